Background: an optimization exercise with open tools, aiming at small area and a short achievable clock period. Do not read the settings as production practice.
At most, simulation tests tie the RTL to the original design; equivalence was not proved.
Order is by start time. A run may have started before the one above it ended, and the first run may already hold edits.
Not every run is shown, and edits may drop behaviour that the tests do not exercise.
For run 16, only the layout was checked, not whether the RTL still works.
No driver is modelled on the clock port, so clocking that relies on it looks cheaper here than on a real chip.
Power is estimated from default activity; no workload was simulated.

==> flow/design.v <==
module cpu (
  input clk, rst,
  output [15:0] MeAaddr, Baddr,
  output [15:0] MeMemResult,
  output [1:0] MeMemControl,
  input [15:0] AmemRead, BmemRead,
  output [175:0] registerValue
);
wire [15:0] nextPC, IfIR;
wire [3:0] registerS, registerM, IdRegisterT, MeRegisterT;
wire [15:0] ExCalResult, MeCalResult;
wire [15:0] IfPC, IdIR, IdPC;
wire [15:0] rs, rm;
wire t;
wire tWriteEnable, tToWrite;
wire [2:0] jumpControl;
wire [1:0] ExMemControl;
wire [15:0] originValueS, originValueM;
wire [15:0] sourceValueS, sourceValueM;
wire [3:0] ExRegisterT;
wire [15:0] ExAaddr;
PCadder pcAdder (
  clk, rst,
  nextPC,
  IfIR,
  rs,
  t,
  jumpControl,
  nextPC
);
instructionReader reader (
  clk, rst,
  nextPC,
  BmemRead,
  Baddr,
  IfIR
);
instructionDecoder decoder (
  clk, rst,
  IfIR,
  registerS, registerM, IdRegisterT,
  jumpControl
);
Register registerFile (
  clk, rst,
  registerS, registerM,
  tWriteEnable, tToWrite,
  MeRegisterT,
  MeCalResult,
  registerValue,
  originValueS, originValueM,
  t
);
flipflop #(16) IfPCFF (clk, rst, nextPC, IfPC);
flipflop #(16) IdIRFF (clk, rst, IfIR, IdIR);
flipflop #(4) ExRegisterTFF ( clk, rst, IdRegisterT, ExRegisterT );
flipflop #(4) MeRegisterTFF(clk, rst, ExRegisterT, MeRegisterT );
flipflop #(2) MeMemControlFF( clk, rst, ExMemControl, MeMemControl );
flipflop #(16) MeMemResultFF(clk, rst, ExCalResult, MeMemResult);
flipflop #(16) MeAaddrResultFF(clk, rst, ExAaddr, MeAaddr);
alu calculator (
  clk, rst,
  rs, rm,
  IfPC, IdIR,
  ExCalResult,
  tWriteEnable, tToWrite
);
memAddressCalculator addrCalculator(
  clk, rst,
  IdIR,
  rm,
  ExMemControl,
  ExAaddr
);
mux_B_buffered MeCalResultMux (
  clk, rst,
  MeMemControl[1],
  AmemRead,
  ExCalResult,
  MeCalResult
);
byPass MeIdByPassS (
  registerS,
  originValueS,
  MeRegisterT,
  MeCalResult,
  sourceValueS
);
byPass MeIdByPassM (
  registerM,
  originValueM,
  MeRegisterT,
  MeCalResult,
  sourceValueM
);
byPass ExIdByPassS (
  registerS,
  sourceValueS,
  ExRegisterT,
  ExCalResult,
  rs
);
byPass ExIdByPassM (
  registerM,
  sourceValueM,
  ExRegisterT,
  ExCalResult,
  rm
);
endmodule
module flipflop (clk, rst, in, out);
parameter width = 1;
input clk, rst;
input [width-1:0] in;
output reg [width-1:0] out;
reg [width-1:0] buffer;
always @ (negedge clk or negedge rst)
  if (!rst)
    buffer <= 0;
  else
    buffer <= in;
always @ (posedge clk or negedge rst)
  if (!rst)
    out <= 0;
  else
    out <= buffer;
endmodule
module mux_B_buffered (clk, rst, chooseA, opA, opB, result);
parameter width = 16;
input clk, rst, chooseA;
input [width-1:0] opA, opB;
output [width-1:0] result;
reg [width:0] opBbuffer;
always @ (negedge clk or negedge rst)
  if (!rst)
    opBbuffer <= 0;
  else
    opBbuffer <= opB;
assign result = chooseA? opA : opBbuffer;
endmodule
module byPass (
  input [3:0] sourceIndex,
  input [15:0] sourceValue,
  input [3:0] updateIndex,
  input [15:0] updateValue,
  output [15:0] selectedValue
);
assign selectedValue = updateIndex == sourceIndex? updateValue : sourceValue;
endmodule
module PCadder (
  input clk, rst,
  input [15:0] currentPCIn,
  input [15:0] instructionIn,
  input [15:0] rs,
  input t,
  input [2:0] jumpControl,
  output [15:0] nextPC
);
reg [15:0] currentPC;
localparam  IDLE = 3'b000,
  EQZ = 3'b001,
  NEZ = 3'b010,
  TEQZ = 3'b011,
  TNEZ = 3'b100,
  JUMP = 3'b101,
  DB = 3'b110;
reg [15:0] instruction, jumpPC;
reg jump;
wire [15:0] imm16s = {instruction[7] ? 8'hff : 8'h00, instruction[7:0]};
wire [15:0] imm16sfrom10 = {instruction[10] ? 5'b11111 : 5'b00000, instruction[10:0]};
always @ (negedge clk or negedge rst)
  if (!rst)
  begin
    instruction <= 16'h0800;
    currentPC <= 16'hffff;
  end
  else
  begin
    instruction <= instructionIn;
    currentPC <= currentPCIn;
  end
always @ (*)
begin
  jumpPC = 0;
  jump = 0;
  if (!rst)
  begin
    jumpPC = 0;
    jump = 0;
  end
  else
  begin
    case (jumpControl)
      EQZ:
        if (rs == 0)
        begin
          jumpPC = currentPC + imm16s;
          jump = 1;
        end
      NEZ:
        if (rs != 0)
        begin
          jumpPC = currentPC + imm16s;
          jump = 1;
        end
      TEQZ:
        if (t == 0)
        begin
          jumpPC = currentPC + imm16s;
          jump = 1;
        end
      TNEZ:
        if (t != 0)
        begin
          jumpPC = currentPC + imm16s;
          jump = 1;
        end
      JUMP:
        begin
          jumpPC = rs;
          jump = 1;
        end
      DB:
        begin
          jumpPC = currentPC + imm16sfrom10;
          jump = 1;
        end
      default: ;
    endcase
  end
end
assign nextPC = jump? jumpPC : currentPC + 1;
endmodule
module instructionReader (
  input clk, rst,
  input [15:0] currentPC,
  input [15:0] memRead,
  output reg [15:0] IRaddr,
  output reg [15:0] currentIR
);
always @ (negedge clk)
  IRaddr <= currentPC;
always @ (negedge rst or posedge clk)
  if (!rst)
    currentIR <= 16'h0800; 
  else
    currentIR <= memRead;
endmodule
module instructionDecoder (
  input clk, rst,
  input [15:0] instruction,
  output reg [3:0] id_registerX, id_registerY, id_registerZ,
  output reg [2:0] jumpControl
);
localparam  IDLE = 3'b000,
  EQZ = 3'b001,
  NEZ = 3'b010,
  TEQZ = 3'b011,
  TNEZ = 3'b100,
  JUMP = 3'b101,
  DB = 3'b110;
reg [15:0] instructionBuffer;
always @ (negedge clk or negedge rst)
  if (!rst)
    instructionBuffer <= 16'b0000100000000000;  
  else
    instructionBuffer <= instruction;
reg [3:0] x_n, y_n, z_n;
reg [2:0] jc_n;
always @ (*)
begin
  x_n = 0;
  y_n = 0;
  z_n = 4'hf;
  jc_n = 0;
    case (instructionBuffer[15:11])
      5'b00000:                          
      begin
        x_n = 4'b1001;             
        z_n = instructionBuffer[10:8];
      end
      5'b00010:                          
        jc_n = DB;
      5'b00100:                          
      begin
        x_n = instructionBuffer[10:8];
        jc_n = EQZ;
      end
      5'b00101:                          
      begin
        x_n = instructionBuffer[10:8];
        jc_n = NEZ;
      end
      5'b00110:                          
      begin
        x_n = instructionBuffer[7:5];
        z_n = instructionBuffer[10:8];
      end
      5'b01000:                          
      begin
        x_n = instructionBuffer[10:8];
        z_n = instructionBuffer[7:5];
      end
      5'b01001:                          
      begin
        x_n = instructionBuffer[10:8];
        z_n = instructionBuffer[10:8];
      end
      5'b01010:                          
        x_n = instructionBuffer[10:8];
      5'b01100:                          
        case (instructionBuffer[10:8])
          3'b000:                        
            jc_n = TEQZ;
          3'b001:                        
            jc_n = TNEZ;
          3'b011:                        
          begin
            x_n = 4'b1001;         
            z_n = 4'b1001;         
          end
          3'b100:                        
          begin
            x_n = instructionBuffer[7:5];
            z_n = 4'b1001;         
          end
        endcase
      5'b01101:                          
        z_n = instructionBuffer[10:8];
      5'b01111:                          
      begin
        x_n = instructionBuffer[7:5];
        z_n = instructionBuffer[10:8];
      end
      5'b10010:                          
      begin
        y_n = 4'b1001;             
        z_n = instructionBuffer[10:8];
      end
      5'b10011:                          
      begin
        y_n = instructionBuffer[10:8];
        z_n = instructionBuffer[7:5];
      end
      5'b11010:                          
      begin
        x_n = instructionBuffer[10:8];
        y_n = 4'b1001;             
      end
      5'b11011:                          
      begin
        x_n = instructionBuffer[7:5];
        y_n = instructionBuffer[10:8];
      end
      5'b11100:                          
      begin
        x_n = instructionBuffer[10:8];
        y_n = instructionBuffer[7:5];
        z_n = instructionBuffer[4:2];
      end
      5'b11101:                          
        case (instructionBuffer[4:0])
          5'b00000:                      
            case (instructionBuffer[7:5])
              3'b000:                    
              begin
                x_n = instructionBuffer[10:8];
                jc_n = JUMP;
              end
              3'b010:                    
                z_n = instructionBuffer[10:8];
            endcase
          5'b00110:                      
          begin
            x_n = instructionBuffer[7:5];
            y_n = instructionBuffer[10:8];
            z_n = instructionBuffer[7:5];
          end
          5'b00111:                      
          begin
            x_n = instructionBuffer[7:5];
            y_n = instructionBuffer[10:8];
            z_n = instructionBuffer[7:5];
          end
          5'b01010:                      
          begin
            x_n = instructionBuffer[7:5];
            y_n = instructionBuffer[10:8];
          end
          5'b01100:                      
          begin
            x_n = instructionBuffer[7:5];
            y_n = instructionBuffer[10:8];
            z_n = instructionBuffer[10:8];
          end
          5'b01101:                      
          begin
            x_n = instructionBuffer[7:5];
            y_n = instructionBuffer[10:8];
            z_n = instructionBuffer[10:8];
          end
        endcase
      5'b11110:                          
        case (instructionBuffer[0])
          1'b0:                          
          begin
            x_n = 4'b1000;         
            z_n = instructionBuffer[10:8];
          end
          1'b1:                          
          begin
            x_n = instructionBuffer[10:8];
            z_n = 4'b1000;         
          end
        endcase
      default:
      begin
        x_n = 0;
        y_n = 0;
        z_n = 4'hF;
        jc_n = 0;
      end
    endcase
end
always @ (posedge clk or negedge rst)
  if (!rst)  
  begin
    id_registerX <= 0;
    id_registerY <= 0;
    id_registerZ <= 4'hf;
    jumpControl <= 0;
  end
  else
  begin
    id_registerX <= x_n;
    id_registerY <= y_n;
    id_registerZ <= z_n;
    jumpControl <= jc_n;
  end
endmodule
module Register (
  input clk, rst,
  input [3:0] readIndexS, readIndexM,
  input tWriteEnable, tToWrite,
  input [3:0] writeIndex,
  input [15:0] dataToWrite,
  output [175:0] registersVGA,
  output [15:0] readResultS, readResultM,
  output tResuit
);
wire [15:0] registers [0:4'b1010];
reg tHold;
assign registersVGA = {
  registers[0],
  registers[1],
  registers[2],
  registers[3],
  registers[4],
  registers[5],
  registers[6],
  registers[7],
  registers[8],
  registers[9],
  registers[10]
  };
assign readResultS = readIndexS <= 10 ? registers[readIndexS] : 16'h0000;
assign readResultM = readIndexM <= 10 ? registers[readIndexM] : 16'h0000;
assign tResuit = tWriteEnable ? tHold : tToWrite;
always @ (posedge clk or negedge rst)
  if (!rst)
    tHold <= 0;
  else
    tHold <= tResuit;
genvar i;
generate
  for (i = 0; i <= 10; i = i + 1)
  begin : regs
    reg [15:0] q;
    always @ (negedge clk or negedge rst)
      if (!rst)
        q <= 0;
      else if (writeIndex == i)
        q <= dataToWrite;
    assign registers[i] = q;
  end
endgenerate
endmodule
module alu(
  input clk, rst,
  input[15:0] opXin, opYin,
  input[15:0] currentPCIn, instructionIn,
  output reg[15:0] res,
  output reg t_written, t
);
reg [15:0] currentPC, instruction, opX, opY;
wire[15:0] imm16 = {8'd0, instruction[7:0]};
wire[15:0] imm16s = { {8{instruction[7]}}, instruction[7:0]};
wire[15:0] imm16from4s = { {12{instruction[3]}}, instruction[3:0]};
wire[3:0] shift_imm4 = instruction[4:2] ? instruction[4:2] : 8;
always @ (negedge clk or negedge rst)
begin
  if (!rst)
  begin
    currentPC <= 0;
   instruction <= 16'b0000100000000000;  
   opX <= 0;
   opY <= 0;
  end
  else
  begin
    currentPC <= currentPCIn;
   instruction <= instructionIn;
   opX <= opXin;
   opY <= opYin;
  end
end
reg [15:0] res_n;
reg tw_n, t_n;
always @ (*)
begin
  tw_n = 1;
  t_n = 0;
  res_n = 0;
    case (instruction[15:11])
      5'b00000:                          
        res_n = opX + imm16s;
      5'b00110:                          
        case (instruction[1:0])
          2'b00:   res_n = opX << shift_imm4;   
          2'b10:   res_n = opX >> shift_imm4;   
          2'b11:   res_n = opX >>> shift_imm4;  
        endcase
      5'b01000:                          
        res_n = opX + imm16from4s;
      5'b01001:                          
        res_n = opX + imm16s;
      5'b01010:                          
      begin
        tw_n = 0;
        t_n = $signed(opX) < imm16s;
      end
      5'b01100:                          
        case (instruction[10:8])
          3'b011:                        
            res_n = opX + imm16s;
          3'b100:                        
            res_n = opX;
        endcase
      5'b01101:                          
        res_n = imm16;
      5'b01111:                          
        res_n = opX;
      5'b11010:                          
        res_n = opX;
      5'b11011:                          
        res_n = opX;
      5'b11100:                          
        case (instruction[1:0])
          2'b01:   res_n = opX + opY;            
          2'b11:   res_n = opX - opY;            
        endcase
      5'b11101:                          
        case (instruction[4:0])
          5'b00000:                      
            case (instruction[7:5])
              3'b010:                    
                res_n = currentPC;
            endcase
          5'b00010:                      
          begin
            tw_n = 0;
            t_n = $signed(opX) < $signed(opY);
          end
          5'b00110:                      
            res_n = opX >> opY;
          5'b00111:                      
            res_n = opX >>> opY;
          5'b01010:                      
          begin
            tw_n = 0;
            t_n = opX != opY;
          end
          5'b01100:                      
            res_n = opX & opY;
          5'b01101:                      
            res_n = opX | opY;
        endcase
      5'b11110:                          
        case (instruction[0])
          1'b0:                          
            res_n = opX;
          1'b1:                          
            res_n = opX;
        endcase
    endcase
end
always @(posedge clk or negedge rst)
  if (!rst)  
  begin
    t_written <= 1;
    t <= 0;
    res <= 0;
  end
  else
  begin
    t_written <= tw_n;
    t <= t_n;
    res <= res_n;
  end
endmodule
module memAddressCalculator (
  input clk, rst,
  input [15:0] instructionIn,
  input [15:0] opMem,
  output reg [1:0] memControl,
  output reg [15:0] memAddr
);
wire [15:0] imm16sfrom5, imm16sfrom8;
reg [15:0] instruction, rm;
assign imm16sfrom5 = { {11{instruction[4]}}, instruction[4:0]};
assign imm16sfrom8 = { {8{instruction[7]}}, instruction[7:0]};
always @ (negedge clk or negedge rst)
  if (!rst)
  begin
    instruction <= 16'b0000100000000000;
    rm <= 0;
  end
  else
  begin
    instruction <= instructionIn;
    rm <= opMem;
  end
reg [15:0] addr_n;
reg [1:0] ctl_n;
always @ (*)
begin
  addr_n = 16'hFFFF;
  ctl_n = 2'b00;
    case (instruction[15:11])
      5'b10010:                          
      begin
        addr_n = rm + imm16sfrom8;
        ctl_n = 2'b10;  
      end
      5'b10011:                          
      begin
        addr_n = rm + imm16sfrom5;
        ctl_n = 2'b10;  
      end
      5'b11010:                          
      begin
        addr_n = rm + imm16sfrom8;
        ctl_n = 2'b01;  
      end
      5'b11011:                          
      begin
        addr_n = rm + imm16sfrom5;
        ctl_n = 2'b01;  
      end
    endcase
end
always @ (posedge clk or negedge rst)
  if (!rst)
  begin
    memAddr <= 16'hFFFF;
    memControl <= 2'b00;
  end
  else
  begin
    memAddr <= addr_n;
    memControl <= ctl_n;
  end
endmodule
==> flow/run.sh <==
#!/bin/bash
# synth_recipe.tcl (not shown) runs the flow's synth.tcl, then flattens the netlist and writes it again
# the make line also repeats each setting of config.mk as NAME=value (left out here)
make -C /OpenROAD-flow-scripts/flow DESIGN_CONFIG=/design/flow/config.mk WORK_HOME=/design/flow/orfs CLKGATE_MAP_FILE= SYNTH_SCRIPT=/design/flow/synth_recipe.tcl finish
==> flow/config.mk <==
export PLATFORM = sky130hd
export DESIGN_NAME = cpu
export DESIGN_NICKNAME = cpu
export VERILOG_FILES = /design/flow/design.v
export SDC_FILE = /design/flow/constraint.sdc
export NUM_CORES = 4
export LEC_CHECK = 0
export CAP_MARGIN = 20
export CORE_MARGIN = 2
export CORE_UTILIZATION = 40
export SLEW_MARGIN = 20
==> flow/constraint.sdc <==
create_clock -name core_clock -period 10.5 [get_ports {clk}]
set_input_delay 2.1000 -clock core_clock [delete_from_list [all_inputs] [get_ports {clk}]]
set_output_delay 2.1000 -clock core_clock [all_outputs]
set_load 0.01 [all_outputs]
==> metrics.yaml, run 1 <==
status: "finished clean"
critical_path_class: "in2reg"
irDropWorstVdd_uv: 221
rsz0062_at_grt: "no"
largest_register_ffs: 176
yosysTopAreaCell: "dfrtn_1"
clock_latency_ps: 630
p_clk_share_pct: 20.8
clock_sinks: 489
synth_edf_count: 0
relSlewSlack_pct: 28.3
tns_ps: 0
finalClockSkew_ps: 63.8
drt_wl_total_microns: 121000
power_density_nw_per_um2: 295
path_delay_family: "simple AND/OR/NAND/NOR gates"
layout-drive-gt1-share_pct: 9.47
num_vias: 25473
combPwrFrac_pct: 43.5
cp-end-kind: "flip-flop"
synth_commonest_cells: "a21oi_1 (383), nor2_1 (340), dfrtn_1 (313)"
internal-power_w: 0.00558
cts.repair.resized: 0
io_pins: 260
gp_congestion: 1.05
power_switching_share_pct: 43.2
finalPower_w: 0.00982
slew_viol_final: 0
row_count: 95
ant_nets: 0
cts_buffers: 53
final-setup-viol-count: 0
grt_max_degree: 144
synth.most_common_cell: "a21oi_1"
min_from: "registerFile.regs[7].q[2]"
worstHoldPathType: "reg2reg"
clockBufferDepth: 3
path_buf_inv: 4
area_growth_pct: 21.6
drc: 0
first_pass_iters: 8
grt_pass1_wl_microns: 175000
start_kind: "input port"
synth_area_leaders: "dfrtn_1 (29%), dfrtp_1 (11%), a21oi_1 (7.0%), ha_1 (5.9%), nor2_1 (4.7%)"
synth-async-reset-ratio_pct: 96.7
largest-register: "registerFile.regs.q"
cp_max_fo: 7
nets: 3439
cts_tree: "built"
hold_viol_final: 0
cp-startpoint: "AmemRead[11]"
critPathSlowestCell: "or4_4"
cts_setup_buffers: 0
path_clk_slew_ps: 40
design.die.area_sq_um: 70500
fp.dieH_microns: 266
portBuffers: 259
start_util_pct: 40.5
synth_top_area_share_pct: 28.6
grt_usage_pct: 33.8
fin_util_pct: 49.3
r2r-start: "decoder.id_registerX[3]"
dpl-instance-area_sq_um: 31300
core_area_sq_um: 67500
ys_ff_latch: 489
hold_buffers: 0
htreeDepth: 2
whs_ps: 538
gr-total-overflow: 0
cp.required_ps: 5760
tightest_slew_ps: 1070
ys_types: 92
max_stage_delay_ps: 590
cts_root_buf: "clkbuf_16"
synthFlopType: "dfrtn_1"
synth.avg_cell_area_sq_um: 9.13
fin_area_sq_um: 33300
seq_area_frac_synth_pct: 44.6
syn-instance-count: 2997
place.detailed.hpwl_microns: 92400
pwr-share-seq_pct: 35.8
first_global_vias: 24900
p_leak_nw: 14.2
num-fill-cells: 6255
critical_path_arrival_ps: 5100
wl_per_cell_microns: 28.8
maxCapViolCount: 0
syn_area_sq_um: 27400
yosys_warnings: 10
antenna_found_initial: 4
p_sw_w: 0.00424
die_x_microns: 266
drt_iter0_drc: 2947
via_per_inst: 6.08
crit_chain: "clkdlybuf4s50_1 -> mux2i_1 -> buf_4 -> inv_1 -> nand3_1 -> o221ai_1 -> or4_4 -> nor4_4 -> nand3_2 -> mux2i_2 -> buf_4 -> a21oi_1 -> mux2i_1"
==> per-stage QoR <==
step / std cells / setup WS (ps)
after CTS: 4187 / 673
after global routing: 4187 / 452
after detailed placement: 4057 / 40.5
after floorplan: 2997 / 913
after global placement: 4057 / 135
final: 4188 / 661
==> power groups by stage <==
stage	logic (W)	clock network (W)	registers [W]
2_1_floorplan	0.00216	0.0000204	0.00320
3_3_place_gp	0.00415	0.0000204	0.00352
5_1_grt	0.00459	0.00217	0.00355
6_report	0.00427	0.00204	0.00351
4_1_cts	0.00422	0.00208	0.00349
3_5_place_dp	0.00419	0.0000204	0.00350
==> cell families after synthesis <==
group | count (synthesis) | share of synthesized area, %
flip-flops | 489 | 44.6
XOR/XNOR | 102 | 3.26
adder cells (fa/ha/maj) | 133 | 6.22
buffers and inverters | 310 | 4.54
multiplexers | 94 | 3.88
AND/OR/NAND/NOR | 891 | 14.8
AO/OA/AOI/OAI | 978 | 22.7
==> final timing paths <==
kind                                                   to  slack [ps]  cells after the start
worst max register to register          reader.IRaddr[14]         900                     14
worst min-delay path            registerFile.regs[7].q[2]         540                      2
worst max-delay path                    reader.IRaddr[14]         660                     13
max in group asynchronous       registerFile.regs[1].q[1]        2820                      2
worst min register to register  registerFile.regs[7].q[2]         540                      2
min in group asynchronous               calculator.res[5]        1380                      1
==> layer usage <==
metal / wire length (microns) / vias to the layer above / global-route usage [%]
met3: 8280 / 222 / 4.98
met2: 56300 / 1148 / 54.9
met1: 50300 / 12758 / 45.0
met5: 15 / - / 0
li1: - / 11343 / -
met4: 5920 / 2 / 14.9
==> cells in the final DEF (no fill, tap or decap), drive strengths merged, types with 15 or more instances in the layout <==
cell	count
a21oi	383
nor2	341
dfrtn	313
nand2	260
clkdlybuf4s50	258
o21ai	166
inv	153
ha	128
buf	125
dfrtp	120
mux2i	72
clkbuf	72
xnor2	62
nor3	62
nand3	46
a221oi	42
a31oi	41
a22oi	41
nand2b	40
xor2	40
dfstp	40
a22o	37
a21o	31
nor2b	30
o221ai	30
o22ai	22
and3	21
a211oi	20
o21a	19
a222oi	19
or3	18
o211ai	18
dfxtp	16
o21bai	15
mux2	15
nor4	15
==> final cells by class <==
class / instances / area [sq um] / share of cell area (%)
Inverter: 113 / 424 / 1.27
Antenna cell: 1 / 2.50 / 0.00752
Timing Repair Buffer: 383 / 3580 / 10.7
Clock buffer: 72 / 1570 / 4.70
Sequential cell: 489 / 12200 / 36.7
Clock inverter: 59 / 423 / 1.27
Tap cell: 873 / 1090 / 3.28
Multi-Input combinational cell: 2198 / 14000 / 42.1
==> tightest hold or removal path: stages (launching register included) <==
cell and delay (ps):
dfrtn_1 480, nand2_1 60, o21ai_0 70
==> run 2: changes to the inputs <==
==> flow/design.v (replaced) <==
module cpu (
  input clk, rst,
  output [15:0] MeAaddr, Baddr,
  output [15:0] MeMemResult,
  output [1:0] MeMemControl,
  input [15:0] AmemRead, BmemRead,
  output [175:0] registerValue
);
localparam NOP = 5'b00001;
localparam IDLE = 3'd0, EQZ = 3'd1, NEZ = 3'd2, TEQZ = 3'd3, TNEZ = 3'd4,
           JUMP = 3'd5, DB = 3'd6;
reg [4:0]  ifop, op;       
reg [10:0] iflo, lo;       
reg [15:0] pc;             
reg        s1, s2;         
always @(posedge clk or negedge rst)
  if (!rst) begin
    ifop <= NOP;
    op <= NOP;
    pc <= 16'h0000;
    s1 <= 1'b0;
    s2 <= 1'b0;
  end else begin
    ifop <= BmemRead[15:11];
    op <= ifop;
    pc <= Baddr;
    s1 <= 1'b1;
    s2 <= s1;
  end
always @(posedge clk) begin
  iflo <= BmemRead[10:0];
  lo <= iflo;
end
reg [3:0] xi, yi, zi;
reg [2:0] jc;
always @(*) begin
  xi = 0;
  yi = 0;
  zi = 4'hf;
  jc = IDLE;
  case (op)
    5'b00000: begin xi = 4'd9; zi = lo[10:8]; end                  
    5'b00010: jc = DB;                                             
    5'b00100: begin xi = lo[10:8]; jc = EQZ; end                   
    5'b00101: begin xi = lo[10:8]; jc = NEZ; end                   
    5'b00110: begin xi = lo[7:5]; zi = lo[10:8]; end               
    5'b01000: begin xi = lo[10:8]; zi = lo[7:5]; end               
    5'b01001: begin xi = lo[10:8]; zi = lo[10:8]; end              
    5'b01010: xi = lo[10:8];                                       
    5'b01100:
      case (lo[10:8])
        3'b000: jc = TEQZ;                                         
        3'b001: jc = TNEZ;                                         
        3'b011: begin xi = 4'd9; zi = 4'd9; end                    
        3'b100: begin xi = lo[7:5]; zi = 4'd9; end                 
        default: ;
      endcase
    5'b01101: zi = lo[10:8];                                       
    5'b01111: begin xi = lo[7:5]; zi = lo[10:8]; end               
    5'b10010: begin yi = 4'd9; zi = lo[10:8]; end                  
    5'b10011: begin yi = lo[10:8]; zi = lo[7:5]; end               
    5'b11010: begin xi = lo[10:8]; yi = 4'd9; end                  
    5'b11011: begin xi = lo[7:5]; yi = lo[10:8]; end               
    5'b11100: begin xi = lo[10:8]; yi = lo[7:5]; zi = lo[4:2]; end  
    5'b11101:
      case (lo[4:0])
        5'b00000:
          case (lo[7:5])
            3'b000: begin xi = lo[10:8]; jc = JUMP; end            
            3'b010: zi = lo[10:8];                                 
            default: ;
          endcase
        5'b00110, 5'b00111:                                        
          begin xi = lo[7:5]; yi = lo[10:8]; zi = lo[7:5]; end
        5'b01010: begin xi = lo[7:5]; yi = lo[10:8]; end           
        5'b01100, 5'b01101:                                        
          begin xi = lo[7:5]; yi = lo[10:8]; zi = lo[10:8]; end
        default: ;
      endcase
    5'b11110:
      if (lo[0]) begin xi = lo[10:8]; zi = 4'd8; end               
      else begin xi = 4'd8; zi = lo[10:8]; end                     
    default: ;
  endcase
end
reg  [15:0] exRes, meRes, exAddr, meAddr;
reg  [3:0]  exZ, meZ;
reg  [1:0]  exCtl, meCtl;
reg         tf;
wire [15:0] meVal = meCtl[1] ? AmemRead : meRes;
reg  [15:0] q [0:9];       
wire [15:0] rv [0:9];      
genvar i;
generate
  for (i = 0; i < 10; i = i + 1) begin : regs
    assign rv[i] = (meZ == i) ? meVal : q[i];
    always @(posedge clk or negedge rst)
      if (!rst)
        q[i] <= 16'h0000;
      else
        q[i] <= rv[i];
  end
endgenerate
assign registerValue = {rv[0], rv[1], rv[2], rv[3], rv[4], rv[5], rv[6], rv[7],
                        rv[8], rv[9], 16'h0000};
reg [15:0] qx, qy;
always @(*) begin
  qx = 16'h0000;
  qy = 16'h0000;
  case (xi)
    4'd0: qx = q[0]; 4'd1: qx = q[1]; 4'd2: qx = q[2]; 4'd3: qx = q[3];
    4'd4: qx = q[4]; 4'd5: qx = q[5]; 4'd6: qx = q[6]; 4'd7: qx = q[7];
    4'd8: qx = q[8]; 4'd9: qx = q[9];
    default: ;
  endcase
  case (yi)
    4'd0: qy = q[0]; 4'd1: qy = q[1]; 4'd2: qy = q[2]; 4'd3: qy = q[3];
    4'd4: qy = q[4]; 4'd5: qy = q[5]; 4'd6: qy = q[6]; 4'd7: qy = q[7];
    4'd9: qy = q[9];
    default: ;
  endcase
end
wire [15:0] opX = (exZ == xi) ? exRes : (meZ == xi) ? meVal : qx;
wire [15:0] opY = (exZ == yi) ? exRes : (meZ == yi) ? meVal : qy;
wire [15:0] sext8 = {{8{lo[7]}}, lo[7:0]};
wire [15:0] sext11 = {{5{lo[10]}}, lo[10:0]};
wire xZero = ~|opX;
reg take;
always @(*)
  case (jc)
    EQZ:  take = xZero;
    NEZ:  take = ~xZero;
    TEQZ: take = ~tf;
    TNEZ: take = tf;
    JUMP: take = 1'b1;
    DB:   take = 1'b1;
    default: take = 1'b0;
  endcase
wire [15:0] relPC = pc + ((jc == DB) ? sext11 : sext8);
wire [15:0] seqPC = pc + {15'd0, s2};
assign Baddr = take ? ((jc == JUMP) ? opX : relPC) : seqPC;
wire is11101 = (op == 5'b11101);
wire isSub = (op == 5'b11100 && lo[1]) || op == 5'b01010 || is11101;
wire [15:0] addB = (op == 5'b11100 || is11101) ? opY :
                   (op == 5'b01000) ? {{12{lo[3]}}, lo[3:0]} : sext8;
wire [16:0] sum = {1'b0, opX} + {1'b0, isSub ? ~addB : addB} + {16'd0, isSub};
wire [3:0] shImm = (lo[4:2] == 3'd0) ? 4'd8 : {1'b0, lo[4:2]};
wire [3:0] shrAmt = (op == 5'b00110) ? shImm : opY[3:0];
wire [15:0] shr = (is11101 && |opY[15:4]) ? 16'h0000 : (opX >> shrAmt);
wire [15:0] shl = opX << shImm;
wire selAdd = op == 5'b00000 || op == 5'b01000 || op == 5'b01001 ||
              (op == 5'b01100 && lo[10:8] == 3'b011) || (op == 5'b11100 && lo[0]);
wire selX = (op == 5'b01100 && lo[10:8] == 3'b100) || op == 5'b01111 ||
            op == 5'b11010 || op == 5'b11011 || op == 5'b11110;
wire selLi = op == 5'b01101;
wire selShl = op == 5'b00110 && lo[1:0] == 2'b00;
wire selShr = (op == 5'b00110 && lo[1]) || (is11101 && lo[4:1] == 4'b0011);
wire selPC = is11101 && lo[7:0] == 8'b01000000;
wire selAnd = is11101 && lo[4:0] == 5'b01100;
wire selOr = is11101 && lo[4:0] == 5'b01101;
wire [15:0] res = ({16{selAdd}} & sum[15:0]) | ({16{selX}} & opX) |
                  ({16{selLi}} & {8'd0, lo[7:0]}) | ({16{selShl}} & shl) |
                  ({16{selShr}} & shr) | ({16{selPC}} & pc) |
                  ({16{selAnd}} & (opX & opY)) | ({16{selOr}} & (opX | opY));
wire tSlti = op == 5'b01010;
wire tSlt = is11101 && lo[4:0] == 5'b00010;
wire tCmp = is11101 && lo[4:0] == 5'b01010;
wire tNext = tSlti ? ~sum[16] : tCmp ? |sum[15:0] : tSlt ? 1'b0 : tf;
wire isMem = op[4] && !op[2] && op[1];           
wire [1:0] ctl = isMem ? (op[3] ? 2'b01 : 2'b10) : 2'b00;
wire [15:0] addr = opY + (op[0] ? {{11{lo[4]}}, lo[4:0]} : sext8);
always @(posedge clk or negedge rst)
  if (!rst) begin
    exZ <= 4'hf;
    meZ <= 4'hf;
    exCtl <= 2'b00;
    meCtl <= 2'b00;
    tf <= 1'b0;
  end else begin
    exZ <= zi;
    meZ <= exZ;
    exCtl <= ctl;
    meCtl <= exCtl;
    tf <= tNext;
  end
always @(posedge clk) begin
  exRes <= res;
  meRes <= exRes;
  exAddr <= addr;
  meAddr <= exAddr;
end
assign MeAaddr = meAddr;
assign MeMemResult = meRes;
assign MeMemControl = meCtl;
endmodule
==> metrics.yaml, run 2 <==
worstReg2RegEnd: "tf"
p_sw_w: 0.00301  # -29%
synthMuxAreaShare_pct: 9.29  # +5.4 points
path_buf_inv: 1  # -3
antenna_found_initial: 1  # -3
path_delay_family: "simple AND/OR/NAND/NOR gates"
synth_top_family_by_area: "compound AO/OA/AOI/OAI gates"
synthXorXnorAreaFrac_pct: 4.07  # +0.81 points
synth.avg_cell_area_sq_um: 8.59  # -5.9%
fin_crit_sh_pct: 95.3
nets: 2400  # -30%
yosys_warnings: 2  # -8
yosysTopAreaCell: "dfrtp_1"
crit_top_cell: "mux2i_1"
seq_area_frac_synth_pct: 37.2  # -7.4 points
start_kind: "flip-flop"
portBuffers: 243  # -6.2%
status: "finished clean"
clock_latency_ps: 560  # -70 ps
area_growth_pct: 23.3
largest-register: "q"
synth-async-reset-ratio_pct: 70.0  # -27 points
via_per_inst: 6.23  # +2.5%
num-fill-cells: 4367  # -30%
cp_max_fo: 35  # +28
synth_commonest_cells: "a21oi_1 (271), nor2_1 (245), dfrtp_1 (191)"
fin_util_pct: 49.8  # +0.43 points
tns_ps: 0  # unchanged
place.detailed.hpwl_microns: 61600  # -33%
p_leak_nw: 9.47  # -33%
synth_area_leaders: "dfrtp_1 (26%), dfxtp_1 (9.5%), a21oi_1 (7.5%), mux2i_1 (6.1%), nor2_1 (5.1%)"
clock_sinks: 287  # -41%
critical_path_class: "reg2out"
ff2ff_setup_slack_ps: 1670  # +770 ps
drc: 0  # unchanged
critical_path_arrival_ps: 7910  # +2810 ps
start_util_pct: 40.3  # -0.21 points
relSlewSlack_pct: 23.6  # -4.8 points
fp.dieH_microns: 217  # -18%
critPathSlowestCell: "dfstp_2"
synth_top_area_share_pct: 26.3  # -2.3 points
cts.repair.resized: 0  # unchanged
setup.worst_path.end: "Baddr[6]"
cts_tree: "built"
synth_edf_count: 0  # unchanged
r2r-start: "op[0]"
combPwrFrac_pct: 51.5  # +8.0 points
gr-total-overflow: 0  # unchanged
rsz0062_at_grt: "no"
max_freq_mhz: 99.9
min_from: "exAddr[10]"
maxCapViolCount: 0  # unchanged
ant_nets: 0  # unchanged
drt_wl_total_microns: 82300  # -32%
pwr-share-seq_pct: 30.5  # -5.3 points
gp_congestion: 1.00  # -4.8%
layout-drive-gt1-share_pct: 10.0  # +0.52 points
row_count: 78  # -18%
p_clk_share_pct: 18.0  # -2.8 points
power_switching_share_pct: 43.9  # +0.79 points
irDropWorstVdd_uv: 201  # -9.3%
synth_fa_ha_area_share_pct: 3.56  # -2.7 points
drt_iter0_drc: 2436  # -17%
slew_viol_final: 0  # unchanged
synth.most_common_cell: "a21oi_1"
largest_register_ffs: 160  # -9.1%
core_area_sq_um: 45100  # -33%
final_common_cell: "a21oi_1"
synth-simple-area-share_pct: 16.0  # +1.3 points
antennaDiodeCount: 0  # -1
synthFlopType: "dfrtp_1"
syn-instance-count: 2117  # -29%
crit_chain: "or3b_2 -> nor4_4 -> a211o_1 -> a22o_2 -> xnor2_1 -> o2111a_1 -> and2_1 -> a31oi_1 -> nor4_1 -> a21oi_1 -> or4_4 -> mux2i_1 -> nor2_2 -> mux2i_1 -> clkdlybuf4s50_1"
io_pins: 260  # unchanged
path_clk_slew_ps: 60  # +20 ps
cp-end-kind: "output pin"
r2r.worst_path.cells: 25  # +11
worst-path-stages: 15  # +2
first_pass_iters: 6  # -2
power_density_nw_per_um2: 305  # +3.5%
cts_setup_buffers: 0  # unchanged
tightest_slew_ps: 1120  # +52.2 ps
period_minus_slack_ps: 10010
grt_max_degree: 120  # -17%
ys_ff_latch: 287  # -41%
final-setup-viol-count: 0  # unchanged
clockBufferDepth: 3  # unchanged
cp.required_ps: 8400  # +2640 ps
whs_path_depth: 0  # -2
htreeDepth: 2  # unchanged
finalWorstSetupSlack_ps: 491  # -169 ps
grt_usage_pct: 34.2  # +0.42 points
layout_common_cells: "a21oi_1 (271), clkdlybuf4s50_1 (242), nor2_1 (241)"
whs_ps: 325  # -213 ps
worstHoldPathType: "reg2reg"
hold_viol_final: 0  # unchanged
pre_cts_ws_ps: 1200  # +1160 ps
num_vias: 18327  # -28%
cp-startpoint: "op[0]"
hold_buffers: 0  # unchanged
grt_pass1_wl_microns: 120000  # -31%
synth_compound_area_share_pct: 24.3  # +1.5 points
first_global_vias: 17511  # -30%
internal-power_w: 0.00384  # -31%
design.die.area_sq_um: 47200  # -33%
cts_root_buf: "clkbuf_16"
wl_per_cell_microns: 28.0  # -3.0%
max_stage_delay_ps: 930  # +340 ps
finalClockSkew_ps: 21.2  # -42.7 ps
die_x_microns: 217  # -18%
ys_types: 103  # +12%
syn_area_sq_um: 18200  # -34%
cts_buffers: 34  # -36%
==> run 2: worst reg2reg max path, stage by stage, from the launching register on <==
cell	delay, ps
dfstp_2	930
or3b_2	570
nor4_4	550
a211o_1	440
a22o_2	570
xnor2_1	260
o2111a_1	760
and2_0	220
a31oi_1	50
mux2_2	430
inv_1	310
fa_1	280
nor2b_1	50
o21ai_0	230
a21boi_0	210
o2111ai_1	290
a21oi_1	150
o311a_1	330
o41ai_1	470
nor2b_1	100
o21a_1	190
o31ai_1	670
nor4b_1	140
nand3_1	130
nor4_1	60
a31oi_1	330
==> run 2: layout make-up <==
cell class | count | area, sq um | area share, %
multi-input combinational | 1618 | 10600 | 47.1
sequential | 287 | 6760 | 30.2
timing repair buffer | 314 | 2970 | 13.3
clock buffer | 48 | 1010 | 4.52
tap | 600 | 751 | 3.35
inverter | 61 | 229 | 1.02
clock inverter | 13 | 140 | 0.625
==> run 2: power groups by stage <==
stage	combinational (W)	clock (W)	sequential [W]
after global routing	0.00376	0.00129	0.00211
after global placement	0.00343	0	0.00207
final	0.00353	0.00123	0.00209
after floorplan	0.00193	0	0.00181
after CTS	0.00348	0.00126	0.00205
after detailed placement	0.00346	0	0.00206
==> run 2: worst min-delay path by stage <==
stage	end
3_5_place_dp	lo[2]
5_1_grt	meAddr[8]
4_1_cts	meAddr[2]
2_1_floorplan	lo[0]
6_report	meAddr[10]
3_3_place_gp	meAddr[7]
==> run 2: stage by stage <==
step	total power, W	instances	cell area, sq um
2_1_floorplan	0.00374	2132	18200
3_3_place_gp	0.00550	2880	21300
3_5_place_dp	0.00553	2880	21300
4_1_cts	0.00679	2941	22400
5_1_grt	0.00716	2941	22400
6_report	0.00685	2941	22400
==> run 2: metal layers <==
metal | routed length, microns | GRT usage [%] | up-vias
met3 | 7920 | 7.07 | 203
met4 | 3160 | 12.1 | 0
met5 | 0 | 0 | -
li1 | - | - | 8089
met1 | 35400 | 48.4 | 8967
met2 | 35800 | 51.7 | 1068
==> run 2: kinds of logic after synthesis <==
group	Yosys count
AO/OA/AOI/OAI	669
AND/OR/NAND/NOR	645
flip-flops	287
buffers and inverters	227
multiplexers	154
XOR/XNOR	83
adder cells (fa/ha/maj)	50
other	2
==> run 3: changes to the inputs <==
--- a/flow/config.mk
+++ b/flow/config.mk
@@ -7,2 +7,3 @@
 export LEC_CHECK = 0
+export ABC_CLOCK_PERIOD_IN_PS = 5000
 export CAP_MARGIN = 20
@@ -10,2 +11,3 @@
 export CORE_UTILIZATION = 40
+export SETUP_SLACK_MARGIN = 4.5
 export SLEW_MARGIN = 20
==> metrics.yaml, run 3 <==
cp_max_fo: 6  # -83%
p_clk_share_pct: 15.0  # -3.0 points
start_kind: "flip-flop"
start_util_pct: 40.3  # unchanged
synth_top_area_share_pct: 26.3  # unchanged
ys_types: 103  # unchanged
seq_area_frac_synth_pct: 37.2  # unchanged
drt_iter0_drc: 2395  # -1.7%
num_vias: 19533  # +6.6%
via_per_inst: 6.28  # +0.72%
portBuffers: 243  # unchanged
finalClockSkew_ps: 21.5  # +0.295 ps
area_growth_pct: 39.0
worstHoldPathType: "reg2reg"
ys_ff_latch: 287  # unchanged
antenna_found_initial: 1  # unchanged
grt_max_degree: 82  # -32%
die_x_microns: 217  # unchanged
htreeDepth: 1  # -1
cp.required_ps: 8400  # about the same
irDropWorstVdd_uv: 177  # -12%
max_freq_mhz: 132  # +32%
synth_commonest_cells: "a21oi_1 (271), nor2_1 (245), dfrtp_1 (191)"
combPwrFrac_pct: 55.8  # +4.3 points
nets: 2569  # +7.0%
synth_edf_count: 0  # unchanged
core_area_sq_um: 45100  # unchanged
final-setup-viol-count: 0  # unchanged
gr-total-overflow: 0  # unchanged
power_switching_share_pct: 44.9  # +0.96 points
hold_viol_final: 0  # unchanged
layout_common_cells: "a21oi_1 (254), nor2_1 (230), clkdlybuf4s50_1 (225)"
drc: 0  # unchanged
critical_path_arrival_ps: 5490  # -2420 ps
io_pins: 260  # unchanged
status: "finished clean"
path_clk_slew_ps: 60  # about the same
power_density_nw_per_um2: 284  # -7.0%
clockBufferDepth: 3  # unchanged
first_global_vias: 18560  # +6.0%
rsz0062_at_grt: "yes"
cts_buffers: 31  # -8.8%
clock_sinks: 287  # unchanged
yosys_warnings: 2  # unchanged
grt_usage_pct: 37.7  # +3.4 points
pwr-share-seq_pct: 29.2  # -1.3 points
final_common_cell: "a21oi_1"
period_minus_slack_ps: 7590  # -2420 ps
drt_wl_total_microns: 92700  # +13%
design.die.area_sq_um: 47200  # unchanged
hold_buffers: 0  # unchanged
cts_root_buf: "clkbuf_16"
syn_area_sq_um: 18200  # unchanged
critical_path_class: "reg2out"
cp-end-kind: "output pin"
gp_congestion: 1.02  # +2.5%
relSlewSlack_pct: 33.1  # +9.5 points
synthFlopType: "dfrtp_1"
num-fill-cells: 4136  # -5.3%
slew_viol_final: 0  # unchanged
grt_pass1_wl_microns: 131000  # +8.7%
place.detailed.hpwl_microns: 65500  # +6.3%
internal-power_w: 0.00396  # +3.1%
yosysTopAreaCell: "dfrtp_1"
synth.most_common_cell: "a21oi_1"
p_sw_w: 0.00322  # +7.1%
multi_input_area_sq_um: 11800  # +12%
syn-instance-count: 2117  # unchanged
wl_per_cell_microns: 29.8  # +6.4%
synth.avg_cell_area_sq_um: 8.59  # unchanged
first_pass_iters: 9  # +3
ant_nets: 0  # unchanged
synth_area_leaders: "dfrtp_1 (26%), dfxtp_1 (9.5%), a21oi_1 (7.5%), mux2i_1 (6.1%), nor2_1 (5.1%)"
synth-async-reset-ratio_pct: 70.0  # unchanged
dp.cells: 2880  # unchanged
tns_ps: 0  # unchanged
largest_register_ffs: 160  # unchanged
largest-register: "q"
p_leak_nw: 10.7  # +13%
instances_no_fill: 3112  # +5.8%
cts_tree: "built"
fin_crit_sh_pct: 72.3  # -23 points
tightest_slew_ps: 994  # -131 ps
layout-drive-gt1-share_pct: 22.4  # +12 points
seqCellArea_sq_um: 6810  # +0.65%
fp.dieH_microns: 217  # unchanged
row_count: 78  # unchanged
maxCapViolCount: 0  # unchanged
clock_latency_ps: 600  # +40 ps
[run 3: area by class of cell]
cell class | count | share of cell area [%]
diodes | 2 | 0.0198
clock buffers | 48 | 3.65
clock inverters | 10 | 0.267
inverters | 61 | 0.935
multi-input cells | 1624 | 46.6
flip-flops and latches | 287 | 26.9
well taps | 600 | 2.97
repair buffers | 480 | 18.6
[run 3: per-stage QoR]
step           utilization [%]  power, W  hold WS, ps  cell area (sq um)  worst slack [ps]
6_report                  56.1   0.00718          325              25300              2910
3_3_place_gp              47.6   0.00564          310              21500              1870
3_5_place_dp              47.6   0.00563          312              21500              1670
4_1_cts                   53.7   0.00697          326              24200              2890
5_1_grt                   56.1   0.00748          329              25300              2780
2_1_floorplan                -   0.00381          310              18500              4210
[run 3: kinds of logic (layout without fill, tap and decap cells)]
group	count (synthesis)	count (layout)	synth area share (%)
compound gates	669	675	24.3
simple gates	645	645	16.0
flops	287	287	37.2
buf+inv	227	599	5.54
mux	154	154	9.29
xor+xnor	83	83	4.07
fa+ha+maj	50	50	3.56
other cells	2	19	0.0413
[run 3: layer usage]
| layer | up-vias | GRT usage, % | part of all wire [%] |
|---|---|---|---|
| li1 | 8482 | - | - |
| met4 | 0 | 15.0 | 5.1 |
| met1 | 9462 | 52.3 | 41 |
| met2 | 1301 | 57.8 | 44 |
| met3 | 288 | 7.11 | 10 |
| met5 | - | 0 | 0 |
[run 3: final timing paths]
kind | cells after the start | to | slack (ps) | startpoint
min in group asynchronous | 1 | q[1][3] | 1440 | rst
max | 21 | Baddr[2] | 2910 | op[0]
max reg2reg | 29 | tf | 4250 | op[0]
min reg2reg | 0 | meAddr[13] | 320 | exAddr[13]
min | 0 | meAddr[13] | 320 | exAddr[13]
max in group asynchronous | 2 | op[1] | 7610 | rst
[run 3: power by group through the flow]
stage / Combinational (W) / Sequential [W] / Clock (W)
finish: 0.00401 / 0.00209 / 0.00108
detailed placement: 0.00355 / 0.00207 / 0
floorplan: 0.00200 / 0.00181 / 0
CTS: 0.00381 / 0.00206 / 0.00110
global placement: 0.00355 / 0.00209 / 0
global route: 0.00424 / 0.00211 / 0.00113
[run 3: what timing repair did]
item | 4_1_cts | 5_1_grt
gates resized for setup | 254 | 102
pin swaps | 41 | 49
endpoints found under the setup margin | 78 | 39
cloned | 10 | 7
setup buffers | 106 | 48
[run 3: critical path: stages (launching register included)]
cell and delay (ps):
dfstp_4 500, buf_6 140, or3_4 400, or3_4 360
o221ai_4 110, buf_6 150, buf_4 110, a22oi_4 100
buf_6 160, xnor2_2 130, or3_4 350, or3_4 350
o211ai_1 190, nand3_1 100, or4_4 600, mux2i_4 230
nor2_4 160, buf_12 130, buf_16 110, buf_8 120
mux2i_1 220, buf_2 160
==> run 4: changes to the inputs <==
--- a/flow/design.v
+++ b/flow/design.v
@@ -33,39 +33,39 @@
 end
-reg [3:0] xi, yi, zi;
+reg [3:0] xd, yd, zd;
 reg [2:0] jc;
 always @(*) begin
-  xi = 0;
-  yi = 0;
-  zi = 4'hf;
+  xd = 0;
+  yd = 0;
+  zd = 4'hf;
   jc = IDLE;
-  case (op)
-    5'b00000: begin xi = 4'd9; zi = lo[10:8]; end                  
+  case (ifop)
+    5'b00000: begin xd = 4'd9; zd = iflo[10:8]; end                  
     5'b00010: jc = DB;                                             
-    5'b00100: begin xi = lo[10:8]; jc = EQZ; end                   
-    5'b00101: begin xi = lo[10:8]; jc = NEZ; end                   
-    5'b00110: begin xi = lo[7:5]; zi = lo[10:8]; end               
-    5'b01000: begin xi = lo[10:8]; zi = lo[7:5]; end               
-    5'b01001: begin xi = lo[10:8]; zi = lo[10:8]; end              
-    5'b01010: xi = lo[10:8];                                       
+    5'b00100: begin xd = iflo[10:8]; jc = EQZ; end                   
+    5'b00101: begin xd = iflo[10:8]; jc = NEZ; end                   
+    5'b00110: begin xd = iflo[7:5]; zd = iflo[10:8]; end               
+    5'b01000: begin xd = iflo[10:8]; zd = iflo[7:5]; end               
+    5'b01001: begin xd = iflo[10:8]; zd = iflo[10:8]; end              
+    5'b01010: xd = iflo[10:8];                                       
     5'b01100:
-      case (lo[10:8])
+      case (iflo[10:8])
         3'b000: jc = TEQZ;                                         
         3'b001: jc = TNEZ;                                         
-        3'b011: begin xi = 4'd9; zi = 4'd9; end                    
-        3'b100: begin xi = lo[7:5]; zi = 4'd9; end                 
+        3'b011: begin xd = 4'd9; zd = 4'd9; end                    
+        3'b100: begin xd = iflo[7:5]; zd = 4'd9; end                 
         default: ;
       endcase
-    5'b01101: zi = lo[10:8];                                       
-    5'b01111: begin xi = lo[7:5]; zi = lo[10:8]; end               
-    5'b10010: begin yi = 4'd9; zi = lo[10:8]; end                  
-    5'b10011: begin yi = lo[10:8]; zi = lo[7:5]; end               
-    5'b11010: begin xi = lo[10:8]; yi = 4'd9; end                  
-    5'b11011: begin xi = lo[7:5]; yi = lo[10:8]; end               
-    5'b11100: begin xi = lo[10:8]; yi = lo[7:5]; zi = lo[4:2]; end  
+    5'b01101: zd = iflo[10:8];                                       
+    5'b01111: begin xd = iflo[7:5]; zd = iflo[10:8]; end               
+    5'b10010: begin yd = 4'd9; zd = iflo[10:8]; end                  
+    5'b10011: begin yd = iflo[10:8]; zd = iflo[7:5]; end               
+    5'b11010: begin xd = iflo[10:8]; yd = 4'd9; end                  
+    5'b11011: begin xd = iflo[7:5]; yd = iflo[10:8]; end               
+    5'b11100: begin xd = iflo[10:8]; yd = iflo[7:5]; zd = iflo[4:2]; end  
     5'b11101:
-      case (lo[4:0])
+      case (iflo[4:0])
         5'b00000:
-          case (lo[7:5])
-            3'b000: begin xi = lo[10:8]; jc = JUMP; end            
-            3'b010: zi = lo[10:8];                                 
+          case (iflo[7:5])
+            3'b000: begin xd = iflo[10:8]; jc = JUMP; end            
+            3'b010: zd = iflo[10:8];                                 
             default: ;
@@ -73,6 +73,6 @@
         5'b00110, 5'b00111:                                        
-          begin xi = lo[7:5]; yi = lo[10:8]; zi = lo[7:5]; end
-        5'b01010: begin xi = lo[7:5]; yi = lo[10:8]; end           
+          begin xd = iflo[7:5]; yd = iflo[10:8]; zd = iflo[7:5]; end
+        5'b01010: begin xd = iflo[7:5]; yd = iflo[10:8]; end           
         5'b01100, 5'b01101:                                        
-          begin xi = lo[7:5]; yi = lo[10:8]; zi = lo[10:8]; end
+          begin xd = iflo[7:5]; yd = iflo[10:8]; zd = iflo[10:8]; end
         default: ;
@@ -80,4 +80,4 @@
     5'b11110:
-      if (lo[0]) begin xi = lo[10:8]; zi = 4'd8; end               
-      else begin xi = 4'd8; zi = lo[10:8]; end                     
+      if (iflo[0]) begin xd = iflo[10:8]; zd = 4'd8; end               
+      else begin xd = 4'd8; zd = iflo[10:8]; end                     
     default: ;
@@ -85,6 +85,33 @@
 end
+reg [3:0]  xi, yi, zi;      
+reg        jEqz, jNez, jTeqz, jTnez, jJr, jB;
+reg        fxE, fxM, fyE, fyM;  
 reg  [15:0] exRes, meRes, exAddr, meAddr;
-reg  [3:0]  exZ, meZ;
+reg         exZero, meZero;
+reg  [3:0]  exZ;
+reg  [9:0]  meSel;          
 reg  [1:0]  exCtl, meCtl;
 reg         tf;
+always @(posedge clk or negedge rst)
+  if (!rst) begin
+    xi <= 4'd0;
+    yi <= 4'd0;
+    zi <= 4'hf;
+    {jEqz, jNez, jTeqz, jTnez, jJr, jB} <= 6'b000000;
+    {fxE, fxM, fyE, fyM} <= 4'b0000;
+  end else begin
+    xi <= xd;
+    yi <= yd;
+    zi <= zd;
+    jEqz <= jc == EQZ;
+    jNez <= jc == NEZ;
+    jTeqz <= jc == TEQZ;
+    jTnez <= jc == TNEZ;
+    jJr <= jc == JUMP;
+    jB <= jc == DB;
+    fxE <= xd == zi;
+    fxM <= xd == exZ;
+    fyE <= yd == zi;
+    fyM <= yd == exZ;
+  end
 wire [15:0] meVal = meCtl[1] ? AmemRead : meRes;
@@ -95,8 +122,5 @@
   for (i = 0; i < 10; i = i + 1) begin : regs
-    assign rv[i] = (meZ == i) ? meVal : q[i];
-    always @(posedge clk or negedge rst)
-      if (!rst)
-        q[i] <= 16'h0000;
-      else
-        q[i] <= rv[i];
+    assign rv[i] = meSel[i] ? meVal : q[i];
+    always @(posedge clk)
+      q[i] <= rv[i];
   end
@@ -122,21 +146,16 @@
 end
-wire [15:0] opX = (exZ == xi) ? exRes : (meZ == xi) ? meVal : qx;
-wire [15:0] opY = (exZ == yi) ? exRes : (meZ == yi) ? meVal : qy;
+wire [15:0] opX = fxE ? exRes : fxM ? meVal : qx;
+wire [15:0] opY = fyE ? exRes : fyM ? meVal : qy;
 wire [15:0] sext8 = {{8{lo[7]}}, lo[7:0]};
 wire [15:0] sext11 = {{5{lo[10]}}, lo[10:0]};
-wire xZero = ~|opX;
-reg take;
-always @(*)
-  case (jc)
-    EQZ:  take = xZero;
-    NEZ:  take = ~xZero;
-    TEQZ: take = ~tf;
-    TNEZ: take = tf;
-    JUMP: take = 1'b1;
-    DB:   take = 1'b1;
-    default: take = 1'b0;
-  endcase
-wire [15:0] relPC = pc + ((jc == DB) ? sext11 : sext8);
+wire xZero = fxE ? exZero : fxM ? (meCtl[1] ? ~|AmemRead : meZero) : ~|qx;
+wire tTake = (jTeqz & ~tf) | (jTnez & tf) | jJr | jB;
+wire takeZ = tTake | jEqz;      
+wire takeNz = tTake | jNez;     
+wire [15:0] relPC = pc + (jB ? sext11 : sext8);
 wire [15:0] seqPC = pc + {15'd0, s2};
-assign Baddr = take ? ((jc == JUMP) ? opX : relPC) : seqPC;
+wire [15:0] target = jJr ? opX : relPC;
+wire [15:0] pcZ = takeZ ? target : seqPC;
+wire [15:0] pcNz = takeNz ? target : seqPC;
+assign Baddr = xZero ? pcZ : pcNz;
 wire is11101 = (op == 5'b11101);
@@ -174,3 +193,3 @@
     exZ <= 4'hf;
-    meZ <= 4'hf;
+    meSel <= 10'h3ff;
     exCtl <= 2'b00;
@@ -178,5 +197,6 @@
     tf <= 1'b0;
+    meRes <= 16'h0000;
   end else begin
     exZ <= zi;
-    meZ <= exZ;
+    meSel <= 10'd1 << exZ;
     exCtl <= ctl;
@@ -184,2 +204,3 @@
     tf <= tNext;
+    meRes <= exRes;
   end
@@ -187,3 +208,4 @@
   exRes <= res;
-  meRes <= exRes;
+  exZero <= ~|res;
+  meZero <= exZero;
   exAddr <= addr;
==> metrics.yaml, run 4 <==
status: "finished clean"
grt_pass1_wl_microns: 123000  # -5.8%
fin_crit_sh_pct: 65.4  # -6.9 points
yosys_warnings: 2  # unchanged
ant_nets: 0  # unchanged
die_x_microns: 222  # +2.3%
drt_iter0_drc: 2302  # -3.9%
pwr-share-seq_pct: 29.9  # +0.7 points
yosysTopAreaCell: "dfxtp_1"
portBuffers: 243  # unchanged
power_density_nw_per_um2: 318  # +12%
via_per_inst: 6.26  # -0.30%
combPwrFrac_pct: 52.8  # -3.0 points
hold_viol_final: 0  # unchanged
place.detailed.hpwl_microns: 63800  # -2.6%
syn_area_sq_um: 19000  # +4.7%
layout_common_cells: "nor2_1 (273), a21oi_1 (253), dfxtp_1 (229)"
clockBufferDepth: 3  # unchanged
synth.most_common_cell: "nor2_1"
rsz0062_at_grt: "yes"
cp-end-kind: "output pin"
final_common_cell: "nor2_1"
cts_tree: "built"
htreeDepth: 2  # +1
row_count: 79  # +1.3%
power_switching_share_pct: 44.3  # -0.56 points
synthFlopType: "dfxtp_1"
p_clk_share_pct: 17.4  # +2.4 points
largest-register: "q"
clock_sinks: 317  # +10%
clock_latency_ps: 580  # -20 ps
p_leak_nw: 9.51  # -11%
fin_util_pct: 51.5  # -4.6 points
io_pins: 260  # unchanged
critical_path_class: "in2out"
start_kind: "input port"
synth.avg_cell_area_sq_um: 8.53  # -0.75%
final-setup-viol-count: 0  # unchanged
wl_per_cell_microns: 27.8  # -6.6%
maxCapViolCount: 0  # unchanged
synth-async-reset-ratio_pct: 26.8  # -43 points
layout-drive-gt1-share_pct: 14.5  # -7.9 points
worstHoldPathType: "reg2reg"
critical_path_arrival_ps: 4770  # -720 ps
internal-power_w: 0.00427  # +7.8%
cts_buffers: 36  # +16%
irDropWorstVdd_uv: 187  # +5.6%
cp.required_ps: 8400  # about the same
tns_ps: 0  # unchanged
synth_commonest_cells: "nor2_1 (274), a21oi_1 (263), dfxtp_1 (232)"
cts_root_buf: "clkbuf_16"
finalClockSkew_ps: 47.0  # +25.5 ps
seq_area_frac_synth_pct: 35.7  # -1.5 points
antenna_found_initial: 1  # unchanged
area_growth_pct: 26.5
ys_ff_latch: 317  # +10%
tightest_slew_ps: 1070  # +76.4 ps
fp.dieH_microns: 222  # +2.3%
largest_register_ffs: 160  # unchanged
path_clk_slew_ps: 60  # about the same
syn-instance-count: 2233  # +5.5%
num_vias: 19318  # -1.1%
period_minus_slack_ps: 6870  # -720 ps
gp_congestion: 0.964  # -5.9%
first_pass_iters: 6  # -3
relSlewSlack_pct: 28.7  # -4.4 points
grt_usage_pct: 33.2  # -4.4 points
hold_buffers: 0  # unchanged
grt_max_degree: 70  # -15%
slew_viol_final: 0  # unchanged
ys_types: 108  # +4.9%
drc: 0  # unchanged
design.die.area_sq_um: 49400  # +4.6%
gr-total-overflow: 0  # unchanged
p_sw_w: 0.00340  # +5.4%
num-fill-cells: 4439  # +7.3%
core_area_sq_um: 46800  # +3.7%
first_global_vias: 18112  # -2.4%
synth_top_area_share_pct: 24.4  # -1.9 points
max_freq_mhz: 146  # +10%
start_util_pct: 40.7  # +0.39 points
nets: 2536  # -1.3%
cp_max_fo: 8  # +2
synth_edf_count: 0  # unchanged
drt_wl_total_microns: 85800  # -7.4%
whs_ps: 323  # -1.88 ps
synth_area_leaders: "dfxtp_1 (24%), dfrtp_1 (8.5%), a21oi_1 (6.9%), mux2i_1 (5.8%), nor2_1 (5.4%)"
==> run 4: path summary, 6_finish.rpt <==
check	slack (ps)	from	end	cells past startpoint
max	3630	AmemRead[14]	Baddr[10]	14
min in group asynchronous	1430	rst	tf	1
max reg2reg	4710	fyM	exZero	18
min	320	exAddr[3]	meAddr[3]	0
min reg2reg	320	exAddr[3]	meAddr[3]	0
max in group asynchronous	7770	rst	xi[0]	2
==> run 4: repair_timing <==
item                       CTS  global route
resized for setup          183            57
buffers inserted            27            20
setup endpoints to repair   32            28
gates cloned                 1             3
pin swaps                   26            34
==> run 4: power groups by stage <==
stage          logic (W)  registers (W)  clock network (W)
2_1_floorplan    0.00213        0.00198                  0
3_3_place_gp     0.00374        0.00227                  0
3_5_place_dp     0.00376        0.00227                  0
4_1_cts          0.00388        0.00225            0.00135
5_1_grt          0.00427        0.00231            0.00139
6_report         0.00404        0.00229            0.00133
==> run 4: worst max-delay path: stages <==
cell and delay, ps:
buf_2 120, nor4b_2 240, nand4_1 170, nor4_4 300, o21ai_1 100, o31a_1 130, o21ai_2 230, mux2_4 340
nor4_4 120, buf_4 180, buf_6 120, buf_16 160, mux2i_2 250, buf_2 170
==> run 4: kinds of logic (layout without fill, tap and decap cells) <==
family          after synthesis  count (layout)  synth area share (%)
simple gates                740             740                  20.1
compound gates              650             650                  22.0
flops                       317             317                  35.7
buf+inv                     237             468                  5.75
mux                         156             156                  9.30
xor+xnor                     81              81                  3.73
fa+ha+maj                    50              50                  3.40
other cells                   2              18                0.0394
==> run 4: layer usage <==
layer  global-route usage (%)  wire [microns]  vias to the layer above  share of wire (%)
li1                         -               -                     8595                  -
met1                     47.5           37400                     9501                 44
met2                     50.4           37600                     1045                 44
met3                     6.14            8080                      177                9.4
met4                     10.8            2710                        0                3.2
met5                        0               0                        -                  0
==> run 4: cell type report <==
| type | instances | area [sq um] | area share, % |
|---|---|---|---|
| multi-input combinational | 1694 | 11700 | 48.5 |
| sequential | 317 | 6810 | 28.3 |
| timing repair buffer | 340 | 3370 | 14.0 |
| clock buffer | 46 | 998 | 4.15 |
| tap | 607 | 759 | 3.15 |
| inverter | 63 | 236 | 0.982 |
| clock inverter | 19 | 231 | 0.961 |
| antenna | 1 | 2.50 | 0.0104 |
==> run 4: through the flow <==
step                instances  worst slack [ps]  total power (W)  area (sq um)
floorplan                2248              4230          0.00411         19200
global placement         2969              2530          0.00601         21900
detailed placement       2970              2550          0.00602         21900
CTS                      3063              3570          0.00747         23600
global route             3086              3550          0.00797         24100
finish                   3087              3630          0.00766         24100
==> run 5: changes to the inputs <==
--- a/flow/design.v
+++ b/flow/design.v
@@ -85,3 +85,3 @@
 end
-reg [3:0]  xi, yi, zi;      
+reg [3:0]  zi;              
 reg        jEqz, jNez, jTeqz, jTnez, jJr, jB;
@@ -96,4 +96,2 @@
   if (!rst) begin
-    xi <= 4'd0;
-    yi <= 4'd0;
     zi <= 4'hf;
@@ -102,4 +100,2 @@
   end else begin
-    xi <= xd;
-    yi <= yd;
     zi <= zd;
@@ -129,18 +125,25 @@
                         rv[8], rv[9], 16'h0000};
-reg [15:0] qx, qy;
+reg [15:0] rx, ry;
 always @(*) begin
-  qx = 16'h0000;
-  qy = 16'h0000;
-  case (xi)
-    4'd0: qx = q[0]; 4'd1: qx = q[1]; 4'd2: qx = q[2]; 4'd3: qx = q[3];
-    4'd4: qx = q[4]; 4'd5: qx = q[5]; 4'd6: qx = q[6]; 4'd7: qx = q[7];
-    4'd8: qx = q[8]; 4'd9: qx = q[9];
+  rx = 16'h0000;
+  ry = 16'h0000;
+  case (xd)
+    4'd0: rx = rv[0]; 4'd1: rx = rv[1]; 4'd2: rx = rv[2]; 4'd3: rx = rv[3];
+    4'd4: rx = rv[4]; 4'd5: rx = rv[5]; 4'd6: rx = rv[6]; 4'd7: rx = rv[7];
+    4'd8: rx = rv[8]; 4'd9: rx = rv[9];
     default: ;
   endcase
-  case (yi)
-    4'd0: qy = q[0]; 4'd1: qy = q[1]; 4'd2: qy = q[2]; 4'd3: qy = q[3];
-    4'd4: qy = q[4]; 4'd5: qy = q[5]; 4'd6: qy = q[6]; 4'd7: qy = q[7];
-    4'd9: qy = q[9];
+  case (yd)
+    4'd0: ry = rv[0]; 4'd1: ry = rv[1]; 4'd2: ry = rv[2]; 4'd3: ry = rv[3];
+    4'd4: ry = rv[4]; 4'd5: ry = rv[5]; 4'd6: ry = rv[6]; 4'd7: ry = rv[7];
+    4'd9: ry = rv[9];
     default: ;
   endcase
+end
+reg [15:0] qx, qy;
+reg        qxZero;
+always @(posedge clk) begin
+  qx <= rx;
+  qy <= ry;
+  qxZero <= ~|rx;
 end
@@ -150,3 +153,3 @@
 wire [15:0] sext11 = {{5{lo[10]}}, lo[10:0]};
-wire xZero = fxE ? exZero : fxM ? (meCtl[1] ? ~|AmemRead : meZero) : ~|qx;
+wire xZero = fxE ? exZero : fxM ? (meCtl[1] ? ~|AmemRead : meZero) : qxZero;
 wire tTake = (jTeqz & ~tf) | (jTnez & tf) | jJr | jB;
==> flow/flow/run.sh (new file) <==
#!/bin/bash
# The standard layout, with the smallest buffer (buf_1) on the ports instead of
# the one buffer_ports picks by itself; repair_timing upsizes those on slow paths.
set -euo pipefail
bash standard.sh "BUFFER_PORTS_ARGS=-buffer_cell sky130_fd_sc_hd__buf_1" finish > make.log 2>&1
==> flow/standard.sh (new file) <==
#!/bin/bash
# synth_recipe.tcl (not shown) runs the flow's synth.tcl, then flattens the netlist and writes it again
# the make line also repeats each setting of config.mk as NAME=value (left out here)
make -C /OpenROAD-flow-scripts/flow DESIGN_CONFIG=/design/flow/config.mk WORK_HOME=/design/flow/orfs CLKGATE_MAP_FILE= SYNTH_SCRIPT=/design/flow/synth_recipe.tcl "${@:-finish}"
removed: flow/run.sh
==> metrics.yaml, run 5 <==
synth_top_area_share_pct: 27.5  # +3.1 points
tns_ps: 0  # unchanged
nets: 2629  # +3.7%
num-fill-cells: 4695  # +5.8%
largest-register: "q"
drt_iter0_drc: 2318  # +0.70%
area_growth_pct: 17.9
critical_path_class: "in2out"
layout-drive-gt1-share_pct: 10.8  # -3.7 points
start_util_pct: 40.4  # -0.29 points
instances_no_fill: 3192  # +3.4%
syn-instance-count: 2343  # +4.9%
start_kind: "input port"
io_pins: 260  # unchanged
synth-async-reset-ratio_pct: 22.5  # -4.3 points
pre_cts_ws_ps: 3220  # +674 ps
tightest_slew_ps: 1100  # +29.9 ps
largest_register_ffs: 160  # unchanged
fin_area_sq_um: 22700  # -5.7%
slew_viol_final: 0  # unchanged
synth.most_common_cell: "dfxtp_1"
synth_commonest_cells: "dfxtp_1 (265), nor2_1 (244), a21oi_1 (210)"
cp.required_ps: 8400  # about the same
dp.cells: 3102  # +4.4%
final_common_cell: "dfxtp_1"
fp.dieH_microns: 223  # +0.58%
dr.max_layer_used: "met5"
status: "finished clean"
maxCapViolCount: 0  # unchanged
finalWorstSetupSlack_ps: 3780  # +150 ps
antenna_found_initial: 1  # unchanged
first_pass_iters: 6  # unchanged
max_freq_mhz: 149  # +2.2%
synth_area_leaders: "dfxtp_1 (28%), dfrtp_1 (7.4%), a21oi_1 (5.5%), nor2_1 (4.8%), o21ai_0 (4.4%)"
gp_congestion: 1.01  # +5.0%
finalClockSkew_ps: 52.0  # +5.00 ps
drt_wl_total_microns: 88200  # +2.7%
place.detailed.hpwl_microns: 65600  # +2.8%
critical_path_arrival_ps: 4620  # -150 ps
clockBufferDepth: 3  # unchanged
portBuffers: 243  # unchanged
met1_length_microns: 35700  # -4.5%
ys_ff_latch: 342  # +7.9%
final-setup-viol-count: 0  # unchanged
first_global_vias: 18560  # +2.5%
via_per_inst: 6.22  # -0.67%
synth_edf_count: 0  # unchanged
cts_root_buf: "clkbuf_16"
power_density_nw_per_um2: 331  # +4.0%
clock_sinks: 342  # +7.9%
ff2ff_setup_slack_ps: 4770  # +60 ps
layout_common_cells: "dfxtp_1 (265), nor2_1 (243), buf_1 (220)"
gr-total-overflow: 0  # unchanged
yosys_warnings: 2  # unchanged
htreeDepth: 2  # unchanged
die_x_microns: 223  # +0.58%
dpl-instance-area_sq_um: 20900  # -4.7%
seq_area_frac_synth_pct: 37.7  # +2.0 points
hold_buffers: 0  # unchanged
wl_met2_microns: 40600  # +7.9%
rsz0062_at_grt: "yes"
hold_viol_final: 0  # unchanged
fin_crit_sh_pct: 64.0  # -1.4 points
row_count: 80  # +1.3%
ant_nets: 0  # unchanged
relSlewSlack_pct: 25.2  # -3.4 points
p_leak_nw: 9.26  # -2.6%
synthFlopType: "dfxtp_1"
whs_ps: 325  # +2.01 ps
cp_max_fo: 3  # -5
core_area_sq_um: 47600  # +1.9%
cp-end-kind: "output pin"
path_clk_slew_ps: 50  # about the same
cts_tree: "built"
grt_pass1_wl_microns: 127000  # +3.2%
period_minus_slack_ps: 6720  # -150 ps
grt_max_degree: 78  # +11%
clock_latency_ps: 610  # +30 ps
design.die.area_sq_um: 49900  # +1.2%
syn_area_sq_um: 19300  # +1.2%
worstHoldPathType: "reg2reg"
yosysTopAreaCell: "dfxtp_1"
drc: 0  # unchanged
ys_types: 93  # -14%
irDropWorstVdd_uv: 203  # +8.6%
grt_usage_pct: 34.5  # +1.3 points
cts_buffers: 40  # +11%
wl_per_cell_microns: 27.6  # -0.64%
num_vias: 19842  # +2.7%
wl_met3_microns: 7350  # -9.1%
synth.avg_cell_area_sq_um: 8.22  # -3.6%
-- run 5: cell count changes after synthesis, moves of 22 or more --
| cell | previous run | this run |
|---|---|---|
| inv_1 | 58 | 111 |
| xnor2_1 | 32 | 57 |
| nand3b_1 | 29 | 7 |
| o211ai_1 | 12 | 60 |
| o21ai_0 | 108 | 168 |
| a21oi_1 | 263 | 210 |
| dfxtp_1 | 232 | 265 |
| nand2_1 | 123 | 204 |
| a221oi_1 | 7 | 35 |
| xor2_1 | 49 | 23 |
| nor2_1 | 274 | 244 |
| mux2i_1 | 110 | 68 |
-- run 5: worst max-delay path: stages --
cell and delay (ps):
buf_8 100, nor4_4 270, buf_4 200, nand3_2 80, o221ai_2 140, o21ai_1 100, o21ai_2 140, mux2_4 330
nor4_4 280, buf_12 170, nor3b_4 40, mux2_4 290, a221oi_4 190, buf_2 170
-- run 5: path summary, 6_finish.rpt --
check | startpoint | endpoint | depth (start not counted)
max | AmemRead[10] | Baddr[14] | 14
min | exAddr[12] | meAddr[12] | 0
max reg2reg | op[4] | exZero | 15
min reg2reg | exAddr[12] | meAddr[12] | 0
max in group asynchronous | rst | pc[15] | 2
min in group asynchronous | rst | meRes[9] | 2
-- run 5: stage by stage --
step           power, W  utilization (%)
4_1_cts         0.00741             47.4
3_5_place_dp    0.00582             43.8
5_1_grt         0.00789             47.7
2_1_floorplan   0.00433                -
6_report        0.00752             47.7
3_3_place_gp    0.00581             43.7
-- run 5: cell families after synthesis --
family | synth area share, %
adders and majority gates | 3.43
other | 0.0390
AOI/OAI and AO/OA | 26.0
muxes | 5.27
xor gates and xnor gates | 3.64
and+or+nand+nor | 17.8
buffers and inverters | 6.13
DFF | 37.7
-- run 5: layout make-up --
cell class	count	area (sq um)	area share, %
clock inverter	14	248	1.09
sequential	342	7260	31.9
clock buffer	60	1220	5.36
inverter	116	442	1.94
antenna	1	2.50	0.0110
timing repair buffer	314	1610	7.07
tap	615	769	3.39
multi-input combinational	1730	11200	49.2
-- run 5: layer usage --
metal / vias up / global-route usage [%]
li1: 8889 / -
met1: 9645 / 44.9
met2: 1070 / 55.8
met3: 236 / 5.52
met4: 2 / 16.8
met5: - / 0
-- run 5: power breakdown --
group | total [W] | switching, W | internal (W)
combinational | 0.00380 | 0.00257 | 0.00123
sequential | 0.00218 | 0.000324 | 0.00186
clock | 0.00154 | 0.000606 | 0.000933
-- run 5: what timing repair did --
action,CTS,global route
pin swaps,10,4
gates resized for setup,48,19
setup buffers,8,4
endpoints found under the setup margin,18,18
gates cloned,2,0
==> run 6: changes to the inputs <==
--- a/flow/design.v
+++ b/flow/design.v
@@ -170,4 +170,12 @@
 wire [3:0] shrAmt = (op == 5'b00110) ? shImm : opY[3:0];
-wire [15:0] shr = (is11101 && |opY[15:4]) ? 16'h0000 : (opX >> shrAmt);
-wire [15:0] shl = opX << shImm;
+function [15:0] rev16(input [15:0] v);
+  integer k;
+  for (k = 0; k < 16; k = k + 1)
+    rev16[k] = v[15 - k];
+endfunction
+wire shLeft = lo[1:0] == 2'b00;       
+wire [15:0] shIn = shLeft ? rev16(opX) : opX;
+wire [15:0] shOut = shIn >> shrAmt;
+wire [15:0] shr = (is11101 && |opY[15:4]) ? 16'h0000 : shOut;
+wire [15:0] shl = rev16(shOut);
 wire selAdd = op == 5'b00000 || op == 5'b01000 || op == 5'b01001 ||
==> metrics.yaml, run 6 <==
die_x_microns: 221  # -0.99%
synth-async-reset-ratio_pct: 22.5  # unchanged
maxCapViolCount: 0  # unchanged
synth_edf_count: 0  # unchanged
final-setup-viol-count: 0  # unchanged
ant_nets: 0  # unchanged
yosysTopAreaCell: "dfxtp_1"
ys_ff_latch: 342  # unchanged
seqCellArea_sq_um: 7260  # about the same
path_buf_inv: 25  # +21
start_kind: "input port"
p_leak_nw: 9.38  # +1.3%
synth_top_family_by_area: "compound AO/OA/AOI/OAI gates"
syn_area_sq_um: 18900  # -2.0%
slew_viol_final: 0  # unchanged
synth_commonest_cells: "nand2_1 (270), dfxtp_1 (265), nor2_1 (237)"
clock_latency_ps: 580  # -30 ps
core_area_sq_um: 46600  # -2.3%
area_growth_pct: 19.8
first_global_vias: 18056  # -2.7%
clock_sinks: 342  # unchanged
yosys_warnings: 2  # unchanged
synth_top_area_share_pct: 28.1  # +0.57 points
via_per_inst: 6.00  # -3.4%
synthMuxAreaShare_pct: 5.62  # +0.35 points
ys_types: 82  # -12%
row_count: 79  # -1.3%
max_freq_mhz: 154  # +3.2%
layout_common_cells: "nand2_1 (269), dfxtp_1 (264), nor2_1 (234)"
grt_usage_pct: 32.3  # -2.2 points
io_pins: 260  # unchanged
cp_max_fo: 4  # +1
irDropWorstVdd_uv: 214  # +5.3%
critical_path_class: "in2reg"
largest_register_ffs: 160  # unchanged
num-fill-cells: 4560  # -2.9%
synthXorXnorAreaFrac_pct: 3.90  # +0.26 points
tns_ps: 0  # unchanged
drt_iter0_drc: 2282  # -1.6%
num_vias: 19316  # -2.7%
relSlewSlack_pct: 23.1  # -2.1 points
final_common_cell: "nand2_1"
cts_root_buf: "clkbuf_16"
tightest_slew_ps: 1150  # +46.3 ps
instances_no_fill: 3218  # +0.81%
htreeDepth: 2  # unchanged
synthFlopType: "dfxtp_1"
status: "finished clean"
grt_pass1_wl_microns: 120000  # -5.5%
critical_path_arrival_ps: 6980  # +2360 ps
syn-instance-count: 2335  # -0.34%
layout-drive-gt1-share_pct: 12.0  # +1.3 points
p_sw_w: 0.00304  # -13%
start_util_pct: 40.6  # +0.11 points
seq_area_frac_synth_pct: 38.4  # +0.77 points
grt_max_degree: 54  # -31%
drc: 0  # unchanged
synth_compound_area_share_pct: 23.5  # -2.5 points
crit_top_cell: "buf_4"
synth.most_common_cell: "nand2_1"
critPathSlowestCell: "nor4_4"
fin_util_pct: 48.6  # +0.89 points
internal-power_w: 0.00389  # -3.3%
finalClockSkew_ps: 13.6  # -38.4 ps
period_minus_slack_ps: 6510  # -209 ps
combPwrFrac_pct: 48.8  # -1.7 points
first_pass_iters: 6  # unchanged
synth-simple-area-share_pct: 18.8  # +1.0 points
multi_input_area_sq_um: 10900  # -2.1%
hold_viol_final: 0  # unchanged
cp-end-kind: "flip-flop"
portBuffers: 243  # unchanged
design.die.area_sq_um: 49000  # -2.0%
max_stage_delay_ps: 360  # +30 ps
pwr-share-seq_pct: 30.3  # +1.3 points
path_delay_family: "buffers and inverters"
cts_tree: "built"
fp.dieH_microns: 221  # -0.99%
path_clk_slew_ps: 60  # about the same
place.detailed.hpwl_microns: 58800  # -10%
dp.cells: 3081  # -0.68%
power_density_nw_per_um2: 306  # -7.4%
synth_fa_ha_area_share_pct: 3.82  # +0.39 points
worstHoldPathType: "reg2reg"
gp_congestion: 0.992  # -1.9%
drt_wl_total_microns: 82600  # -6.3%
rsz0062_at_grt: "yes"
synth_area_leaders: "dfxtp_1 (28%), dfrtp_1 (7.6%), a21oi_1 (5.9%), nand2_1 (5.4%), o21ai_0 (5.0%)"
power_switching_share_pct: 43.9  # -2.6 points
p_clk_share_pct: 20.9  # +0.4 points
gr-total-overflow: 0  # unchanged
wl_per_cell_microns: 25.7  # -7.0%
nets: 2667  # +1.4%
cts_buffers: 40  # unchanged
fin_crit_sh_pct: 62.0  # -2.0 points
clockBufferDepth: 3  # unchanged
finalPower_w: 0.00693  # -7.8%
largest-register: "q"
synth.avg_cell_area_sq_um: 8.09  # -1.7%
antenna_found_initial: 4  # +3
cp.required_ps: 10980  # +2580 ps
-- run 6: cell types whose count changed after synthesis, sizes merged, moves of 9 or more --
cell / previous run / this run
nor3: 32 / 42
o21ai: 172 / 193
buf: 49 / 40
nand2: 204 / 270
a22oi: 39 / 20
o211ai: 60 / 14
a21oi: 210 / 221
a221oi: 40 / 22
nand3: 63 / 42
-- run 6: worst paths after layout --
| kind | start | end | slack, ps | depth (start not counted) |
|---|---|---|---|---|
| worst min register to register | exAddr[1] | meAddr[1] | 320 | 0 |
| max in group asynchronous | rst | ifop[0] | 7900 | 2 |
| min in group asynchronous | rst | meRes[13] | 1580 | 1 |
| worst min-delay path | exAddr[1] | meAddr[1] | 320 | 0 |
| worst max register to register | lo[2] | pc[15] | 4590 | 34 |
| worst max-delay path | AmemRead[15] | pc[15] | 3990 | 36 |
-- run 6: area by class of cell --
| class | count | share of cell area, % |
|---|---|---|
| Antenna cell | 1 | 0.0111 |
| Clock buffer | 56 | 5.38 |
| Clock inverter | 14 | 0.603 |
| Inverter | 104 | 1.73 |
| Multi-Input combinational cell | 1740 | 48.4 |
| Sequential cell | 342 | 32.1 |
| Tap cell | 607 | 3.36 |
| Timing Repair Buffer | 354 | 8.44 |
-- run 6: cell families after synthesis --
group | after synthesis
xor gates and xnor gates | 84
and+or+nand+nor | 775
other | 2
AOI/OAI and AO/OA | 710
buffers and inverters | 271
adders and majority gates | 57
DFF | 342
muxes | 94
-- run 6: per-layer routing --
layer	track usage, %	wire length [microns]
met4	15.5	4130
met3	5.42	7350
met5	0	11
met1	43.5	34200
met2	50.4	36900
-- run 6: power by group through the flow --
stage	logic, W	clock network (W)	registers [W]
after global routing	0.00363	0.00152	0.00214
final	0.00338	0.00145	0.00210
after floorplan	0.00195	0	0.00201
after global placement	0.00300	0	0.00211
after detailed placement	0.00300	0	0.00211
after CTS	0.00318	0.00147	0.00209
-- run 6: stage by stage --
stage	setup WS (ps)	hold slack (ps)	area, sq um
floorplan	4550	310	18900
global placement	3110	311	20400
detailed placement	3020	312	20400
CTS	4060	326	22300
global route	3890	332	22600
finish	3990	324	22600
-- run 6: worst register-to-register path, delay by kind of cell, from the launching register on --
kind	cells	cell delay (ps)
xor+xnor	1	170
simple gates	1	90
buf+inv	23	2930
flops	1	680
compound gates	8	1580
fa+ha+maj	1	360
-- run 6: what timing repair did --
item	4_1_cts	5_1_grt
resized for setup	52	66
hold buffers	0	0
pin swaps	10	9
gates cloned	3	0
hold endpoints to repair	0	0
setup endpoints to repair	19	21
buffers inserted	54	9
==> run 7: changes to the inputs <==
--- a/flow/design.v
+++ b/flow/design.v
@@ -89,3 +89,2 @@
 reg  [15:0] exRes, meRes, exAddr, meAddr;
-reg         exZero, meZero;
 reg  [3:0]  exZ;
@@ -143,3 +142,2 @@
 reg [15:0] qx, qy;
-reg        qxZero;
 always @(posedge clk) begin
@@ -147,3 +145,2 @@
   qy <= ry;
-  qxZero <= ~|rx;
 end
@@ -153,3 +150,5 @@
 wire [15:0] sext11 = {{5{lo[10]}}, lo[10:0]};
-wire xZero = fxE ? exZero : fxM ? (meCtl[1] ? ~|AmemRead : meZero) : qxZero;
+wire useAm = fxM & ~fxE & meCtl[1];
+wire earlyZero = fxE ? ~|exRes : fxM ? ~|meRes : ~|qx;
+wire amZero = ~|AmemRead;
 wire tTake = (jTeqz & ~tf) | (jTnez & tf) | jJr | jB;
@@ -162,3 +161,4 @@
 wire [15:0] pcNz = takeNz ? target : seqPC;
-assign Baddr = xZero ? pcZ : pcNz;
+wire [15:0] pcE = earlyZero ? pcZ : pcNz;
+assign Baddr = useAm ? (amZero ? pcZ : pcNz) : pcE;
 wire is11101 = (op == 5'b11101);
@@ -219,4 +219,2 @@
   exRes <= res;
-  exZero <= ~|res;
-  meZero <= exZero;
   exAddr <= addr;
==> metrics.yaml, run 7 <==
clock_sinks: 339  # -0.88%
finalClockSkew_ps: 26.7  # +13.0 ps
largest-register: "q"
whs_ps: 325  # +0.487 ps
slew_viol_final: 0  # unchanged
tns_ps: 0  # unchanged
num-fill-cells: 4348  # -4.6%
wl_per_cell_microns: 24.1  # -6.1%
grt_pass1_wl_microns: 106000  # -11%
gp_congestion: 1.00  # +0.91%
yosysTopAreaCell: "dfxtp_1"
via_per_inst: 5.94  # -1.0%
multi_input_area_sq_um: 10100  # -7.3%
fin_crit_sh_pct: 59.7  # -2.3 points
cp-end-kind: "output pin"
period_minus_slack_ps: 6270  # -243 ps
synth_top_area_share_pct: 29.0  # +0.91 points
synth_edf_count: 0  # unchanged
design.die.area_sq_um: 46900  # -4.2%
first_global_vias: 16215  # -10%
portBuffers: 243  # unchanged
grt_max_degree: 78  # +44%
critical_path_arrival_ps: 4170  # -2810 ps
die_x_microns: 217  # -2.1%
drc: 0  # unchanged
dpl-instance-area_sq_um: 19500  # -4.3%
finalWorstSetupSlack_ps: 4230  # +243 ps
area_growth_pct: 17.7
synth.most_common_cell: "nor2_1"
fp.dieH_microns: 217  # -2.1%
final-setup-viol-count: 0  # unchanged
irDropWorstVdd_uv: 189  # -12%
fin_util_pct: 47.9  # -0.65 points
drt_iter0_drc: 2131  # -6.6%
core_area_sq_um: 44400  # -4.6%
start_kind: "input port"
synth_commonest_cells: "nor2_1 (268), dfxtp_1 (262), a21oi_1 (246)"
path_clk_slew_ps: 50  # about the same
syn-instance-count: 2192  # -6.1%
power_density_nw_per_um2: 338  # +10%
nets: 2474  # -7.2%
start_util_pct: 40.7  # +0.15 points
gr-total-overflow: 0  # unchanged
worstHoldPathType: "reg2reg"
seq_area_frac_synth_pct: 39.8  # +1.4 points
ant_nets: 0  # unchanged
critical_path_class: "in2out"
drt_wl_total_microns: 72600  # -12%
relSlewSlack_pct: 26.3  # +3.2 points
hold_buffers: 0  # unchanged
synthFlopType: "dfxtp_1"
rsz0062_at_grt: "yes"
cp.required_ps: 8400  # -2580 ps
layout_common_cells: "nor2_1 (263), dfxtp_1 (260), buf_1 (232)"
yosys_warnings: 2  # unchanged
largest_register_ffs: 160  # unchanged
seqCellArea_sq_um: 7200  # -0.81%
htreeDepth: 2  # unchanged
pre_cts_ws_ps: 2550  # -464 ps
fin_area_sq_um: 21300  # -5.9%
grt_usage_pct: 29.9  # -2.5 points
status: "finished clean"
synth_area_leaders: "dfxtp_1 (29%), dfrtp_1 (7.9%), a21oi_1 (6.8%), nor2_1 (5.6%), nand2_1 (4.5%)"
num_vias: 17882  # -7.4%
cts_buffers: 39  # -2.5%
tightest_slew_ps: 1110  # -40.1 ps
synth-async-reset-ratio_pct: 22.7  # +0.20 points
io_pins: 260  # unchanged
layout-drive-gt1-share_pct: 9.59  # -2.4 points
place.detailed.hpwl_microns: 54100  # -8.0%
synth.avg_cell_area_sq_um: 8.25  # +2.0%
first_pass_iters: 6  # unchanged
max_freq_mhz: 160  # +3.9%
clockBufferDepth: 3  # unchanged
cts_root_buf: "clkbuf_16"
cp_max_fo: 5  # +1
ys_types: 81  # -1.2%
final_common_cell: "nor2_1"
cts_tree: "built"
antennaDiodeCount: 0  # -1
syn_area_sq_um: 18100  # -4.2%
maxCapViolCount: 0  # unchanged
p_leak_nw: 8.80  # -6.2%
row_count: 77  # -2.5%
antenna_found_initial: 0  # -4
ys_ff_latch: 339  # -0.88%
hold_viol_final: 0  # unchanged
clock_latency_ps: 580  # about the same
run 7: cell types whose count changed after synthesis, sizes merged, moves of 16 or more:
cell,previous run,this run
o21ai,193,146
mux2i,72,51
inv,104,120
nor2,237,268
nand2,270,219
a21oi,221,247
nand2b,34,17
run 7: path summary, 6_finish.rpt:
check	start	slack, ps	endpoint	depth (start not counted)
setup reg to reg	op[4]	4800	tf	14
max in group asynchronous	rst	8270	fxM	2
min in group asynchronous	rst	1690	pc[14]	2
hold / removal	exAddr[1]	320	meAddr[1]	0
setup / recovery	AmemRead[9]	4230	Baddr[15]	12
hold reg to reg	exAddr[1]	320	meAddr[1]	0
run 7: metrics by stage:
step                      std cells  total power (W)
after detailed placement       2925          0.00559
after CTS                      3001          0.00709
after global routing           3010          0.00759
after floorplan                2207          0.00427
final                          3010          0.00720
after global placement         2925          0.00556
run 7: layout make-up:
type | instances | area share [%]
sequential | 339 | 33.8
clock inverter | 16 | 1.01
multi-input combinational | 1590 | 47.7
inverter | 120 | 2.12
clock buffer | 55 | 5.44
timing repair buffer | 298 | 6.46
tap | 592 | 3.48
run 7: cell families after synthesis:
| family | Yosys count | synth area share [%] |
|---|---|---|
| fa+ha+maj | 52 | 3.72 |
| compound gates | 676 | 23.7 |
| other cells | 2 | 0.0415 |
| mux | 76 | 5.74 |
| xor+xnor | 81 | 3.92 |
| simple gates | 686 | 16.7 |
| buf+inv | 280 | 6.36 |
| flops | 339 | 39.8 |
run 7: report_power, final:
| group | internal, W | switching (W) | leakage [nW] |
|---|---|---|---|
| combinational | 0.00120 | 0.00241 | 5.00 |
| sequential | 0.00184 | 0.000296 | 3.13 |
| clock | 0.000872 | 0.000574 | 0.668 |
run 7: timing repair:
action	4_1_cts	5_1_grt
pin swaps	9	11
endpoints found under the hold margin	0	0
gates resized for setup	48	27
buffers inserted	4	8
endpoints found under the setup margin	19	17
cloned	1	1
run 7: critical path, cell delays in order:
cell,delay (ps)
buf_6,100
nor4_4,330
nand4_1,210
nand3_2,140
o21ai_4,100
mux2i_4,220
nand3_4,120
nand2b_4,160
nor3_2,50
mux2_4,280
nor3_4,190
buf_2,160
run 7: layer usage:
layer,up-vias,routed length (microns),GRT usage (%)
li1,8189,-,-
met1,8570,31500,42.8
met2,996,31800,45.5
met3,127,6650,4.55
met4,0,2570,10.7
met5,-,0,0
==> run 8: changes to the inputs <==
--- a/flow/design.v
+++ b/flow/design.v
@@ -152,3 +152,9 @@
 wire earlyZero = fxE ? ~|exRes : fxM ? ~|meRes : ~|qx;
-wire amZero = ~|AmemRead;
+wire xZero;
+zeroSelect xZeroSelect (
+  .am(AmemRead),
+  .useAm(useAm),
+  .early(earlyZero),
+  .zero(xZero)
+);
 wire tTake = (jTeqz & ~tf) | (jTnez & tf) | jJr | jB;
@@ -161,4 +167,8 @@
 wire [15:0] pcNz = takeNz ? target : seqPC;
-wire [15:0] pcE = earlyZero ? pcZ : pcNz;
-assign Baddr = useAm ? (amZero ? pcZ : pcNz) : pcE;
+mux16 baddrMux (
+  .sel(xZero),
+  .a(pcZ),
+  .b(pcNz),
+  .y(Baddr)
+);
 wire is11101 = (op == 5'b11101);
@@ -226 +236,15 @@
 endmodule
+module zeroSelect (
+  input [15:0] am,
+  input useAm, early,
+  output zero
+);
+assign zero = useAm ? ~|am : early;
+endmodule
+module mux16 (
+  input sel,
+  input [15:0] a, b,
+  output [15:0] y
+);
+assign y = sel ? a : b;
+endmodule
--- a/flow/config.mk
+++ b/flow/config.mk
@@ -7,7 +7,7 @@
 export LEC_CHECK = 0
-export ABC_CLOCK_PERIOD_IN_PS = 5000
 export CAP_MARGIN = 20
 export CORE_MARGIN = 2
-export CORE_UTILIZATION = 40
-export SETUP_SLACK_MARGIN = 4.5
+export CORE_UTILIZATION = 55
+export SETUP_SLACK_MARGIN = 5
 export SLEW_MARGIN = 20
+export SYNTH_HIERARCHICAL = 1
==> metrics.yaml, run 8 <==
status: "finished clean"
p_leak_nw: 9.08  # +3.2%
clockBufferDepth: 3  # unchanged
power_density_nw_per_um2: 342  # +1.2%
seqCellArea_sq_um: 7210  # +0.16%
start_kind: "input port"
clock_latency_ps: 580  # about the same
syn_area_sq_um: 18700  # +3.6%
final_common_cell: "dfxtp_1"
first_global_vias: 17265  # +6.5%
num_vias: 18936  # +5.9%
maxCapViolCount: 0  # unchanged
area_growth_pct: 17.1
clock_sinks: 339  # unchanged
row_count: 67  # -13%
dr.max_layer_used: "met4"
r2r.worst_path.cells: 16  # +2
antenna_found_initial: 0  # unchanged
gr-total-overflow: 0  # unchanged
via_per_inst: 6.47  # +8.9%
drc: 0  # unchanged
synth_top_area_share_pct: 28.0  # -1.0 points
ys_ff_latch: 339  # unchanged
syn-instance-count: 2224  # +1.5%
finalClockSkew_ps: 18.1  # -8.60 ps
fp.dieH_microns: 189  # -13%
min_from: "exAddr[5]"
cp-end-kind: "output pin"
ff2ff_setup_slack_ps: 5280  # +480 ps
worstHoldPathType: "reg2reg"
synth_commonest_cells: "dfxtp_1 (262), nor2_1 (252), a21oi_1 (229)"
period_minus_slack_ps: 5860  # -407 ps
seq_area_frac_synth_pct: 38.4  # -1.4 points
start_util_pct: 55.9  # +15 points
largest-register: "q"
whs_path_depth: 0  # unchanged
layout-drive-gt1-share_pct: 13.2  # +3.6 points
yosys_warnings: 8  # +6
cp.required_ps: 8400  # about the same
pre_cts_ws_ps: 4030  # +1470 ps
portBuffers: 243  # unchanged
io_pins: 260  # unchanged
rsz0062_at_grt: "yes"
cts_root_buf: "clkbuf_16"
synth-async-reset-ratio_pct: 22.7  # unchanged
tns_ps: 0  # unchanged
antennaDiodeCount: 0  # unchanged
design.die.area_sq_um: 35500  # -24%
relSlewSlack_pct: 21.1  # -5.2 points
yosysTopAreaCell: "dfxtp_1"
cts_tree: "built"
tightest_slew_ps: 1180  # +70.1 ps
grt_max_degree: 59  # -24%
layout_common_cells: "dfxtp_1 (258), nor2_1 (252), buf_1 (232)"
slew_viol_final: 0  # unchanged
cts_buffers: 38  # -2.6%
max_freq_mhz: 171  # +6.9%
fin_util_pct: 65.4  # +18 points
synth_area_leaders: "dfxtp_1 (28%), dfrtp_1 (7.6%), a21oi_1 (6.1%), nor2_1 (5.1%), nand2_1 (4.0%)"
ys_types: 96  # +19%
largest_register_ffs: 160  # unchanged
wl_met3_microns: 8540  # +28%
drt_wl_total_microns: 73800  # +1.7%
num-fill-cells: 2858  # -34%
synth.most_common_cell: "dfxtp_1"
ant_nets: 0  # unchanged
irDropWorstVdd_uv: 222  # +18%
r2r-start: "op[4]"
wl_per_cell_microns: 25.2  # +4.6%
synth_edf_count: 0  # unchanged
core_area_sq_um: 33500  # -25%
place.detailed.hpwl_microns: 54200  # +0.31%
htreeDepth: 2  # unchanged
nets: 2534  # +2.4%
first_pass_iters: 8  # +2
drt_iter0_drc: 2297  # +7.8%
synth.avg_cell_area_sq_um: 8.42  # +2.1%
hold_viol_final: 0  # unchanged
grt_pass1_wl_microns: 109000  # +2.8%
worstReg2RegEnd: "tf"
gp_congestion: 1.05  # +4.9%
cp_max_fo: 16  # +11
grt_usage_pct: 40.4  # +11 points
met1_length_microns: 29200  # -7.3%
wl_met2_microns: 31400  # -1.1%
critical_path_arrival_ps: 3760  # -410 ps
final-setup-viol-count: 0  # unchanged
critical_path_class: "in2out"
die_x_microns: 189  # -13%
synthFlopType: "dfxtp_1"
fin_crit_sh_pct: 55.8  # -3.9 points
multi_input_area_sq_um: 10800  # +6.3%
worstHoldEndpoint: "meAddr[5]"
finalWorstSetupSlack_ps: 4640  # +407 ps
path_clk_slew_ps: 60  # about the same
[run 8: final cells by class]
cell class / count / area share (%)
clock buffers: 53 / 5.20
clock inverters: 17 / 0.907
inverters: 113 / 1.93
multi-input cells: 1633 / 49.2
flip-flops and latches: 339 / 32.9
well taps: 448 / 2.55
repair buffers: 323 / 7.37
[run 8: logic make-up (layout without fill, tap and decap cells)]
group / after synthesis / in the layout / synth area share [%]
compound gates: 685 / 685 / 23.5
mux: 111 / 111 / 7.53
fa+ha+maj: 52 / 52 / 3.59
xor+xnor: 89 / 89 / 4.16
buf+inv: 267 / 506 / 6.15
simple gates: 679 / 679 / 16.6
other cells: 2 / 17 / 0.0401
flops: 339 / 339 / 38.4
[run 8: worst max-delay path, cell delays in order]
cell and delay, ps:
buf_2 130, nor4_1 380, nand4_1 170, o22ai_2 140, buf_6 270, mux2_2 400
buf_2 150
[run 8: per-stage QoR]
step | instances | hold slack, ps | cell area, sq um | power, W
global route | 2926 | 336 | 21900 | 0.00785
detailed placement | 2810 | 312 | 19900 | 0.00566
finish | 2926 | 325 | 21900 | 0.00751
global placement | 2810 | 310 | 19900 | 0.00562
CTS | 2918 | 325 | 21800 | 0.00730
floorplan | 2239 | 310 | 18800 | 0.00441
[run 8: modules after synthesis, one instance, submodules excluded]
module      cells  flops+latches  area (sq um)  times used
zeroSelect      8              0          53.8           1
mux16          18              0           249           1
cpu          2198            339         18400           1
[run 8: report_power, final]
part           internal [W]  switching, W  leakage, nW
clock network      0.000845      0.000581        0.662
logic               0.00140       0.00252         5.29
registers           0.00184      0.000323         3.13
total               0.00408       0.00343         9.08
[run 8: metal layers]
metal	vias up	track usage [%]
met5	-	0
met4	0	21.4
met3	263	8.38
met2	1369	59.9
met1	8890	55.6
li1	8414	-
[run 8: repair_timing]
item,CTS,global route
resized for setup,84,38
gates cloned,0,0
pin swaps,11,7
hold endpoints to repair,0,0
hold buffers,0,0
setup buffers,38,8
endpoints found under the setup margin,29,33
[run 8: how the worst max path moves through the flow]
stage	from	to	slack (ps)
6_report	AmemRead[13]	Baddr[13]	4640
5_1_grt	AmemRead[3]	Baddr[3]	4600
4_1_cts	AmemRead[10]	Baddr[10]	4670
3_5_place_dp	AmemRead[8]	Baddr[8]	4030
3_3_place_gp	AmemRead[6]	Baddr[6]	4110
2_1_floorplan	AmemRead[7]	tf	4990
==> run 9: changes to the inputs <==
==> flow/flow/run.sh (replaced) <==
#!/bin/bash
# The standard layout, with the smallest buffer (buf_1) on the ports, and
# clock tree synthesis without dummy loads.
set -euo pipefail
bash standard.sh "BUFFER_PORTS_ARGS=-buffer_cell sky130_fd_sc_hd__buf_1" "CTS_ARGS=-sink_clustering_enable -repair_clock_nets -dont_use_dummy_load" finish > make.log 2>&1
==> metrics.yaml, run 9 <==
status: "finished clean"
critPathSlowestCell: "mux2_2"
synthFlopType: "dfxtp_1"
cp-startpoint: "AmemRead[13]"
drc: 0  # unchanged
max_stage_delay_ps: 400  # about the same
die_x_microns: 189  # unchanged
ys_types: 96  # unchanged
yosys_warnings: 8  # unchanged
finalClockSkew_ps: 49.1  # +31.0 ps
grt_pass1_wl_microns: 109000  # -0.45%
synth_edf_count: 0  # unchanged
fin_crit_sh_pct: 55.8  # about the same
crit_top_cell: "buf_2"
synth-async-reset-ratio_pct: 22.7  # unchanged
clock_latency_ps: 570  # about the same
via_per_inst: 6.51  # +0.55%
path_buf_inv: 3  # unchanged
start_util_pct: 55.9  # unchanged
hold_buffers: 0  # unchanged
wl_per_cell_microns: 25.4  # +0.81%
relSlewSlack_pct: 26.8  # +5.8 points
gr-total-overflow: 0  # unchanged
design.die.area_sq_um: 35500  # unchanged
ys_ff_latch: 339  # unchanged
first_global_vias: 17201  # -0.37%
cp_max_fo: 16  # unchanged
nets: 2546  # +0.47%
ant_nets: 0  # unchanged
tightest_slew_ps: 1090  # -82.7 ps
worstHoldPathType: "reg2reg"
drt_iter0_drc: 2428  # +5.7%
syn-instance-count: 2224  # unchanged
grt_usage_pct: 40.3  # -0.11 points
r2r-start: "op[4]"
io_pins: 260  # unchanged
ff2ff_setup_slack_ps: 5290  # about the same
finalPower_w: 0.00727  # -3.3%
layout-drive-gt1-share_pct: 13.2  # -0.014 points
synth.avg_cell_area_sq_um: 8.42  # unchanged
layout_common_cells: "dfxtp_1 (258), nor2_1 (252), buf_1 (230)"
path_clk_slew_ps: 50  # about the same
rsz0062_at_grt: "yes"
slew_viol_final: 0  # unchanged
first_pass_iters: 7  # -1
setup.worst_path.end: "Baddr[13]"
final-setup-viol-count: 0  # unchanged
synth.most_common_cell: "dfxtp_1"
cp.required_ps: 8400  # about the same
tns_ps: 0  # unchanged
worst-path-stages: 7  # unchanged
fp.dieH_microns: 189  # unchanged
p_leak_nw: 8.96  # -1.4%
seq_area_frac_synth_pct: 38.4  # unchanged
grt_max_degree: 59  # unchanged
critical_path_arrival_ps: 3750  # about the same
core_area_sq_um: 33500  # unchanged
r2r.worst_path.cells: 16  # unchanged
cp-end-kind: "output pin"
hold_viol_final: 0  # unchanged
clock_sinks: 339  # unchanged
num_vias: 18916  # -0.11%
synth_commonest_cells: "dfxtp_1 (262), nor2_1 (252), a21oi_1 (229)"
syn_area_sq_um: 18700  # unchanged
period_minus_slack_ps: 5850  # -5.00 ps
start_kind: "input port"
worstReg2RegEnd: "tf"
yosysTopAreaCell: "dfxtp_1"
area_growth_pct: 15.9
portBuffers: 243  # unchanged
maxCapViolCount: 0  # unchanged
cts_buffers: 38  # unchanged
cts_root_buf: "clkbuf_16"
final_common_cell: "dfxtp_1"
gp_congestion: 1.05  # unchanged
max_freq_mhz: 171  # about the same
synth_top_area_share_pct: 28.0  # unchanged
drt_wl_total_microns: 73900  # +0.15%
path_delay_family: "buffers and inverters"
htreeDepth: 2  # unchanged
antenna_found_initial: 0  # unchanged
largest-register: "q"
clockBufferDepth: 3  # unchanged
crit_chain: "buf_2 -> nor4_1 -> nand4_1 -> o22ai_2 -> buf_6 -> mux2_2 -> buf_2"
largest_register_ffs: 160  # unchanged
irDropWorstVdd_uv: 223  # +0.53%
critical_path_class: "in2out"
synth_area_leaders: "dfxtp_1 (28%), dfrtp_1 (7.6%), a21oi_1 (6.1%), nor2_1 (5.1%), nand2_1 (4.0%)"
row_count: 67  # unchanged
place.detailed.hpwl_microns: 54200  # unchanged
power_density_nw_per_um2: 335  # -2.3%
cts_tree: "built"
## run 9: cell counts after synthesis
Identical to the previous run, type by type.
## run 9: final cells by class
cell class | count | area (sq um)
inverter | 113 | 424
tap | 448 | 561
sequential | 339 | 7210
clock buffer | 38 | 951
timing repair buffer | 335 | 1720
antenna | 1 | 2.50
fill | 2914 | 11800
multi-input combinational | 1633 | 10800
## run 9: per-layer routing
layer  up-vias  global-route usage, %  wire (microns)
li1       8397                      -               -
met4         0                   20.3            4370
met3       247                   8.44            8220
met1      8916                   55.4           29500
met5         -                      0               0
met2      1356                   60.2           31800
## run 9: worst min path at each step
stage          startpoint    endpoint  slack, ps  depth (start not counted)
6_report        exAddr[7]   meAddr[7]        320                          0
5_1_grt        exAddr[13]  meAddr[13]        330                          0
4_1_cts         exAddr[5]   meAddr[5]        320                          0
3_5_place_dp   exAddr[11]  meAddr[11]        310                          0
3_3_place_gp   exAddr[14]  meAddr[14]        310                          0
2_1_floorplan   exAddr[0]   meAddr[0]        310                          0
## run 9: stage by stage
step                      utilization (%)  std cells  instance area [sq um]  hold slack (ps)  setup WS [ps]
after global routing                 64.7       2906                  21700              335           4590
final                                64.7       2907                  21700              324           4650
after detailed placement             59.3       2810                  19900              312           4030
after floorplan                         -       2239                  18800              310           4990
after CTS                            63.7       2884                  21300              325           4670
after global placement               59.3       2810                  19900              310           4110
## run 9: repair_timing
item,4_1_cts,5_1_grt
endpoints found under the hold margin,0,0
pin swaps,7,13
endpoints found under the setup margin,29,34
setup buffers,36,21
resized for setup,83,55
## run 9: cell families after synthesis
family | after synthesis | share of synthesized area, %
XOR/XNOR | 89 | 4.16
buffers and inverters | 267 | 6.15
adder cells (fa/ha/maj) | 52 | 3.59
AND/OR/NAND/NOR | 679 | 16.6
other | 2 | 0.0401
multiplexers | 111 | 7.53
flip-flops | 339 | 38.4
AO/OA/AOI/OAI | 685 | 23.5
## run 9: power breakdown
group	total, W	switching (W)	internal (W)
logic	0.00396	0.00253	0.00143
registers	0.00217	0.000321	0.00184
clock network	0.00114	0.000505	0.000634
## run 9: per-module statistics from Yosys (local to each module, per instance)
module      cells inside  times used  area [sq um]  flops+latches
zeroSelect             8           1          53.8              0
mux16                 18           1           249              0
cpu                 2198           1         18400            339
==> run 10: changes to the inputs <==
--- a/flow/design.v
+++ b/flow/design.v
@@ -88,2 +88,4 @@
 reg        fxE, fxM, fyE, fyM;  
+reg        aSub, aBy, aB4;      
+reg        tSlti, tSlt, tCmp;   
 reg  [15:0] exRes, meRes, exAddr, meAddr;
@@ -98,2 +100,4 @@
     {fxE, fxM, fyE, fyM} <= 4'b0000;
+    {aSub, aBy, aB4} <= 3'b000;
+    {tSlti, tSlt, tCmp} <= 3'b000;
   end else begin
@@ -110,2 +114,8 @@
     fyM <= yd == exZ;
+    aSub <= (ifop == 5'b11100 && iflo[1]) || ifop == 5'b01010 || ifop == 5'b11101;
+    aBy <= ifop == 5'b11100 || ifop == 5'b11101;
+    aB4 <= ifop == 5'b01000;
+    tSlti <= ifop == 5'b01010;
+    tSlt <= ifop == 5'b11101 && iflo[4:0] == 5'b00010;
+    tCmp <= ifop == 5'b11101 && iflo[4:0] == 5'b01010;
   end
@@ -146,3 +156,5 @@
 end
-wire [15:0] opX = fxE ? exRes : fxM ? meVal : qx;
+wire useAm = fxM & ~fxE & meCtl[1];
+wire [15:0] opXEarly = fxE ? exRes : fxM ? meRes : qx;
+wire [15:0] opX = useAm ? AmemRead : opXEarly;
 wire [15:0] opY = fyE ? exRes : fyM ? meVal : qy;
@@ -150,4 +162,3 @@
 wire [15:0] sext11 = {{5{lo[10]}}, lo[10:0]};
-wire useAm = fxM & ~fxE & meCtl[1];
-wire earlyZero = fxE ? ~|exRes : fxM ? ~|meRes : ~|qx;
+wire earlyZero = ~|opXEarly;
 wire xZero;
@@ -164,6 +175,8 @@
 wire [15:0] seqPC = pc + {15'd0, s2};
-wire [15:0] target = jJr ? opX : relPC;
+wire [15:0] target = jJr ? opXEarly : relPC;
 wire [15:0] pcZ = takeZ ? target : seqPC;
 wire [15:0] pcNz = takeNz ? target : seqPC;
-mux16 baddrMux (
+baddrMux baddrSelect (
+  .am(AmemRead),
+  .useAm(jJr & useAm),
   .sel(xZero),
@@ -174,6 +187,4 @@
 wire is11101 = (op == 5'b11101);
-wire isSub = (op == 5'b11100 && lo[1]) || op == 5'b01010 || is11101;
-wire [15:0] addB = (op == 5'b11100 || is11101) ? opY :
-                   (op == 5'b01000) ? {{12{lo[3]}}, lo[3:0]} : sext8;
-wire [16:0] sum = {1'b0, opX} + {1'b0, isSub ? ~addB : addB} + {16'd0, isSub};
+wire [15:0] addB = aBy ? opY : aB4 ? {{12{lo[3]}}, lo[3:0]} : sext8;
+wire [16:0] sum = {1'b0, opX} + {1'b0, aSub ? ~addB : addB} + {16'd0, aSub};
 wire [3:0] shImm = (lo[4:2] == 3'd0) ? 4'd8 : {1'b0, lo[4:2]};
@@ -204,5 +215,2 @@
                   ({16{selAnd}} & (opX & opY)) | ({16{selOr}} & (opX | opY));
-wire tSlti = op == 5'b01010;
-wire tSlt = is11101 && lo[4:0] == 5'b00010;
-wire tCmp = is11101 && lo[4:0] == 5'b01010;
 wire tNext = tSlti ? ~sum[16] : tCmp ? |sum[15:0] : tSlt ? 1'b0 : tf;
@@ -243,4 +251,5 @@
 endmodule
-module mux16 (
-  input sel,
+module baddrMux (
+  input [15:0] am,
+  input useAm, sel,
   input [15:0] a, b,
@@ -248,3 +257,3 @@
 );
-assign y = sel ? a : b;
+assign y = useAm ? am : sel ? a : b;
 endmodule
==> flow/flow/run.sh (replaced) <==
#!/bin/bash
# The standard layout, with the smallest buffer (buf_1) on the ports instead of
# the one buffer_ports picks by itself; repair_timing upsizes those on slow paths.
set -euo pipefail
bash standard.sh "BUFFER_PORTS_ARGS=-buffer_cell sky130_fd_sc_hd__buf_1" finish > make.log 2>&1
==> metrics.yaml, run 10 <==
status: "finished clean"
dpl-instance-area_sq_um: 20000  # +0.82%
gr-total-overflow: 0  # unchanged
power_density_nw_per_um2: 318  # -4.9%
clock_sinks: 345  # +1.8%
largest-register: "q"
clock_latency_ps: 590  # +20 ps
grt_max_degree: 50  # -15%
finalPower_w: 0.00710  # -2.2%
clockBufferDepth: 3  # unchanged
first_pass_iters: 7  # unchanged
fin_crit_sh_pct: 56.6  # +0.84 points
synthFlopType: "dfxtp_1"
ff2ff_setup_slack_ps: 4560  # -730 ps
relSlewSlack_pct: 17.4  # -9.5 points
critPathSlowestCell: "o21ai_0"
design.die.area_sq_um: 35600  # +0.20%
layout-drive-gt1-share_pct: 13.7  # +0.50 points
start_util_pct: 56.0  # +0.11 points
start_kind: "flip-flop"
row_count: 67  # unchanged
portBuffers: 243  # unchanged
path_clk_slew_ps: 70  # +20 ps
tns_ps: 0  # unchanged
antenna_found_initial: 0  # unchanged
max_freq_mhz: 168  # -1.5%
seq_area_frac_synth_pct: 39.1  # +0.72 points
grt_usage_pct: 43.6  # +3.3 points
min_from: "exAddr[13]"
dp.cells: 2858  # +1.7%
r2r.worst_path.cells: 34  # +18
drt_wl_total_microns: 79900  # +8.1%
cp.required_ps: 10980  # +2580 ps
largest_register_ffs: 160  # unchanged
ys_types: 92  # -4.2%
whs_ps: 305  # -19.0 ps
cp-end-kind: "flip-flop"
synth.most_common_cell: "dfxtp_1"
worstHoldEndpoint: "meAddr[13]"
whs_path_depth: 0  # unchanged
synth_commonest_cells: "dfxtp_1 (262), nand2_1 (259), nor2_1 (234)"
tightest_slew_ps: 1200  # +112 ps
synth_top_area_share_pct: 27.9  # -0.056 points
cts_buffers: 38  # unchanged
slew_viol_final: 0  # unchanged
period_minus_slack_ps: 5940  # +88.0 ps
critical_path_class: "reg2reg"
worstHoldPathType: "reg2reg"
fp.dieH_microns: 189  # about the same
crit_top_cell: "buf_4"
synth-async-reset-ratio_pct: 24.1  # +1.3 points
layout_common_cells: "nand2_1 (259), dfxtp_1 (257), nor2_1 (231)"
max_stage_delay_ps: 950  # +550 ps
area_growth_pct: 18.9
place.detailed.hpwl_microns: 56400  # +4.0%
drc: 0  # unchanged
ant_nets: 0  # unchanged
syn_area_sq_um: 18800  # +0.20%
finalClockSkew_ps: 44.0  # -5.07 ps
die_x_microns: 189  # about the same
via_per_inst: 6.57  # +0.92%
cts_root_buf: "clkbuf_16"
grt_pass1_wl_microns: 116000  # +6.8%
ys_ff_latch: 345  # +1.8%
critical_path_arrival_ps: 6420  # +2670 ps
instances_no_fill: 2984  # +2.6%
gp_congestion: 1.05  # -0.50%
io_pins: 260  # unchanged
yosys_warnings: 8  # unchanged
worstReg2RegEnd: "pc[13]"
synth_area_leaders: "dfxtp_1 (28%), dfrtp_1 (8.4%), mux2i_1 (5.5%), nand2_1 (5.2%), o21ai_0 (5.1%)"
irDropWorstVdd_uv: 228  # +2.3%
hold_viol_final: 0  # unchanged
num_vias: 19595  # +3.6%
maxCapViolCount: 0  # unchanged
htreeDepth: 2  # unchanged
first_global_vias: 18103  # +5.2%
core_area_sq_um: 33500  # unchanged
cts_tree: "built"
final_common_cell: "nand2_1"
cp_max_fo: 17  # +1
p_leak_nw: 9.28  # +3.6%
synth.avg_cell_area_sq_um: 8.34  # -1.0%
final-setup-viol-count: 0  # unchanged
wl_per_cell_microns: 26.8  # +5.3%
syn-instance-count: 2251  # +1.2%
fin_area_sq_um: 22300  # +2.8%
drt_iter0_drc: 2679  # +10%
nets: 2591  # +1.8%
synth_edf_count: 0  # unchanged
r2r-start: "fxM"
antennaDiodeCount: 0  # -1
rsz0062_at_grt: "yes"
yosysTopAreaCell: "dfxtp_1"
run 10: cell types whose count changed in the layout (fill, tap and decap cells not counted), sizes merged, moves of 18 or more:
cell    change
a211oi     -23
a21oi      -46
a221oi     -24
clkbuf     +19
inv        +18
mux2i      +41
nand2      +62
nand3      -21
nor2       -21
o21ai      +66
run 10: critical path, delay by kind of cell, from the launching register on:
family | cells | cell delay, ps
compound gates | 3 | 1180
buf+inv | 27 | 3620
flops | 1 | 340
mux | 2 | 320
simple gates | 2 | 360
run 10: per-layer routing:
layer	vias to the layer above	GRT usage [%]	part of all wire, %
li1	8499	-	-
met2	1553	65.2	43
met5	-	0	0
met1	9182	56.5	38
met3	361	10.7	12
met4	0	27.6	7.2
run 10: cell families (layout without fill, tap and decap cells):
group           count (synthesis)  count (layout)  synth area share, %
simple gates                  678             678                 16.0
compound gates                671             671                 22.3
flops                         345             345                 39.1
buf+inv                       280             549                 6.30
mux                           141             142                 8.75
xor+xnor                       84              84                 3.92
fa+ha+maj                      50              50                 3.45
other cells                     2              17               0.0400
run 10: what timing repair did:
action | CTS | global route
resized for setup | 80 | 69
gates cloned | 2 | 0
hold buffers | 0 | 0
pin swaps | 25 | 22
buffers inserted | 46 | 9
setup endpoints to repair | 69 | 27
run 10: power by group:
part | switching [W] | internal, W
sequential | 0.000322 | 0.00184
clock | 0.000583 | 0.000756
combinational | 0.00233 | 0.00127
total | 0.00324 | 0.00386
run 10: per-module statistics from Yosys, one instance, submodules excluded:
module      times used  flops+latches  cells inside
cpu                  1            345          2190
zeroSelect           1              0             8
baddrMux             1              0            53
run 10: layout make-up:
cell class	instances	area, sq um
fillers	2817	11200
flip-flops and latches	345	7360
inverters	130	488
multi-input cells	1642	10800
well taps	448	561
repair buffers	350	1900
clock inverters	18	164
clock buffers	51	1080
run 10: worst max path at each step:
stage,depth (start not counted),startpoint,endpoint
2_1_floorplan,6,AmemRead[14],Baddr[12]
3_3_place_gp,7,AmemRead[1],Baddr[14]
3_5_place_dp,18,AmemRead[2],tf
4_1_cts,14,pc[1],Baddr[13]
5_1_grt,34,fxM,pc[13]
6_report,34,fxM,pc[13]
run 10: through the flow:
step | utilization, % | worst slack [ps]
finish | 66.6 | 4560
global route | 66.6 | 4470
CTS | 65.6 | 4710
detailed placement | 59.8 | 4090
global placement | 59.8 | 4150
floorplan | - | 5190
==> run 11: changes to the inputs <==
--- a/flow/design.v
+++ b/flow/design.v
@@ -162,3 +162,3 @@
 wire [15:0] sext11 = {{5{lo[10]}}, lo[10:0]};
-wire earlyZero = ~|opXEarly;
+wire earlyZero = fxE ? ~|exRes : fxM ? ~|meRes : ~|qx;
 wire xZero;
==> flow/flow/run.sh (replaced) <==
#!/bin/bash
# The standard layout, with the smallest buffer (buf_1) on the ports, and
# clock tree synthesis without dummy loads.
set -euo pipefail
bash standard.sh "BUFFER_PORTS_ARGS=-buffer_cell sky130_fd_sc_hd__buf_1" "CTS_ARGS=-sink_clustering_enable -repair_clock_nets -dont_use_dummy_load" finish > make.log 2>&1
==> metrics.yaml, run 11 <==
grt_pass1_wl_microns: 112000  # -3.5%
worst-path-stages: 15  # -56%
fp.dieH_microns: 191  # +1.2%
worstReg2RegEnd: "exRes[14]"
gp_congestion: 1.05  # +0.42%
path_delay_family: "compound AO/OA/AOI/OAI gates"
cts_root_buf: "clkbuf_16"
synth_top_area_share_pct: 27.3  # -0.67 points
r2r.worst_path.cells: 17  # -50%
num_vias: 19322  # -1.4%
cts_buffers: 38  # unchanged
ys_ff_latch: 345  # unchanged
yosysTopAreaCell: "dfxtp_1"
relSlewSlack_pct: 27.0  # +9.6 points
fin_crit_sh_pct: 54.8  # -1.8 points
area_growth_pct: 14.1
cp.required_ps: 8400  # -2580 ps
synth_commonest_cells: "nor2_1 (274), dfxtp_1 (262), nand2_1 (238)"
clock_sinks: 345  # unchanged
first_pass_iters: 6  # -1
crit_chain: "ha_2 -> inv_2 -> fa_2 -> nor2b_2 -> o21ai_2 -> a21boi_2 -> o211ai_1 -> a21oi_2 -> nor3_4 -> o31ai_2 -> xor2_1 -> o221a_2 -> mux2i_1 -> o21ai_1 -> buf_2"
via_per_inst: 6.54  # -0.39%
hold_viol_final: 0  # unchanged
syn_area_sq_um: 19200  # +2.5%
start_util_pct: 55.8  # -0.16 points
finalClockSkew_ps: 64.8  # +20.8 ps
slew_viol_final: 0  # unchanged
antenna_found_initial: 3  # +3
tightest_slew_ps: 1080  # -121 ps
largest_register_ffs: 160  # unchanged
place.detailed.hpwl_microns: 55700  # -1.3%
whs_ps: 324  # +19.2 ps
drt_wl_total_microns: 76400  # -4.4%
nets: 2584  # -0.27%
design.die.area_sq_um: 36500  # +2.4%
instances_no_fill: 2954  # -1.0%
largest-register: "q"
cp-startpoint: "pc[0]"
whs_path_depth: 0  # unchanged
syn-instance-count: 2305  # +2.4%
worstHoldPathType: "reg2reg"
critical_path_arrival_ps: 3650  # -2770 ps
tns_ps: 0  # unchanged
drt_iter0_drc: 2298  # -14%
max_freq_mhz: 174  # +3.4%
cp-end-kind: "output pin"
synthFlopType: "dfxtp_1"
path_buf_inv: 2  # -93%
yosys_warnings: 8  # unchanged
gr-total-overflow: 0  # unchanged
clock_latency_ps: 580  # about the same
critPathSlowestCell: "dfrtp_1"
layout_common_cells: "nor2_1 (272), dfxtp_1 (257), nand2_1 (238)"
hold_buffers: 0  # unchanged
portBuffers: 243  # unchanged
period_minus_slack_ps: 5750  # -193 ps
layout-drive-gt1-share_pct: 10.8  # -2.9 points
max_stage_delay_ps: 390  # -560 ps
dp.cells: 2892  # +1.2%
rsz0062_at_grt: "yes"
final-setup-viol-count: 0  # unchanged
final_common_cell: "nor2_1"
seq_area_frac_synth_pct: 38.2  # -0.94 points
power_density_nw_per_um2: 297  # -6.7%
critical_path_class: "reg2out"
first_global_vias: 17708  # -2.2%
status: "finished clean"
cts_tree: "built"
drc: 0  # unchanged
synth-async-reset-ratio_pct: 24.1  # unchanged
start_kind: "flip-flop"
die_x_microns: 191  # +1.2%
grt_usage_pct: 41.2  # -2.4 points
synth.most_common_cell: "nor2_1"
path_clk_slew_ps: 60  # about the same
grt_max_degree: 68  # +36%
htreeDepth: 2  # unchanged
ff2ff_setup_slack_ps: 5580  # +1020 ps
ys_types: 91  # -1.1%
io_pins: 260  # unchanged
core_area_sq_um: 34500  # +2.8%
setup.worst_path.end: "Baddr[14]"
synth_area_leaders: "dfxtp_1 (27%), dfrtp_1 (8.2%), mux2i_1 (5.7%), a21oi_1 (5.4%), nor2_1 (5.3%)"
synth.avg_cell_area_sq_um: 8.34  # about the same
finalPower_w: 0.00651  # -8.3%
r2r-start: "meCtl[1]"
synth_edf_count: 0  # unchanged
irDropWorstVdd_uv: 207  # -9.3%
row_count: 68  # +1.5%
p_leak_nw: 8.99  # -3.1%
maxCapViolCount: 0  # unchanged
clockBufferDepth: 3  # unchanged
wl_per_cell_microns: 25.9  # -3.4%
cp_max_fo: 3  # -14
num-fill-cells: 3036  # +7.8%
ant_nets: 0  # unchanged
## run 11: cell count changes after synthesis, moves of 10 or more
| cell | previous run | this run |
|---|---|---|
| o21ai_1 | 23 | 12 |
| nand2_1 | 259 | 238 |
| nor4_1 | 15 | 26 |
| a22oi_1 | 43 | 33 |
| mux4_2 | 15 | 25 |
| nor2_1 | 234 | 274 |
| inv_1 | 129 | 110 |
| a21oi_1 | 185 | 207 |
| nand3_1 | 30 | 43 |
| a211oi_1 | 15 | 30 |
| mux2_2 | 21 | 8 |
| a221oi_1 | 15 | 25 |
## run 11: worst register-to-register path: cells and delay by family, from the launching register on
family	cells	cell delay, ps
AO/OA/AOI/OAI	8	2040
XOR/XNOR	1	170
adder cells (fa/ha/maj)	1	250
buffers and inverters	2	530
flip-flops	1	1010
AND/OR/NAND/NOR	5	810
## run 11: cell type report
cell class	count	area (sq um)	share of cell area, %
inverter	112	424	1.93
clock buffer	38	951	4.34
antenna	1	2.50	0.0114
timing repair buffer	302	1490	6.79
tap	455	569	2.60
multi-input combinational	1701	11100	50.8
sequential	345	7360	33.6
## run 11: worst min path at each step
| stage | slack (ps) | to | start |
|---|---|---|---|
| 5_1_grt | 330 | meAddr[2] | exAddr[2] |
| 3_5_place_dp | 310 | meAddr[0] | exAddr[0] |
| 6_report | 320 | meAddr[8] | exAddr[8] |
| 3_3_place_gp | 310 | meAddr[3] | exAddr[3] |
| 2_1_floorplan | 310 | meAddr[0] | exAddr[0] |
| 4_1_cts | 320 | meAddr[3] | exAddr[3] |
## run 11: stage by stage
step                      util (%)  cell area, sq um  worst slack, ps
after floorplan                  -             19300             5190
after global placement        59.1             20400             3830
after detailed placement      59.1             20400             3850
after CTS                     62.6             21600             4810
after global routing          63.6             21900             4540
final                         63.7             21900             4750
## run 11: cell families after synthesis
| logic type | after synthesis | share of synthesized area, % |
|---|---|---|
| AO/OA/AOI/OAI | 684 | 22.4 |
| XOR/XNOR | 79 | 3.60 |
| adder cells (fa/ha/maj) | 50 | 3.37 |
| buffers and inverters | 275 | 6.10 |
| flip-flops | 345 | 38.2 |
| multiplexers | 143 | 9.19 |
| other | 2 | 0.0391 |
| AND/OR/NAND/NOR | 727 | 17.1 |
## run 11: metal layers
| metal | GRT usage [%] | vias to the layer above | wire length [microns] |
|---|---|---|---|
| met4 | 25.0 | 2 | 5340 |
| met3 | 9.49 | 313 | 8540 |
| met2 | 62.8 | 1299 | 33000 |
| met1 | 53.0 | 9118 | 29500 |
| li1 | - | 8590 | - |
| met5 | 0 | - | 5 |
## run 11: modules after synthesis (local to each module, per instance)
module | cell area [sq um] | copies in the design | cells inside
cpu | 18800 | 1 | 2244
baddrMux | 345 | 1 | 53
zeroSelect | 53.8 | 1 | 8
## run 11: repair_timing
action / in CTS / in global routing
gates resized for setup: 55 / 73
cloned: 1 / 1
pin swaps: 10 / 20
hold endpoints to repair: 0 / 0
buffers inserted: 5 / 16
endpoints found under the setup margin: 99 / 48
## run 11: power by group
group | total, W | internal [W] | switching, W
Combinational | 0.00321 | 0.00111 | 0.00210
Clock | 0.00115 | 0.000634 | 0.000512
Sequential | 0.00216 | 0.00182 | 0.000340
==> run 12: changes to the inputs <==
==> flow/design.v: back to that of run 8 <==
--- a/flow/config.mk
+++ b/flow/config.mk
@@ -9,3 +9,3 @@
 export CORE_MARGIN = 2
-export CORE_UTILIZATION = 55
+export CORE_UTILIZATION = 45
 export SETUP_SLACK_MARGIN = 5
==> metrics.yaml, run 12 <==
layout_common_cells: "dfxtp_1 (257), nor2_1 (252), buf_1 (227)"
fin_area_sq_um: 21900  # -0.34%
maxCapViolCount: 0  # unchanged
io_pins: 260  # unchanged
status: "finished clean"
rsz0062_at_grt: "yes"
clock_sinks: 339  # -1.7%
syn-instance-count: 2224  # -3.5%
gr-total-overflow: 0  # unchanged
relSlewSlack_pct: 25.6  # -1.3 points
grt_max_degree: 65  # -4.4%
tightest_slew_ps: 1120  # +31.6 ps
irDropWorstVdd_uv: 195  # -5.8%
num-fill-cells: 3879  # +28%
wl_per_cell_microns: 25.4  # -1.7%
min_from: "exAddr[2]"
clock_latency_ps: 580  # about the same
period_minus_slack_ps: 5830  # +78.9 ps
drt_iter0_drc: 2108  # -8.3%
portBuffers: 243  # unchanged
finalClockSkew_ps: 53.8  # -11.0 ps
design.die.area_sq_um: 43300  # +19%
seq_area_frac_synth_pct: 38.4  # +0.22 points
grt_usage_pct: 33.5  # -7.7 points
ys_types: 96  # +5.5%
start_util_pct: 45.8  # -10 points
drt_wl_total_microns: 75900  # -0.63%
largest_register_ffs: 160  # unchanged
critPathSlowestCell: "mux2_4"
max_stage_delay_ps: 280  # -110 ps
max_freq_mhz: 172  # -1.4%
worstHoldEndpoint: "meAddr[2]"
critical_path_class: "in2out"
dpl-instance-area_sq_um: 20000  # -1.9%
grt_pass1_wl_microns: 111000  # -1.4%
start_kind: "input port"
via_per_inst: 6.14  # -6.1%
die_x_microns: 208  # +8.9%
synth_top_area_share_pct: 28.0  # +0.73 points
synth_commonest_cells: "dfxtp_1 (262), nor2_1 (252), a21oi_1 (229)"
ys_ff_latch: 339  # -1.7%
htreeDepth: 2  # unchanged
r2r.worst_path.cells: 14  # -3
yosysTopAreaCell: "dfxtp_1"
antennaDiodeCount: 0  # -1
synthFlopType: "dfxtp_1"
core_area_sq_um: 40900  # +19%
layout-drive-gt1-share_pct: 13.2  # +2.3 points
cts_root_buf: "clkbuf_16"
clockBufferDepth: 3  # unchanged
gp_congestion: 0.994  # -5.3%
final-setup-viol-count: 0  # unchanged
whs_path_depth: 0  # unchanged
tns_ps: 0  # unchanged
largest-register: "q"
num_vias: 18353  # -5.0%
drc: 0  # unchanged
hold_viol_final: 0  # unchanged
antenna_found_initial: 0  # -3
r2r-start: "op[1]"
ff2ff_setup_slack_ps: 5260  # -320 ps
crit_chain: "buf_6 -> mux2i_4 -> a211oi_2 -> a21oi_2 -> inv_2 -> nand2_2 -> o21ai_2 -> mux2_4 -> mux2_4 -> buf_6"
yosys_warnings: 8  # unchanged
path_clk_slew_ps: 70  # about the same
nets: 2543  # -1.6%
synth-async-reset-ratio_pct: 22.7  # -1.3 points
synth_area_leaders: "dfxtp_1 (28%), dfrtp_1 (7.6%), a21oi_1 (6.1%), nor2_1 (5.1%), nand2_1 (4.0%)"
fin_crit_sh_pct: 55.5  # +0.75 points
hold_buffers: 0  # unchanged
slew_viol_final: 0  # unchanged
first_pass_iters: 6  # unchanged
cts_buffers: 38  # unchanged
syn_area_sq_um: 18700  # -2.6%
synth.most_common_cell: "dfxtp_1"
place.detailed.hpwl_microns: 56200  # +0.93%
worstHoldPathType: "reg2reg"
area_growth_pct: 16.7
fp.dieH_microns: 208  # +8.9%
synth_edf_count: 0  # unchanged
critical_path_arrival_ps: 3730  # +80 ps
cts_tree: "built"
synth.avg_cell_area_sq_um: 8.42  # +0.95%
first_global_vias: 16867  # -4.7%
cp-end-kind: "output pin"
cp.required_ps: 8400  # about the same
p_leak_nw: 8.99  # about the same
power_density_nw_per_um2: 333  # +12%
row_count: 74  # +8.8%
cp_max_fo: 4  # +1
final_common_cell: "dfxtp_1"
ant_nets: 0  # unchanged
finalPower_w: 0.00728  # +12%
worstReg2RegEnd: "tf"
-- run 12: how the worst max path moves through the flow --
stage                     start        to  slack, ps  cells after the start
floorplan           AmemRead[7]        tf       4990                     16
global placement    AmemRead[6]  Baddr[6]       4070                     10
detailed placement  AmemRead[8]  Baddr[8]       4000                     10
global route        AmemRead[3]        tf       4620                     18
CTS                 AmemRead[6]  Baddr[6]       4650                     10
finish              AmemRead[6]  Baddr[6]       4670                     10
-- run 12: Yosys stat by module (local to each module, per instance) --
module,cell area (sq um),cells,flip-flops and latches,copies in the design
cpu,18400,2198,339,1
mux16,249,18,0,1
zeroSelect,53.8,8,0,1
-- run 12: area by class of cell --
cell class	instances	area (sq um)	share of cell area, %
clock buffers	38	951	4.35
inverters	113	424	1.94
multi-input cells	1633	10900	49.7
flip-flops and latches	339	7210	33.0
well taps	532	666	3.05
repair buffers	332	1750	8.00
-- run 12: worst max-delay path, delay by kind of cell --
kind / cells / cell delay (ps)
simple gates: 1 / 80
compound gates: 3 / 450
buf+inv: 3 / 320
mux: 3 / 750
-- run 12: power breakdown --
part	internal (W)	leakage [nW]	switching (W)	total (W)
clock network	0.000634	0.468	0.000502	0.00114
logic	0.00144	5.39	0.00253	0.00397
registers	0.00184	3.13	0.000334	0.00218
-- run 12: cell families (layout without fill, tap and decap cells) --
group	Yosys count	in the layout	share of synthesized area, %
mux	111	111	7.53
buf+inv	267	483	6.15
xor+xnor	89	89	4.16
other cells	2	17	0.0401
flops	339	339	38.4
fa+ha+maj	52	52	3.59
compound gates	685	685	23.5
simple gates	679	679	16.6
-- run 12: what timing repair did --
action                     4_1_cts  5_1_grt
gates resized for setup         79       73
pin swaps                        7       13
hold endpoints to repair         0        0
cloned                           0        0
setup buffers                   38       17
setup endpoints to repair       27       45
-- run 12: layer usage --
metal  GRT usage (%)  share of wire [%]
met1            45.6                 41
met2            52.2                 45
met3            5.66                8.7
met4            15.1                5.0
met5               0                  0
-- run 12: stage by stage --
stage / hold slack, ps / utilization [%] / worst slack (ps) / instances
2_1_floorplan: 310 / - / 4990 / 2239
6_report: 314 / 53.4 / 4670 / 2987
4_1_cts: 317 / 52.4 / 4650 / 2969
5_1_grt: 326 / 53.4 / 4620 / 2987
3_3_place_gp: 313 / 48.8 / 4070 / 2893
3_5_place_dp: 312 / 48.8 / 4000 / 2893
==> run 13: changes to the inputs <==
==> flow/flow/run.sh (replaced) <==
#!/bin/bash
# The standard layout with three changes to how it is made: the smallest
# buffer (buf_1) on the ports, clock tree synthesis without dummy loads, and
# timing repair free to resize a cell into one of another footprint.
set -euo pipefail
bash standard.sh "BUFFER_PORTS_ARGS=-buffer_cell sky130_fd_sc_hd__buf_1" \
  "CTS_ARGS=-sink_clustering_enable -repair_clock_nets -dont_use_dummy_load" \
  "MATCH_CELL_FOOTPRINT=0" finish > make.log 2>&1
--- a/flow/config.mk
+++ b/flow/config.mk
@@ -9,3 +9,3 @@
 export CORE_MARGIN = 2
-export CORE_UTILIZATION = 45
+export CORE_UTILIZATION = 55
 export SETUP_SLACK_MARGIN = 5
==> metrics.yaml, run 13 <==
antennaDiodeCount: 0  # unchanged
max_freq_mhz: 171  # -0.41%
synthFlopType: "dfxtp_1"
synth-simple-area-share_pct: 16.6  # unchanged
synth_commonest_cells: "dfxtp_1 (262), nor2_1 (252), a21oi_1 (229)"
synthMuxAreaShare_pct: 7.53  # unchanged
grt_max_degree: 59  # -9.2%
critical_path_arrival_ps: 3750  # +20 ps
gr-total-overflow: 0  # unchanged
fin_crit_sh_pct: 55.7  # +0.23 points
gp_congestion: 1.02  # +2.1%
finalPower_w: 0.00717  # -1.5%
cts_root_buf: "clkbuf_16"
drt_iter0_drc: 2305  # +9.3%
maxCapViolCount: 0  # unchanged
via_per_inst: 6.50  # +5.8%
critical_path_class: "in2out"
synth.avg_cell_area_sq_um: 8.42  # unchanged
yosysTopAreaCell: "dfxtp_1"
instances_no_fill: 2894  # -3.1%
cp-end-kind: "output pin"
ff2ff_setup_slack_ps: 5210  # -50 ps
clock_latency_ps: 570  # about the same
cts_buffers: 37  # -2.6%
worstReg2RegEnd: "tf"
area_growth_pct: 14.7
largest-register: "q"
io_pins: 260  # unchanged
synth_fa_ha_area_share_pct: 3.59  # unchanged
relSlewSlack_pct: 24.2  # -1.4 points
ant_nets: 0  # unchanged
start_util_pct: 55.9  # +10 points
syn_area_sq_um: 18700  # unchanged
irDropWorstVdd_uv: 243  # +25%
first_global_vias: 17270  # +2.4%
drc: 0  # unchanged
whs_ps: 319  # +5.48 ps
nets: 2534  # -0.35%
synth_edf_count: 0  # unchanged
setup.worst_path.end: "Baddr[6]"
place.detailed.hpwl_microns: 53800  # -4.2%
finalClockSkew_ps: 52.2  # -1.57 ps
period_minus_slack_ps: 5850  # +24.2 ps
layout_common_cells: "dfxtp_1 (258), nor2_1 (252), buf_1 (234)"
start_kind: "input port"
clockBufferDepth: 3  # unchanged
synth_area_leaders: "dfxtp_1 (28%), dfrtp_1 (7.6%), a21oi_1 (6.1%), nor2_1 (5.1%), nand2_1 (4.0%)"
cp-startpoint: "AmemRead[6]"
p_leak_nw: 8.88  # -1.3%
wl_per_cell_microns: 25.2  # -0.99%
row_count: 67  # -9.5%
dp.cells: 2809  # -2.9%
slew_viol_final: 0  # unchanged
synth-async-reset-ratio_pct: 22.7  # unchanged
synth_compound_area_share_pct: 23.5  # unchanged
design.die.area_sq_um: 35500  # -18%
grt_pass1_wl_microns: 108000  # -2.2%
path_clk_slew_ps: 50  # -20 ps
yosys_warnings: 8  # unchanged
ys_types: 96  # unchanged
grt_usage_pct: 40.0  # +6.5 points
die_x_microns: 189  # -9.4%
cp.required_ps: 8400  # about the same
cts_tree: "built"
ys_ff_latch: 339  # unchanged
crit_chain: "buf_6 -> mux2i_4 -> a211oi_2 -> a21oi_2 -> inv_2 -> nand2_2 -> o21ai_2 -> mux2_4 -> mux2_4 -> buf_6"
antenna_found_initial: 2  # +2
status: "finished clean"
power_density_nw_per_um2: 334  # +0.17%
max_stage_delay_ps: 300  # +20 ps
drt_wl_total_microns: 72800  # -4.1%
first_pass_iters: 6  # unchanged
portBuffers: 243  # unchanged
tightest_slew_ps: 1130  # +14.9 ps
tns_ps: 0  # unchanged
largest_register_ffs: 160  # unchanged
htreeDepth: 2  # unchanged
hold_viol_final: 0  # unchanged
synth_top_family_by_area: "compound AO/OA/AOI/OAI gates"
synthXorXnorAreaFrac_pct: 4.16  # unchanged
seq_area_frac_synth_pct: 38.4  # unchanged
critPathSlowestCell: "mux2_4"
final-setup-viol-count: 0  # unchanged
num_vias: 18810  # +2.5%
synth_top_area_share_pct: 28.0  # unchanged
core_area_sq_um: 33500  # -18%
final_common_cell: "dfxtp_1"
syn-instance-count: 2224  # unchanged
cp_max_fo: 5  # +1
rsz0062_at_grt: "yes"
fp.dieH_microns: 189  # -9.4%
r2r-start: "op[4]"
layout-drive-gt1-share_pct: 12.3  # -0.89 points
clock_sinks: 339  # unchanged
synth.most_common_cell: "dfxtp_1"
hold_buffers: 0  # unchanged
worstHoldPathType: "reg2reg"
r2r.worst_path.cells: 16  # +2
## run 13: changes by cell type in the layout (fill, tap and decap cells not counted), sizes merged
cell    before  now
buf        329  319
clkbuf      41   42
## run 13: layout make-up
cell class,count,area [sq um]
Inverter,113,424
Fill cell,2898,12000
Tap cell,448,561
Clock buffer,37,926
Sequential cell,339,7210
Multi-Input combinational cell,1633,10800
Timing Repair Buffer,324,1590
## run 13: Yosys stat by module, one instance, submodules excluded
module,cells,times used
zeroSelect,8,1
mux16,18,1
cpu,2198,1
## run 13: worst max-delay path: cells and delay by family
family	cells	cell delay [ps]
multiplexers	3	780
AND/OR/NAND/NOR	1	90
buffers and inverters	3	340
AO/OA/AOI/OAI	3	460
## run 13: cells by family (layout without fill, tap and decap cells)
kind of cell	after synthesis	count (layout)
buffers and inverters	267	474
multiplexers	111	111
XOR/XNOR	89	89
flip-flops	339	339
AND/OR/NAND/NOR	679	679
other	2	17
adder cells (fa/ha/maj)	52	52
AO/OA/AOI/OAI	685	685
## run 13: worst min-delay path by stage
stage,endpoint,depth (start not counted),startpoint
floorplan,meAddr[0],0,exAddr[0]
global placement,meAddr[1],0,exAddr[1]
detailed placement,meAddr[11],0,exAddr[11]
CTS,meAddr[11],0,exAddr[11]
global route,meAddr[10],0,exAddr[10]
finish,meAddr[11],0,exAddr[11]
## run 13: metrics by stage
step,setup slack (ps),util [%],cell area [sq um]
2_1_floorplan,4960,-,18800
3_3_place_gp,3820,59.2,19900
3_5_place_dp,4010,59.2,19900
4_1_cts,4660,63.4,21200
5_1_grt,4600,64.1,21500
6_report,4650,64.1,21500
## run 13: timing repair
item | 4_1_cts | 5_1_grt
endpoints found under the setup margin | 38 | 48
resized for setup | 70 | 53
buffers inserted | 38 | 10
pin swaps | 4 | 7
## run 13: where the power goes
| part | internal (W) | leakage, nW | switching, W |
|---|---|---|---|
| logic | 0.00139 | 5.29 | 0.00249 |
| registers | 0.00184 | 3.13 | 0.000331 |
| clock network | 0.000618 | 0.456 | 0.000494 |
## run 13: layer usage
layer  vias up  global-route usage, %  share of wire [%]
met1      8880                   54.8                 40
met2      1315                   60.8                 43
met5         -                      0              0.026
met4         4                   18.4                5.3
met3       238                   8.23                 11
li1       8373                      -                  -
==> run 14: changes to the inputs <==
==> flow/design.v: back to that of run 11 <==
==> flow/flow/run.sh (replaced) <==
#!/bin/bash
# The standard layout with these changes to how it is made:
# - synthesis maps with an area-leaning ABC script (flow/abc_speed.script, put in
#   place of ORFS's in a copy of its scripts folder); everything else in synthesis
#   is ORFS's own, so the registers are the standard synthesis's;
# - the smallest buffer (buf_1) on the ports;
# - clock tree synthesis without dummy loads;
# - timing repair free to resize a cell into one of another footprint.
set -euo pipefail
rm -rf myscripts
cp -r "$FLOW_HOME/scripts" myscripts
cp flow/abc_speed.script myscripts/abc_speed.script
bash standard.sh "SCRIPTS_DIR=$PWD/myscripts" \
  "BUFFER_PORTS_ARGS=-buffer_cell sky130_fd_sc_hd__buf_1" \
  "CTS_ARGS=-sink_clustering_enable -repair_clock_nets -dont_use_dummy_load" \
  "MATCH_CELL_FOOTPRINT=0" finish > make.log 2>&1
==> flow/flow/abc_speed.script (new file) <==
&get -n
&st
&dch
&nf -R 100
&put
==> metrics.yaml, run 14 <==
status: "finished clean"
critPathSlowestCell: "nor4_4"
clock_sinks: 345  # +1.8%
period_minus_slack_ps: 6020  # +167 ps
instances_no_fill: 2858  # -1.2%
finalClockSkew_ps: 69.9  # +17.7 ps
fp.dieH_microns: 182  # -3.6%
start_kind: "input port"
cts_root_buf: "clkbuf_16"
row_count: 65  # -3.0%
area_growth_pct: 21.7
io_pins: 260  # unchanged
layout_common_cells: "nand2_1 (323), dfxtp_1 (257), o21ai_0 (227)"
first_global_vias: 17182  # -0.51%
synth.avg_cell_area_sq_um: 8.28  # -1.7%
antenna_found_initial: 1  # -1
clock_latency_ps: 540  # -30 ps
drt_iter0_drc: 2284  # -0.91%
synth_area_leaders: "dfxtp_1 (30%), dfrtp_1 (9.1%), o21ai_0 (7.4%), nand2_1 (7.0%), mux2i_1 (5.5%)"
cts_tree: "built"
fin_util_pct: 67.6  # +3.5 points
dp.cells: 2775  # -1.2%
synth-async-reset-ratio_pct: 24.1  # +1.3 points
largest-register: "q"
power_density_nw_per_um2: 309  # -7.4%
ant_nets: 0  # unchanged
final_common_cell: "nand2_1"
tightest_slew_ps: 1080  # -46.8 ps
grt_pass1_wl_microns: 102000  # -6.2%
wl_per_cell_microns: 24.4  # -2.9%
gr-total-overflow: 0  # unchanged
ys_types: 53  # -45%
final-setup-viol-count: 0  # unchanged
core_area_sq_um: 31300  # -6.6%
drc: 0  # unchanged
grt_max_degree: 59  # unchanged
path_clk_slew_ps: 60  # about the same
cp_max_fo: 8  # +3
relSlewSlack_pct: 27.2  # +2.9 points
grt_usage_pct: 40.2  # +0.22 points
synth_edf_count: 0  # unchanged
syn_area_sq_um: 17400  # -7.2%
synth_commonest_cells: "nand2_1 (323), dfxtp_1 (262), o21ai_0 (257)"
largest_register_ffs: 160  # unchanged
nets: 2541  # +0.28%
num_vias: 18404  # -2.2%
place.detailed.hpwl_microns: 49200  # -8.6%
start_util_pct: 55.5  # -0.35 points
cp-end-kind: "output pin"
max_stage_delay_ps: 410  # +110 ps
p_leak_nw: 8.21  # -7.4%
crit_chain: "buf_12 -> nor4_4 -> nand4_1 -> mux2i_4 -> buf_12 -> mux2i_4 -> o21ai_2 -> buf_2"
tns_ps: 0  # unchanged
path_buf_inv: 3  # unchanged
yosys_warnings: 8  # unchanged
portBuffers: 243  # unchanged
cts_buffers: 36  # -2.7%
ff2ff_setup_slack_ps: 5480  # +270 ps
synthFlopType: "dfxtp_1"
slew_viol_final: 0  # unchanged
irDropWorstVdd_uv: 244  # +0.32%
num-fill-cells: 2598  # -10%
yosysTopAreaCell: "dfxtp_1"
clockBufferDepth: 3  # unchanged
maxCapViolCount: 0  # unchanged
cp.required_ps: 8400  # about the same
layout-drive-gt1-share_pct: 10.9  # -1.3 points
syn-instance-count: 2100  # -5.6%
synth.most_common_cell: "nand2_1"
whs_ps: 325  # +5.41 ps
ys_ff_latch: 345  # +1.8%
first_pass_iters: 8  # +2
fin_crit_sh_pct: 57.3  # +1.6 points
seq_area_frac_synth_pct: 42.3  # +3.8 points
critical_path_arrival_ps: 3920  # +170 ps
gp_congestion: 1.01  # -0.38%
hold_viol_final: 0  # unchanged
critical_path_class: "in2out"
via_per_inst: 6.44  # -0.93%
synth_top_area_share_pct: 30.2  # +2.2 points
path_delay_family: "simple AND/OR/NAND/NOR gates"
worstHoldPathType: "reg2reg"
max_freq_mhz: 166  # -2.8%
rsz0062_at_grt: "yes"
die_x_microns: 182  # -3.6%
drt_wl_total_microns: 69800  # -4.1%
design.die.area_sq_um: 33000  # -7.1%
htreeDepth: 2  # unchanged
run 14: cell count changes after synthesis, moves of 31 or more:
cell	delta
clkbuf_1	-98
mux2i_1	+31
nor2_1	-97
inv_1	-113
o22ai_1	+45
clkinv_1	+159
nand2_1	+125
o21ai_0	+112
a21oi_1	-63
run 14: final timing paths:
check,startpoint,cells after the start,end
max in group asynchronous,rst,2,pc[8]
worst min register to register,exAddr[0],0,meAddr[0]
worst min-delay path,exAddr[0],0,meAddr[0]
worst max register to register,meCtl[1],23,tf
min in group asynchronous,rst,1,jNez
worst max-delay path,AmemRead[2],8,Baddr[5]
run 14: layer usage:
| metal | part of all wire (%) | up-vias | routed length, microns | track usage [%] |
|---|---|---|---|---|
| met5 | 0 | - | 0 | 0 |
| met4 | 6.1 | 0 | 4260 | 22.0 |
| met3 | 12 | 319 | 8090 | 7.76 |
| met2 | 44 | 1375 | 30900 | 64.0 |
| met1 | 38 | 8474 | 26500 | 51.8 |
| li1 | - | 8236 | - | - |
run 14: modules after synthesis, one instance, submodules excluded:
module	copies in the design	cells	flip-flops and latches
zeroSelect	1	7	0
baddrMux	1	48	0
cpu	1	2045	345
run 14: per-stage QoR:
stage	worst slack, ps	area (sq um)	power [W]
floorplan	4980	17600	0.00392
global placement	4180	19200	0.00498
detailed placement	4010	19200	0.00502
CTS	4680	20500	0.00620
global route	4530	21200	0.00685
finish	4480	21200	0.00654
run 14: cell type report:
| type | instances | area, sq um | area share [%] |
|---|---|---|---|
| clock buffer | 36 | 901 | 4.26 |
| timing repair buffer | 318 | 1610 | 7.59 |
| multi-input combinational | 1597 | 10200 | 48.1 |
| sequential | 345 | 7370 | 34.8 |
| inverter | 159 | 597 | 2.82 |
| tap | 402 | 503 | 2.38 |
| antenna | 1 | 2.50 | 0.0118 |
run 14: timing repair:
action                     CTS  global route
hold buffers                 0             0
pin swaps                   16            29
resized for setup           80           108
setup endpoints to repair  136            81
buffers inserted            16            28
gates cloned                 0             2
run 14: kinds of logic after synthesis:
family | synth area share, %
buffers and inverters | 4.12
adders and majority gates | 3.73
DFF | 42.3
xor gates and xnor gates | 4.54
AOI/OAI and AO/OA | 22.4
muxes | 5.80
and+or+nand+nor | 17.1
other | 0.0432
run 14: power by group:
group | switching [W] | internal [W] | total, W
combinational | 0.00218 | 0.00113 | 0.00331
clock | 0.000487 | 0.000602 | 0.00109
sequential | 0.000302 | 0.00184 | 0.00214
==> run 15: changes to the inputs <==
--- a/flow/design.v
+++ b/flow/design.v
@@ -85,3 +85,3 @@
 end
-reg [3:0]  zi;              
+reg [3:0]  xi, yi, zi;      
 reg        jEqz, jNez, jTeqz, jTnez, jJr, jB;
@@ -97,2 +97,4 @@
   if (!rst) begin
+    xi <= 4'd0;
+    yi <= 4'd0;
     zi <= 4'hf;
@@ -103,2 +105,4 @@
   end else begin
+    xi <= xd;
+    yi <= yd;
     zi <= zd;
@@ -134,23 +138,18 @@
                         rv[8], rv[9], 16'h0000};
-reg [15:0] rx, ry;
+reg [15:0] qx, qy;
 always @(*) begin
-  rx = 16'h0000;
-  ry = 16'h0000;
-  case (xd)
-    4'd0: rx = rv[0]; 4'd1: rx = rv[1]; 4'd2: rx = rv[2]; 4'd3: rx = rv[3];
-    4'd4: rx = rv[4]; 4'd5: rx = rv[5]; 4'd6: rx = rv[6]; 4'd7: rx = rv[7];
-    4'd8: rx = rv[8]; 4'd9: rx = rv[9];
+  qx = 16'h0000;
+  qy = 16'h0000;
+  case (xi)
+    4'd0: qx = q[0]; 4'd1: qx = q[1]; 4'd2: qx = q[2]; 4'd3: qx = q[3];
+    4'd4: qx = q[4]; 4'd5: qx = q[5]; 4'd6: qx = q[6]; 4'd7: qx = q[7];
+    4'd8: qx = q[8]; 4'd9: qx = q[9];
     default: ;
   endcase
-  case (yd)
-    4'd0: ry = rv[0]; 4'd1: ry = rv[1]; 4'd2: ry = rv[2]; 4'd3: ry = rv[3];
-    4'd4: ry = rv[4]; 4'd5: ry = rv[5]; 4'd6: ry = rv[6]; 4'd7: ry = rv[7];
-    4'd9: ry = rv[9];
+  case (yi)
+    4'd0: qy = q[0]; 4'd1: qy = q[1]; 4'd2: qy = q[2]; 4'd3: qy = q[3];
+    4'd4: qy = q[4]; 4'd5: qy = q[5]; 4'd6: qy = q[6]; 4'd7: qy = q[7];
+    4'd9: qy = q[9];
     default: ;
   endcase
-end
-reg [15:0] qx, qy;
-always @(posedge clk) begin
-  qx <= rx;
-  qy <= ry;
 end
==> metrics.yaml, run 15 <==
layout_common_cells: "a21oi_1 (304), nor2_1 (265), dfxtp_1 (226)"
area_growth_pct: 22.0
synth.avg_cell_area_sq_um: 8.52  # +2.9%
syn-instance-count: 1936  # -7.8%
rsz0062_at_grt: "yes"
clock_latency_ps: 540  # about the same
largest-register: "q"
min_from: "exAddr[15]"
worstHoldEndpoint: "meAddr[15]"
drc: 0  # unchanged
status: "finished clean"
r2r-start: "yi[0]"
yosysTopAreaCell: "dfxtp_1"
final-setup-viol-count: 0  # unchanged
whs_path_depth: 0  # unchanged
cts_buffers: 35  # -2.8%
portBuffers: 243  # unchanged
clock_sinks: 321  # -7.0%
die_x_microns: 177  # -2.5%
design.die.area_sq_um: 31400  # -5.0%
irDropWorstVdd_uv: 189  # -22%
first_global_vias: 16357  # -4.8%
yosys_warnings: 8  # unchanged
drt_wl_total_microns: 65500  # -6.2%
nets: 2368  # -6.8%
finalPower_w: 0.00600  # -8.2%
ys_types: 53  # unchanged
drt_iter0_drc: 3211  # +41%
synth_commonest_cells: "a21oi_1 (321), nor2_1 (274), dfxtp_1 (230)"
wl_met3_microns: 8530  # +5.5%
ff2ff_setup_slack_ps: 5260  # -220 ps
start_util_pct: 55.8  # +0.27 points
cts_tree: "built"
grt_usage_pct: 40.2  # about the same
r2r.worst_path.cells: 22  # -4.3%
clockBufferDepth: 3  # unchanged
cts_root_buf: "clkbuf_16"
wl_per_cell_microns: 24.5  # +0.30%
p_leak_nw: 7.94  # -3.3%
fp.dieH_microns: 177  # -2.5%
seq_area_frac_synth_pct: 41.9  # -0.38 points
grt_pass1_wl_microns: 96000  # -5.5%
slew_viol_final: 0  # unchanged
antenna_found_initial: 0  # -1
wl_met2_microns: 28400  # -8.1%
path_clk_slew_ps: 60  # about the same
antennaDiodeCount: 0  # -1
layout-drive-gt1-share_pct: 12.3  # +1.4 points
hold_viol_final: 0  # unchanged
synth-async-reset-ratio_pct: 28.3  # +4.3 points
tightest_slew_ps: 1060  # -26.7 ps
num-fill-cells: 2447  # -5.8%
row_count: 63  # -3.1%
tns_ps: 0  # unchanged
start_kind: "flip-flop"
finalWorstSetupSlack_ps: 4380  # -99.5 ps
cp_max_fo: 15  # +7
period_minus_slack_ps: 6120  # +99.5 ps
core_area_sq_um: 29600  # -5.6%
worstHoldPathType: "reg2reg"
num_vias: 17791  # -3.3%
gr-total-overflow: 0  # unchanged
grt_max_degree: 56  # -5.1%
maxCapViolCount: 0  # unchanged
power_density_nw_per_um2: 298  # -3.5%
dr.max_layer_used: "met4"
critical_path_arrival_ps: 4020  # +100 ps
synthFlopType: "dfxtp_1"
cp.required_ps: 8400  # about the same
synth_edf_count: 0  # unchanged
gp_congestion: 0.981  # -3.0%
synth_top_area_share_pct: 27.9  # -2.3 points
relSlewSlack_pct: 29.4  # +2.2 points
largest_register_ffs: 160  # unchanged
worstReg2RegEnd: "tf"
via_per_inst: 6.65  # +3.3%
final_common_cell: "a21oi_1"
finalClockSkew_ps: 46.3  # -23.6 ps
fin_crit_sh_pct: 58.3  # +0.95 points
io_pins: 260  # unchanged
htreeDepth: 2  # unchanged
place.detailed.hpwl_microns: 45100  # -8.3%
syn_area_sq_um: 16500  # -5.1%
synth_area_leaders: "dfxtp_1 (28%), dfrtp_1 (11%), a21oi_1 (9.7%), nor2_1 (6.2%), a222oi_1 (5.6%)"
ys_ff_latch: 321  # -7.0%
critical_path_class: "reg2out"
first_pass_iters: 16  # +8
ant_nets: 0  # unchanged
max_freq_mhz: 163  # -1.6%
pre_cts_ws_ps: 3960  # -52.9 ps
synth.most_common_cell: "a21oi_1"
met1_length_microns: 25300  # -4.4%
cp-end-kind: "output pin"
[run 15: metal layers]
| layer | GRT usage, % | vias to the layer above |
|---|---|---|
| met3 | 7.13 | 261 |
| met5 | 0 | - |
| met4 | 17.9 | 0 |
| met2 | 60.3 | 1372 |
| met1 | 56.6 | 8296 |
| li1 | - | 7862 |
[run 15: power by group]
| part | switching, W | total [W] | internal, W |
|---|---|---|---|
| combinational | 0.00178 | 0.00280 | 0.00102 |
| sequential | 0.000453 | 0.00215 | 0.00169 |
| clock | 0.000464 | 0.00105 | 0.000585 |
| total | 0.00270 | 0.00600 | 0.00330 |
[run 15: cell families (layout without fill, tap and decap cells)]
logic type      count (synthesis)  in the layout  synth area share (%)
flops                         321            321                  41.9
fa+ha+maj                      48             48                  3.78
buf+inv                        70            402                  1.96
other cells                     2             17                0.0456
xor+xnor                       93             93                  4.94
compound gates                628            628                  23.7
mux                            84             84                  5.15
simple gates                  690            691                  18.5
[run 15: Yosys stat by module (local to each module, per instance)]
module | cells inside | flip-flops and latches
cpu | 1881 | 321
baddrMux | 48 | 0
zeroSelect | 7 | 0
[run 15: per-stage QoR]
step / cell area [sq um] / instances / hold WS (ps) / utilization, %
after floorplan: 16700 / 1951 / 310 / -
after global placement: 18300 / 2594 / 310 / 61.8
after detailed placement: 18300 / 2594 / 312 / 61.8
after CTS: 19700 / 2656 / 322 / 66.6
after global routing: 20100 / 2674 / 329 / 68.0
final: 20100 / 2674 / 324 / 68.0
[run 15: layout make-up]
| type | instances | area, sq um | area share, % |
|---|---|---|---|
| Clock buffer | 35 | 876 | 4.36 |
| Inverter | 54 | 203 | 1.01 |
| Multi-Input combinational cell | 1561 | 10100 | 50.0 |
| Sequential cell | 321 | 6930 | 34.5 |
| Tap cell | 390 | 488 | 2.43 |
| Timing Repair Buffer | 313 | 1550 | 7.69 |
[run 15: critical path: stages, from the launching register on]
cell	delay, ps
dfrtp_2	440
buf_4	160
nand2b_4	80
nor2_2	70
buf_4	220
a222oi_1	340
a21boi_2	210
and3_4	210
nand4_1	220
nor3_2	230
a21oi_1	70
o21ai_1	160
inv_2	60
mux2i_4	310
buf_6	210
mux2i_4	260
o21ai_2	80
clkbuf_2	140
[run 15: worst max path at each step]
stage	cells after the start	end	slack (ps)	from
finish	17	Baddr[2]	4380	xi[0]
global route	17	Baddr[0]	4230	xi[0]
CTS	18	Baddr[0]	4520	xi[0]
detailed placement	19	tf	3960	AmemRead[3]
global placement	23	exAddr[15]	4110	AmemRead[2]
floorplan	5	Baddr[0]	4900	AmemRead[1]
[run 15: what timing repair did]
action	CTS	global route
endpoints found under the setup margin	138	54
gates cloned	2	1
gates resized for setup	93	63
pin swaps	23	18
buffers inserted	25	17
hold buffers	0	0
endpoints found under the hold margin	0	0
==> run 16: changes to the inputs <==
--- a/flow/design.v
+++ b/flow/design.v
@@ -85,3 +85,3 @@
 end
-reg [3:0]  xi, yi, zi;      
+reg [3:0]  zi;              
 reg        jEqz, jNez, jTeqz, jTnez, jJr, jB;
@@ -97,4 +97,2 @@
   if (!rst) begin
-    xi <= 4'd0;
-    yi <= 4'd0;
     zi <= 4'hf;
@@ -105,4 +103,2 @@
   end else begin
-    xi <= xd;
-    yi <= yd;
     zi <= zd;
@@ -138,18 +134,23 @@
                         rv[8], rv[9], 16'h0000};
-reg [15:0] qx, qy;
+reg [15:0] rx, ry;
 always @(*) begin
-  qx = 16'h0000;
-  qy = 16'h0000;
-  case (xi)
-    4'd0: qx = q[0]; 4'd1: qx = q[1]; 4'd2: qx = q[2]; 4'd3: qx = q[3];
-    4'd4: qx = q[4]; 4'd5: qx = q[5]; 4'd6: qx = q[6]; 4'd7: qx = q[7];
-    4'd8: qx = q[8]; 4'd9: qx = q[9];
+  rx = 16'h0000;
+  ry = 16'h0000;
+  case (xd)
+    4'd0: rx = rv[0]; 4'd1: rx = rv[1]; 4'd2: rx = rv[2]; 4'd3: rx = rv[3];
+    4'd4: rx = rv[4]; 4'd5: rx = rv[5]; 4'd6: rx = rv[6]; 4'd7: rx = rv[7];
+    4'd8: rx = rv[8]; 4'd9: rx = rv[9];
     default: ;
   endcase
-  case (yi)
-    4'd0: qy = q[0]; 4'd1: qy = q[1]; 4'd2: qy = q[2]; 4'd3: qy = q[3];
-    4'd4: qy = q[4]; 4'd5: qy = q[5]; 4'd6: qy = q[6]; 4'd7: qy = q[7];
-    4'd9: qy = q[9];
+  case (yd)
+    4'd0: ry = rv[0]; 4'd1: ry = rv[1]; 4'd2: ry = rv[2]; 4'd3: ry = rv[3];
+    4'd4: ry = rv[4]; 4'd5: ry = rv[5]; 4'd6: ry = rv[6]; 4'd7: ry = rv[7];
+    4'd9: ry = rv[9];
     default: ;
   endcase
+end
+reg [15:0] qx, qy;
+always @(posedge clk) begin
+  qx <= rx;
+  qy <= ry;
 end
@@ -162,9 +163,2 @@
 wire earlyZero = fxE ? ~|exRes : fxM ? ~|meRes : ~|qx;
-wire xZero;
-zeroSelect xZeroSelect (
-  .am(AmemRead),
-  .useAm(useAm),
-  .early(earlyZero),
-  .zero(xZero)
-);
 wire tTake = (jTeqz & ~tf) | (jTnez & tf) | jJr | jB;
@@ -177,10 +171,17 @@
 wire [15:0] pcNz = takeNz ? target : seqPC;
-baddrMux baddrSelect (
-  .am(AmemRead),
-  .useAm(jJr & useAm),
-  .sel(xZero),
-  .a(pcZ),
-  .b(pcNz),
-  .y(Baddr)
-);
+genvar g;
+generate
+  for (g = 0; g < 4; g = g + 1) begin : baddrSlices
+    baddrSlice slice (
+      .am(AmemRead),
+      .useAm(useAm),
+      .amBits(AmemRead[4*g+3:4*g]),
+      .jrAm(jJr & useAm),
+      .early(earlyZero),
+      .a(pcZ[4*g+3:4*g]),
+      .b(pcNz[4*g+3:4*g]),
+      .y(Baddr[4*g+3:4*g])
+    );
+  end
+endgenerate
 wire is11101 = (op == 5'b11101);
@@ -243,16 +244,11 @@
 endmodule
-module zeroSelect (
+module baddrSlice (
   input [15:0] am,
-  input useAm, early,
-  output zero
+  input [3:0] amBits,
+  input useAm, jrAm, early,
+  input [3:0] a, b,
+  output [3:0] y
 );
-assign zero = useAm ? ~|am : early;
+wire zero = useAm ? ~|am : early;
+assign y = jrAm ? amBits : zero ? a : b;
 endmodule
-module baddrMux (
-  input [15:0] am,
-  input useAm, sel,
-  input [15:0] a, b,
-  output [15:0] y
-);
-assign y = useAm ? am : sel ? a : b;
-endmodule
==> flow/flow/run.sh (replaced) <==
#!/bin/bash
# The standard layout with these changes to how it is made: the smallest
# buffer (buf_1) on the ports, clock tree synthesis without dummy loads, and
# timing repair free to resize a cell into one of another footprint, aiming at
# 5.5 ns of setup slack.
set -euo pipefail
bash standard.sh "BUFFER_PORTS_ARGS=-buffer_cell sky130_fd_sc_hd__buf_1" \
  "CTS_ARGS=-sink_clustering_enable -repair_clock_nets -dont_use_dummy_load" \
  "MATCH_CELL_FOOTPRINT=0" "SETUP_SLACK_MARGIN=5.5" finish > make.log 2>&1
removed: flow/flow/abc_speed.script
==> metrics.yaml, run 16 <==
status: "stopped before the end"
failing_step: "global routing"
tool.error: "[ERROR GRT-0232] Routing congestion too high. Check the congestion heatmap in the GUI."
hold_buffers: 0  # unchanged
clock_sinks: 345  # +7.5%
start_util_pct: 55.5  # -0.27 points
die_x_microns: 193  # +9.0%
dp.cells: 2989  # +15%
gr-total-overflow: 4
worst_endpoint_kind: "primary output"
synth_fa_ha_area_share_pct: 3.30  # -0.48 points
synthXorXnorAreaFrac_pct: 3.79  # -1.2 points
ys_types: 94  # +77%
grt_max_degree: 71
seq_area_frac_synth_pct: 37.4  # -4.5 points
yosys_warnings: 8  # unchanged
portBuffers: 243  # unchanged
synth-simple-area-share_pct: 19.4  # +0.85 points
synth_area_leaders: "dfxtp_1 (27%), dfrtp_1 (8.0%), a21oi_1 (5.0%), o21ai_0 (5.0%), nor2_1 (4.9%)"
synthFlopType: "dfxtp_1"
grt-worst-endpoint: "Baddr[14]"
syn-instance-count: 2397  # +24%
synth_top_area_share_pct: 26.7  # -1.2 points
htreeDepth: 2  # unchanged
cts_buffers: 38  # +8.6%
synth_top_family_by_area: "compound AO/OA/AOI/OAI gates"
synth_compound_area_share_pct: 24.1  # +0.40 points
synth.avg_cell_area_sq_um: 8.20  # -3.7%
antenna_found_initial: 17
fp.dieH_microns: 193  # +9.0%
ys_ff_latch: 345  # +7.5%
place.detailed.hpwl_microns: 56200  # +25%
synth_edf_count: 0  # unchanged
io_pins: 260  # unchanged
clockBufferDepth: 3  # unchanged
synth_commonest_cells: "dfxtp_1 (262), nor2_1 (254), nand2_1 (251)"
dpl-instance-area_sq_um: 20900  # +14%
row_count: 69  # +9.5%
gp_congestion: 1.05  # +6.9%
synth.most_common_cell: "dfxtp_1"
grt_usage_pct: 74.8
synthMuxAreaShare_pct: 5.76  # +0.61 points
synth-async-reset-ratio_pct: 24.1  # -4.3 points
cts_root_buf: "clkbuf_16"
syn_area_sq_um: 19600  # +19%
yosysTopAreaCell: "dfxtp_1"
run 16: cell types whose count changed after synthesis, moves of 32 or more:
cell	previous run	this run
a21oi_1	321	198
a222oi_1	93	17
clkbuf_1	0	113
clkinv_1	54	1
dfxtp_1	230	262
inv_1	0	126
nand2_1	208	251
o21ai_0	110	197
o22ai_1	1	40
run 16: worst max-delay path by stage:
stage | startpoint | end | slack [ps] | cells after the start
after detailed placement | AmemRead[3] | tf | 3860 | 16
after floorplan | AmemRead[3] | Baddr[11] | 5240 | 4
after CTS | pc[0] | Baddr[14] | 4570 | 18
after global placement | AmemRead[2] | tf | 4020 | 17
run 16: Yosys stat by module (local to each module, per instance):
| module | times used | flops+latches |
|---|---|---|
| baddrSlice | 4 | 0 |
| cpu | 1 | 345 |
run 16: logic make-up after synthesis:
family	count (synthesis)
adder cells (fa/ha/maj)	50
AND/OR/NAND/NOR	783
XOR/XNOR	85
buffers and inverters	296
AO/OA/AOI/OAI	745
flip-flops	345
multiplexers	91
other	2
run 16: layer usage:
metal  GRT usage [%]  GRT overflow
met5            34.5             0
met1            75.0             0
met4            73.3             3
met2            88.6             1
met3            62.6             0
run 16: timing repair:
action | in CTS
cloned | 6
pin swaps | 94
buffers inserted | 287
setup endpoints to repair | 198
resized for setup | 798
run 16: power by group through the flow:
stage	sequential (W)	combinational [W]	clock [W]
global placement	0.00205	0.00259	0
floorplan	0.00196	0.00168	0
CTS	0.00208	0.00371	0.00114
detailed placement	0.00206	0.00260	0
run 16: metrics by stage:
stage | util [%] | hold WS [ps] | setup WS [ps]
3_5_place_dp | 59.1 | 312 | 3860
4_1_cts | 74.8 | 325 | 4570
2_1_floorplan | - | 310 | 5240
3_3_place_gp | 59.0 | 311 | 4020
==> run 17: changes to the inputs <==
--- a/flow/design.v
+++ b/flow/design.v
@@ -85,3 +85,4 @@
 end
-reg [3:0]  zi;              
+reg [9:0]  xoh;             
+reg [3:0]  yi, zi;          
 reg        jEqz, jNez, jTeqz, jTnez, jJr, jB;
@@ -97,2 +98,4 @@
   if (!rst) begin
+    xoh <= 10'd1;
+    yi <= 4'd0;
     zi <= 4'hf;
@@ -103,2 +106,4 @@
   end else begin
+    xoh <= 10'd1 << xd;
+    yi <= yd;
     zi <= zd;
@@ -134,23 +139,19 @@
                         rv[8], rv[9], 16'h0000};
-reg [15:0] rx, ry;
+reg [15:0] qx, qy;
+reg        qxZero;
+integer k;
 always @(*) begin
-  rx = 16'h0000;
-  ry = 16'h0000;
-  case (xd)
-    4'd0: rx = rv[0]; 4'd1: rx = rv[1]; 4'd2: rx = rv[2]; 4'd3: rx = rv[3];
-    4'd4: rx = rv[4]; 4'd5: rx = rv[5]; 4'd6: rx = rv[6]; 4'd7: rx = rv[7];
-    4'd8: rx = rv[8]; 4'd9: rx = rv[9];
+  qx = 16'h0000;
+  qy = 16'h0000;
+  qxZero = 1'b0;
+  for (k = 0; k < 10; k = k + 1) begin
+    qx = qx | ({16{xoh[k]}} & q[k]);
+    qxZero = qxZero | (xoh[k] & ~|q[k]);
+  end
+  case (yi)
+    4'd0: qy = q[0]; 4'd1: qy = q[1]; 4'd2: qy = q[2]; 4'd3: qy = q[3];
+    4'd4: qy = q[4]; 4'd5: qy = q[5]; 4'd6: qy = q[6]; 4'd7: qy = q[7];
+    4'd9: qy = q[9];
     default: ;
   endcase
-  case (yd)
-    4'd0: ry = rv[0]; 4'd1: ry = rv[1]; 4'd2: ry = rv[2]; 4'd3: ry = rv[3];
-    4'd4: ry = rv[4]; 4'd5: ry = rv[5]; 4'd6: ry = rv[6]; 4'd7: ry = rv[7];
-    4'd9: ry = rv[9];
-    default: ;
-  endcase
-end
-reg [15:0] qx, qy;
-always @(posedge clk) begin
-  qx <= rx;
-  qy <= ry;
 end
@@ -162,3 +163,10 @@
 wire [15:0] sext11 = {{5{lo[10]}}, lo[10:0]};
-wire earlyZero = fxE ? ~|exRes : fxM ? ~|meRes : ~|qx;
+wire earlyZero = fxE ? ~|exRes : fxM ? ~|meRes : qxZero;
+wire xZero;
+zeroSelect xZeroSelect (
+  .am(AmemRead),
+  .useAm(useAm),
+  .early(earlyZero),
+  .zero(xZero)
+);
 wire tTake = (jTeqz & ~tf) | (jTnez & tf) | jJr | jB;
@@ -171,17 +179,10 @@
 wire [15:0] pcNz = takeNz ? target : seqPC;
-genvar g;
-generate
-  for (g = 0; g < 4; g = g + 1) begin : baddrSlices
-    baddrSlice slice (
-      .am(AmemRead),
-      .useAm(useAm),
-      .amBits(AmemRead[4*g+3:4*g]),
-      .jrAm(jJr & useAm),
-      .early(earlyZero),
-      .a(pcZ[4*g+3:4*g]),
-      .b(pcNz[4*g+3:4*g]),
-      .y(Baddr[4*g+3:4*g])
-    );
-  end
-endgenerate
+baddrMux baddrSelect (
+  .am(AmemRead),
+  .useAm(jJr & useAm),
+  .sel(xZero),
+  .a(pcZ),
+  .b(pcNz),
+  .y(Baddr)
+);
 wire is11101 = (op == 5'b11101);
@@ -244,11 +245,16 @@
 endmodule
-module baddrSlice (
+module zeroSelect (
   input [15:0] am,
-  input [3:0] amBits,
-  input useAm, jrAm, early,
-  input [3:0] a, b,
-  output [3:0] y
-);
-wire zero = useAm ? ~|am : early;
-assign y = jrAm ? amBits : zero ? a : b;
+  input useAm, early,
+  output zero
+);
+assign zero = useAm ? ~|am : early;
 endmodule
+module baddrMux (
+  input [15:0] am,
+  input useAm, sel,
+  input [15:0] a, b,
+  output [15:0] y
+);
+assign y = useAm ? am : sel ? a : b;
+endmodule
==> flow/flow/run.sh (replaced) <==
#!/bin/bash
# The standard layout with these changes to how it is made:
# - synthesis maps with an area-leaning ABC script (flow/abc_speed.script, put in
#   place of ORFS's in a copy of its scripts folder); everything else in synthesis
#   is ORFS's own, so the registers are the standard synthesis's;
# - the smallest buffer (buf_1) on the ports;
# - clock tree synthesis without dummy loads;
# - timing repair free to resize a cell into one of another footprint.
set -euo pipefail
rm -rf myscripts
cp -r "$FLOW_HOME/scripts" myscripts
cp flow/abc_speed.script myscripts/abc_speed.script
bash standard.sh "SCRIPTS_DIR=$PWD/myscripts" \
  "BUFFER_PORTS_ARGS=-buffer_cell sky130_fd_sc_hd__buf_1" \
  "CTS_ARGS=-sink_clustering_enable -repair_clock_nets -dont_use_dummy_load" \
  "MATCH_CELL_FOOTPRINT=0" finish > make.log 2>&1
==> flow/flow/abc_speed.script (new file) <==
&get -n
&st
&dch
&nf -R 100
&put
==> metrics.yaml, run 17 <==
yosys_warnings: 8  # unchanged
period_minus_slack_ps: 5990
max_freq_mhz: 167
synth_commonest_cells: "a21oi_1 (294), nor2_1 (280), dfxtp_1 (230)"
yosysTopAreaCell: "dfxtp_1"
ys_types: 57  # -39%
final-setup-viol-count: 0
syn-instance-count: 1988  # -17%
synth_top_area_share_pct: 27.2  # +0.53 points
num_vias: 18525
portBuffers: 243  # unchanged
start_util_pct: 55.6  # +0.068 points
syn_area_sq_um: 16900  # -14%
drt_iter0_drc: 3616
synthFlopType: "dfxtp_1"
critical_path_arrival_ps: 3890
path_clk_slew_ps: 40
ys_ff_latch: 327  # -5.2%
antenna_found_initial: 0
core_area_sq_um: 30400
first_pass_iters: 10
worstReg2RegEnd: "tf"
maxCapViolCount: 0
layout_common_cells: "nor2_1 (279), a21oi_1 (279), dfxtp_1 (226)"
synth.avg_cell_area_sq_um: 8.51  # +3.8%
synth_area_leaders: "dfxtp_1 (27%), dfrtp_1 (11%), a21oi_1 (8.7%), nor2_1 (6.2%), a222oi_1 (5.9%)"
whs_ps: 323
p_leak_nw: 8.08
layout-drive-gt1-share_pct: 10.6
grt_usage_pct: 41.2
r2r-start: "meCtl[1]"
grt_max_degree: 78
pre_cts_ws_ps: 3960  # +105 ps
wl_per_cell_microns: 25.5
gr-total-overflow: 0
synth-async-reset-ratio_pct: 29.7  # +5.6 points
largest_register_ffs: 160
start_kind: "input port"
rsz0062_at_grt: "yes"
cp_max_fo: 8
irDropWorstVdd_uv: 225
hold_buffers: 0  # unchanged
place.detailed.hpwl_microns: 51300  # -8.9%
antennaDiodeCount: 0
num-fill-cells: 2518
seq_area_frac_synth_pct: 41.7  # +4.3 points
cts_tree: "built"
dpl-instance-area_sq_um: 18700  # -11%
setup.worst_path.end: "Baddr[13]"
htreeDepth: 2  # unchanged
status: "finished clean"
fin_area_sq_um: 20300
power_density_nw_per_um2: 317
cts_buffers: 36  # -5.3%
clock_sinks: 327  # -5.2%
cts_root_buf: "clkbuf_16"
ff2ff_setup_slack_ps: 5220
io_pins: 260  # unchanged
finalClockSkew_ps: 51.2
fp.dieH_microns: 179  # -7.1%
r2r.worst_path.cells: 18
hold_viol_final: 0
first_global_vias: 16758
drc: 0
largest-register: "q"
ant_nets: 0
clock_latency_ps: 550
synth_edf_count: 0  # unchanged
area_growth_pct: 20.2
nets: 2410
cp-startpoint: "AmemRead[11]"
worstHoldPathType: "reg2reg"
dp.cells: 2658  # -11%
relSlewSlack_pct: 35.9
critical_path_class: "in2out"
synth.most_common_cell: "a21oi_1"
drt_wl_total_microns: 69400
via_per_inst: 6.81
tightest_slew_ps: 961
die_x_microns: 179  # -7.1%
row_count: 64  # -7.2%
grt_pass1_wl_microns: 100000
gp_congestion: 1.03  # -1.4%
fin_crit_sh_pct: 57.0
design.die.area_sq_um: 32200
cp.required_ps: 8400
tns_ps: 0
instances_no_fill: 2722
cp-end-kind: "output pin"
finalWorstSetupSlack_ps: 4510
slew_viol_final: 0
clockBufferDepth: 3  # unchanged
-- run 17: changes by cell type after synthesis, moves of 28 or more --
cell	change
a21oi_1	+96
a22oi_1	-32
a211oi_1	-28
a222oi_1	+83
o21ai_0	-74
inv_1	-126
clkbuf_1	-113
clkinv_1	+46
dfxtp_1	-32
-- run 17: logic make-up (layout without fill, tap and decap cells) --
logic type                 count (synthesis)  count (layout)  synth area share (%)
AOI/OAI and AO/OA                        623             623                  23.0
xor gates and xnor gates                  93              93                  4.82
adders and majority gates                 48              48                  3.68
buffers and inverters                     63             386                  1.75
DFF                                      327             327                  41.7
muxes                                     82              82                  4.91
other                                      2              17                0.0444
and+or+nand+nor                          750             750                  20.0
-- run 17: worst min-delay path by stage --
stage                     startpoint   endpoint  cells past startpoint
after global routing       exAddr[6]  meAddr[6]                      0
after CTS                  exAddr[6]  meAddr[6]                      0
after global placement     exAddr[9]  meAddr[9]                      0
after floorplan            exAddr[0]  meAddr[0]                      0
final                      exAddr[6]  meAddr[6]                      0
after detailed placement   exAddr[6]  meAddr[6]                      0
-- run 17: metrics by stage --
step / util, % / power (W)
finish: 66.8 / 0.00643
CTS: 65.3 / 0.00617
global route: 66.8 / 0.00676
floorplan: - / 0.00389
detailed placement: 61.3 / 0.00500
global placement: 61.3 / 0.00495
-- run 17: modules after synthesis (local to each module, per instance) --
module,cells inside,copies in the design,cell area (sq um),flip-flops and latches
cpu,1933,1,16600,327
baddrMux,48,1,300,0
zeroSelect,7,1,45.0,0
-- run 17: critical path: stages --
cell	delay, ps
buf_1	160
nor4_4	350
nand4_1	200
mux2i_4	280
clkbuf_16	290
mux2i_4	270
o21ai_2	90
buf_2	150
-- run 17: report_power, final --
part | switching (W) | internal, W | total [W] | leakage [nW]
clock | 0.000474 | 0.000601 | 0.00107 | 0.444
sequential | 0.000613 | 0.00172 | 0.00233 | 3.13
combinational | 0.00191 | 0.00112 | 0.00303 | 4.51
total | 0.00299 | 0.00344 | 0.00643 | 8.08
-- run 17: repair_timing --
item / CTS / global route
pin swaps: 9 / 34
endpoints found under the setup margin: 122 / 44
buffers inserted: 14 / 13
resized for setup: 53 / 112
cloned: 0 / 1
-- run 17: area by class of cell --
cell class,count,area (sq um),share of cell area (%)
clock buffer,36,901,4.43
timing repair buffer,303,1470,7.21
multi-input combinational,1613,10200,50.2
sequential,327,7090,34.9
inverter,47,176,0.868
tap,396,495,2.44
-- run 17: routing by layer --
layer / GRT usage, % / vias up / share of wire (%)
li1: - / 8139 / -
met2: 65.0 / 1372 / 45
met1: 55.2 / 8766 / 38
met4: 15.9 / 0 / 4.7
met3: 9.16 / 248 / 13
met5: 0 / - / 0
==> run 18: changes to the inputs <==
--- a/flow/config.mk
+++ b/flow/config.mk
@@ -9,3 +9,3 @@
 export CORE_MARGIN = 2
-export CORE_UTILIZATION = 55
+export CORE_UTILIZATION = 48
 export SETUP_SLACK_MARGIN = 5
==> metrics.yaml, run 18 <==
cts_root_buf: "clkbuf_16"
drt_wl_total_microns: 69200  # -0.20%
ant_nets: 0  # unchanged
status: "finished clean"
cp.required_ps: 8400  # about the same
power_density_nw_per_um2: 317  # about the same
cts_tree: "built"
max_freq_mhz: 167  # -0.11%
synth_compound_area_share_pct: 23.0  # unchanged
final_common_cell: "nor2_1"
place.detailed.hpwl_microns: 52300  # +2.0%
wl_per_cell_microns: 24.8  # -2.8%
io_pins: 260  # unchanged
fp.dieH_microns: 192  # +6.9%
yosys_warnings: 8  # unchanged
ys_ff_latch: 327  # unchanged
largest-register: "q"
clock_sinks: 327  # unchanged
synth_commonest_cells: "a21oi_1 (294), nor2_1 (280), dfxtp_1 (230)"
synth.most_common_cell: "a21oi_1"
clockBufferDepth: 3  # unchanged
yosysTopAreaCell: "dfxtp_1"
cp-end-kind: "output pin"
antennaDiodeCount: 0  # unchanged
synthXorXnorAreaFrac_pct: 4.82  # unchanged
syn_area_sq_um: 16900  # unchanged
irDropWorstVdd_uv: 256  # +14%
syn-instance-count: 1988  # unchanged
synth-async-reset-ratio_pct: 29.7  # unchanged
ys_types: 57  # unchanged
design.die.area_sq_um: 36700  # +14%
hold_viol_final: 0  # unchanged
first_global_vias: 16561  # -1.2%
row_count: 68  # +6.3%
whs_ps: 325  # +2.08 ps
synth_edf_count: 0  # unchanged
start_kind: "input port"
portBuffers: 243  # unchanged
dp.cells: 2720  # +2.3%
synth_fa_ha_area_share_pct: 3.68  # unchanged
via_per_inst: 6.48  # -4.8%
die_x_microns: 192  # +6.9%
synthMuxAreaShare_pct: 4.91  # unchanged
clock_latency_ps: 570  # +20 ps
fin_crit_sh_pct: 57.1  # +0.065 points
hold_buffers: 0  # unchanged
instances_no_fill: 2794  # +2.6%
synth_top_family_by_area: "compound AO/OA/AOI/OAI gates"
first_pass_iters: 10  # unchanged
final-setup-viol-count: 0  # unchanged
area_growth_pct: 21.1
drc: 0  # unchanged
start_util_pct: 48.8  # -6.7 points
synth_top_area_share_pct: 27.2  # unchanged
synth-simple-area-share_pct: 20.0  # unchanged
p_leak_nw: 8.16  # +0.95%
cts_buffers: 37  # +2.8%
tns_ps: 0  # unchanged
gp_congestion: 0.995  # -3.7%
gr-total-overflow: 0  # unchanged
path_clk_slew_ps: 60  # +20 ps
grt_max_degree: 82  # +5.1%
antenna_found_initial: 0  # unchanged
largest_register_ffs: 160  # unchanged
critical_path_arrival_ps: 3900  # about the same
layout_common_cells: "nor2_1 (280), a21oi_1 (278), dfxtp_1 (225)"
layout-drive-gt1-share_pct: 11.0  # +0.41 points
grt_pass1_wl_microns: 102000  # +1.5%
htreeDepth: 2  # unchanged
tightest_slew_ps: 1070  # +109 ps
worstHoldPathType: "reg2reg"
synth.avg_cell_area_sq_um: 8.51  # unchanged
period_minus_slack_ps: 6000  # +6.80 ps
seq_area_frac_synth_pct: 41.7  # unchanged
finalClockSkew_ps: 43.3  # -7.94 ps
relSlewSlack_pct: 28.4  # -7.5 points
core_area_sq_um: 34600  # +14%
synthFlopType: "dfxtp_1"
num_vias: 18095  # -2.3%
rsz0062_at_grt: "yes"
synth_area_leaders: "dfxtp_1 (27%), dfrtp_1 (11%), a21oi_1 (8.7%), nor2_1 (6.2%), a222oi_1 (5.9%)"
nets: 2423  # +0.54%
cp_max_fo: 8  # unchanged
grt_usage_pct: 36.6  # -4.5 points
fin_util_pct: 59.1  # -7.6 points
drt_iter0_drc: 2802  # -23%
maxCapViolCount: 0  # unchanged
slew_viol_final: 0  # unchanged
critical_path_class: "in2out"
## run 18: cell types whose count changed in the layout (fill, tap and decap cells not counted), sizes merged
cell    delta
buf       +16
clkbuf     -3
## run 18: cell families after synthesis
| logic type | after synthesis |
|---|---|
| buf+inv | 63 |
| mux | 82 |
| simple gates | 750 |
| other cells | 2 |
| fa+ha+maj | 48 |
| xor+xnor | 93 |
| compound gates | 623 |
| flops | 327 |
## run 18: per-module statistics from Yosys, one instance, submodules excluded
module      cell area [sq um]  copies in the design  flip-flops and latches  cells
baddrMux                  300                     1                       0     48
cpu                     16600                     1                     327   1933
zeroSelect               45.0                     1                       0      7
## run 18: power by group
part           leakage [nW]  switching [W]  internal [W]
sequential             3.13       0.000635       0.00172
clock                 0.456       0.000489      0.000618
combinational          4.57        0.00188       0.00114
total                  8.16        0.00300       0.00348
## run 18: path summary, 6_finish.rpt
path / to / slack (ps) / startpoint / depth (start not counted)
worst min-delay path: meAddr[7] / 320 / exAddr[7] / 0
min in group asynchronous: pc[12] / 1460 / rst / 1
worst max-delay path: Baddr[13] / 4500 / AmemRead[8] / 9
max in group asynchronous: pc[5] / 7950 / rst / 2
worst min register to register: meAddr[7] / 320 / exAddr[7] / 0
worst max register to register: exAddr[15] / 5410 / yi[3] / 26
## run 18: cell type report
cell class	count	area, sq um
clock buffers	37	926
fillers	3207	14100
inverters	47	176
multi-input cells	1613	10200
flip-flops and latches	327	7090
well taps	455	569
repair buffers	315	1550
## run 18: per-layer routing
layer | global-route usage, % | part of all wire (%) | routed length, microns | vias to the layer above
li1 | - | - | - | 8169
met1 | 52.3 | 41 | 28500 | 8592
met2 | 55.4 | 44 | 30400 | 1173
met3 | 6.56 | 11 | 7790 | 161
met4 | 13.3 | 3.7 | 2550 | 0
met5 | 0 | 0 | 0 | -
## run 18: stage by stage
| step | total power, W | setup WS [ps] | cell area [sq um] |
|---|---|---|---|
| finish | 0.00648 | 4500 | 20500 |
| global route | 0.00681 | 4470 | 20500 |
| CTS | 0.00627 | 4620 | 20100 |
| detailed placement | 0.00503 | 3960 | 18800 |
| global placement | 0.00501 | 3980 | 18800 |
| floorplan | 0.00389 | 4900 | 17100 |
## run 18: what timing repair did
action | in CTS | in global routing
pin swaps | 16 | 32
setup buffers | 27 | 10
setup endpoints to repair | 82 | 32
resized for setup | 68 | 79
endpoints found under the hold margin | 0 | 0
## run 18: critical path: stages
cell     delay (ps)
buf_2           150
nor4_4          390
nand4_1         210
mux2i_4         260
buf_12          190
buf_12          120
mux2i_1         210
o21ai_2         100
buf_2           150
==> run 19: changes to the inputs <==
--- a/flow/flow/run.sh
+++ b/flow/flow/run.sh
@@ -6,3 +6,3 @@
 # - the smallest buffer (buf_1) on the ports;
-# - clock tree synthesis without dummy loads;
+# - clock tree synthesis without dummy loads, built from clkbuf_8;
 # - timing repair free to resize a cell into one of another footprint.
@@ -14,3 +14,3 @@
   "BUFFER_PORTS_ARGS=-buffer_cell sky130_fd_sc_hd__buf_1" \
-  "CTS_ARGS=-sink_clustering_enable -repair_clock_nets -dont_use_dummy_load" \
+  "CTS_ARGS=-sink_clustering_enable -repair_clock_nets -dont_use_dummy_load -buf_list {sky130_fd_sc_hd__clkbuf_8}" \
   "MATCH_CELL_FOOTPRINT=0" finish > make.log 2>&1
--- a/flow/config.mk
+++ b/flow/config.mk
@@ -9,3 +9,3 @@
 export CORE_MARGIN = 2
-export CORE_UTILIZATION = 48
+export CORE_UTILIZATION = 55
 export SETUP_SLACK_MARGIN = 5
==> metrics.yaml, run 19 <==
status: "finished clean"
yosys_warnings: 8  # unchanged
finalClockSkew_ps: 55.2  # +11.9 ps
synthFlopType: "dfxtp_1"
ant_nets: 0  # unchanged
cp.required_ps: 8400  # about the same
synth_edf_count: 0  # unchanged
cp-end-kind: "output pin"
clock_latency_ps: 640  # +70 ps
cts_root_buf: "clkbuf_8"
pwr-share-seq_pct: 37.4  # +1.1 points
hold_viol_final: 0  # unchanged
row_count: 64  # -5.9%
die_x_microns: 179  # -6.4%
slew_viol_final: 0  # unchanged
period_minus_slack_ps: 6010  # +13.0 ps
yosysTopAreaCell: "dfxtp_1"
largest_register_ffs: 160  # unchanged
area_growth_pct: 19.5
first_pass_iters: 12  # +2
seqCellArea_sq_um: 7090  # about the same
combPwrFrac_pct: 48.2  # +1.6 points
core_area_sq_um: 30400  # -12%
cp_max_fo: 4  # -4
seq_area_frac_synth_pct: 41.7  # unchanged
place.detailed.hpwl_microns: 51300  # -2.0%
htreeDepth: 2  # unchanged
antenna_found_initial: 0  # unchanged
synth.most_common_cell: "a21oi_1"
antennaDiodeCount: 0  # unchanged
critical_path_class: "reg2out"
gr-total-overflow: 0  # unchanged
fp.dieH_microns: 179  # -6.4%
start_kind: "flip-flop"
syn_area_sq_um: 16900  # unchanged
start_util_pct: 55.6  # +6.7 points
hold_buffers: 0  # unchanged
drc: 0  # unchanged
max_freq_mhz: 166  # -0.22%
synth_top_area_share_pct: 27.2  # unchanged
rsz0062_at_grt: "yes"
num-fill-cells: 2541  # -21%
synthMuxAreaShare_pct: 4.91  # unchanged
critical_path_arrival_ps: 3910  # about the same
synth-simple-area-share_pct: 20.0  # unchanged
tns_ps: 0  # unchanged
multi_input_area_sq_um: 10200  # about the same
wl_per_cell_microns: 25.2  # +1.7%
worstHoldPathType: "reg2reg"
grt_pass1_wl_microns: 101000  # -0.58%
tightest_slew_ps: 957  # -113 ps
drt_iter0_drc: 3690  # +32%
largest-register: "q"
instances_no_fill: 2747  # -1.7%
layout-drive-gt1-share_pct: 11.4  # +0.45 points
synth_compound_area_share_pct: 23.0  # unchanged
via_per_inst: 6.76  # +4.4%
layout_common_cells: "nor2_1 (280), a21oi_1 (278), dfxtp_1 (226)"
grt_max_degree: 78  # -4.9%
nets: 2435  # +0.50%
synth_commonest_cells: "a21oi_1 (294), nor2_1 (280), dfxtp_1 (230)"
fin_crit_sh_pct: 57.2  # +0.12 points
syn-instance-count: 1988  # unchanged
p_sw_w: 0.00297  # -1.1%
design.die.area_sq_um: 32200  # -12%
power_density_nw_per_um2: 310  # -2.1%
clock_sinks: 327  # unchanged
irDropWorstVdd_uv: 186  # -27%
ys_ff_latch: 327  # unchanged
first_global_vias: 16836  # +1.7%
synth_top_family_by_area: "compound AO/OA/AOI/OAI gates"
final_common_cell: "nor2_1"
p_leak_nw: 8.05  # -1.3%
synth.avg_cell_area_sq_um: 8.51  # unchanged
path_clk_slew_ps: 60  # about the same
maxCapViolCount: 0  # unchanged
synth-async-reset-ratio_pct: 29.7  # unchanged
cts_tree: "built"
ys_types: 57  # unchanged
relSlewSlack_pct: 36.2  # +7.8 points
synthXorXnorAreaFrac_pct: 4.82  # unchanged
portBuffers: 243  # unchanged
cts_buffers: 53  # +43%
p_clk_share_pct: 14.4  # -2.7 points
internal-power_w: 0.00329  # -5.5%
num_vias: 18572  # +2.6%
gp_congestion: 1.03  # +3.8%
clockBufferDepth: 3  # unchanged
drt_wl_total_microns: 69200  # unchanged
dp.cells: 2658  # -2.3%
grt_usage_pct: 41.7  # +5.0 points
synth_area_leaders: "dfxtp_1 (27%), dfrtp_1 (11%), a21oi_1 (8.7%), nor2_1 (6.2%), a222oi_1 (5.9%)"
power_switching_share_pct: 47.5  # +1.1 points
synth_fa_ha_area_share_pct: 3.68  # unchanged
io_pins: 260  # unchanged
final-setup-viol-count: 0  # unchanged
-- run 19: changes by cell type in the layout (fill, tap and decap cells not counted), moves of 3 or more --
cell and delta:
nor3_2 -3, clkbuf_8 +53, buf_1 -4, clkbuf_16 -37, mux2i_1 -3
-- run 19: logic make-up after synthesis --
group,Yosys count
compound gates,623
xor+xnor,93
fa+ha+maj,48
buf+inv,63
flops,327
mux,82
other cells,2
simple gates,750
-- run 19: modules after synthesis (local to each module, per instance) --
module	copies in the design	area (sq um)	flip-flops and latches	cells inside
cpu	1	16600	327	1933
baddrMux	1	300	0	48
zeroSelect	1	45.0	0	7
-- run 19: final timing paths --
check | end | slack, ps | startpoint | cells past startpoint
max in group asynchronous | meCtl[1] | 7680 | rst | 2
worst max-delay path | Baddr[15] | 4490 | pc[2] | 20
min in group asynchronous | meRes[14] | 1430 | rst | 1
worst min-delay path | meAddr[11] | 320 | exAddr[11] | 0
worst min register to register | meAddr[11] | 320 | exAddr[11] | 0
worst max register to register | tf | 5290 | meCtl[1] | 17
-- run 19: area by class of cell --
class | count | share of cell area (%)
well taps | 396 | 2.45
multi-input cells | 1613 | 50.4
flip-flops and latches | 327 | 35.1
clock buffers | 53 | 3.61
inverters | 47 | 0.873
repair buffers | 311 | 7.59
-- run 19: stage by stage --
| step | util, % | total power (W) | hold WS (ps) | setup WS [ps] | area, sq um |
|---|---|---|---|---|---|
| after global placement | 61.3 | 0.00495 | 311 | 4040 | 18600 |
| final | 66.4 | 0.00626 | 319 | 4490 | 20200 |
| after detailed placement | 61.3 | 0.00500 | 313 | 3960 | 18700 |
| after floorplan | - | 0.00389 | 310 | 4900 | 17100 |
| after CTS | 65.6 | 0.00608 | 321 | 4590 | 20000 |
| after global routing | 66.4 | 0.00659 | 328 | 4290 | 20200 |
-- run 19: timing repair --
action / 4_1_cts / 5_1_grt
setup buffers: 24 / 12
pin swaps: 27 / 9
resized for setup: 126 / 39
endpoints found under the setup margin: 121 / 26
-- run 19: worst max-delay path: stages, from the launching register on --
cell and delay (ps):
dfrtp_2 440, ha_4 270, a21oi_2 110, nand2_1 90, a21o_1 190, a21o_1 180
nand3_1 100, nand2_2 80, a31oi_4 200, o21a_1 180, o21ai_2 90, a21o_1 170
a21oi_2 130, xnor2_1 130, nor2_1 80, a21oi_2 150, nor2_1 60, a21oi_1 180
mux2i_1 130, o21ai_2 190, buf_2 170
-- run 19: power groups by stage --
stage | Combinational, W | Clock, W | Sequential (W)
floorplan | 0.00181 | 0 | 0.00209
global placement | 0.00266 | 0 | 0.00230
detailed placement | 0.00270 | 0 | 0.00230
CTS | 0.00289 | 0.000906 | 0.00228
global route | 0.00326 | 0.000957 | 0.00237
finish | 0.00302 | 0.000902 | 0.00234
-- run 19: routing by layer --
layer	vias to the layer above	part of all wire [%]	global-route usage, %
met5	-	0	0
met4	0	4.2	16.4
met3	230	12	8.71
met2	1380	45	65.7
met1	8785	39	56.1
li1	8177	-	-
==> run 20: changes to the inputs <==
--- a/flow/flow/run.sh
+++ b/flow/flow/run.sh
@@ -6,3 +6,3 @@
 # - the smallest buffer (buf_1) on the ports;
-# - clock tree synthesis without dummy loads, built from clkbuf_8;
+# - clock tree synthesis without dummy loads, built from clkbuf_4 and clkbuf_8;
 # - timing repair free to resize a cell into one of another footprint.
@@ -14,3 +14,3 @@
   "BUFFER_PORTS_ARGS=-buffer_cell sky130_fd_sc_hd__buf_1" \
-  "CTS_ARGS=-sink_clustering_enable -repair_clock_nets -dont_use_dummy_load -buf_list {sky130_fd_sc_hd__clkbuf_8}" \
+  "CTS_ARGS=-sink_clustering_enable -repair_clock_nets -dont_use_dummy_load -buf_list {sky130_fd_sc_hd__clkbuf_4 sky130_fd_sc_hd__clkbuf_8}" \
   "MATCH_CELL_FOOTPRINT=0" finish > make.log 2>&1
==> metrics.yaml, run 20 <==
gp_congestion: 1.03  # unchanged
synthMuxAreaShare_pct: 4.91  # unchanged
path_buf_inv: 1  # unchanged
core_area_sq_um: 30400  # unchanged
finalClockSkew_ps: 55.2  # unchanged
worst-path-stages: 20  # unchanged
syn-instance-count: 1988  # unchanged
hold_buffers: 0  # unchanged
cp_max_fo: 4  # unchanged
portBuffers: 243  # unchanged
antenna_found_initial: 0  # unchanged
via_per_inst: 6.76  # unchanged
max_freq_mhz: 166  # unchanged
setup.worst_path.end: "Baddr[15]"
wl_per_cell_microns: 25.2  # unchanged
ant_nets: 0  # unchanged
first_global_vias: 16836  # unchanged
largest_register_ffs: 160  # unchanged
drt_wl_total_microns: 69200  # unchanged
start_kind: "flip-flop"
relSlewSlack_pct: 36.2  # unchanged
cp-end-kind: "output pin"
r2r.worst_path.cells: 17  # unchanged
clock_sinks: 327  # unchanged
critPathSlowestCell: "dfrtp_2"
syn_area_sq_um: 16900  # unchanged
synth_area_leaders: "dfxtp_1 (27%), dfrtp_1 (11%), a21oi_1 (8.7%), nor2_1 (6.2%), a222oi_1 (5.9%)"
die_x_microns: 179  # unchanged
cts_root_buf: "clkbuf_8"
synth_commonest_cells: "a21oi_1 (294), nor2_1 (280), dfxtp_1 (230)"
r2r-start: "meCtl[1]"
area_growth_pct: 19.5  # unchanged
antennaDiodeCount: 0  # unchanged
p_leak_nw: 8.05  # unchanged
min_from: "exAddr[11]"
layout-drive-gt1-share_pct: 11.4  # unchanged
tightest_slew_ps: 957  # unchanged
synth-simple-area-share_pct: 20.0  # unchanged
place.detailed.hpwl_microns: 51300  # unchanged
largest-register: "q"
hold_viol_final: 0  # unchanged
slew_viol_final: 0  # unchanged
maxCapViolCount: 0  # unchanged
synth_edf_count: 0  # unchanged
grt_pass1_wl_microns: 101000  # unchanged
cp.required_ps: 8400  # about the same
worstReg2RegEnd: "tf"
ff2ff_setup_slack_ps: 5290  # about the same
critical_path_class: "reg2out"
ys_ff_latch: 327  # unchanged
drc: 0  # unchanged
path_clk_slew_ps: 60  # about the same
fin_util_pct: 66.4  # unchanged
fp.dieH_microns: 179  # unchanged
fin_area_sq_um: 20200  # unchanged
period_minus_slack_ps: 6010  # unchanged
synth.most_common_cell: "a21oi_1"
cts_buffers: 53  # unchanged
worstHoldPathType: "reg2reg"
start_util_pct: 55.6  # unchanged
yosys_warnings: 8  # unchanged
fin_crit_sh_pct: 57.2  # unchanged
yosysTopAreaCell: "dfxtp_1"
path_delay_family: "compound AO/OA/AOI/OAI gates"
clock_latency_ps: 640  # about the same
synth-async-reset-ratio_pct: 29.7  # unchanged
clockBufferDepth: 3  # unchanged
row_count: 64  # unchanged
finalPower_w: 0.00626  # unchanged
synth_compound_area_share_pct: 23.0  # unchanged
cts_tree: "built"
ys_types: 57  # unchanged
design.die.area_sq_um: 32200  # unchanged
final-setup-viol-count: 0  # unchanged
crit_chain: "ha_4 -> a21oi_2 -> nand2_1 -> a21o_1 -> a21o_1 -> nand3_1 -> nand2_2 -> a31oi_4 -> o21a_1 -> o21ai_2 -> a21o_1 -> a21oi_2 -> xnor2_1 -> nor2_1 -> a21oi_2 -> nor2_1 -> a21oi_1 -> mux2i_1 -> o21ai_2 -> buf_2"
grt_usage_pct: 41.7  # unchanged
nets: 2435  # unchanged
htreeDepth: 2  # unchanged
seq_area_frac_synth_pct: 41.7  # unchanged
drt_iter0_drc: 3690  # unchanged
gr-total-overflow: 0  # unchanged
critical_path_arrival_ps: 3910  # about the same
synth_top_area_share_pct: 27.2  # unchanged
io_pins: 260  # unchanged
synthFlopType: "dfxtp_1"
irDropWorstVdd_uv: 186  # unchanged
tns_ps: 0  # unchanged
max_stage_delay_ps: 440  # about the same
synthXorXnorAreaFrac_pct: 4.82  # unchanged
power_density_nw_per_um2: 310  # unchanged
grt_max_degree: 78  # unchanged
synth_fa_ha_area_share_pct: 3.68  # unchanged
synth_top_family_by_area: "compound AO/OA/AOI/OAI gates"
dpl-instance-area_sq_um: 18700  # unchanged
synth.avg_cell_area_sq_um: 8.51  # unchanged
layout_common_cells: "nor2_1 (280), a21oi_1 (278), dfxtp_1 (226)"
num_vias: 18572  # unchanged
rsz0062_at_grt: "yes"
final_common_cell: "nor2_1"
status: "finished clean"
first_pass_iters: 12  # unchanged
cp-startpoint: "pc[2]"
## run 20: cells by family after synthesis
family	Yosys count
other cells	2
simple gates	750
flops	327
compound gates	623
fa+ha+maj	48
buf+inv	63
mux	82
xor+xnor	93
## run 20: worst register-to-register path, delay by kind of cell (launching register included)
family                    cells  cell delay (ps)
AOI/OAI and AO/OA             2              520
xor gates and xnor gates      2              690
buffers and inverters         2              890
DFF                           1              700
and+or+nand+nor              11             2310
## run 20: layout make-up
cell class                 count  area, sq um
tap                          396          495
inverter                      47          176
sequential                   327         7090
fill                        2541        10200
clock buffer                  53          729
timing repair buffer         311         1530
multi-input combinational   1613        10200
## run 20: per-module statistics from Yosys (local to each module, per instance)
module	times used	area, sq um
cpu	1	16600
baddrMux	1	300
zeroSelect	1	45.0
## run 20: repair_timing
item,CTS,global route
setup buffers,24,12
resized for setup,126,39
endpoints found under the hold margin,0,0
setup endpoints to repair,121,26
pin swaps,27,9
cloned,0,0
## run 20: power breakdown
part           total, W  internal, W  switching (W)
Sequential      0.00234      0.00172       0.000620
Clock          0.000902     0.000442       0.000460
Combinational   0.00302      0.00112        0.00189
## run 20: metal layers
metal  up-vias  wire, microns  global-route usage (%)
met2      1380          31100                    65.7
met4         0           2900                    16.4
met3       230           8280                    8.71
met1      8785          26900                    56.1
li1       8177              -                       -
met5         -              0                       0
## run 20: per-stage QoR
stage | worst slack (ps) | hold slack, ps | instances
after detailed placement | 3960 | 313 | 2658
after CTS | 4590 | 321 | 2735
after floorplan | 4900 | 310 | 2003
final | 4490 | 319 | 2747
after global placement | 4040 | 311 | 2657
after global routing | 4290 | 328 | 2747
## run 20: worst min-delay path by stage
stage,end,cells past startpoint
2_1_floorplan,meAddr[0],0
3_3_place_gp,meAddr[9],0
3_5_place_dp,meAddr[6],0
4_1_cts,meAddr[11],0
5_1_grt,meAddr[11],0
6_report,meAddr[11],0
==> run 21: changes to the inputs <==
--- a/flow/flow/run.sh
+++ b/flow/flow/run.sh
@@ -6,3 +6,3 @@
 # - the smallest buffer (buf_1) on the ports;
-# - clock tree synthesis without dummy loads, built from clkbuf_4 and clkbuf_8;
+# - clock tree synthesis without dummy loads;
 # - timing repair free to resize a cell into one of another footprint.
@@ -14,3 +14,3 @@
   "BUFFER_PORTS_ARGS=-buffer_cell sky130_fd_sc_hd__buf_1" \
-  "CTS_ARGS=-sink_clustering_enable -repair_clock_nets -dont_use_dummy_load -buf_list {sky130_fd_sc_hd__clkbuf_4 sky130_fd_sc_hd__clkbuf_8}" \
+  "CTS_ARGS=-sink_clustering_enable -repair_clock_nets -dont_use_dummy_load" \
   "MATCH_CELL_FOOTPRINT=0" finish > make.log 2>&1
--- a/flow/config.mk
+++ b/flow/config.mk
@@ -9,3 +9,3 @@
 export CORE_MARGIN = 2
-export CORE_UTILIZATION = 55
+export CORE_UTILIZATION = 60
 export SETUP_SLACK_MARGIN = 5
==> metrics.yaml, run 21 <==
gp_congestion: 1.06  # +2.7%
grt_max_degree: 77  # -1.3%
gr-total-overflow: 0  # unchanged
core_area_sq_um: 27800  # -8.7%
synth-simple-area-share_pct: 20.0  # unchanged
ant_nets: 0  # unchanged
period_minus_slack_ps: 6050  # +37.3 ps
drt_iter0_drc: 3697  # +0.19%
irDropWorstVdd_uv: 264  # +42%
synth_commonest_cells: "a21oi_1 (294), nor2_1 (280), dfxtp_1 (230)"
p_sw_w: 0.00305  # +2.6%
largest_register_ffs: 160  # unchanged
nets: 2412  # -0.94%
rsz0062_at_grt: "yes"
synth_edf_count: 0  # unchanged
final-setup-viol-count: 0  # unchanged
synthXorXnorAreaFrac_pct: 4.82  # unchanged
fin_util_pct: 73.1  # +6.7 points
syn_area_sq_um: 16900  # unchanged
internal-power_w: 0.00342  # +4.2%
yosysTopAreaCell: "dfxtp_1"
synth_top_family_by_area: "compound AO/OA/AOI/OAI gates"
layout_common_cells: "nor2_1 (279), a21oi_1 (275), dfxtp_1 (226)"
syn-instance-count: 1988  # unchanged
cp.required_ps: 8400  # about the same
clock_latency_ps: 550  # -90 ps
critical_path_arrival_ps: 3950  # +40 ps
relSlewSlack_pct: 26.5  # -9.7 points
maxCapViolCount: 0  # unchanged
largest-register: "q"
power_switching_share_pct: 47.1  # -0.38 points
synth_area_leaders: "dfxtp_1 (27%), dfrtp_1 (11%), a21oi_1 (8.7%), nor2_1 (6.2%), a222oi_1 (5.9%)"
clock_sinks: 327  # unchanged
first_pass_iters: 14  # +2
tightest_slew_ps: 1100  # +141 ps
synth-async-reset-ratio_pct: 29.7  # unchanged
grt_pass1_wl_microns: 102000  # +0.68%
start_kind: "input port"
cts_root_buf: "clkbuf_16"
area_growth_pct: 20.2
num_vias: 19125  # +3.0%
seq_area_frac_synth_pct: 41.7  # unchanged
max_stage_delay_ps: 390  # -50 ps
power_density_nw_per_um2: 319  # +2.9%
place.detailed.hpwl_microns: 50100  # -2.3%
synth_compound_area_share_pct: 23.0  # unchanged
crit_chain: "buf_2 -> nor4_4 -> nand4_1 -> mux2i_4 -> buf_12 -> clkbuf_16 -> mux2i_1 -> o21ai_1 -> buf_2"
crit_top_cell: "buf_2"
cts_buffers: 35  # -34%
max_freq_mhz: 165  # -0.62%
wl_per_cell_microns: 26.1  # +3.6%
synthMuxAreaShare_pct: 4.91  # unchanged
synth_fa_ha_area_share_pct: 3.68  # unchanged
path_buf_inv: 4  # +3
fin_crit_sh_pct: 57.6  # +0.36 points
p_clk_share_pct: 16.3  # +1.9 points
clockBufferDepth: 3  # unchanged
num-fill-cells: 2083  # -18%
hold_buffers: 0  # unchanged
antenna_found_initial: 0  # unchanged
critPathSlowestCell: "nor4_4"
portBuffers: 243  # unchanged
hold_viol_final: 0  # unchanged
yosys_warnings: 8  # unchanged
path_delay_family: "buffers and inverters"
worstHoldPathType: "reg2reg"
finalClockSkew_ps: 59.9  # +4.69 ps
first_global_vias: 17288  # +2.7%
whs_ps: 325  # +5.42 ps
synth.avg_cell_area_sq_um: 8.51  # unchanged
ys_ff_latch: 327  # unchanged
pwr-share-seq_pct: 36.5  # -0.9 points
row_count: 61  # -4.7%
synth_top_area_share_pct: 27.2  # unchanged
status: "finished clean"
finalWorstSetupSlack_ps: 4450  # -37.3 ps
combPwrFrac_pct: 47.3  # -0.9 points
drc: 0  # unchanged
path_clk_slew_ps: 50  # about the same
die_x_microns: 172  # -4.2%
layout-drive-gt1-share_pct: 10.4  # -1.1 points
design.die.area_sq_um: 29500  # -8.2%
final_common_cell: "nor2_1"
p_leak_nw: 8.07  # +0.34%
critical_path_class: "in2out"
fp.dieH_microns: 172  # -4.2%
dp.cells: 2638  # -0.75%
ys_types: 57  # unchanged
instances_no_fill: 2707  # -1.5%
tns_ps: 0  # unchanged
grt_usage_pct: 45.5  # +3.8 points
cp-end-kind: "output pin"
slew_viol_final: 0  # unchanged
start_util_pct: 60.9  # +5.3 points
via_per_inst: 7.07  # +4.5%
drt_wl_total_microns: 70700  # +2.1%
io_pins: 260  # unchanged
pre_cts_ws_ps: 3900  # -63.5 ps
synth.most_common_cell: "a21oi_1"
cp_max_fo: 5  # +1
htreeDepth: 2  # unchanged
synthFlopType: "dfxtp_1"
cts_tree: "built"
ff2ff_setup_slack_ps: 5230  # -60 ps
-- run 21: cell counts after synthesis --
Identical to the previous run, type by type.
-- run 21: final timing paths --
kind | start | endpoint | cells after the start
max | AmemRead[15] | Baddr[9] | 9
min | exAddr[10] | meAddr[10] | 0
max reg2reg | xoh[1] | tf | 17
min reg2reg | exAddr[10] | meAddr[10] | 0
max in group asynchronous | rst | pc[3] | 2
min in group asynchronous | rst | fxM | 1
-- run 21: metal layers --
layer / global-route usage [%] / routed length [microns]
met2: 68.4 / 30300
met3: 10.6 / 10600
met4: 22.1 / 4350
met1: 61.9 / 25500
met5: 0 / 0
-- run 21: cell families (layout without fill, tap and decap cells) --
| group | Yosys count | after routing |
|---|---|---|
| and+or+nand+nor | 750 | 750 |
| AOI/OAI and AO/OA | 623 | 623 |
| DFF | 327 | 327 |
| xor gates and xnor gates | 93 | 93 |
| muxes | 82 | 82 |
| buffers and inverters | 63 | 388 |
| adders and majority gates | 48 | 48 |
| other | 2 | 18 |
-- run 21: repair_timing --
action                                  4_1_cts  5_1_grt
resized for setup                            82       71
buffers inserted                             12       20
pin swaps                                     6       18
endpoints found under the setup margin      122       26
gates cloned                                  1        0
-- run 21: modules after synthesis (local to each module, per instance) --
| module | times used | cells |
|---|---|---|
| zeroSelect | 1 | 7 |
| baddrMux | 1 | 48 |
| cpu | 1 | 1933 |
-- run 21: area by class of cell --
class,instances,area [sq um],area share (%)
antenna,1,2.50,0.0123
timing repair buffer,306,1500,7.39
tap,378,473,2.33
multi-input combinational,1613,10200,50.2
inverter,47,176,0.868
clock buffer,35,876,4.31
sequential,327,7080,34.9
-- run 21: worst register-to-register path: stages, from the launching register on --
cell and delay (ps):
dfrtp_1 690, a222oi_1 420, nand3_1 190, o22ai_1 170, o21ai_0 160, mux2i_1 820, clkinv_1 400, ha_1 410
a21oi_1 270, o31ai_4 140, a21oi_1 310, xnor2_1 140, nor4_1 290, nand4b_1 160, nor3b_1 210, nand4_1 110
o21ai_0 150, nand3_1 80
-- run 21: metrics by stage --
stage / total power (W) / area [sq um]
floorplan: 0.00389 / 17100
CTS: 0.00616 / 19900
finish: 0.00648 / 20300
global placement: 0.00494 / 18600
detailed placement: 0.00501 / 18600
global route: 0.00675 / 20300
-- run 21: power groups by stage --
stage / clock network (W) / registers, W / logic [W]
6_report: 0.00105 / 0.00236 / 0.00306
5_1_grt: 0.00110 / 0.00237 / 0.00327
4_1_cts: 0.00105 / 0.00229 / 0.00282
3_5_place_dp: 0 / 0.00230 / 0.00270
3_3_place_gp: 0 / 0.00230 / 0.00264
2_1_floorplan: 0 / 0.00209 / 0.00181
==> run 22: changes to the inputs <==
--- a/flow/flow/run.sh
+++ b/flow/flow/run.sh
@@ -7,4 +7,5 @@
 # - clock tree synthesis without dummy loads;
-# - timing repair free to resize a cell into one of another footprint.
+# - timing repair free to resize a cell into one of another footprint;
 set -euo pipefail
+export FLOW_FLOWDIR=$PWD/flow
 rm -rf myscripts
@@ -15,2 +16,3 @@
   "CTS_ARGS=-sink_clustering_enable -repair_clock_nets -dont_use_dummy_load" \
-  "MATCH_CELL_FOOTPRINT=0" finish > make.log 2>&1
+  "MATCH_CELL_FOOTPRINT=0" \
+  "POST_CTS_TCL=$PWD/flow/post_cts.tcl" finish > make.log 2>&1
==> flow/flow/post_cts.tcl (new file) <==
# After clock tree synthesis and its timing repair: give back area on cells off
# the critical paths (flow/sizer.tcl), then legalize the placement again.
source $::env(FLOW_FLOWDIR)/sizer.tcl
set_propagated_clock [all_clocks]
estimate_parasitics -placement
report_worst_slack -max
my_downsize
detailed_placement
check_placement -verbose
estimate_parasitics -placement
report_worst_slack -max
==> flow/flow/sizer.tcl (new file) <==
proc my_family {master} {
  if {[regexp {^(sky130_fd_sc_hd__[a-z0-9]+)_([0-9]+)$} $master -> fam drv]} {
    return [list $fam $drv]
  }
  return {}
}
set ::my_dont_use {}
if {[info exists ::env(DONT_USE_CELLS)]} { set ::my_dont_use $::env(DONT_USE_CELLS) }
proc my_sizes {master} {

  set fd [my_family $master]
  if {$fd eq {}} { return {} }
  lassign $fd fam drv
  set out {}
  foreach d {0 1 2 3 4 6 8 12 16} {
    set c ${fam}_$d
    if {$d == $drv} { continue }
    if {[lsearch -exact $::my_dont_use $c] >= 0} { continue }
    if {[llength [get_lib_cells -quiet $c]] == 0} { continue }
    lappend out $c
  }
  return $out
}
proc my_ws {} { estimate_parasitics $::my_par_mode; return [expr {[sta::worst_slack_cmd max] * 1e9}] }
set ::my_par_mode -placement
proc my_upsize {max_iter} {
  set ws [my_ws]
  puts "my_upsize: start worst slack [format %.4f $ws]"
  set tried [dict create]
  for {set it 0} {$it < $max_iter} {incr it} {
    set path [lindex [find_timing_paths -path_delay max -group_path_count 1 -sort_by_slack] 0]
    set insts {}
    foreach pt [get_property $path points] {
      set pin [get_property $pt pin]
      set inst [get_cells -quiet -of_objects $pin]
      if {$inst eq ""} { continue }
      set name [get_full_name $inst]
      if {[string match clkbuf_* $name] || [string match clkload* $name]} { continue }
      if {[lsearch -exact $insts $name] < 0} { lappend insts $name }
    }
    set best_ws $ws
    set best {}
    foreach name $insts {
      set inst [get_cells $name]
      set master [get_property $inst ref_name]
      if {[string match *df* $master]} { continue }
      foreach c [my_sizes $master] {
        replace_cell $name $c
        set w [my_ws]
        if {$w > $best_ws + 0.001} { set best_ws $w; set best [list $name $c] }
        replace_cell $name $master
      }
    }
    if {$best eq {}} { break }
    replace_cell {*}$best
    set ws $best_ws
    puts "my_upsize: [lindex $best 0] -> [lindex $best 1], worst slack [format %.4f $ws]"
  }
  puts "my_upsize: end worst slack [format %.4f $ws] after $it steps"
}

# Area recovery: try each cell (other than flip-flops and clock buffers) at a
# smaller drive strength of its family, and keep it if the worst setup slack does
# not drop, the worst hold slack stays above 0.1 ns (or where it was), and no
# slew or load goes over the library's limits. Parasitics are estimated again
# for every trial.
proc my_cell_area {c} { return [get_property [get_lib_cells $c] area] }
proc my_downsize {} {
  set ws [my_ws]
  set hold_floor [expr {min([sta::worst_slack_cmd min] * 1e9, 0.1)}]
  set saved 0.0
  set n 0
  foreach inst [get_cells *] {
    set name [get_full_name $inst]
    if {[string match clkbuf_* $name] || [string match clkload* $name]} { continue }
    set master [get_property $inst ref_name]
    if {[string match *df* $master] || [string match *tap* $master] || [string match *fill* $master] || [string match *conb* $master]} { continue }
    set fd [my_family $master]
    if {$fd eq {}} { continue }
    set drv [lindex $fd 1]
    set a0 [my_cell_area $master]
    foreach c [my_sizes $master] {
      if {[my_cell_area $c] >= $a0} { continue }
      replace_cell $name $c
      if {[my_ws] >= $ws - 0.0005 && [expr {[sta::worst_slack_cmd min] * 1e9}] >= $hold_floor && [sta::max_slew_violation_count] == 0 && [sta::max_capacitance_violation_count] == 0} {
        set saved [expr {$saved + $a0 - [my_cell_area $c]}]
        incr n
        break
      }
      replace_cell $name $master
    }
  }
  puts "my_downsize: $n cells smaller, [format %.1f $saved] um2 saved, worst slack [format %.4f [my_ws]]"
}
--- a/flow/config.mk
+++ b/flow/config.mk
@@ -9,3 +9,3 @@
 export CORE_MARGIN = 2
-export CORE_UTILIZATION = 60
+export CORE_UTILIZATION = 55
 export SETUP_SLACK_MARGIN = 5
==> metrics.yaml, run 22 <==
p_sw_w: 0.00296  # -2.8%
tightest_slew_ps: 1060  # -42.6 ps
design.die.area_sq_um: 32200  # +8.9%
syn_area_sq_um: 16900  # unchanged
cp.required_ps: 8400  # about the same
core_area_sq_um: 30400  # +9.5%
hold_viol_final: 0  # unchanged
grt_pass1_wl_microns: 100000  # -1.6%
ys_ff_latch: 327  # unchanged
critPathSlowestCell: "nor4_4"
layout-drive-gt1-share_pct: 8.93  # -1.4 points
p_clk_share_pct: 16.9  # +0.6 points
seq_area_frac_synth_pct: 41.7  # unchanged
r2r.worst_path.cells: 19  # +2
tns_ps: 0  # unchanged
area_growth_pct: 18.6
synth_area_leaders: "dfxtp_1 (27%), dfrtp_1 (11%), a21oi_1 (8.7%), nor2_1 (6.2%), a222oi_1 (5.9%)"
worstReg2RegEnd: "tf"
portBuffers: 243  # unchanged
synth-async-reset-ratio_pct: 29.7  # unchanged
critical_path_arrival_ps: 3860  # -90 ps
synthFlopType: "dfxtp_1"
first_pass_iters: 14  # unchanged
synth_edf_count: 0  # unchanged
r2r-start: "yi[1]"
largest-register: "q"
slew_viol_final: 0  # unchanged
relSlewSlack_pct: 29.7  # +3.1 points
finalWorstSetupSlack_ps: 4540  # +85.3 ps
fin_crit_sh_pct: 56.8  # -0.81 points
worstHoldPathType: "reg2reg"
row_count: 64  # +4.9%
io_pins: 260  # unchanged
finalClockSkew_ps: 51.5  # -8.43 ps
cp_max_fo: 8  # +3
internal-power_w: 0.00340  # -0.82%
synth.avg_cell_area_sq_um: 8.51  # unchanged
largest_register_ffs: 160  # unchanged
place.detailed.hpwl_microns: 51300  # +2.4%
drc: 0  # unchanged
status: "finished clean"
gp_congestion: 1.03  # -2.6%
synth.most_common_cell: "a21oi_1"
clock_latency_ps: 550  # about the same
antennaDiodeCount: 0  # -1
drt_iter0_drc: 3786  # +2.4%
start_util_pct: 55.6  # -5.3 points
period_minus_slack_ps: 5960  # -85.3 ps
start_kind: "input port"
drt_wl_total_microns: 69000  # -2.3%
min_from: "exAddr[6]"
maxCapViolCount: 0  # unchanged
fp.dieH_microns: 179  # +4.3%
synth_top_area_share_pct: 27.2  # unchanged
worstHoldEndpoint: "meAddr[6]"
num_vias: 18371  # -3.9%
yosys_warnings: 8  # unchanged
pwr-share-seq_pct: 36.7  # +0.2 points
final-setup-viol-count: 0  # unchanged
whs_path_depth: 0  # unchanged
synth_commonest_cells: "a21oi_1 (294), nor2_1 (280), dfxtp_1 (230)"
grt_usage_pct: 41.2  # -4.3 points
layout_common_cells: "nor2_1 (279), a21oi_1 (279), buf_1 (236)"
p_leak_nw: 7.97  # -1.3%
combPwrFrac_pct: 46.5  # -0.8 points
ant_nets: 0  # unchanged
max_freq_mhz: 168  # +1.4%
num-fill-cells: 2579  # +24%
clock_sinks: 327  # unchanged
gr-total-overflow: 0  # unchanged
antenna_found_initial: 0  # unchanged
yosysTopAreaCell: "dfxtp_1"
die_x_microns: 179  # +4.3%
cts_tree: "built"
ys_types: 57  # unchanged
wl_per_cell_microns: 25.3  # -3.0%
pre_cts_ws_ps: 3960  # +63.5 ps
first_global_vias: 16779  # -2.9%
crit_chain: "buf_4 -> nor4_4 -> nand4_1 -> mux2i_4 -> clkbuf_16 -> mux2i_1 -> o21ai_1 -> clkbuf_2"
ff2ff_setup_slack_ps: 4950  # -280 ps
via_per_inst: 6.74  # -4.6%
irDropWorstVdd_uv: 225  # -15%
power_switching_share_pct: 46.6  # -0.51 points
nets: 2413  # +0.041%
path_clk_slew_ps: 40  # about the same
critical_path_class: "in2out"
syn-instance-count: 1988  # unchanged
max_stage_delay_ps: 360  # -30 ps
power_density_nw_per_um2: 317  # -0.50%
rsz0062_at_grt: "yes"
grt_max_degree: 78  # +1.3%
cp-end-kind: "output pin"
## run 22: how the worst max path moves through the flow
stage                start          to  cells after the start
6_report       AmemRead[8]    Baddr[4]                      8
3_5_place_dp   AmemRead[2]  exAddr[15]                     23
3_3_place_gp   AmemRead[2]  exAddr[15]                     23
5_1_grt              pc[0]   Baddr[14]                     20
2_1_floorplan  AmemRead[1]    Baddr[0]                      5
## run 22: through the flow
step | std cells | utilization, % | hold slack (ps) | total power, W | instance area [sq um]
detailed placement | 2658 | 61.3 | 313 | 0.00500 | 18700
finish | 2725 | 65.9 | 323 | 0.00636 | 20100
global placement | 2657 | 61.3 | 311 | 0.00495 | 18600
floorplan | 2003 | - | 310 | 0.00389 | 17100
global route | 2725 | 65.9 | 332 | 0.00669 | 20100
## run 22: layout make-up
type	instances	area [sq um]	area share [%]
Tap cell	396	495	2.47
Multi-Input combinational cell	1613	10000	50.0
Sequential cell	327	7090	35.3
Inverter	47	180	0.898
Clock buffer	36	901	4.49
Timing Repair Buffer	306	1360	6.78
## run 22: metal layers
metal / track usage, % / up-vias / routed length (microns)
li1: - / 8141 / -
met1: 55.2 / 8710 / 26800
met2: 64.8 / 1303 / 30900
met3: 9.22 / 217 / 8390
met4: 16.2 / 0 / 2930
met5: 0 / - / 0
## run 22: power by group through the flow
stage                     clock network, W  logic (W)  registers [W]
after floorplan                          0    0.00181        0.00209
after global placement                   0    0.00266        0.00230
after detailed placement                 0    0.00270        0.00230
after global routing               0.00112    0.00320        0.00236
final                              0.00107    0.00295        0.00233
## run 22: logic make-up (layout without fill, tap and decap cells)
logic type / Yosys count / count (layout) / synth area share (%)
multiplexers: 82 / 82 / 4.91
AND/OR/NAND/NOR: 750 / 750 / 20.0
buffers and inverters: 63 / 389 / 1.75
adder cells (fa/ha/maj): 48 / 48 / 3.68
other: 2 / 17 / 0.0444
flip-flops: 327 / 327 / 41.7
AO/OA/AOI/OAI: 623 / 623 / 23.0
XOR/XNOR: 93 / 93 / 4.82
## run 22: per-module statistics from Yosys (local to each module, per instance)
module	flip-flops and latches	times used	cell area (sq um)	cells
cpu	327	1	16600	1933
zeroSelect	0	1	45.0	7
baddrMux	0	1	300	48
## run 22: worst max-delay path, delay by kind of cell
family | cells | cell delay (ps)
and+or+nand+nor | 2 | 560
buffers and inverters | 3 | 530
muxes | 2 | 530
AOI/OAI and AO/OA | 1 | 130
==> run 23: changes to the inputs <==
--- a/flow/flow/run.sh
+++ b/flow/flow/run.sh
@@ -17,2 +17,3 @@
   "MATCH_CELL_FOOTPRINT=0" \
-  "POST_CTS_TCL=$PWD/flow/post_cts.tcl" finish > make.log 2>&1
+  "POST_CTS_TCL=$PWD/flow/post_cts.tcl" \
+  "POST_GLOBAL_ROUTE_TCL=$PWD/flow/post_grt.tcl" finish > make.log 2>&1
==> flow/flow/post_grt.tcl (new file) <==
source $::env(FLOW_FLOWDIR)/sizer.tcl
set ::my_par_mode -global_routing
global_route -start_incremental
estimate_parasitics -global_routing
report_worst_slack -max
my_downsize
global_route -end_incremental -congestion_report_file $::env(REPORTS_DIR)/congestion_post_bench_downsize.rpt
estimate_parasitics -global_routing
report_worst_slack -max
write_guides $::env(RESULTS_DIR)/route.guide
==> metrics.yaml, run 23 <==
cp.required_ps: 8400  # about the same
maxCapViolCount: 0  # unchanged
synth_top_area_share_pct: 27.2  # unchanged
area_growth_pct: 16.6
first_global_vias: 16779  # unchanged
fin_util_pct: 64.8  # -1.1 points
place.detailed.hpwl_microns: 51300  # unchanged
syn-instance-count: 1988  # unchanged
synth_edf_count: 0  # unchanged
hold_viol_final: 0  # unchanged
ys_ff_latch: 327  # unchanged
cp_max_fo: 8  # unchanged
path_clk_slew_ps: 40  # about the same
power_density_nw_per_um2: 319  # +0.54%
clock_latency_ps: 550  # about the same
grt_usage_pct: 41.2  # unchanged
layout_common_cells: "a21oi_1 (282), nor2_1 (279), buf_1 (260)"
antennaDiodeCount: 0  # unchanged
core_area_sq_um: 30400  # unchanged
critical_path_class: "in2out"
layout-drive-gt1-share_pct: 5.71  # -3.2 points
start_kind: "input port"
num_vias: 18478  # +0.58%
clock_sinks: 327  # unchanged
fp.dieH_microns: 179  # unchanged
period_minus_slack_ps: 5970  # +10.8 ps
final-setup-viol-count: 0  # unchanged
worstHoldPathType: "reg2reg"
final_common_cell: "a21oi_1"
relSlewSlack_pct: 8.33  # -21 points
row_count: 64  # unchanged
max_freq_mhz: 167  # -0.18%
irDropWorstVdd_uv: 225  # +0.37%
drt_wl_total_microns: 69000  # about the same
portBuffers: 243  # unchanged
status: "finished clean"
synth_area_leaders: "dfxtp_1 (27%), dfrtp_1 (11%), a21oi_1 (8.7%), nor2_1 (6.2%), a222oi_1 (5.9%)"
io_pins: 260  # unchanged
first_pass_iters: 14  # unchanged
yosys_warnings: 8  # unchanged
tns_ps: 0  # unchanged
dpl-instance-area_sq_um: 18700  # unchanged
largest_register_ffs: 160  # unchanged
synth_commonest_cells: "a21oi_1 (294), nor2_1 (280), dfxtp_1 (230)"
synth.avg_cell_area_sq_um: 8.51  # unchanged
slew_viol_final: 0  # unchanged
gp_congestion: 1.03  # unchanged
start_util_pct: 55.6  # unchanged
ant_nets: 0  # unchanged
antenna_found_initial: 0  # unchanged
fin_area_sq_um: 19700  # -1.7%
die_x_microns: 179  # unchanged
gr-total-overflow: 0  # unchanged
cp-end-kind: "output pin"
synthFlopType: "dfxtp_1"
fin_crit_sh_pct: 56.9  # +0.10 points
design.die.area_sq_um: 32200  # unchanged
finalClockSkew_ps: 52.4  # +0.948 ps
synth-async-reset-ratio_pct: 29.7  # unchanged
finalPower_w: 0.00629  # -1.1%
grt_pass1_wl_microns: 100000  # unchanged
drc: 0  # unchanged
cts_tree: "built"
via_per_inst: 6.78  # +0.58%
p_leak_nw: 7.76  # -2.7%
largest-register: "q"
yosysTopAreaCell: "dfxtp_1"
grt_max_degree: 78  # unchanged
whs_ps: 323  # -0.0550 ps
synth.most_common_cell: "a21oi_1"
tightest_slew_ps: 1370  # +312 ps
wl_per_cell_microns: 25.3  # about the same
seq_area_frac_synth_pct: 41.7  # unchanged
drt_iter0_drc: 3561  # -5.9%
syn_area_sq_um: 16900  # unchanged
ys_types: 57  # unchanged
nets: 2413  # unchanged
critical_path_arrival_ps: 3870  # about the same
run 23: cell count changes in the layout (fill, tap and decap cells not counted), moves of 3 or more:
| cell | before | now |
|---|---|---|
| clkbuf_1 | 0 | 27 |
| mux2i_2 | 5 | 0 |
| buf_1 | 236 | 260 |
| buf_6 | 3 | 0 |
| o21ai_1 | 15 | 18 |
| clkbuf_2 | 29 | 3 |
| a21oi_1 | 279 | 282 |
| buf_4 | 23 | 4 |
| o21ai_2 | 5 | 2 |
| mux2i_4 | 10 | 1 |
| mux2i_1 | 60 | 74 |
| a21oi_2 | 14 | 11 |
run 23: path summary, 6_finish.rpt:
kind	start	to	slack, ps	cells past startpoint
max in group asynchronous	rst	pc[2]	7430	2
worst min register to register	exAddr[6]	meAddr[6]	320	0
worst max register to register	yi[3]	tf	4820	19
worst min-delay path	exAddr[6]	meAddr[6]	320	0
min in group asynchronous	rst	pc[3]	1620	1
worst max-delay path	AmemRead[14]	Baddr[4]	4530	8
run 23: critical path: stages:
cell and delay (ps):
buf_2 160, nor4_4 380, nand4_1 200, mux2i_4 280, clkbuf_16 250, mux2i_1 230, o21ai_1 130, clkbuf_1 140
run 23: cell families (layout without fill, tap and decap cells):
group	count (synthesis)	count (layout)	synth area share, %
simple gates	750	750	20.0
compound gates	623	623	23.0
flops	327	327	41.7
xor+xnor	93	93	4.82
mux	82	82	4.91
buf+inv	63	389	1.75
fa+ha+maj	48	48	3.68
other cells	2	17	0.0444
run 23: modules after synthesis (local to each module, per instance):
module	cell area, sq um	flops+latches	copies in the design
baddrMux	300	0	1
cpu	16600	327	1
zeroSelect	45.0	0	1
run 23: cell type report:
class	instances	area (sq um)
Sequential cell	327	7090
Clock buffer	36	901
Fill cell	2671	10700
Timing Repair Buffer	306	1210
Multi-Input combinational cell	1613	9850
Inverter	47	180
Tap cell	396	495
run 23: where the power goes:
group / internal, W / switching, W / total [W]
sequential: 0.00172 / 0.000607 / 0.00233
combinational: 0.00102 / 0.00187 / 0.00289
clock: 0.000601 / 0.000474 / 0.00107
total: 0.00334 / 0.00295 / 0.00629
run 23: layer usage:
| metal | GRT usage [%] | wire [microns] |
|---|---|---|
| met1 | 55.2 | 26600 |
| met2 | 64.8 | 30700 |
| met3 | 9.22 | 8580 |
| met4 | 16.2 | 3130 |
| met5 | 0 | 0 |
run 23: per-stage QoR:
| step | instances | worst slack [ps] |
|---|---|---|
| 2_1_floorplan | 2003 | 4900 |
| 6_report | 2725 | 4530 |
| 3_5_place_dp | 2658 | 3960 |
| 3_3_place_gp | 2657 | 4040 |

## what the ideal ports hide
In the flow no input, the clock included, has a driving cell. The finished layouts below were timed again as built, in two steps.
Step 1: set_driving_cell puts a clkbuf_16 on clk and a buf_2 on each other input, an assumption about the parent block.
Step 2 adds t to the input delays and takes it off the output delays; t is the mean of the earliest and latest rising clock arrival at the registers after step 1. Input paths then give back, and output paths get back, about the clock's delay inside the block.
Three values: no drivers, after step 1, after step 2; two values: the first two.
run	t, ns	slack for setup (ns)	latest minus earliest clock arrival (ns)	pins driven straight from the clock port
run 2	0.607	0.491 / 0.431 / 1.038	0.026 / 0.025	1
run 3	0.655	2.912 / 2.850 / 3.124	0.021 / 0.021	1
run 4	0.611	3.632 / 3.586 / 3.596	0.048 / 0.048	1
run 5	0.646	3.782 / 3.743 / 3.699	0.056 / 0.056	1
run 6	0.629	3.991 / 4.013 / 3.384	0.015 / 0.015	1
run 7	0.616	4.234 / 4.201 / 3.972	0.027 / 0.026	1
run 8	0.621	4.641 / 4.623 / 4.317	0.020 / 0.020	1
run 9	0.600	4.646 / 4.628 / 4.318	0.059 / 0.060	1
run 10	0.619	4.558 / 4.511 / 4.003	0.045 / 0.045	1
run 11	0.609	4.751 / 4.694 / 4.588	0.067 / 0.067	1
run 12	0.609	4.672 / 4.637 / 4.246	0.054 / 0.055	1
run 13	0.595	4.648 / 4.617 / 4.199	0.053 / 0.052	1
run 14	0.559	4.481 / 4.434 / 4.434	0.071 / 0.070	1
run 15	0.573	4.381 / 4.328 / 4.426	0.051 / 0.051	1
run 17	0.579	4.510 / 4.486 / 4.281	0.051 / 0.051	1
run 18	0.597	4.503 / 4.473 / 4.440	0.044 / 0.043	1
run 19	0.660	4.490 / 4.439 / 4.479	0.056 / 0.057	1
run 20	0.660	4.490 / 4.439 / 4.479	0.056 / 0.057	1
run 21	0.577	4.453 / 4.411 / 4.411	0.060 / 0.060	1
run 22	0.583	4.538 / 4.500 / 4.504	0.052 / 0.051	1
run 23	0.583	4.527 / 4.489 / 4.215	0.053 / 0.052	1
After both steps setup and hold are still met in every run listed. For run 6, which loses most, drivers alone change the setup slack by +0.022 ns; drivers and shift together by -0.607 ns.
